From an optimization exercise on the open Yosys and OpenROAD flow, aimed at small area; shortcuts taken in it are not production practice.
Where RTL was checked, it was by simulation tests only, not by an equivalence proof against the original.
Runs are listed by start time; runs that overlapped did not see each other's results, and the first one shown may already differ from the original design.
Some runs may be left out. An edit can pass the tests and still lose a function that they never use.
For runs 2, 3 and 7, only the layout was checked, not whether the RTL still works.
The clock cells of runs 9 to 16 come from the design's own scripts or RTL, not from TritonCTS.
The flow treats the clock pin as an ideal source. Dropping or thinning the clock tree relies on that and would not hold on a real chip.
No activity file was given, so power comes from the tool's default toggle rates.

### design.v
module keypad_encoder_4x4(input [7:0]data,output reg [3:0] encode_data);
  always @(data) begin
    case(data)
      8'h81: encode_data = 4'd0;
      8'h82: encode_data = 4'd1;
      8'h84: encode_data = 4'd2;
      8'h88: encode_data = 4'd3;
      8'h41: encode_data = 4'd4;
      8'h42: encode_data = 4'd5;
      8'h44: encode_data = 4'd6;
      8'h48: encode_data = 4'd7;
      8'h21: encode_data = 4'd8;
      8'h22: encode_data = 4'd9;
      8'h24: encode_data = 4'd10;
      8'h28: encode_data = 4'd11;
      8'h11: encode_data = 4'd12;
      8'h12: encode_data = 4'd13;
      8'h14: encode_data = 4'd14;
      8'h18: encode_data = 4'd15;
      default: encode_data = 4'd0;
  endcase
 end
endmodule
module keypad_scanner #(parameter rows_count=4, 
                        parameter cols_count=4)(input clk, rst, start, input [rows_count-1:0] rows, input ack, 
                                                output reg[cols_count-1:0] cols,output reg[cols_count+rows_count-1:0] data, output reg done);
  typedef enum {scan_rows, detect_row, wait_key_release} States_e;
  States_e state,nextState;
  always_ff @(posedge clk) begin: rst_clk_blk
    if(!rst) begin
      state <= scan_rows;
    end
    else
      state <= nextState;
  end:rst_clk_blk
  always_ff @(posedge clk) begin: Scanning
   if (!rst) begin 
      cols <= '0;
      cols[0] <= 1; 
   end
   else begin
   if(start == 1) begin:start_fsm
    case(state) 
      scan_rows: begin
                     if(rows == 0) begin
                       cols <= {cols[cols_count-2:0],cols[cols_count-1]}; 
                     end
      end
 endcase
   end
  end
  end:Scanning
  always_comb begin
     case(state) 
      scan_rows: begin 
                   data = '0;
                   done = 0;
                 end
      detect_row: begin 
                    if (ack == 0) begin data = {rows,cols};
                                        done = 1;
                                  end
                    else begin data = 0;
                               done = 0;
                  end
                end            
      wait_key_release: begin 
                   data = 0;
                   done = 0;
                 end  
      default: begin 
                   data = 0;
                   done = 0;
                 end  
    endcase
  end
  always_comb begin: state_change
   case(state) 
     scan_rows: begin
                 if(rows != 0 )
                      nextState = detect_row;
                 else
                      nextState = scan_rows;
     end
     detect_row: if(ack == 1) begin
                    nextState = wait_key_release;
                 end
                 else nextState = detect_row;
     wait_key_release: if(rows != 0) nextState = wait_key_release;
                       else          nextState = scan_rows;
     default: nextState = scan_rows;
   endcase
  end:state_change
endmodule
module keypad_controller #(parameter cols_count=4,parameter rows_count=4)(
                           input clk, rst, enable, ack,
                           output [cols_count-1:0] cols,
                           input [rows_count-1:0]rows,
                           output reg [3:0] encode_data,
                           output reg done);
  wire [cols_count+rows_count-1:0] data;
  keypad_scanner kpad_scanner(.clk(clk), .rst(rst), .start(enable), .rows(rows),.cols(cols),.data(data),.ack(ack),.done(done));
  keypad_encoder_4x4 kpad_encode(.data(data),.encode_data(encode_data));
endmodule
module alu #(parameter BCDdigits=2)(           input [3:0]operator,
					       input bit op1_sign,
					       input bit op2_sign,
                                               input [BCDdigits*4-1:0] operand1,operand2,
                                               output reg [BCDdigits*4*2-1:0]result,
                                               output reg sign);
  parameter plus     = 4'd10;
  parameter subtract = 4'd11;
  parameter mul      = 4'd12;
  parameter div      = 4'd13;
  always_comb begin
     sign = 0;
     case(operator) 
        plus: begin
             if(op1_sign == 0 && op2_sign == 0) begin
	     result =  operand1 + operand2;
             sign = 0;
	     end
	     else if(op1_sign == 0 && op2_sign == 1) begin
	     result =  operand1 - operand2;
             sign = 0;
	     end
	     else if(op1_sign == 1 && op2_sign == 0) begin
	       if (operand1 < operand2) begin
	         result =  operand2 - operand1;
                 sign = 0;
	       end
	       else begin
	         result = operand1 - operand2;
	         sign = 1;
	       end
	       end
	     else begin
	     result =  operand1 + operand2;
             sign = 1;
	     end
            end
        subtract: begin
             if(op1_sign == 0 && op2_sign == 0) begin
	      if (operand1 < operand2) begin
               result = operand2 - operand1;
               sign = 1;
             end
             else begin
               result = operand1 - operand2;
               sign = 0;
             end
             end
            else if(op1_sign == 1 && op2_sign == 1) begin
	      if (operand1 < operand2) begin
               result = operand2 - operand1;
               sign = 0;
             end
             else begin
               result = operand1 - operand2;
               sign = 1;
             end
             end
            else if(op1_sign == 0 && op2_sign == 1) begin
	       result = operand1 + operand2;
               sign = 0;
            end
            else begin
	       result = operand1 + operand2;
               sign = 1;
             end
            end
        mul: begin
             if(op1_sign == 0 && op2_sign == 0) begin
	      result =  operand1 * operand2;
              sign = 0;
	     end
	     else if(op1_sign == 0 && op2_sign == 1) begin
	     result =  operand1 * operand2;
             sign = 1;
	     end
	     else if(op1_sign == 1 && op2_sign == 0) begin
	     result =  operand1 * operand2;
             sign = 1;
	     end
	     else begin
	     result =  operand1 * operand2;
             sign = 0;
	     end
            end
        div: begin
               if(operand2 == 0) result = 0;      
               else  begin
             if(op1_sign == 0 && op2_sign == 0) begin
	      result =  operand1 / operand2;
              sign = 0;
	     end
	     else if(op1_sign == 0 && op2_sign == 1) begin
	     result =  operand1 / operand2;
             sign = 1;
	     end
	     else if(op1_sign == 1 && op2_sign == 0) begin
	     result =  operand1 / operand2;
             sign = 1;
	     end
	     else begin
	     result =  operand1 / operand2;
             sign = 0;
	     end
	       end
            end
        default: begin 
	          result = 0;
		  sign = 0;
		 end
      endcase
  end
endmodule
module BCD2binary #(parameter BCDdigits = 4)(input [BCDdigits*4-1:0] bcd,
                                             output reg [BCDdigits*4-1:0] binary);
 always @(bcd)begin
    binary = bcd[15:12]* 10'd1000 + bcd[11:8] * 8'd100 +bcd[7:4] * 8'd10 + bcd[3:0]; 
 end
endmodule
module binary2BCD(input [15:0] binary,
                  output reg [15:0] bcd);
  reg[3:0] digit1,digit2,digit3,digit4;
  integer counter;
  always @(binary) begin
      digit1 = 0;
      digit2 = 0;
      digit3 = 0;
      digit4 = 0;
      counter = 0;
   if(binary <= 16'h270f) begin   
    for (counter = 15; counter >= 0; counter = counter - 1) begin
      if(digit2 >= 5)  digit2 = digit2 + 3;
      if(digit3 >= 5)  digit3 = digit3 + 3;
      if(digit4 >= 5)  digit4 = digit4 + 3;
      digit1 = digit1 << 1;
      digit1[0] = digit2[3];
      digit2 = digit2 << 1;
      digit2[0] = digit3[3];
      digit3 = digit3 << 1;
      digit3[0] = digit4[3];
      digit4 = digit4 << 1;
      digit4[0] = binary[counter];  
    end
   bcd = {digit1,digit2,digit3,digit4};
  end
  else begin
    bcd = {4'h0,4'ha,4'hb,4'hb};
  end
  end
endmodule
`timescale 1 ns / 1 ns
module control_logic #(parameter BCDdigits=2)(input [3:0] data,
                                            input clk, rst, done,
                                            output reg ack,
                                            output reg [BCDdigits*4*2-1:0] display,
                                            output reg sign);
  typedef enum {start, receiveBCDdigits_set1, receiveOperation, receiveBCDdigits_set2, compute_and_continue, ack_BCDdigits_set1, ack_BCDdigits_set2, ack_operation} States_e;
  States_e state,nextState;
  reg [BCDdigits*4-1:0] operand1,operand2;
  reg [3:0] operator;
  reg op1_sign;
  wire [BCDdigits*4*2-1:0] op_bin1,op_bin2;
  wire [BCDdigits*4*2-1:0] op;
  wire op2_sign,alu_sign;
  reg [15:0] alu_op1,alu_op2;    
  reg [31:0] alu_result;
  reg [15:0] condt_result;
  assign condt_result = (alu_result > 32'd9999) ? '1:alu_result[15:0];
  assign op2_sign = '0;
  alu#(.BCDdigits(4)) alu(.operator(operator),.operand1(op_bin1),.operand2(op_bin2),.result(alu_result),.sign(alu_sign),.op1_sign(op1_sign),.op2_sign(op2_sign));  
  BCD2binary bb1(.bcd(alu_op1),.binary(op_bin1));
  BCD2binary bb2(.bcd(alu_op2),.binary(op_bin2));
  binary2BCD b2b(.binary(condt_result),.bcd(op));
  always_ff @(posedge clk) begin: rst_clk_blk
    if(!rst) begin
     state <= start;
    end
    else
      state <= nextState;
  end:rst_clk_blk
 always @(posedge clk) begin:fsm_logic
      case(state)
        start:   begin  ack <= '0;
                   operand1 <= '0;
                   operand2 <= '0;
                   operator <= '0;
                   alu_op1  <= '0;
                   alu_op2  <= '0; 
                   op1_sign <= '0;
                 end
        receiveBCDdigits_set1: begin 
                            ack <= 1;
                            if(data <= 4'd9) begin   
                              operand1 <= {operand1[BCDdigits*4-4-1:0],data};   
                            end
                            sign <= 0;
                           end
        ack_BCDdigits_set1: 
                            begin 
                               ack <= 0;
                               alu_op1 <= operand1;
                               display <= operand1;
                            end
        receiveOperation: begin
                           ack <= 1;
                           operator <= data[3:0];   
                          end
        ack_operation: 
                       begin 
                          ack <= 0;
                       end
        receiveBCDdigits_set2: begin 
                           ack <= 1;
                             operand2 <= {operand2[BCDdigits*4-4-1:0],data};   
                           sign <= 0;
                         end
        ack_BCDdigits_set2: 
                            begin
                              ack <= 0;
			      sign <= 0;
                              display <= operand2;
                              alu_op2 <= operand2;
                            end
        compute_and_continue: begin 
                         ack <= 1;
                         if(data >=4'd9) begin   
                           if(op != 16'habb) alu_op1 <= op;
                           else alu_op1 <= 0;
                           op1_sign <= alu_sign;
                           operand2 <= '0;
                           alu_op2 <= '0;
                           operator <= data[3:0];
                           display <= op; 
			   sign <= alu_sign;
                         end
                   end
        endcase
  end:fsm_logic
  always_comb begin: always_comb_nextstate
    case(state)
         start:           if(done == 1) nextState = receiveBCDdigits_set1;
                          else nextState = start;
        receiveBCDdigits_set1: 
                          if (done == 1) nextState = ack_BCDdigits_set1;
                          else nextState = receiveBCDdigits_set1;
        ack_BCDdigits_set1: 
                         if(done == 1 && data <= 4'd9) 
                           nextState = receiveBCDdigits_set1;
                         else if (done == 1 && data <=4'd13) 
                           nextState = receiveOperation;
                         else if(done ==1)
                           nextState = start;
                         else nextState = ack_BCDdigits_set1;
        receiveOperation:
                          if(done == 1) nextState = ack_operation;
                          else nextState = receiveOperation;
        ack_operation: 
                     if(done==1)
                       nextState = receiveBCDdigits_set2;
                     else nextState = ack_operation;
        receiveBCDdigits_set2:
                          if (done == 1) nextState = ack_BCDdigits_set2;
                          else nextState = receiveBCDdigits_set2;
        ack_BCDdigits_set2:
                         if(done == 1 && data <= 4'd9) 
                           nextState = receiveBCDdigits_set2;
                         else if (done == 1 && data <= 4'd14) 
                           nextState = compute_and_continue;
                         else if(done ==1)
                           nextState = start;
                         else nextState = ack_BCDdigits_set2;
        compute_and_continue: if (data <= 4'd13)
                           nextState = ack_operation;
                         else if (done == 1)
                           nextState = start;
                         else nextState = compute_and_continue;
        default : nextState = start;       
        endcase
  end: always_comb_nextstate
endmodule
module BCD2seg7 (input [3:0] bcd,
                 output reg [7:0]leds);
	always @(bcd)
		case (bcd)      
			4'h0: leds = 8'b0111_1110;
	   		4'h1: leds = 8'b0011_0000;
			4'h2: leds = 8'b0110_1101;
			4'h3: leds = 8'b0111_1001;
			4'h4: leds = 8'b0011_0011;
			4'h5: leds = 8'b0101_1011;
			4'h6: leds = 8'b0101_1111;
			4'h7: leds = 8'b0111_0000;
			4'h8: leds = 8'b0111_1111;
			4'h9: leds = 8'b0111_1011;
			4'ha: leds = 8'b0100_1111;   
			4'hb: leds = 8'b0000_0101;   
			default: leds = 8'b0000_0000;
		endcase
endmodule
module display #(parameter BCDdigits = 2)(input [BCDdigits*4*2-1:0] display_data,
                                          output wire [7:0]seven_seg_data1,seven_seg_data2,seven_seg_data3,seven_seg_data4);
 BCD2seg7 disp1(.bcd(display_data[15:12]),.leds(seven_seg_data1));
 BCD2seg7 disp2(.bcd(display_data[11:8]),.leds(seven_seg_data2));
 BCD2seg7 disp3(.bcd(display_data[7:4]),.leds(seven_seg_data3));
 BCD2seg7 disp4(.bcd(display_data[3:0]),.leds(seven_seg_data4));
endmodule
`timescale 1 ns / 1 ns
module calculator #(parameter BCDdigits = 2,parameter cols_count=4,parameter rows_count=4)(
                                                                                          input clk,rst,start,
                                                                                          output [cols_count-1:0] cols,
                                                                                          input [rows_count-1:0] rows,
                                                                                          output reg [7:0] digit1,digit2,digit3,digit4,
                                                                                          output reg sign);
  wire [BCDdigits*4*2-1:0] display;
  wire [3:0]encode_data;
  wire done,ack;
  keypad_controller kpad_controller(.clk(clk), .rst(rst), .enable(start), .ack(ack),.cols(cols),.rows(rows),.encode_data(encode_data),.done(done));
  control_logic control_logic(.data(encode_data), .clk(clk), .rst(rst), .done(done), .ack(ack), .display(display),.sign(sign));
  display disp(.display_data(display[15:0]),.seven_seg_data1(digit1),.seven_seg_data2(digit2),.seven_seg_data3(digit3),.seven_seg_data4(digit4));
 endmodule
### run.sh
#!/bin/bash
# synth_recipe.tcl (not shown) runs the flow's synth.tcl, then flattens the netlist and writes it again
# the make line also repeats each setting of config.mk as NAME=value (left out here)
make -C /OpenROAD-flow-scripts/flow DESIGN_CONFIG=/design/flow/config.mk WORK_HOME=/design/flow/orfs CLKGATE_MAP_FILE= SYNTH_SCRIPT=/design/flow/synth_recipe.tcl finish
### config.mk
export PLATFORM = sky130hd
export DESIGN_NAME = calculator
export DESIGN_NICKNAME = calculator
export VERILOG_FILES = /design/flow/design.v
export SDC_FILE = /design/flow/constraint.sdc
export NUM_CORES = 4
export LEC_CHECK = 0
export CAP_MARGIN = 20
export CORE_MARGIN = 2
export CORE_UTILIZATION = 40
export SLEW_MARGIN = 20
### constraint.sdc
create_clock -name core_clock -period 85.0 [get_ports {clk}]
set_input_delay 17.0000 -clock core_clock [delete_from_list [all_inputs] [get_ports {clk}]]
set_output_delay 17.0000 -clock core_clock [all_outputs]
set_load 0.01 [all_outputs]
==> results.txt, run 1 <==
status timing/DRC/antenna clean; initial antenna violation count 3; flop-to-flop setup slack around 5500 ps; Inserted Diodes 0; FF-to-FF End digit2[0]$_DFF_P_; Yosys warning count 8; layout net count between 5000 and 6000; I/O Pins 44; pin slew with the least headroom to its limit ~1100 ps; Sequential cell area between 2000 and 3000 sq um; Worst Hold End kpad_controller.kpad_scanner.state[0]$_SDFF_PN0_; WP data required between 80000 and 90000 ps; clock latency on the worst-skew pair roughly 350 ps; max incr delay on CP just over 700 ps; commonest register cell after synthesis edfxtp_1; Max Fanout on Critical Path 18; Layout Area Growth over Synthesis 9.290%; Starting DRT DRC Count 2555; fmax 12.58 MHz; CTS sink cnt 100; Startpoint Class register; Max Cap Viol 0; CTS root buffer clkbuf_16; DRC Markers 0; Synth cell types 150; TritonCTS clock tree yes; EDFF count, synth between 60 and 70; Tcrit/Tclk final 93.55%; ANT nets after route 0; worst hold stages 1; Routed WL per cell about 18 um; Cells after Synth 4767; DRT Pass-1 Iters 6; PortBufs 39; Initial Util approximately 40%; Final min period around 80000 ps; die area about 92000 sq um; Worst slew margin a little over a quarter; Layout fillers slightly above 9000; Rows 110; gp weighted congestion 0.9306; Vias approximately 36000; GRT overflow 0; most common cell after layout, fill and taps aside ha_1; Arrival @ worst endpoint 79730 ps; pin count of the biggest net entering global routing 44; # setup viols final 0; layout cell share with drive strength beyond 1 11.29%; CTS max path bufs 2; Die Ht roughly 300 um; Hold WC Path Type reg2reg; Final Hold Viols 0; Hold Startpoint kpad_controller.kpad_scanner.state[1]$_SDFF_PN0_; vias in the first global route 33290; Worst setup EP type register; sequential area share after synthesis under 10%; flops & latches, synth 100; Mean Syn Cell Area 7.555 sq um; R2R cell count ~390; multi-input combinational cell area between 30000 and 40000 sq um; htree depth 3; WL final approximately 110000 um; clock skew 6.968 ps; Clock transition at path regs approximately 70 ps; Cell Area, Synth approximately 36000 sq um; Detailed Place HPWL about 85000 um; worst r2r src control_logic.alu_op2[6]$_SDFFCE_PN0P_; Core ar. 89600 sq um; most used cell, CP o21a_1; Setup CP Type reg2reg; final slew viol count 0; Die W 304.1 um; global-route wire length before repair about 170000 um; CTS Buf Count 9; final core occ a little over two fifths; GRT Resource Usage Total about 22%; slowest CP cell a2111oi_0; Synth async-reset ratio 0%; commonest cells after routing, fill and taps aside ha_1 (505), nor2_1 (485), nand2_1 (381), inv_1 (321), a21oi_1 (252); Via-to-Cell Ratio 5.920
## per-layer routing
metal | vias up | wire length, um | track usage, %
li1 | 17860 | - | -
met1 | 16890 | 51280 | 31.45
met2 | 865 | 49000 | 36.90
met3 | 133 | 4973 | 1.247
met4 | 6 | 1707 | 3.922
met5 | - | 41 | 0
## cells by family (layout without fill, tap and decap cells)
kind of cell,Yosys count,after routing,synth area share (%)
simple gates,1802,1804,25.05
compound gates,1371,1371,27.56
fa+ha+maj,623,623,23.99
buf+inv,468,542,5.117
xor+xnor,233,233,5.847
mux,168,168,5.110
flops,100,100,7.309
other cells,2,22,0.02085
## state kept, by name, indices dropped and copies added (netlist names), 7 cells and up
| signal | flops |
|---|---|
| control_logic.operand1 | 8 |
| control_logic.operand2 | 8 |
| digit1 | 7 |
| control_logic.display | 16 |
| digit2 | 7 |
| digit4 | 7 |
| control_logic.alu_op1 | 16 |
| digit3 | 7 |
| control_logic.alu_op2 | 8 |
## through the flow
step           std cells  TNS (ps)  hold slack [ps]  area, sq um  setup slack (ps)
6_report            6039         0            508.1        39360              5485
5_1_grt             6039     -2927            531.6        39360            -261.9
4_1_cts             5978         0            508.6        38370             99.90
3_5_place_dp        5962     -8257            499.3        38060            -856.0
3_3_place_gp        5962         0            503.1        38060              1712
2_1_floorplan       4787         0            460.0        36090              2949
## synthesized netlist by cell type, types with 79 or more instances
cell / number / area share (%)
nor3_1: 248 / 3.4
a21oi_1: 270 / 3.8
ha_1: 505 / 18
fa_1: 114 / 6.3
clkbuf_1: 79 / 0.82
xnor2_1: 143 / 3.5
nand2_1: 382 / 4.0
mux2_2: 98 / 3.1
inv_1: 324 / 3.4
o21a_1: 190 / 4.0
nor2_1: 499 / 5.2
o21ai_0: 188 / 2.6
a21o_1: 79 / 1.6
nand3_1: 104 / 1.4
xor2_1: 83 / 2.0
## worst max path at each step
stage,to,slack (ps),start,cells past startpoint
after floorplan,digit4[5]$_DFF_P_,2950,control_logic.alu_op2[6]$_SDFFCE_PN0P_,421
after global placement,digit4[3]$_DFF_P_,1710,control_logic.alu_op2[6]$_SDFFCE_PN0P_,393
after detailed placement,digit4[6]$_DFF_P_,-860,control_logic.alu_op2[6]$_SDFFCE_PN0P_,393
after CTS,digit4[6]$_DFF_P_,100,control_logic.alu_op2[6]$_SDFFCE_PN0P_,396
after global routing,digit4[6]$_DFF_P_,-260,control_logic.alu_op2[6]$_SDFFCE_PN0P_,400
final,digit2[0]$_DFF_P_,5480,control_logic.alu_op2[6]$_SDFFCE_PN0P_,394
## worst max-delay path: cells and delay by family, from the launching register on
kind            cells  cell delay [ps]
flops               1              450
mux                 9             2520
compound gates    198            39550
simple gates      112            21670
xor+xnor            1               90
fa+ha+maj          41            11340
buf+inv            33             3610
## layout make-up
class	count	area share [%]
clock buffer	11	0.6421
tap	1176	3.738
timing repair buffer	182	3.729
multi-input combinational	4221	81.82
clock inverter	5	0.09218
inverter	344	3.293
sequential	100	6.688
## timing repair
item	4_1_cts	5_1_grt
endpoints found under the setup margin	35	60
buffers inserted	0	59
hold buffers	0	0
pin swaps	0	24
resized for setup	7	122
gates cloned	0	2
Power of run 1 is left out: the tool's default activity adds up to more than one toggle a clock period on the data nets, which glitch-free logic cannot reach.
==> run 2, diff against run 1 <==
==> design.v (replaced) <==
module calculator #(parameter BCDdigits = 2, parameter cols_count = 4, parameter rows_count = 4)(
  input clk, rst, start,
  output [cols_count-1:0] cols,
  input  [rows_count-1:0] rows,
  output reg [7:0] digit1, digit2, digit3, digit4,
  output reg sign);
  reg [1:0] c;           
  reg       busy;        
  wire      rnz = |rows;
  always @(posedge clk) begin
    busy <= rnz;
    if (!rst) c <= 2'd0;
    else if (start & ~busy & ~rnz) c <= {c[1] ^ c[0], ~c[0]};
  end
  assign cols = {c[1] & c[0], c[1] & ~c[0], ~c[1] & c[0], ~c[1] & ~c[0]};
  wire ev = ~busy & rnz;                          
  wire [3:0] k = {rows[0] | rows[1], rows[0] | rows[2], c};
  wire kdig = ~k[3] | (~k[2] & ~k[1]);            
  wire kop  = k[3] & (k[2] ^ k[1]);               
  wire keq  = k[3] & k[2] & k[1] & ~k[0];         
  wire kclr = k[3] & k[2] & k[1] & k[0];          
  reg e, f;
  reg [1:0] op, nop;     
  reg s;                 
  reg F;                 
  reg act, kind;         
  reg [5:0] cnt;
  reg [15:0] d;          
  reg [13:0] q;          
  wire [7:0] A = d[15:8];
  wire [3:0] st = cnt[3:0];
  wire [1:0] slot = cnt[5:4];
  function [1:0] fa(input a, input b, input ci); fa = {(a & b) | (ci & (a ^ b)), a ^ b ^ ci}; endfunction
  function [1:0] ha(input a, input b); ha = {a & b, a ^ b}; endfunction
  wire [3:0] h = d[7:4], l = d[3:0];
  wire [1:0] b1 = ha(l[1], h[0]);
  wire [1:0] b2 = fa(l[2], h[1], b1[1]);
  wire [1:0] b3a = fa(l[3], h[2], h[0]);
  wire [1:0] b3 = ha(b3a[0], b2[1]);
  wire [1:0] b4a = fa(h[3], h[1], b3a[1]);
  wire [1:0] b4 = ha(b4a[0], b3[1]);
  wire [1:0] b5a = fa(h[2], b4a[1], b4[1]);
  wire [1:0] b6 = ha(h[3], b5a[1]);
  wire [7:0] B = {b6[1], b6[0], b5a[0], b4[0], b3[0], b2[0], b1[0], l[0]};
  wire bz = ~|d[7:0];
  wire mul = ~op[1] & ~op[0];
  wire div = ~op[1] & op[0];
  wire sub = op[1] & (op[0] ^ s);
  wire cmp   = act & kind;
  wire pass1 = cmp & (slot == 2'd0) & ~(st[3] & st[2] & st[1]);
  wire pass2 = cmp & (slot == 2'd1) & ~(st[3] & st[2] & st[1]) & sub;
  wire dab   = cmp & (slot == 2'd2) & ~(st[3] & st[2] & st[1]);
  wire errf  = cmp & (slot == 2'd3) & F;
  wire right = (pass1 & ~div) | pass2;
  wire dv    = pass1 & div;
  wire [7:0] X = dv ? {A[6:0], q[13]} : A;
  wire [7:0] Y = dv ? ~B : (pass1 & (mul ? q[0] : ~(st[3] | st[2] | st[1] | st[0]))) ? B : 8'd0;
  wire cin = dv ? 1'b1 : mul & pass1 ? 1'b0 : (q[0] ^ (pass1 ? sub : ~F));
  wire [8:0] cy;
  wire [7:0] sm;
  assign cy[0] = cin;
  genvar gi;
  generate for (gi = 0; gi < 8; gi = gi + 1) begin : add
    assign {cy[gi+1], sm[gi]} = fa(X[gi], Y[gi], cy[gi]);
  end endgenerate
  wire [8:0] sum = {cy[8], sm};
  wire ge = ~bz & (A[7] | sum[8]);
  wire [7:0] An = dv ? (ge ? sum[7:0] : X) : sum[8:1];
  function [3:0] c3(input [3:0] n, input en);
    reg g;
    begin
      g = en & (n[3] | (n[2] & (n[1] | n[0])));
      c3 = {n[3] | g,
            g ? n[3] & n[0] : n[2],
            g ? (n[2] & n[1] & n[0]) | (n[3] & ~n[0]) : n[1],
            g ? ~n[0] & (n[1] | n[3]) : n[0]};
    end
  endfunction
  wire [15:0] dc = {d[15:12], c3(d[11:8], dab), c3(d[7:4], dab), c3(d[3:0], dab)};
  wire ovf5 = d[15] | (d[14] & (d[13] | d[12]));
  wire [1:0] ei = ~cnt[1:0];
  wire ebit = k[ei] & ~(e & ~f & ~kdig);
  wire pbit = ((st[3] | st[2]) & ~st[0]) | (st[3] & st[1] & st[0]);
  wire ent = act & ~kind;
  wire shl = (ent & ~(cnt[5] | cnt[4] | cnt[3] | cnt[2])) | dab | errf;
  wire sbit = errf ? pbit : dab ? q[13] : ebit;
  wire clr_hi = ent & (cnt == 6'd4);
  wire go   = ev & ~act;
  wire eNEW = go & (~(e | f) | (e & ~f & ~kdig & ~kop) | (e & f & kclr));
  wire eDIG = go & e & kdig;
  wire eOP2 = go & ~e & f;
  wire eCMP = go & e & (kop | (f & keq));
  wire clr_all = eNEW | eOP2 | (cmp & (cnt == 6'd31));
  always @(posedge clk) begin
    if (!rst) begin
      e <= 1'b0; f <= 1'b0; act <= 1'b0;
    end else begin
      if (eNEW) begin e <= 1'b1; f <= 1'b0; end
      if (eOP2) begin e <= 1'b1; f <= 1'b1; end
      if (eCMP) begin e <= 1'b0; f <= ~keq; end
      if (go & (eNEW | eDIG | eOP2 | eCMP)) begin act <= 1'b1; kind <= eCMP; cnt <= 6'd0; end
      else if (act) begin
        cnt <= cnt ^ {&cnt[4:0], &cnt[3:0], &cnt[2:0], &cnt[1:0], cnt[0], 1'b1};
        if ((~kind & cnt == 6'd4) | (kind & cnt == 6'd63)) act <= 1'b0;
      end
    end
    if (eNEW) begin op <= 2'b10; s <= 1'b0; end
    if (eCMP) begin nop <= k[1:0]; F <= 1'b0; end
    if (cmp & cnt == 6'd14) begin
      if (mul) F <= |A;
      if (sub) F <= A[0];
      if (div & bz) s <= 1'b0;
    end
    if (cmp & cnt == 6'd30 & sub) s <= s ^ F;
    if (cmp & cnt == 6'd31 & op[1]) F <= 1'b0;
    if (dab & ovf5) F <= 1'b1;
    if (cmp & cnt == 6'd63) op <= nop;
    if (clr_all) d <= 16'd0;
    else if (shl) d <= {dc[14:0], sbit};
    else begin
      if (clr_hi) d[15:8] <= 8'd0;
      else if (pass1 | pass2) d[15:8] <= An;
    end
    if (eNEW | errf) q <= 14'd0;
    else if (right) q <= {sum[0], q[13:1]};
    else if (dv) q <= {q[12:0], ge};
    else if (dab) q <= {q[12:0], q[13]};
  end
  localparam [15:0] SA = 16'h07ed, SB = 16'h039f, SC = 16'h03fb, SD = 16'h076d,
                    SE = 16'h0d45, SF = 16'h0771, SG = 16'h0f7c;
  function [7:0] seg(input [3:0] n);
    seg = {1'b0, SA[n], SB[n], SC[n], SD[n], SE[n], SF[n], SG[n]};
  endfunction
  always @* begin
    digit1 = seg(d[15:12]);
    digit2 = seg(d[11:8]);
    digit3 = seg(d[7:4]);
    digit4 = seg(d[3:0]);
    sign = s & ~e;
  end
endmodule
==> results.txt, run 2 <==
status timing/DRC/antenna clean; Synth top area share between 10% and 20%; Sum Neg Setup Slack 0 ps; Hold WC Path Type reg2reg; Die Ht about 110 um; Post-Layout Cell Count around 700; DRT Pass-1 Iters 5; Mean Syn Cell Area just over 8 sq um; Via-to-Cell Ratio ~5.5; Max Fanout on Critical Path 8; gp weighted congestion a little over 0.9; Clock transition at path regs about 70 ps; sw power about 30 uW; Cells after Synth around 560; Final min period roughly 19000 ps; Sw Ratio approximately 36%; clock skew 7.710 ps; Routed WL per cell approximately 15 um; Core ar. between 10000 and 15000 sq um; Largest regs d: 16 flops, q: 14 flops, cnt: 6 flops; Biggest register d; Starting DRT DRC Count 230; WL final about 11000 um; most common cell after layout, fill and taps aside nor2_1; PortBufs 39; die area ~12000 sq um; largest area contributor in the netlist dfxtp_1; CTS max path bufs 2; Inserted Diodes 0; Initial Util slightly above 40%; placed cell count ~700; largest cells by area after synthesis dfxtp_1 (17%), ha_1 (11%), edfxtp_1 (7.3%); PD cells between 15 and 20 nW/um^2; Tcrit/Tclk final a little under a quarter; sequential share of power approximately 38%; Setup CP Type reg2out; DRC Markers 0; Int Power approximately 53 uW; Hold Buf Count CTS 0; clock latency on the worst-skew pair approximately 300 ps; fmax between 50 and 60 MHz; top-count cell post-synth nor2_1; global-route wire length before repair between 15000 and 20000 um; Post-CTS Setup Bufs 0; Final Hold Viols 0; GRT overflow 0; Pleak around 0.0019 uW; I/O Pins 44; RSZ-0062 raised after global routing no; sequential area share after synthesis between 20% and 30%; Startpoint Class register; Max Cap Viol 0; WP data required about 70000 ps; CTS Buf Count 5; vias in the first global route approximately 3800; CTS root buffer clkbuf_16; commonest cells after routing, fill and taps aside nor2_1 (70), inv_1 (42), o21ai_0 (41), ha_1 (39), clkdlybuf4s50_1 (39); htree depth 2; layout net count approximately 630; Arrival @ worst endpoint 2480 ps; Rows 38; ANT nets after route 0; Vias approximately 3900; worst vdd ir 0.01093 mV; layout cell share with drive strength beyond 1 under 10%; Post-synth top cells nor2_1 (70), inv_1 (42), o21ai_0 (42), ha_1 (39), dfxtp_1 (38); dpl cell area about 5000 sq um; Worst setup EP type output port; Detailed Place HPWL roughly 8000 um; TritonCTS clock tree yes; Worst slew margin between 30% and 40%; Cell Area, Synth ~4500 sq um; Yosys warning count 1; pin count of the biggest net entering global routing 28; GRT Resource Usage Total 18.63%; CTS sink cnt between 40 and 50; final slew viol count 0; Clk pwr share around a quarter; post_cts resized 0; combinational power share between 30% and 40%; # setup viols final 0; Synth async-reset ratio 0%; max reg flops 16; WHS a little over 500 ps; pin slew with the least headroom to its limit approximately 1000 ps; Design Area, Final 5051 sq um; Die W approximately 110 um; commonest register cell after synthesis dfxtp_1; Layout Area Growth over Synthesis 11.58%; Synth cell types 74; initial antenna violation count 0; flops & latches, synth 49; EDFF count, synth 11
-- run 2: cell types whose count changed in the layout (fill, tap and decap cells not counted), sizes merged, moves of 249 or more --
cell   before  now
inv       338   43
nor3      261    6
a21oi     278   29
ha        505   39
nand2     386   36
nor2      503   70
-- run 2: worst paths after layout --
path	cells after the start	startpoint	endpoint	slack [ps]
hold reg to reg	1	nop[1]$_DFFE_PP_	op[1]$_SDFFCE_PN1P_	510
setup reg to reg	20	act$_SDFF_PN0_	d[8]$_SDFFE_PP0P_	78810
setup / recovery	6	d[5]$_SDFFE_PP0N_	digit3[1]	65520
hold / removal	1	nop[1]$_DFFE_PP_	op[1]$_SDFFCE_PN1P_	510
-- run 2: area by class of cell --
| class | count | area (sq um) |
|---|---|---|
| Inverter | 43 | 161.4 |
| Fill cell | 1083 | 5884 |
| Tap cell | 140 | 175.2 |
| Clock buffer | 5 | 125.1 |
| Timing Repair Buffer | 40 | 397.9 |
| Sequential cell | 49 | 1091 |
| Clock inverter | 3 | 21.27 |
| Multi-Input combinational cell | 430 | 3079 |
-- run 2: power by group through the flow --
stage,clock [uW],sequential [uW],combinational [uW]
5_1_grt,21.6,32.2,35.3
4_1_cts,20.9,31.5,31.6
6_report,20.5,31.5,31.4
3_3_place_gp,0,31.9,30.9
2_1_floorplan,0,28.8,22.2
3_5_place_dp,0,32.1,31.4
-- run 2: through the flow --
| step | power (uW) | setup WS [ps] | util, % |
|---|---|---|---|
| floorplan | 50.98 | 66400 | - |
| global placement | 62.85 | 65620 | 44.85 |
| detailed placement | 63.53 | 65520 | 44.85 |
| CTS | 84.13 | 65480 | 46.19 |
| global route | 89.10 | 65300 | 46.19 |
| finish | 83.47 | 65520 | 46.19 |
-- run 2: routing by layer --
metal  GRT usage, %  vias to the layer above  wire length [um]  share of wire, %
met3          2.881                       14               423               3.9
li1               -                     1995                 -                 -
met2          31.29                       85              5201                48
met5              0                        -                 0                 0
met4          3.929                        0               126               1.2
met1          25.36                     1825              5184                47
-- run 2: critical path, stage by stage (launching register included) --
cell	delay, ps
dfxtp_1	400
inv_1	260
ha_1	210
nor2b_1	510
o21ai_0	140
o21ai_0	100
clkdlybuf4s50_1	560
-- run 2: cell families (layout without fill, tap and decap cells) --
family,after synthesis,after routing,synth area share (%)
buffers and inverters,80,91,8.126
XOR/XNOR,6,6,1.161
adder cells (fa/ha/maj),51,51,16.09
multiplexers,19,19,4.533
flip-flops,49,49,24.10
AO/OA/AOI/OAI,166,166,25.84
AND/OR/NAND/NOR,184,184,20.07
other,1,4,0.08284
==> run 3, diff against run 2 <==
==> flow/run.sh (new file) <==
#!/bin/bash
# Own layout flow: the standard ORFS flow, except
#  - ports are buffered with buf_1 cells.
# Every tool's output goes to a log file in this folder.
set -uo pipefail
W=$PWD
P=$FLOW_PLATFORM
ARGS=$(grep -m1 '^make -C' standard.sh | sed -E 's/.*SYNTH_SCRIPT=[^ ]+ //; s/"\$\{@:-finish\}"//')
export OWN_ABC_SCRIPT=$W/flow/area.abc

regs() { grep -oE '^ *sky130_fd_sc_hd__(df|edf|sdf|dl)[a-z]*_[0-9]+ +[^ ]+' "$1" | sed -E 's/_[0-9]+ +/ /; s/^ *//' | sort; }

# 1. standard synthesis, for reference
make -C $FLOW_HOME DESIGN_CONFIG=$FLOW_CONFIG WORK_HOME=$W/ref CLKGATE_MAP_FILE= SYNTH_SCRIPT=$W/synth_recipe.tcl $ARGS synth > ref_synth.log 2>&1
regs ref/results/$P/calculator/base/1_2_yosys.v > ref_regs.txt

# 2. own synthesis
make -C $FLOW_HOME DESIGN_CONFIG=$FLOW_CONFIG WORK_HOME=$W/orfs CLKGATE_MAP_FILE= SYNTH_SCRIPT=$W/flow/own_synth.tcl $ARGS synth > own_synth.log 2>&1
regs orfs/results/$P/calculator/base/1_2_yosys.v > own_regs.txt
if ! cmp -s ref_regs.txt own_regs.txt || [ ! -s own_regs.txt ]; then
  echo "registers differ from the standard synthesis: using it" > fallback.log
  rm -rf orfs
  SYN=$W/synth_recipe.tcl
else
  SYN=$W/flow/own_synth.tcl
fi

# 3. rest of the flow
make -C $FLOW_HOME DESIGN_CONFIG=$FLOW_CONFIG WORK_HOME=$W/orfs CLKGATE_MAP_FILE= SYNTH_SCRIPT=$SYN $ARGS \
  BUFFER_PORTS_ARGS="-buffer_cell sky130_fd_sc_hd__buf_1" finish > own_finish.log 2>&1

ODB=$W/orfs/results/$P/calculator/base/6_final.odb
if [[ -f $ODB ]]; then
  : # left out here: write the final layout as DEF
fi
==> flow/area.abc (new file) <==
strash
dch -f
amap
strash
dch -f
amap
==> flow/own_synth.tcl (new file) <==
# Same as synth_recipe.tcl (standard synthesis), except that full/half adders are
# not extracted and ABC maps for area with flow/area.abc.  Registers are untouched.
proc synth {args} { yosys synth -nofsm -noshare {*}$args }
proc extract_fa {args} { puts "own flow: extract_fa skipped" }
proc abc {args} {
  set keep {}
  set skip 0
  foreach a $args {
    if {$skip} { set skip 0; continue }
    if {$a eq "-script" || $a eq "-D" || $a eq "-constr"} { set skip 1; continue }
    lappend keep $a
  }
  puts "own flow: abc $keep -script $::env(OWN_ABC_SCRIPT)"
  yosys abc {*}$keep -script $::env(OWN_ABC_SCRIPT)
}
source $::env(SCRIPTS_DIR)/synth.tcl
# left out here: clear keep_hierarchy, flatten, clean up, hide names made inside functions, write 1_2_yosys.v
==> standard.sh (new file) <==
#!/bin/bash
# synth_recipe.tcl (not shown) runs the flow's synth.tcl, then flattens the netlist and writes it again
# the make line also repeats each setting of config.mk as NAME=value (left out here)
make -C /OpenROAD-flow-scripts/flow DESIGN_CONFIG=/design/flow/config.mk WORK_HOME=/design/flow/orfs CLKGATE_MAP_FILE= SYNTH_SCRIPT=/design/flow/synth_recipe.tcl "${@:-finish}"
removed: run.sh
==> results.txt, run 3 <==
post-synthesis mux area share 0%; clock skew around 11 ps; PortBufs 39; Final min period between 15000 and 20000 ps; max incr delay on CP 750 ps; ANT nets after route 0; Yosys warning count 1; post-synthesis compound-gate area fraction 36.52%; Mean Syn Cell Area 6.542 sq um; status timing/DRC/antenna clean; layout net count 585; Vias 3908; pin count of the biggest net entering global routing 26; Hold WC Path Type reg2reg; flops & latches, synth between 40 and 50; GRT overflow 0; Largest regs d: 16 flops, q: 14 flops, cnt: 6 flops; Setup CP Type in2reg; Hold Buf Count CTS 0; DRC Markers 0; CTS sink cnt a little under 50; RSZ-0062 raised after global routing no; flop-to-flop setup slack roughly 80000 ps; htree depth 2; Max Fanout on Critical Path 8; Sum Neg Setup Slack 0 ps; Layout Area Growth over Synthesis 10.90%; global-route wire length before repair between 15000 and 20000 um; slowest CP cell nor3_1; I/O Pins 44; pin slew with the least headroom to its limit 976.1 ps; Routed WL per cell 13.66 um; placed cell count 676; CTS Buf Count 5; clock latency on the worst-skew pair ~300 ps; Pleak 0.001283 uW; Final Hold Viols 0; post_cts resized 0; top-count cell post-synth nor2_1; CTS root buffer clkbuf_8; Rows 33; Die Ht about 97 um; Detailed Place HPWL ~7000 um; DRT Pass-1 Iters 5; largest cells by area after synthesis dfxtp_1 (22%), nor2_1 (11%), o21ai_0 (9.8%); Worst setup EP type register; PnR Total Power ~76 uW; Cells after Synth 530; adder-cell share of the synthesized area 0%; die area ~9400 sq um; main combinational cell family by area after synthesis compound AO/OA/AOI/OAI gates; initial antenna violation count 0; PD cells 19.66 nW/um^2; Max Cap Viol 0; commonest cells after routing, fill and taps aside nor2_1 (103), nand2_1 (76), o21ai_0 (68), clkinv_1 (57), buf_1 (39); sequential area share after synthesis about a third; layout cell share with drive strength beyond 1 1.900%; # setup viols final 0; Arrival @ worst endpoint 19560 ps; CTS max path bufs 2; Post-CTS Setup Bufs 0; Starting DRT DRC Count 219; fmax between 50 and 60 MHz; EDFF count, synth 11; Worst slew margin between 30% and 40%; GRT Resource Usage Total between 15 and 20%; final slew viol count 0; Via-to-Cell Ratio 5.713; Die W between 90 and 100 um; Post-synth top cells nor2_1 (103), nand2_1 (76), o21ai_0 (68), clkinv_1 (57), dfxtp_1 (38); Inserted Diodes 0; Post-Layout Cell Count ~680; Synth cell types 35; Cell Area, Synth 3467 sq um; Clock transition at path regs 100 ps; Tcrit/Tclk final 22.73%; Biggest register d; gp weighted congestion around 0.86; Synth async-reset ratio 0%; most common cell after layout, fill and taps aside nor2_1; Core ar. 8299 sq um; TritonCTS clock tree yes; Startpoint Class primary input; WP data required between 80000 and 90000 ps; Synth top area share 21.94%; max reg flops 16; Synth Area in XOR/XNOR 0%; vias in the first global route ~3500; critical-path cell list buf_1, nor2_1, clkinv_1, nor3_1, nor3_1, clkinv_1, nor3_1, clkinv_1, o21ai_0, a21oi_1, nor2_1; worst vdd ir approximately 0.0092 mV; Initial Util 41.78%; Post-Synth Simple-Gate Area roughly a quarter; WL final 9345 um; commonest register cell after synthesis dfxtp_1; largest area contributor in the netlist dfxtp_1
-- run 3: cell count changes after synthesis, sizes merged, moves of 12 or more --
cell    delta
clkinv    +56
inv       -42
nand2     +40
ha        -39
nor2      +33
o21ai     +24
a31oi     +18
clkbuf    -18
o22ai     +17
mux2i     -16
buf       -15
nor2b     -15
nor3      +13
fa        -12
-- run 3: per-stage QoR --
stage	hold slack, ps	area [sq um]	util (%)	worst slack (ps)
floorplan	449.5	3478	-	66120
global placement	465.0	3749	45.17	65540
global route	508.6	3845	46.33	65270
finish	482.8	3845	46.33	65680
CTS	484.0	3845	46.33	65680
detailed placement	471.7	3749	45.17	65370
-- run 3: cell type report --
cell class,count,area (sq um)
Sequential cell,49,1091
Clock buffer,6,82.58
Multi-Input combinational cell,423,2143
Inverter,57,214.0
Tap cell,105,131.4
Clock inverter,2,13.76
Fill cell,925,4454
Timing Repair Buffer,42,168.9
-- run 3: metal layers --
metal / vias up / track usage (%) / share of wire (%)
li1: 2029 / - / -
met5: - / 0 / 0
met3: 13 / 2.806 / 4.2
met4: 0 / 4.117 / 1.3
met1: 1784 / 27.59 / 50
met2: 82 / 32.43 / 44
-- run 3: cell families (layout without fill, tap and decap cells) --
logic type      Yosys count  count (layout)
buf+inv                  61             107
flops                    49              49
other cells               1               4
compound gates          205             205
simple gates            214             214
-- run 3: final timing paths --
path	cells after the start	end	startpoint
worst max register to register	31	d[9]$_SDFFE_PP0P_	cnt[5]$_SDFFCE_PP0P_
worst min register to register	2	q[10]$_SDFFE_PP0P_	q[11]$_SDFFE_PP0P_
worst max-delay path	11	f$_SDFFE_PN0P_	rows[0]
worst min-delay path	2	q[10]$_SDFFE_PP0P_	q[11]$_SDFFE_PP0P_
-- run 3: critical path: cells and delay by family --
kind	cells	cell delay, ps
simple gates	5	1670
buf+inv	4	660
compound gates	2	240
-- run 3: power by group --
group | switching [uW] | internal, uW
logic | 18.7 | 11.4
clock network | 7.87 | 6.61
registers | 4.49 | 26.5
==> run 4, diff against run 3 <==
--- a/design.v
+++ b/design.v
@@ -23,7 +23,7 @@
   reg [1:0] op, nop;     
   reg s;                 
   reg F;                 
-  reg act, kind;         
+  reg act;               
   reg [5:0] cnt;
   reg [15:0] d;          
   reg [13:0] q;          
@@ -46,16 +46,17 @@
   wire mul = ~op[1] & ~op[0];
   wire div = ~op[1] & op[0];
   wire sub = op[1] & (op[0] ^ s);
-  wire cmp   = act & kind;
+  wire cmp   = act & ~e;
   wire pass1 = cmp & (slot == 2'd0) & ~(st[3] & st[2] & st[1]);
   wire pass2 = cmp & (slot == 2'd1) & ~(st[3] & st[2] & st[1]) & sub;
   wire dab   = cmp & (slot == 2'd2) & ~(st[3] & st[2] & st[1]);
   wire errf  = cmp & (slot == 2'd3) & F;
   wire right = (pass1 & ~div) | pass2;
   wire dv    = pass1 & div;
-  wire [7:0] X = dv ? {A[6:0], q[13]} : A;
-  wire [7:0] Y = dv ? ~B : (pass1 & (mul ? q[0] : ~(st[3] | st[2] | st[1] | st[0]))) ? B : 8'd0;
-  wire cin = dv ? 1'b1 : mul & pass1 ? 1'b0 : (q[0] ^ (pass1 ? sub : ~F));
+  wire q0 = q[0] & ~(pass1 & F);
+  wire [7:0] X = dv ? {A[6:0], q[13] & ~F} : A;
+  wire [7:0] Y = dv ? ~B : (pass1 & (mul ? q0 : ~(st[3] | st[2] | st[1] | st[0]))) ? B : 8'd0;
+  wire cin = dv ? 1'b1 : mul & pass1 ? 1'b0 : (q0 ^ (pass1 ? sub : ~F));
   wire [8:0] cy;
   wire [7:0] sm;
   assign cy[0] = cin;
@@ -81,7 +82,7 @@
   wire [1:0] ei = ~cnt[1:0];
   wire ebit = k[ei] & ~(e & ~f & ~kdig);
   wire pbit = ((st[3] | st[2]) & ~st[0]) | (st[3] & st[1] & st[0]);
-  wire ent = act & ~kind;
+  wire ent = act & e;
   wire shl = (ent & ~(cnt[5] | cnt[4] | cnt[3] | cnt[2])) | dab | errf;
   wire sbit = errf ? pbit : dab ? q[13] : ebit;
   wire clr_hi = ent & (cnt == 6'd4);
@@ -98,17 +99,16 @@
       if (eNEW) begin e <= 1'b1; f <= 1'b0; end
       if (eOP2) begin e <= 1'b1; f <= 1'b1; end
       if (eCMP) begin e <= 1'b0; f <= ~keq; end
-      if (go & (eNEW | eDIG | eOP2 | eCMP)) begin act <= 1'b1; kind <= eCMP; cnt <= 6'd0; end
+      if (go & (eNEW | eDIG | eOP2 | eCMP)) begin act <= 1'b1; cnt <= 6'd0; end
       else if (act) begin
         cnt <= cnt ^ {&cnt[4:0], &cnt[3:0], &cnt[2:0], &cnt[1:0], cnt[0], 1'b1};
-        if ((~kind & cnt == 6'd4) | (kind & cnt == 6'd63)) act <= 1'b0;
+        if ((e & cnt == 6'd4) | (~e & cnt == 6'd63)) act <= 1'b0;
       end
     end
-    if (eNEW) begin op <= 2'b10; s <= 1'b0; end
-    if (eCMP) begin nop <= k[1:0]; F <= 1'b0; end
+    if (eNEW) begin op <= 2'b10; s <= 1'b0; F <= 1'b1; end
+    if (eCMP) nop <= k[1:0];
     if (cmp & cnt == 6'd14) begin
-      if (mul) F <= |A;
-      if (sub) F <= A[0];
+      F <= (mul & |A) | (sub & A[0]);
       if (div & bz) s <= 1'b0;
     end
     if (cmp & cnt == 6'd30 & sub) s <= s ^ F;
@@ -121,8 +121,7 @@
       if (clr_hi) d[15:8] <= 8'd0;
       else if (pass1 | pass2) d[15:8] <= An;
     end
-    if (eNEW | errf) q <= 14'd0;
-    else if (right) q <= {sum[0], q[13:1]};
+    if (right) q <= {sum[0], q[13:1]};
     else if (dv) q <= {q[12:0], ge};
     else if (dab) q <= {q[12:0], q[13]};
   end
@@ -131,9 +130,20 @@
   function [7:0] seg(input [3:0] n);
     seg = {1'b0, SA[n], SB[n], SC[n], SD[n], SE[n], SF[n], SG[n]};
   endfunction
+  function [7:0] seg09(input [3:0] n, input e10);
+    seg09 = {1'b0,
+      n[3] | (~n[2] & ~n[0]) | (n[2] & n[0]) | n[1],
+      e10 ? (~n[3] & ~n[2]) | (n[3] & ~n[1]) | (~n[1] & ~n[0]) | (n[1] & n[0])
+          : ~n[2] | (~n[1] & ~n[0]) | (n[1] & n[0]),
+      n[2] | ~n[1] | n[0],
+      n[3] | (~n[2] & n[1]) | (~n[2] & ~n[0]) | (n[2] & ~n[1] & n[0]) | (n[1] & ~n[0]),
+      (~n[2] & ~n[0]) | (n[1] & ~n[0]),
+      n[3] | (n[2] & ~n[1]) | (n[2] & ~n[0]) | (~n[1] & ~n[0]),
+      n[3] | (~n[2] & n[1]) | (n[2] & ~n[1]) | (n[2] & ~n[0])};
+  endfunction
   always @* begin
-    digit1 = seg(d[15:12]);
-    digit2 = seg(d[11:8]);
+    digit1 = seg09(d[15:12], 1'b0);
+    digit2 = seg09(d[11:8], 1'b1);
     digit3 = seg(d[7:4]);
     digit4 = seg(d[3:0]);
     sign = s & ~e;
--- a/config.mk
+++ b/config.mk
@@ -8,4 +8,6 @@
 export CAP_MARGIN = 20
 export CORE_MARGIN = 2
 export CORE_UTILIZATION = 40
+export CTS_BUF_LIST = sky130_fd_sc_hd__clkbuf_8
+export CTS_CLUSTER_SIZE = 25
 export SLEW_MARGIN = 20
==> results.txt, run 4 <==
clock skew about 9.4 ps; commonest cells after routing, fill and taps aside nor2_1 (78), clkinv_1 (64), o21ai_0 (62), nand2_1 (57), buf_1 (39); critical-path cell list buf_1, or2_0, nor3_1, nor3_1, clkinv_1, a211oi_1, a31o_1, nor2_1, clkinv_1, a211oi_1; WP data required ~85000 ps; Post-synth top cells nor2_1 (78), clkinv_1 (64), o21ai_0 (62), nand2_1 (57), a21oi_1 (33); sequential area share after synthesis a little over a third; PortBufs 39; Max Fanout on Critical Path 10; slowest CP cell nor2_1; PD cells between 20 and 25 nW/um^2; WL final 8657 um; Largest regs d: 16 flops, q: 14 flops, cnt: 6 flops; Routed WL per cell approximately 14 um; Detailed Place HPWL 6737 um; max reg flops 16; placed cell count 622; CTS root buffer clkbuf_8; pin slew with the least headroom to its limit about 820 ps; initial antenna violation count 0; Clock transition at path regs ~80 ps; Layout Area Growth over Synthesis 10.74%; sequential share of power just under 40%; clock latency on the worst-skew pair 300 ps; TritonCTS clock tree yes; Sum Neg Setup Slack 0 ps; htree depth 2; vias in the first global route between 3000 and 4000; status timing/DRC/antenna clean; fmax 51.56 MHz; Yosys warning count 1; worst vdd ir ~0.011 mV; Clk pwr share 16.2%; Synth cell types 38; largest cells by area after synthesis edfxtp_1 (22%), dfxtp_1 (14%), o21ai_0 (9.3%); post_cts resized 0; Final WS setup 65600 ps; Pleak 0.001194 uW; # setup viols final 0; R2R cell count 31; I/O Pins 44; RSZ-0062 raised after global routing no; GRT overflow 0; Rows 33; Cells after Synth 477; Via-to-Cell Ratio 5.597; largest area contributor in the netlist edfxtp_1; final slew viol count 0; GRT Resource Usage Total roughly 20%; Biggest register d; commonest register cell after synthesis edfxtp_1; final core occ a little under half; EDFF count, synth 24; Vias 3526; Synth top area share 21.55%; Hold Startpoint nop[1]$_DFFE_PP_; flops & latches, synth 48; worst r2r src e$_SDFFE_PP0P_; Initial Util between 40 and 50%; Worst path top cell family by delay simple AND/OR/NAND/NOR gates; Startpoint Class primary input; gp weighted congestion around 0.87; Sw Ratio around 44%; Final Hold Viols 0; Critical path buffers and inverters 3; Setup WS pre-CTS approximately 65000 ps; Layout fillers roughly 870; DRT Pass-1 Iters 4; Final min period ~19000 ps; pin count of the biggest net entering global routing 25; ANT nets after route 0; Mean Syn Cell Area about 7.0 sq um; Max Cap Viol 0; layout cell share with drive strength beyond 1 ~1.7%; CTS max path bufs 2; Worst slew margin between 40% and 50%; layout net count between 500 and 600; sw power 35.98 uW; die area slightly above 9000 sq um; Worst Hold End op[1]$_SDFFCE_PN1P_; Starting DRT DRC Count 197; global-route wire length before repair approximately 14000 um; Int Power 45.89 uW; DRC Markers 0; CTS Buf Count 5; max incr delay on CP 550 ps; Post-Layout Cell Count 630; PnR Total Power slightly above 80 uW; Hold Buf Count CTS 0; FF-to-FF End d[12]$_SDFFE_PP0P_; Post-CTS Setup Bufs 0; combinational power share between 40 and 50%; Synth async-reset ratio 0%; Worst setup EP type register; most common cell after layout, fill and taps aside nor2_1; Cell Area, Synth approximately 3300 sq um; Hold WC Path Type reg2reg; Die W 95.44 um; Setup CP Type in2reg; flop-to-flop setup slack slightly below 80000 ps; Core ar. roughly 8200 sq um; worst hold stages 1; top-count cell post-synth nor2_1; Tcrit/Tclk final roughly 23%; Inserted Diodes 0; CTS sink cnt 48; Arrival @ worst endpoint 19610 ps; Die Ht 95.44 um
run 4: kinds of logic after synthesis:
kind of cell	Yosys count	share of synthesized area, %
other	1	0.1121
buffers and inverters	68	8.081
and+or+nand+nor	175	22.00
AOI/OAI and AO/OA	185	33.90
DFF	48	35.91
run 4: layout make-up:
cell class | count | area (sq um) | share of cell area [%]
Sequential cell | 48 | 1201 | 32.43
Clock buffer | 5 | 68.82 | 1.858
Clock inverter | 3 | 16.27 | 0.4392
Tap cell | 105 | 131.4 | 3.547
Multi-Input combinational cell | 364 | 1884 | 50.88
Timing Repair Buffer | 41 | 161.4 | 4.358
Inverter | 64 | 240.2 | 6.486
run 4: worst max-delay path by stage:
stage,startpoint,endpoint,slack (ps),cells past startpoint
6_report,rows[0],d[2]$_SDFFE_PP0N_,65600,10
5_1_grt,rows[0],d[2]$_SDFFE_PP0N_,65250,10
4_1_cts,rows[0],d[2]$_SDFFE_PP0N_,65610,10
3_5_place_dp,rows[0],d[2]$_SDFFE_PP0N_,65290,10
3_3_place_gp,rows[0],d[2]$_SDFFE_PP0N_,65410,10
2_1_floorplan,rows[1],d[0]$_SDFFE_PP0N_,66060,9
run 4: power by group through the flow:
stage	clock (uW)	combinational, uW	sequential (uW)
after floorplan	0	27.5	30.7
after CTS	13.7	36.9	31.6
after global routing	14.6	42.2	32.4
final	13.3	36.8	31.7
after global placement	0	36.3	32.2
after detailed placement	0	36.7	32.2
run 4: worst reg2reg max path, delay by kind of cell (launching register included):
kind	cells	cell delay, ps
AND/OR/NAND/NOR	14	1420
flip-flops	1	390
AO/OA/AOI/OAI	12	2590
buffers and inverters	5	1610
run 4: routing by layer:
layer	vias to the layer above	routed length, um	global-route usage [%]
met5	-	0	0
met4	0	127	6.071
met3	12	382	3.083
met2	80	3721	29.69
met1	1587	4426	29.88
li1	1847	-	-
run 4: through the flow:
stage	cell area, sq um	hold slack [ps]
final	3704	531.4
after global routing	3704	572.9
after detailed placement	3618	509.7
after global placement	3618	506.6
after floorplan	3356	486.9
after CTS	3704	529.5
==> run 5, diff against run 4 <==
--- a/design.v
+++ b/design.v
@@ -54,9 +54,10 @@
   wire right = (pass1 & ~div) | pass2;
   wire dv    = pass1 & div;
   wire q0 = q[0] & ~(pass1 & F);
-  wire [7:0] X = dv ? {A[6:0], q[13] & ~F} : A;
-  wire [7:0] Y = dv ? ~B : (pass1 & (mul ? q0 : ~(st[3] | st[2] | st[1] | st[0]))) ? B : 8'd0;
-  wire cin = dv ? 1'b1 : mul & pass1 ? 1'b0 : (q0 ^ (pass1 ? sub : ~F));
+  wire st0 = ~(st[3] | st[2] | st[1] | st[0]);
+  wire [7:0] X = dv ? {A[6:0] | {7{st0}}, ~(q[13] & ~F)} : A;
+  wire [7:0] Y = (dv | (pass1 & (mul ? q0 : st0))) ? B : 8'd0;
+  wire cin = ~dv & ~(mul & pass1) & (q0 ^ (pass1 ? sub : ~F));
   wire [8:0] cy;
   wire [7:0] sm;
   assign cy[0] = cin;
@@ -65,7 +66,7 @@
     assign {cy[gi+1], sm[gi]} = fa(X[gi], Y[gi], cy[gi]);
   end endgenerate
   wire [8:0] sum = {cy[8], sm};
-  wire ge = ~bz & (A[7] | sum[8]);
+  wire ge = ~bz & ~((A[7] | st0) & sum[8]);
   wire [7:0] An = dv ? (ge ? sum[7:0] : X) : sum[8:1];
   function [3:0] c3(input [3:0] n, input en);
     reg g;
@@ -92,6 +93,8 @@
   wire eOP2 = go & ~e & f;
   wire eCMP = go & e & (kop | (f & keq));
   wire clr_all = eNEW | eOP2 | (cmp & (cnt == 6'd31));
+  always @(posedge clk)
+    cnt <= go ? 6'd0 : cnt ^ {&cnt[4:0], &cnt[3:0], &cnt[2:0], &cnt[1:0], cnt[0], 1'b1};
   always @(posedge clk) begin
     if (!rst) begin
       e <= 1'b0; f <= 1'b0; act <= 1'b0;
@@ -99,11 +102,8 @@
       if (eNEW) begin e <= 1'b1; f <= 1'b0; end
       if (eOP2) begin e <= 1'b1; f <= 1'b1; end
       if (eCMP) begin e <= 1'b0; f <= ~keq; end
-      if (go & (eNEW | eDIG | eOP2 | eCMP)) begin act <= 1'b1; cnt <= 6'd0; end
-      else if (act) begin
-        cnt <= cnt ^ {&cnt[4:0], &cnt[3:0], &cnt[2:0], &cnt[1:0], cnt[0], 1'b1};
-        if ((e & cnt == 6'd4) | (~e & cnt == 6'd63)) act <= 1'b0;
-      end
+      if (go) act <= 1'b1;
+      else if ((e & cnt == 6'd4) | (~e & cnt == 6'd63)) act <= 1'b0;
     end
     if (eNEW) begin op <= 2'b10; s <= 1'b0; F <= 1'b1; end
     if (eCMP) nop <= k[1:0];
==> flow/area.abc (replaced) <==
strash
dc2
dc2
dch -f
amap
strash
dch -f
amap
strash
dch -f
amap
--- a/config.mk
+++ b/config.mk
@@ -8,6 +8,7 @@
 export CAP_MARGIN = 20
 export CORE_MARGIN = 2
 export CORE_UTILIZATION = 40
-export CTS_BUF_LIST = sky130_fd_sc_hd__clkbuf_8
-export CTS_CLUSTER_SIZE = 25
+export CTS_BUF_LIST = sky130_fd_sc_hd__clkbuf_16
+export CTS_CLUSTER_DIAMETER = 500
+export CTS_CLUSTER_SIZE = 50
 export SLEW_MARGIN = 20
==> results.txt, run 5 <==
status timing/DRC/antenna clean; critical-path cell list buf_1, nor2_1, clkinv_1, nor3_1, nor3_1, clkinv_1, nor2_1, o221ai_1, o31ai_1, nor2_1, clkinv_1, a311oi_1; commonest register cell after synthesis dfxtp_1; Hold WC Path Type reg2reg; max incr delay on CP between 300 and 400 ps; EDFF count, synth 18; Post-synth top cells nor2_1 (95), clkinv_1 (62), o21ai_0 (48), nand2_1 (42), a21oi_1 (34); Via-to-Cell Ratio between 5 and 6; Cell Area, Synth 3298 sq um; ANT nets after route 0; PD cells about 28 nW/um^2; max reg flops 16; CTS max path bufs 2; Worst path top cell family by delay simple AND/OR/NAND/NOR gates; Yosys warning count 1; Synth async-reset ratio 0%; Largest regs d: 16 flops, q: 14 flops, cnt: 6 flops; Post-CTS Setup Bufs 0; Core ar. 8093 sq um; Starting DRT DRC Count approximately 280; Final Hold Viols 0; clock skew about 4.3 ps; Hold Buf Count CTS 0; pin slew with the least headroom to its limit about 970 ps; Die W 94.81 um; Tcrit/Tclk final between 20% and 30%; CTS Buf Count 5; PortBufs 39; initial antenna violation count 0; WHS around 500 ps; most common cell after layout, fill and taps aside nor2_1; # setup viols final 0; CTS sink cnt 48; Sum Neg Setup Slack 0 ps; WP data required between 80000 and 90000 ps; sequential area share after synthesis 34.60%; layout net count between 500 and 600; Mean Syn Cell Area approximately 6.9 sq um; Biggest register d; Inserted Diodes 0; flops & latches, synth between 40 and 50; Initial Util roughly 41%; Die Ht 94.81 um; vias in the first global route around 3200; GRT Resource Usage Total about a fifth; slowest CP cell clkinv_1; global-route wire length before repair 15160 um; final slew viol count 0; pin count of the biggest net entering global routing 16; worst hold stages 1; Arrival @ worst endpoint just under 20000 ps; RSZ-0062 raised after global routing no; Vias 3614; DRT Pass-1 Iters 5; Max Cap Viol 0; Detailed Place HPWL between 6000 and 7000 um; die area roughly 9000 sq um; Final min period between 15000 and 20000 ps; htree depth 2; Max Fanout on Critical Path 12; clock latency on the worst-skew pair roughly 290 ps; Clock transition at path regs 60 ps; Synth top area share 18.21%; post_cts resized 0; Layout fillers around 900; Startpoint Class primary input; Cells after Synth roughly 480; R2R cell count 31; Worst slew margin roughly 36%; WL final roughly 9000 um; Routed WL per cell ~14 um; largest area contributor in the netlist dfxtp_1; top-count cell post-synth nor2_1; largest cells by area after synthesis dfxtp_1 (18%), edfxtp_1 (16%), nor2_1 (11%); TritonCTS clock tree yes; Rows 33; Worst setup EP type register; Setup CP Type in2reg; worst vdd ir 0.01449 mV; layout cell share with drive strength beyond 1 roughly 1.5%; I/O Pins 44; CTS root buffer clkbuf_16; gp weighted congestion a little under 1; fmax just over 50 MHz; commonest cells after routing, fill and taps aside nor2_1 (95), clkinv_1 (62), o21ai_0 (48), nand2_1 (42), buf_1 (39); DRC Markers 0; GRT overflow 0; Pleak 0.001198 uW; Layout Area Growth over Synthesis 13.05%; Crit path depth 12; Synth cell types 36; Critical path buffers and inverters 4
## run 5: layer usage
metal  GRT usage, %  wire length, um  share of wire, %
met5              0                0                 0
met3          3.512              542               6.0
met1          30.42             4381                49
met2          32.51             3996                44
met4          5.918              108               1.2
## run 5: metrics by stage
stage          total power [uW]  util, %  cell area [sq um]  cells  setup WS (ps)
6_report                  106.2    46.07               3729    628          65760
5_1_grt                   114.7    46.07               3729    628          65340
4_1_cts                   106.3    46.07               3729    628          65750
3_5_place_dp              83.97    44.05               3565    620          65440
3_3_place_gp              83.38    44.05               3565    620          65600
2_1_floorplan             68.86        -               3309    479          66120
## run 5: path summary, 6_finish.rpt
check                           slack (ps)                   to        startpoint
worst min-delay path                   500  op[1]$_SDFFCE_PN1P_  nop[1]$_DFFE_PP_
worst max register to register       78710   d[13]$_SDFFE_PP0P_  act$_SDFFE_PN0P_
worst min register to register         500  op[1]$_SDFFCE_PN1P_  nop[1]$_DFFE_PP_
worst max-delay path                 65760    d[0]$_SDFFE_PP0N_           rows[0]
## run 5: area by class of cell
cell class | count | area, sq um | area share, %
Multi-Input combinational cell | 365 | 1906 | 51.11
Timing Repair Buffer | 40 | 153.9 | 4.128
Tap cell | 105 | 131.4 | 3.523
Sequential cell | 48 | 1141 | 30.60
Inverter | 62 | 232.7 | 6.242
Clock buffer | 5 | 125.1 | 3.356
Clock inverter | 3 | 38.79 | 1.040
## run 5: power breakdown
part / leakage (uW) / total [uW] / switching, uW / internal [uW]
logic: 0.000711 / 47.9 / 31.4 / 16.5
clock network: 0.0000812 / 22.1 / 8.45 / 13.7
registers: 0.000406 / 36.1 / 7.33 / 28.8
## run 5: cells by family after synthesis
family / Yosys count / share of synthesized area (%)
and+or+nand+nor: 199 / 25.95
AOI/OAI and AO/OA: 162 / 31.37
buffers and inverters: 66 / 7.967
DFF: 48 / 34.60
other: 1 / 0.1137
## run 5: worst reg2reg max path, delay by kind of cell (launching register included)
| family | cells | cell delay, ps |
|---|---|---|
| AND/OR/NAND/NOR | 16 | 2950 |
| AO/OA/AOI/OAI | 11 | 1580 |
| buffers and inverters | 4 | 1120 |
| flip-flops | 1 | 500 |
==> run 6, diff against run 5 <==
--- a/flow/run.sh
+++ b/flow/run.sh
@@ -7,6 +7,9 @@
 P=$FLOW_PLATFORM
 ARGS=$(grep -m1 '^make -C' standard.sh | sed -E 's/.*SYNTH_SCRIPT=[^ ]+ //; s/"\$\{@:-finish\}"//')
 export OWN_ABC_SCRIPT=$W/flow/area.abc
+# extra make arguments for the layout steps, one per line
+EXTRA=()
+if [[ -f flow/extra_args.txt ]]; then mapfile -t EXTRA < flow/extra_args.txt; fi
 
 regs() { grep -oE '^ *sky130_fd_sc_hd__(df|edf|sdf|dl)[a-z]*_[0-9]+ +[^ ]+' "$1" | sed -E 's/_[0-9]+ +/ /; s/^ *//' | sort; }
 
@@ -27,7 +30,7 @@
 
 # 3. rest of the flow
 make -C $FLOW_HOME DESIGN_CONFIG=$FLOW_CONFIG WORK_HOME=$W/orfs CLKGATE_MAP_FILE= SYNTH_SCRIPT=$SYN $ARGS \
-  BUFFER_PORTS_ARGS="-buffer_cell sky130_fd_sc_hd__buf_1" finish > own_finish.log 2>&1
+  BUFFER_PORTS_ARGS="-buffer_cell sky130_fd_sc_hd__buf_1" "${EXTRA[@]}" finish > own_finish.log 2>&1
 
 ODB=$W/orfs/results/$P/calculator/base/6_final.odb
 if [[ -f $ODB ]]; then
==> flow/area.abc (replaced) <==
strash
&get -n
&deepsyn -T 30
&put
dch -f
amap
strash
dch -f
amap
strash
dch -f
amap
==> flow/extra_args.txt (new file) <==
CTS_ARGS=-sink_clustering_enable -repair_clock_nets -buf_list sky130_fd_sc_hd__clkbuf_8 -root_buf sky130_fd_sc_hd__clkbuf_8 -sink_clustering_size 30 -sink_clustering_max_diameter 300 -dont_use_dummy_load
--- a/config.mk
+++ b/config.mk
@@ -8,7 +8,4 @@
 export CAP_MARGIN = 20
 export CORE_MARGIN = 2
 export CORE_UTILIZATION = 40
-export CTS_BUF_LIST = sky130_fd_sc_hd__clkbuf_16
-export CTS_CLUSTER_DIAMETER = 500
-export CTS_CLUSTER_SIZE = 50
 export SLEW_MARGIN = 20
==> results.txt, run 6 <==
status timing/DRC/antenna clean; Post-synth top cells nor2_1 (115), clkinv_1 (49), nand2_1 (42), o21ai_0 (33), dfxtp_1 (30); Startpoint Class primary input; GRT Resource Usage Total ~20%; Die W ~93 um; flops & latches, synth 48; Routed WL per cell 13.93 um; fmax approximately 51 MHz; DR top layer met4; Layout Area Growth over Synthesis 10.98%; flop-to-flop setup slack about 80000 ps; Rows 32; PD cells around 28 nW/um^2; Biggest register d; Hold Startpoint nop[1]$_DFFE_PP_; Sum Neg Setup Slack 0 ps; Die Ht between 90 and 100 um; worst hold stages 1; Arrival @ worst endpoint just under 20000 ps; worst vdd ir approximately 0.011 mV; Tcrit/Tclk final between 20% and 30%; R2R cell count 24; Cells after Synth 451; CTS max path bufs 2; vias in the first global route roughly 3200; met3 wire length 411 um; Mean Syn Cell Area approximately 7.0 sq um; commonest cells after routing, fill and taps aside nor2_1 (115), clkinv_1 (49), nand2_1 (42), buf_1 (39), o21ai_0 (33); Worst slew margin 37.02%; TritonCTS clock tree yes; Synth top area share about a fifth; most common cell after layout, fill and taps aside nor2_1; DRT Pass-1 Iters 5; final slew viol count 0; pin slew with the least headroom to its limit about 940 ps; Cell Area, Synth approximately 3200 sq um; largest cells by area after synthesis dfxtp_1 (19%), edfxtp_1 (17%), nor2_1 (14%); Yosys warning count 1; clock latency on the worst-skew pair 310 ps; Clock transition at path regs 80 ps; Max Fanout on Critical Path 15; PortBufs 39; max incr delay on CP about 460 ps; top-count cell post-synth nor2_1; RSZ-0062 raised after global routing no; die area 8616 sq um; global-route wire length before repair 14210 um; Hold WC Path Type reg2reg; Worst setup EP type register; critical-path cell list buf_1, nor2_1, clkinv_1, nor3_1, nor3_1, o21ai_0, clkinv_1, nor3_1, clkinv_1, a2111oi_0; Pleak 0.001133 uW; Largest regs d: 16 flops, q: 14 flops, cnt: 6 flops; I/O Pins 44; initial antenna violation count 0; Max Cap Viol 0; PnR Total Power around 99 uW; worst r2r src act$_SDFFE_PN0P_; placed cell count about 600; commonest register cell after synthesis dfxtp_1; GRT overflow 0; Starting DRT DRC Count slightly below 200; EDFF count, synth 18; DRC Markers 0; Worst Hold End op[1]$_SDFFCE_PN1P_; Post-Layout Cell Count approximately 600; Layout fillers between 800 and 900; Critical path buffers and inverters 4; slowest CP cell clkinv_1; Initial Util approximately two fifths; sequential area share after synthesis 36.16%; # setup viols final 0; Final min period just under 20000 ps; post_cts resized 0; layout cell share with drive strength beyond 1 between 1.5 and 2%; layout net count 506; largest area contributor in the netlist dfxtp_1; pin count of the biggest net entering global routing 18; CTS root buffer clkbuf_8; Inserted Diodes 0; ANT nets after route 0; WL final ~8300 um; met2 WL 4060 um; Synth cell types 38; Setup CP Type in2reg; CTS sink cnt 48; Post-CTS Setup Bufs 0; WP data required 85170 ps; CTS Buf Count 5; htree depth 2; Hold Buf Count CTS 0; met1 wire length 3781 um; Worst path top cell family by delay simple AND/OR/NAND/NOR gates; Final Hold Viols 0; max reg flops 16; clock skew about 27 ps; gp weighted congestion about 0.9; Via-to-Cell Ratio around 5.6; Vias roughly 3400; Detailed Place HPWL 6403 um; Synth async-reset ratio 0%; Core ar. roughly 7700 sq um; FF-to-FF End d[13]$_SDFFE_PP0P_
==> run 6: cell count changes in the layout (fill, tap and decap cells not counted), sizes merged, moves of 4 or more <==
cell / change
nor2: +20
o21ai: -15
clkinv: -13
o22ai: +9
a21oi: -7
nor3: -7
or3: -7
a211oi: +6
o221ai: -5
a32oi: -4
nand4: +4
o211ai: -4
==> run 6: kinds of logic (layout without fill, tap and decap cells) <==
group | after synthesis | after routing | share of synthesized area (%)
simple gates | 208 | 208 | 27.68
flops | 48 | 48 | 36.16
compound gates | 141 | 141 | 29.26
other cells | 1 | 4 | 0.1188
buf+inv | 53 | 96 | 6.780
==> run 6: worst max-delay path by stage <==
stage,cells after the start,from,end,slack (ps)
after global routing,10,rows[0],d[0]$_SDFFE_PP0N_,65050
after global placement,10,rows[0],d[0]$_SDFFE_PP0N_,65300
after floorplan,9,rows[0],d[0]$_SDFFE_PP0N_,65880
final,10,rows[0],d[0]$_SDFFE_PP0N_,65420
after CTS,10,rows[0],d[0]$_SDFFE_PP0N_,65410
after detailed placement,10,rows[0],d[0]$_SDFFE_PP0N_,65100
==> run 6: stage by stage <==
step	setup slack, ps	instance area, sq um	util [%]	hold WS [ps]
3_3_place_gp	65300	3433	44.66	498.0
6_report	65420	3502	45.56	522.1
4_1_cts	65410	3502	45.56	518.4
5_1_grt	65050	3502	45.56	555.4
2_1_floorplan	65880	3167	-	463.3
3_5_place_dp	65100	3433	44.66	499.5
==> run 6: metal layers <==
metal | vias to the layer above | GRT usage [%]
met5 | - | 0
met2 | 93 | 35.14
met3 | 9 | 2.197
met4 | 0 | 4.902
li1 | 1729 | -
met1 | 1524 | 25.82
==> run 6: report_power, final <==
part	switching [uW]	internal (uW)	leakage (uW)	total, uW
Combinational	34.2	18.2	0.000690	52.4
Sequential	6.21	28.6	0.000407	34.8
Clock	6.80	5.31	0.0000359	12.1
Total	47.2	52.1	0.00113	99.3
==> run 6: layout make-up <==
class	instances	area [sq um]	share of cell area, %
Clock buffer	5	68.82	1.965
Inverter	49	183.9	5.252
Multi-Input combinational cell	353	1812	51.73
Sequential cell	48	1141	32.58
Tap cell	102	127.6	3.644
Timing Repair Buffer	42	168.9	4.823
==> run 6: worst reg2reg max path: stages (launching register included) <==
cell and delay [ps]:
dfxtp_1 470, nand4_1 150, nor2_1 190, clkinv_1 100, nor2_1 580, clkinv_1 540, or2_0 390, nor2_1 140
a21oi_1 70, a21oi_1 210, a21oi_1 130, o22ai_1 180, o21ai_0 160, nor2_1 160, nor2_1 70, nor2_1 130
nor2_1 60, nand2_1 110, nor2_1 60, o21ai_0 270, nor2_1 90, o21ai_0 740, nor2_1 80, nor4_1 290
a211oi_1 80
==> run 7, diff against run 6 <==
--- a/design.v
+++ b/design.v
@@ -84,9 +84,9 @@
   wire ebit = k[ei] & ~(e & ~f & ~kdig);
   wire pbit = ((st[3] | st[2]) & ~st[0]) | (st[3] & st[1] & st[0]);
   wire ent = act & e;
-  wire shl = (ent & ~(cnt[5] | cnt[4] | cnt[3] | cnt[2])) | dab | errf;
+  wire shl_hi = dab | errf;                                   
+  wire shl = (ent & ~(cnt[5] | cnt[4] | cnt[3] | cnt[2])) | shl_hi;   
   wire sbit = errf ? pbit : dab ? q[13] : ebit;
-  wire clr_hi = ent & (cnt == 6'd4);
   wire go   = ev & ~act;
   wire eNEW = go & (~(e | f) | (e & ~f & ~kdig & ~kop) | (e & f & kclr));
   wire eDIG = go & e & kdig;
@@ -103,7 +103,7 @@
       if (eOP2) begin e <= 1'b1; f <= 1'b1; end
       if (eCMP) begin e <= 1'b0; f <= ~keq; end
       if (go) act <= 1'b1;
-      else if ((e & cnt == 6'd4) | (~e & cnt == 6'd63)) act <= 1'b0;
+      else if ((e & cnt == 6'd3) | (~e & cnt == 6'd63)) act <= 1'b0;
     end
     if (eNEW) begin op <= 2'b10; s <= 1'b0; F <= 1'b1; end
     if (eCMP) nop <= k[1:0];
@@ -116,9 +116,9 @@
     if (dab & ovf5) F <= 1'b1;
     if (cmp & cnt == 6'd63) op <= nop;
     if (clr_all) d <= 16'd0;
-    else if (shl) d <= {dc[14:0], sbit};
     else begin
-      if (clr_hi) d[15:8] <= 8'd0;
+      if (shl) d[7:0] <= {dc[6:0], sbit};
+      if (shl_hi) d[15:8] <= dc[14:7];
       else if (pass1 | pass2) d[15:8] <= An;
     end
     if (right) q <= {sum[0], q[13:1]};
==> results.txt, run 7 <==
PnR Total Power 92.92 uW; commonest cells after routing, fill and taps aside nor2_1 (117), clkinv_1 (57), o21ai_0 (39), buf_1 (39), nand2_1 (38); DRT Pass-1 Iters 4; pin count of the biggest net entering global routing 17; PortBufs 39; status timing/DRC/antenna clean; initial antenna violation count 0; Hold Startpoint s$_DFF_P_; worst hold stages 1; most common cell after layout, fill and taps aside nor2_1; Post-CTS Setup Bufs 0; PD cells between 20 and 30 nW/um^2; Via-to-Cell Ratio between 5 and 6; ANT nets after route 0; Sequential cell area 1141 sq um; top-count cell post-synth nor2_1; Hold WC Path Type reg2reg; flops & latches, synth 48; Cell Area, Synth 3193 sq um; Worst Hold End s$_DFF_P_; largest area contributor in the netlist dfxtp_1; Final Hold Viols 0; vias in the first global route roughly 3200; GRT Resource Usage Total roughly a fifth; FF-to-FF End d[15]$_SDFFE_PP0P_; Die W just over 90 um; Tcrit/Tclk final 22.65%; layout net count a little over 500; # setup viols final 0; Worst setup EP type register; layout cell share with drive strength beyond 1 between 1.5 and 2%; CTS root buffer clkbuf_8; Detailed Place HPWL approximately 6900 um; Die Ht 93.35 um; WP data required around 85000 ps; Rows 32; I/O Pins 44; Startpoint Class primary input; largest cells by area after synthesis dfxtp_1 (19%), edfxtp_1 (17%), nor2_1 (14%); Biggest register d; pin slew with the least headroom to its limit 962.1 ps; die area a little under 9000 sq um; EDFF count, synth 18; Synth cell types 35; max reg flops 16; worst vdd ir approximately 0.017 mV; Max Cap Viol 0; post_cts resized 0; RSZ-0062 raised after global routing no; Yosys warning count 1; Sum Neg Setup Slack 0 ps; CTS max path bufs 2; Clock transition at path regs 80 ps; DRC Markers 0; WL final between 8000 and 9000 um; flop-to-flop setup slack just under 80000 ps; clock latency on the worst-skew pair 310 ps; Post-synth top cells nor2_1 (117), clkinv_1 (57), o21ai_0 (39), nand2_1 (38), a21oi_1 (31); Largest regs d: 16 flops, q: 14 flops, cnt: 6 flops; Synth top area share between 10% and 20%; Hold Buf Count CTS 0; R2R cell count 30; Worst slew margin around a third; CTS Buf Count 5; htree depth 2; fmax between 50 and 60 MHz; clock skew roughly 18 ps; CTS sink cnt 48; Final WS setup between 60000 and 70000 ps; Starting DRT DRC Count 199; Final min period slightly below 20000 ps; Core ar. around 7700 sq um; Vias ~3400; Mean Syn Cell Area approximately 6.9 sq um; sequential area share after synthesis a little over a third; TritonCTS clock tree yes; Pleak between 0.001 and 0.0015 uW; Inserted Diodes 0; GRT overflow 0; gp weighted congestion slightly below 0.9; final slew viol count 0; Setup WS pre-CTS ~65000 ps; worst r2r src act$_SDFFE_PN0P_; Cells after Synth ~460; global-route wire length before repair 15010 um; Synth async-reset ratio 0%; Arrival @ worst endpoint between 15000 and 20000 ps; Initial Util roughly two fifths; Max Fanout on Critical Path 12; Routed WL per cell about 15 um; commonest register cell after synthesis dfxtp_1; Setup CP Type in2reg; Layout Area Growth over Synthesis 11.01%; Layout fillers roughly 800; multi-input combinational cell area ~1800 sq um
==> run 7: worst max-delay path: stages <==
cell	delay [ps]
buf_1	90
nor4_1	540
nor3_2	230
o21ai_0	170
o22ai_1	170
nor3_1	410
o22ai_1	120
buf_4	220
nor2_1	170
clkinv_1	160
o221ai_1	190
==> run 7: logic make-up after synthesis <==
group | share of synthesized area (%)
AOI/OAI and AO/OA | 27.98
buffers and inverters | 7.641
DFF | 35.74
other | 0.1174
and+or+nand+nor | 28.53
==> run 7: layer usage <==
layer / part of all wire, % / vias up / GRT usage [%]
li1: - / 1740 / -
met1: 47 / 1568 / 29.67
met2: 45 / 120 / 34.47
met3: 5.8 / 14 / 3.223
met4: 1.4 / 0 / 5.515
met5: 0 / - / 0
==> run 7: power breakdown <==
part           switching [uW]  leakage [uW]  internal, uW
Clock                    7.26     0.0000359          5.33
Sequential               6.17      0.000405          28.4
Combinational            30.3      0.000709          15.4
Total                    43.8       0.00115          49.2
==> run 7: worst max-delay path by stage <==
stage          slack [ps]  startpoint                  to
6_report            65750     rows[1]  d[13]$_SDFFE_PP0P_
5_1_grt             65390     rows[0]  d[10]$_SDFFE_PP0P_
4_1_cts             65590     rows[0]  d[15]$_SDFFE_PP0P_
3_5_place_dp        65290     rows[0]  d[15]$_SDFFE_PP0P_
3_3_place_gp        65470     rows[0]  d[15]$_SDFFE_PP0P_
2_1_floorplan       65720     rows[1]  d[15]$_SDFFE_PP0P_
==> run 7: final cells by class <==
cell class,instances,area share [%]
repair buffers,42,4.765
multi-input cells,357,51.46
flip-flops and latches,48,32.19
inverters,57,6.036
well taps,102,3.600
clock buffers,5,1.941
==> run 7: stage by stage <==
step | hold WS (ps) | cell area, sq um | std cells | util [%]
floorplan | 440.9 | 3204 | 466 | -
global placement | 453.5 | 3471 | 606 | 44.92
detailed placement | 469.4 | 3471 | 606 | 44.92
CTS | 485.3 | 3540 | 611 | 45.81
global route | 494.6 | 3545 | 611 | 45.87
finish | 478.8 | 3545 | 611 | 45.87
==> run 8, diff against run 7 <==
--- a/design.v
+++ b/design.v
@@ -55,9 +55,10 @@
   wire dv    = pass1 & div;
   wire q0 = q[0] & ~(pass1 & F);
   wire st0 = ~(st[3] | st[2] | st[1] | st[0]);
-  wire [7:0] X = dv ? {A[6:0] | {7{st0}}, ~(q[13] & ~F)} : A;
-  wire [7:0] Y = (dv | (pass1 & (mul ? q0 : st0))) ? B : 8'd0;
-  wire cin = ~dv & ~(mul & pass1) & (q0 ^ (pass1 ? sub : ~F));
+  wire q13m = q[13] & ~F;
+  wire [7:0] X = dv ? {A[6:0], q13m} : A;
+  wire [7:0] Y = dv ? ~B : (pass1 & (mul ? q0 : st0)) ? B : 8'd0;
+  wire cin = dv | (~(mul & pass1) & (q0 ^ (pass1 ? sub : ~F)));
   wire [8:0] cy;
   wire [7:0] sm;
   assign cy[0] = cin;
@@ -66,8 +67,9 @@
     assign {cy[gi+1], sm[gi]} = fa(X[gi], Y[gi], cy[gi]);
   end endgenerate
   wire [8:0] sum = {cy[8], sm};
-  wire ge = ~bz & ~((A[7] | st0) & sum[8]);
-  wire [7:0] An = dv ? (ge ? sum[7:0] : X) : sum[8:1];
+  wire ge = ~bz & (A[7] | sum[8]);
+  wire dsh = dv & ~ge;                  
+  wire [7:0] An = dv ? sum[7:0] : sum[8:1];
   function [3:0] c3(input [3:0] n, input en);
     reg g;
     begin
@@ -118,7 +120,7 @@
     if (clr_all) d <= 16'd0;
     else begin
       if (shl) d[7:0] <= {dc[6:0], sbit};
-      if (shl_hi) d[15:8] <= dc[14:7];
+      if (shl_hi | dsh) d[15:8] <= {dc[14:8], dv ? q13m : dc[7]};
       else if (pass1 | pass2) d[15:8] <= An;
     end
     if (right) q <= {sum[0], q[13:1]};
==> results.txt, run 8 <==
CTS sink cnt 48; Core ar. ~7700 sq um; Final Hold Viols 0; CTS max path bufs 2; WP data required around 85000 ps; max reg flops 16; gp weighted congestion 0.8656; PD cells 28.96 nW/um^2; WL final slightly below 8000 um; GRT overflow 0; GRT Resource Usage Total between 10% and 20%; Die Ht between 90 and 100 um; CTS Buf Count 5; Mean Syn Cell Area about 7 sq um; Inserted Diodes 0; flops & latches, synth 48; # setup viols final 0; vias in the first global route 3033; Setup CP Type in2reg; RSZ-0062 raised after global routing no; Layout Area Growth over Synthesis 10.45%; Startpoint Class primary input; top-count cell post-synth nor2_1; Detailed Place HPWL ~6000 um; layout net count about 510; clock latency on the worst-skew pair approximately 300 ps; Worst path top cell family by delay simple AND/OR/NAND/NOR gates; die area 8657 sq um; Rows 32; most common cell after layout, fill and taps aside nor2_1; Final min period a little under 20000 ps; Worst slew margin approximately 33%; CTS root buffer clkbuf_8; Cells after Synth between 400 and 500; global-route wire length before repair roughly 14000 um; Post-CTS Setup Bufs 0; largest cells by area after synthesis dfxtp_1 (19%), edfxtp_1 (17%), nor2_1 (11%); clock skew between 15 and 20 ps; Arrival @ worst endpoint just under 20000 ps; Post-synth top cells nor2_1 (97), clkinv_1 (56), o21ai_0 (46), nand2_1 (41), dfxtp_1 (30); Hold WC Path Type reg2reg; Die W 93.05 um; Worst setup EP type register; Yosys warning count 1; Cell Area, Synth approximately 3200 sq um; Routed WL per cell around 13 um; Critical path buffers and inverters 3; I/O Pins between 40 and 50; Max Fanout on Critical Path 16; commonest cells after routing, fill and taps aside nor2_1 (97), clkinv_1 (56), o21ai_0 (46), nand2_1 (41), buf_1 (39); critical-path cell list buf_1, nor2_1, clkinv_1, nor3_1, nor3_1, clkinv_1, o21ai_0, or2_0, a21oi_1, o21ai_0, a31oi_1; Biggest register d; ANT nets after route 0; status timing/DRC/antenna clean; worst vdd ir ~0.012 mV; Largest regs d: 16 flops, q: 14 flops, cnt: 6 flops; Synth top area share 18.93%; Starting DRT DRC Count about 190; post_cts resized 0; TritonCTS clock tree yes; htree depth 2; final slew viol count 0; DRT Pass-1 Iters 4; Clock transition at path regs about 80 ps; WHS a little under 500 ps; Tcrit/Tclk final 23.07%; slowest CP cell or2_0; pin count of the biggest net entering global routing 25; Via-to-Cell Ratio approximately 5.6; PortBufs 39; Sum Neg Setup Slack 0 ps; Pleak around 0.0011 uW; max incr delay on CP approximately 830 ps; largest area contributor in the netlist dfxtp_1; DRC Markers 0; initial antenna violation count 0; Synth async-reset ratio 0%; sequential area share after synthesis 35.98%; Max Cap Viol 0; pin slew with the least headroom to its limit 1005 ps; layout cell share with drive strength beyond 1 under 10%; Hold Buf Count CTS 0; EDFF count, synth 18; Initial Util 41.26%; commonest register cell after synthesis dfxtp_1; Synth cell types 33; fmax approximately 51 MHz; Vias 3332
run 8: routing by layer:
metal | part of all wire, % | global-route usage, % | vias up
met1 | 50 | 27.96 | 1517
met2 | 45 | 30.37 | 80
li1 | - | - | 1729
met3 | 4.0 | 2.740 | 6
met5 | 0 | 0 | -
met4 | 0.72 | 5.392 | 0
run 8: kinds of logic after synthesis:
kind of cell | Yosys count | synth area share (%)
buffers and inverters | 60 | 7.574
other | 1 | 0.1182
flip-flops | 48 | 35.98
AO/OA/AOI/OAI | 154 | 30.73
AND/OR/NAND/NOR | 190 | 25.60
run 8: final timing paths:
| path | depth (start not counted) | to | slack, ps | startpoint |
|---|---|---|---|---|
| worst max-delay path | 11 | d[15]$_SDFFE_PP0P_ | 65390 | rows[0] |
| worst max register to register | 28 | d[13]$_SDFFE_PP0P_ | 79670 | act$_SDFFE_PN0P_ |
| worst min register to register | 2 | cnt[2]$_SDFF_PP0_ | 490 | cnt[2]$_SDFF_PP0_ |
| worst min-delay path | 2 | cnt[2]$_SDFF_PP0_ | 490 | cnt[2]$_SDFF_PP0_ |
run 8: through the flow:
step / util, % / setup slack (ps) / instance area (sq um) / std cells / total power (uW)
finish: 45.57 / 65390 / 3503 / 599 / 101.4
global route: 45.57 / 65040 / 3503 / 599 / 112.1
CTS: 45.57 / 65400 / 3503 / 599 / 101.6
detailed placement: 44.68 / 65120 / 3435 / 594 / 89.26
global placement: 44.68 / 65290 / 3435 / 594 / 88.62
floorplan: - / 66010 / 3183 / 456 / 74.68
run 8: final cells by class:
class / instances / area [sq um]
clock buffers: 5 / 68.82
fillers: 854 / 4184
inverters: 56 / 210.2
multi-input cells: 348 / 1802
flip-flops and latches: 48 / 1141
well taps: 102 / 127.6
repair buffers: 40 / 153.9
run 8: worst register-to-register path: cells and delay by family, from the launching register on:
kind,cells,cell delay [ps]
flops,1,470
simple gates,15,2110
compound gates,10,1620
buf+inv,3,980
run 8: power breakdown:
group	leakage, uW	internal (uW)	switching [uW]
logic	0.000672	20.4	32.9
clock network	0.0000359	5.32	6.99
registers	0.000406	28.6	7.24
total	0.00111	54.3	47.1
==> run 9, diff against run 8 <==
--- a/flow/run.sh
+++ b/flow/run.sh
@@ -10,6 +10,7 @@
 # extra make arguments for the layout steps, one per line
 EXTRA=()
 if [[ -f flow/extra_args.txt ]]; then mapfile -t EXTRA < flow/extra_args.txt; fi
+EXTRA=("${EXTRA[@]//@W@/$W}")
 
 regs() { grep -oE '^ *sky130_fd_sc_hd__(df|edf|sdf|dl)[a-z]*_[0-9]+ +[^ ]+' "$1" | sed -E 's/_[0-9]+ +/ /; s/^ *//' | sort; }
 
==> flow/cts_hook.tcl (new file) <==
# Sourced before ORFS's CTS step: replaces TritonCTS by a one-level clock
# tree.  The clock net's sinks are split by x position into OWN_CTS_GROUPS
# groups of equal size, each driven by one OWN_CTS_BUF placed at its
# group's centre.  The clock port then drives only these buffers.
rename clock_tree_synthesis tritoncts_clock_tree_synthesis
proc clock_tree_synthesis {args} {
  set ngroups $::env(OWN_CTS_GROUPS)
  set block [ord::get_db_block]
  set db [ord::get_db]
  set master [$db findMaster $::env(OWN_CTS_BUF)]
  set clk [$block findNet $::env(OWN_CTS_NET)]
  set sinks {}
  foreach it [$clk getITerms] {
    set inst [$it getInst]
    set loc [$inst getLocation]
    lappend sinks [list [lindex $loc 0] [lindex $loc 1] $it]
  }
  set sinks [lsort -integer -index 0 $sinks]
  set n [llength $sinks]
  puts "own CTS: $n sinks, $ngroups buffers of [$master getName]"
  for {set g 0} {$g < $ngroups} {incr g} {
    set lo [expr {$g * $n / $ngroups}]
    set hi [expr {($g + 1) * $n / $ngroups - 1}]
    set grp [lrange $sinks $lo $hi]
    set sx 0; set sy 0
    foreach s $grp { incr sx [lindex $s 0]; incr sy [lindex $s 1] }
    set cx [expr {$sx / [llength $grp]}]
    set cy [expr {$sy / [llength $grp]}]
    set buf [odb::dbInst_create $block $master "clkbuf_own_$g"]
    set net [odb::dbNet_create $block "clknet_own_$g"]
    $net setSigType CLOCK
    [$buf findITerm A] connect $clk
    [$buf findITerm X] connect $net
    foreach s $grp {
      set it [lindex $s 2]
      $it disconnect
      $it connect $net
    }
    $buf setLocation $cx $cy
    $buf setPlacementStatus PLACED
    puts "own CTS: clkbuf_own_$g drives [llength $grp] sinks at ($cx, $cy)"
  }
  $clk setSigType CLOCK
}
==> flow/extra_args.txt (replaced) <==
PRE_CTS_TCL=@W@/flow/cts_hook.tcl
OWN_CTS_GROUPS=3
OWN_CTS_BUF=sky130_fd_sc_hd__clkbuf_8
OWN_CTS_NET=clk
==> results.txt, run 9 <==
Initial Util approximately 41%; Tcrit/Tclk final around 23%; Post-Layout Cell Count 597; GRT Resource Usage Total a little under a fifth; post-synthesis compound-gate area fraction 30.73%; max reg flops 16; sequential area share after synthesis between 30% and 40%; Starting DRT DRC Count roughly 130; Yosys warning count 1; combinational power share a little over half; Inserted Diodes 0; Layout fillers around 860; FF-to-FF End d[13]$_SDFFE_PP0P_; Via-to-Cell Ratio 5.578; # setup viols final 0; Largest regs d: 16 flops, q: 14 flops, cnt: 6 flops; WP data required 85030 ps; PortBufs 39; slowest CP cell or2_0; R2R cell count 28; Sw Ratio ~47%; post_cts resized 0; DRT Pass-1 Iters 4; Int Power about 52 uW; die area approximately 8700 sq um; layout cell share with drive strength beyond 1 less than 1%; Rows 32; sequential share of power 36.4%; fmax roughly 51 MHz; post-synthesis mux area share 0%; Synth cell types 33; Pleak 0.001099 uW; WL final ~8000 um; flops & latches, synth 48; Core ar. about 7700 sq um; pin slew with the least headroom to its limit just under 1000 ps; Biggest register d; EDFF count, synth 18; Worst setup EP type register; Worst slew margin 35.47%; Clock transition at path regs ~100 ps; Routed WL per cell 13.34 um; flop-to-flop setup slack around 80000 ps; layout net count approximately 500; Die Ht ~93 um; Layout Area Growth over Synthesis 9.586%; max incr delay on CP roughly 800 ps; Synth async-reset ratio 0%; commonest cells after routing, fill and taps aside nor2_1 (97), clkinv_1 (56), o21ai_0 (46), nand2_1 (41), buf_1 (39); Detailed Place HPWL around 6000 um; Cells after Synth 453; gp weighted congestion approximately 0.87; Startpoint Class primary input; placed cell count around 600; clock latency on the worst-skew pair 160 ps; Post-Synth Simple-Gate Area approximately 26%; Cell Area, Synth between 3000 and 4000 sq um; RSZ-0062 raised after global routing no; worst vdd ir between 0.01 and 0.015 mV; Sum Neg Setup Slack 0 ps; worst r2r src act$_SDFFE_PN0P_; Max Cap Viol 0; most common cell after layout, fill and taps aside nor2_1; main combinational cell family by area after synthesis compound AO/OA/AOI/OAI gates; Mean Syn Cell Area 7.002 sq um; Clk pwr share 9.6%; Synth Area in XOR/XNOR 0%; vias in the first global route between 3000 and 4000; Post-CTS Setup Bufs 0; Post-synth top cells nor2_1 (97), clkinv_1 (56), o21ai_0 (46), nand2_1 (41), dfxtp_1 (30); Final min period about 20000 ps; Setup CP Type in2reg; commonest register cell after synthesis dfxtp_1; Vias 3330; I/O Pins 44; critical-path cell list buf_1, nor2_1, clkinv_1, nor3_1, nor3_1, clkinv_1, o21ai_0, or2_0, a21oi_1, o21ai_0, a31oi_1; Synth top area share 18.93%; Final Hold Viols 0; ANT nets after route 0; largest cells by area after synthesis dfxtp_1 (19%), edfxtp_1 (17%), nor2_1 (11%); Arrival @ worst endpoint around 20000 ps; Max Fanout on Critical Path 16; multi-input combinational cell area roughly 1800 sq um; clock skew between 6 and 7 ps; status timing/DRC/antenna clean; Hold Buf Count CTS 0; Worst path top cell family by delay simple AND/OR/NAND/NOR gates; Hold WC Path Type reg2reg; PD cells around 28 nW/um^2; Die W 93.05 um; GRT overflow 0; final slew viol count 0; pin count of the biggest net entering global routing 25; Worst Hold End cnt[2]$_SDFF_PP0_; worst hold stages 2; Sequential cell area ~1100 sq um; global-route wire length before repair between 10000 and 15000 um; Critical path buffers and inverters 3; sw power roughly 46 uW; DRC Markers 0; adder-cell share of the synthesized area 0%; largest area contributor in the netlist dfxtp_1; Hold Startpoint cnt[2]$_SDFF_PP0_; initial antenna violation count 0; top-count cell post-synth nor2_1
-- run 9: cell counts after synthesis --
No cell type changed its count.
-- run 9: area by class of cell --
| cell class | count | share of cell area, % |
|---|---|---|
| multi-input combinational | 348 | 51.84 |
| timing repair buffer | 40 | 4.428 |
| buffer | 3 | 1.188 |
| sequential | 48 | 32.83 |
| inverter | 56 | 6.048 |
| tap | 102 | 3.672 |
-- run 9: logic make-up after synthesis --
| kind of cell | count (synthesis) |
|---|---|
| other | 1 |
| AO/OA/AOI/OAI | 154 |
| flip-flops | 48 |
| AND/OR/NAND/NOR | 190 |
| buffers and inverters | 60 |
-- run 9: worst register-to-register path, delay by kind of cell (launching register included) --
kind                   cells  cell delay [ps]
DFF                        1              480
and+or+nand+nor           15             2150
buffers and inverters      3             1000
AOI/OAI and AO/OA         10             1610
-- run 9: metrics by stage --
step                hold WS, ps  total power, uW  utilization (%)  instance area, sq um  setup slack, ps
finish                    488.6            98.68            45.21                  3476            65300
global route              532.5            108.7            45.21                  3476            64920
CTS                       480.3            96.19            45.21                  3476            65090
detailed placement        476.1            89.26            44.68                  3435            65120
global placement          472.9            88.62            44.68                  3435            65290
floorplan                 451.9            74.68                -                  3183            66010
-- run 9: worst max path at each step --
stage                               endpoint  cells past startpoint  slack, ps    start
after floorplan           d[15]$_SDFFE_PP0P_                     10      66010  rows[0]
after global placement    d[15]$_SDFFE_PP0P_                     11      65290  rows[0]
after detailed placement  d[15]$_SDFFE_PP0P_                     11      65120  rows[0]
after CTS                 d[15]$_SDFFE_PP0P_                     11      65090  rows[0]
after global routing      d[15]$_SDFFE_PP0P_                     11      64920  rows[0]
final                     d[15]$_SDFFE_PP0P_                     11      65300  rows[0]
-- run 9: power by group through the flow --
| stage | registers, uW | logic, uW | clock network, uW |
|---|---|---|---|
| CTS | 36.3 | 53.3 | 6.62 |
| global placement | 36.1 | 52.5 | 0 |
| finish | 35.9 | 53.4 | 9.43 |
| global route | 36.7 | 61.8 | 10.2 |
| detailed placement | 36.2 | 53.1 | 0 |
| floorplan | 34.0 | 40.6 | 0 |
-- run 9: routing by layer --
layer / global-route usage, % / routed length (um) / part of all wire [%]
met5: 0 / 0 / 0
met4: 2.451 / 93 / 1.2
met3: 0.8058 / 309 / 3.9
met2: 31.40 / 3582 / 45
met1: 27.40 / 3979 / 50
==> run 10, diff against run 9 <==
==> flow/extra_args.txt (replaced) <==
PRE_CTS_TCL=@W@/flow/cts_hook.tcl
OWN_CTS_GROUPS=3
OWN_CTS_BUF=sky130_fd_sc_hd__clkbuf_8
OWN_CTS_NET=clk
SKIP_REPAIR_TIE_FANOUT=1
==> results.txt, run 10 <==
status timing/DRC/antenna clean; DRC Markers 0; CP Launch Point rows[0]; DRT Pass-1 Iters 4; worst vdd ir 0.01602 mV; Starting DRT DRC Count approximately 190; Worst path top cell family by delay simple AND/OR/NAND/NOR gates; critical-path cell list buf_1, nor2_1, clkinv_1, nor3_1, nor3_1, clkinv_1, o21ai_0, or2_0, a21oi_1, o21ai_0, a31oi_1; Setup CP Type in2reg; commonest cells after routing, fill and taps aside nor2_1 (97), clkinv_1 (56), o21ai_0 (46), nand2_1 (41), buf_1 (39); Inserted Diodes 0; Mean Syn Cell Area between 7 and 8 sq um; slowest CP cell or2_0; Cells after Synth about 450; Initial Util roughly 41%; Critical path buffers and inverters 3; Routed WL per cell 13.44 um; post_cts resized 0; Vias ~3300; fmax 50.83 MHz; Rows 32; clock latency on the worst-skew pair between 150 and 200 ps; top-count cell post-synth nor2_1; gp weighted congestion 0.8476; pin count of the biggest net entering global routing 25; clock skew around 8.3 ps; worst r2r src act$_SDFFE_PN0P_; vias in the first global route roughly 3000; Post-synth top cells nor2_1 (97), clkinv_1 (56), o21ai_0 (46), nand2_1 (41), dfxtp_1 (30); Final Hold Viols 0; Layout Area Growth over Synthesis 9.231%; Int Power 52.25 uW; layout net count around 500; combinational power share roughly 54%; Biggest register d; Startpoint Class primary input; ANT nets after route 0; Largest regs d: 16 flops, q: 14 flops, cnt: 6 flops; GRT overflow 0; Yosys warning count 1; Max Cap Viol 0; Final min period slightly below 20000 ps; WP data required 85040 ps; Final WS setup around 65000 ps; Synth top area share between 10% and 20%; Hold Startpoint cnt[2]$_SDFF_PP0_; Sw Ratio a little under half; Synth cell types 33; RSZ-0062 raised after global routing no; Die Ht between 90 and 100 um; Worst slew margin 34.90%; Setup WS pre-CTS approximately 65000 ps; largest cells by area after synthesis dfxtp_1 (19%), edfxtp_1 (17%), nor2_1 (11%); Hold WC Path Type reg2reg; Synth async-reset ratio 0%; max incr delay on CP 800 ps; sequential area share after synthesis 35.98%; EDFF count, synth 18; # setup viols final 0; flops & latches, synth 48; initial antenna violation count 0; Clock transition at path regs 110 ps; most common cell after layout, fill and taps aside nor2_1; sw power 46.82 uW; final slew viol count 0; sequential share of power a little over a third; PD cells between 20 and 30 nW/um^2; PortBufs 39; Max Fanout on Critical Path 16; Post-CTS Setup Bufs 0; largest area contributor in the netlist dfxtp_1; WL final ~8000 um; layout cell share with drive strength beyond 1 less than 1%; pin slew with the least headroom to its limit between 900 and 1000 ps; Pleak 0.001089 uW; Core ar. approximately 7700 sq um; GRT Resource Usage Total 18.56%; die area slightly below 9000 sq um; Tcrit/Tclk final between 20% and 30%; global-route wire length before repair 13860 um; Cell Area, Synth roughly 3200 sq um; commonest register cell after synthesis dfxtp_1; Arrival @ worst endpoint 19710 ps; I/O Pins 44; Sum Neg Setup Slack 0 ps; Worst setup EP type register; Clk pwr share under 10%; max reg flops 16; Die W a little over 90 um; Detailed Place HPWL ~6100 um; Hold Buf Count CTS 0; Via-to-Cell Ratio about 5.6
==> run 10: power groups by stage <==
stage                     Combinational, uW  Sequential (uW)  Clock [uW]
after floorplan                        40.6             34.0           0
after global placement                 52.6             36.2           0
after detailed placement               53.4             36.2           0
after CTS                              53.6             36.2        6.62
after global routing                   61.5             36.9        10.3
final                                  53.9             35.8        9.42
==> run 10: worst register-to-register path: cells and delay by family (launching register included) <==
family | cells | cell delay (ps)
flops | 1 | 480
compound gates | 10 | 1680
simple gates | 15 | 2160
buf+inv | 3 | 1010
==> run 10: per-layer routing <==
metal	wire, um	vias to the layer above	track usage, %
met5	0	-	0
met4	125	0	2.328
met3	268	12	0.8058
met2	3585	65	31.82
met1	4006	1499	26.76
li1	-	1730	-
==> run 10: cells by family (layout without fill, tap and decap cells) <==
logic type	Yosys count	count (layout)	share of synthesized area, %
DFF	48	48	35.98
and+or+nand+nor	190	190	25.60
AOI/OAI and AO/OA	154	154	30.73
other	1	1	0.1182
buffers and inverters	60	99	7.574
==> run 10: path summary, 6_finish.rpt <==
check                                     endpoint  slack (ps)  cells after the start
worst max-delay path            d[15]$_SDFFE_PP0P_       65330                     11
worst min-delay path             cnt[2]$_SDFF_PP0_         490                      2
worst max register to register  d[13]$_SDFFE_PP0P_       79580                     28
worst min register to register   cnt[2]$_SDFF_PP0_         490                      2
==> run 10: layout make-up <==
class | instances | area [sq um]
repair buffers | 40 | 153.9
plain buffers | 3 | 41.29
inverters | 56 | 210.2
well taps | 102 | 127.6
fillers | 841 | 4223
flip-flops and latches | 48 | 1141
multi-input cells | 345 | 1790
==> run 10: metrics by stage <==
step	util (%)	cell area [sq um]	power [uW]	hold slack (ps)	std cells
5_1_grt	45.07	3465	108.7	511.8	594
3_5_place_dp	44.53	3423	89.57	471.9	591
2_1_floorplan	-	3172	74.68	451.9	453
3_3_place_gp	44.53	3423	88.80	477.0	591
4_1_cts	45.07	3465	96.43	474.5	594
6_report	45.07	3465	99.08	486.3	594
==> run 11, diff against run 10 <==
--- a/flow/run.sh
+++ b/flow/run.sh
@@ -7,6 +7,7 @@
 P=$FLOW_PLATFORM
 ARGS=$(grep -m1 '^make -C' standard.sh | sed -E 's/.*SYNTH_SCRIPT=[^ ]+ //; s/"\$\{@:-finish\}"//')
 export OWN_ABC_SCRIPT=$W/flow/area.abc
+export OWN_ABC_SEEDS="0 1 2 3 4 5 6 7 8 9"
 # extra make arguments for the layout steps, one per line
 EXTRA=()
 if [[ -f flow/extra_args.txt ]]; then mapfile -t EXTRA < flow/extra_args.txt; fi
==> flow/area.abc (replaced) <==
strash
&get -n
&deepsyn -T 30 -S @SEED@
&put
dch -f
amap
strash
dch -f
amap
strash
dch -f
amap
==> flow/own_synth.tcl (replaced) <==
# Same as synth_recipe.tcl (standard synthesis), except that full/half adders are
# not extracted and ABC maps for area with flow/area.abc, tried with each
# random seed in OWN_ABC_SEEDS; the smallest netlist is kept.  Registers are
# untouched.
proc synth {args} { yosys synth -nofsm -noshare {*}$args }
proc extract_fa {args} { puts "own flow: extract_fa skipped" }
proc abc {args} {
  set keep {}
  set libs {}
  set skip 0
  set prev ""
  foreach a $args {
    if {$skip} { set skip 0; continue }
    if {$a eq "-script" || $a eq "-D" || $a eq "-constr"} { set skip 1; continue }
    lappend keep $a
    if {$prev eq "-liberty"} { lappend libs -liberty $a }
    set prev $a
  }
  set fd [open $::env(OWN_ABC_SCRIPT) r]
  set template [read $fd]
  close $fd
  yosys design -save own_pre_abc
  set best_area ""
  set best_script ""
  foreach seed $::env(OWN_ABC_SEEDS) {
    set script $::env(RESULTS_DIR)/own_area_$seed.abc
    set fd [open $script w]
    puts -nonewline $fd [string map [list @SEED@ $seed] $template]
    close $fd
    yosys design -load own_pre_abc
    yosys abc {*}$keep -script $script
    set statfile $::env(RESULTS_DIR)/own_abc_stat_$seed.txt
    yosys tee -q -o $statfile stat {*}$libs
    set fd [open $statfile r]
    set area ""
    foreach line [split [read $fd] "\n"] {
      if {[regexp {Chip area for module .*: ([0-9.]+)} $line -> a]} { set area $a }
    }
    close $fd
    puts "own flow: abc seed $seed area $area"
    if {$area ne "" && ($best_area eq "" || $area < $best_area)} {
      set best_area $area
      set best_script $script
    }
  }
  puts "own flow: keeping $best_script (area $best_area)"
  yosys design -load own_pre_abc
  yosys abc {*}$keep -script $best_script
}
source $::env(SCRIPTS_DIR)/synth.tcl
# left out here: clear keep_hierarchy, flatten, clean up, hide names made inside functions, write 1_2_yosys.v
==> results.txt, run 11 <==
PD cells ~27 nW/um^2; Hold Buf Count CTS 0; Max Fanout on Critical Path 14; post-synthesis compound-gate area fraction 30.69%; layout cell share with drive strength beyond 1 less than 1%; # setup viols final 0; Synth Area in XOR/XNOR 0%; Die Ht approximately 92 um; clock skew between 10 and 15 ps; I/O Pins 44; WP data required ~85000 ps; PortBufs 39; max reg flops 16; die area around 8500 sq um; worst vdd ir about 0.013 mV; global-route wire length before repair about 14000 um; top-count cell post-synth nor2_1; adder-cell share of the synthesized area 0%; Final WS setup roughly 65000 ps; status timing/DRC/antenna clean; Synth async-reset ratio 0%; vias in the first global route between 2000 and 3000; Via-to-Cell Ratio 5.453; Routed WL per cell ~14 um; Worst slew margin 34.50%; Synth cell types 37; DRT Pass-1 Iters 5; RSZ-0062 raised after global routing no; commonest register cell after synthesis dfxtp_1; GRT Resource Usage Total 19.22%; Post-Synth Simple-Gate Area 25.39%; largest area contributor in the netlist dfxtp_1; Yosys warning count 1; largest cells by area after synthesis dfxtp_1 (19%), edfxtp_1 (17%), nor2_1 (11%); Die W between 90 and 100 um; main combinational cell family by area after synthesis compound AO/OA/AOI/OAI gates; Post-CTS Setup Bufs 0; sequential area share after synthesis between 30% and 40%; Hold WC Path Type reg2reg; Detailed Place HPWL roughly 6200 um; Max Cap Viol 0; ANT nets after route 0; Post-synth top cells nor2_1 (92), clkinv_1 (52), nand2_1 (46), o21ai_0 (42), a21oi_1 (31); EDFF count, synth 18; Core ar. around 7600 sq um; most common cell after layout, fill and taps aside nor2_1; Arrival @ worst endpoint just under 20000 ps; Startpoint Class primary input; DRC Markers 0; Worst setup EP type register; Cells after Synth around 440; Cell Area, Synth 3119 sq um; Sum Neg Setup Slack 0 ps; Final min period about 20000 ps; clock latency on the worst-skew pair about 160 ps; layout net count 490; pin count of the biggest net entering global routing 21; Mean Syn Cell Area 7.057 sq um; initial antenna violation count 0; gp weighted congestion approximately 0.86; Rows 32; Tcrit/Tclk final between 20 and 25%; pin slew with the least headroom to its limit around 970 ps; post_cts resized 0; commonest cells after routing, fill and taps aside nor2_1 (92), clkinv_1 (52), nand2_1 (46), o21ai_0 (42), buf_1 (39); Pleak 0.001099 uW; WL final roughly 8000 um; Starting DRT DRC Count roughly 190; fmax around 51 MHz; GRT overflow 0; Setup CP Type in2reg; Synth top area share between 10% and 20%; Biggest register d; Final Hold Viols 0; Vias around 3200; flops & latches, synth 48; PnR Total Power approximately 93 uW; Largest regs d: 16 flops, q: 14 flops, cnt: 6 flops; Initial Util roughly two fifths; post-synthesis mux area share 0%; Setup WS pre-CTS between 60000 and 70000 ps; Layout Area Growth over Synthesis 9.386%; final slew viol count 0; Inserted Diodes 0; Clock transition at path regs 100 ps
run 11: area by class of cell:
class / count / area [sq um]
plain buffers: 3 / 41.29
fillers: 813 / 4235
inverters: 52 / 195.2
multi-input cells: 338 / 1753
flip-flops and latches: 48 / 1141
well taps: 102 / 127.6
repair buffers: 40 / 153.9
run 11: power breakdown:
| part | switching [uW] | internal, uW | total [uW] |
|---|---|---|---|
| Clock | 5.97 | 3.28 | 9.25 |
| Sequential | 6.85 | 28.4 | 35.3 |
| Combinational | 31.5 | 17.4 | 48.9 |
| Total | 44.3 | 49.1 | 93.4 |
run 11: critical path, stage by stage:
cell and delay [ps]:
buf_1 110, nor4_1 90, nor3_1 790, o211ai_1 370, o21ai_0 250, or2_0 710, or3_1 240, o22ai_1 80
run 11: path summary, 6_finish.rpt:
check / startpoint / to / slack [ps] / cells after the start
min reg2reg: c[1]$_SDFFE_PN0P_ / nop[1]$_DFFE_PP_ / 530 / 0
max: rows[0] / d[12]$_SDFFE_PP0P_ / 65400 / 8
max reg2reg: e$_SDFFE_PP0P_ / d[12]$_SDFFE_PP0P_ / 79400 / 27
min: c[1]$_SDFFE_PN0P_ / nop[1]$_DFFE_PP_ / 530 / 0
run 11: cell families (layout without fill, tap and decap cells):
kind of cell	after synthesis	after routing
other cells	1	1
buf+inv	56	95
flops	48	48
compound gates	150	150
simple gates	187	187
run 11: routing by layer:
metal / GRT usage [%] / vias to the layer above / wire length [um]
li1: - / 1682 / -
met1: 28.71 / 1423 / 4097
met2: 31.33 / 63 / 3579
met3: 1.546 / 11 / 332
met4: 2.114 / 0 / 107
met5: 0 / - / 0
run 11: per-stage QoR:
step / cells / hold WS [ps] / util [%] / instance area [sq um]
2_1_floorplan: 442 / 463.3 / - / 3119
5_1_grt: 583 / 540.7 / 44.62 / 3412
3_5_place_dp: 580 / 510.6 / 44.08 / 3371
3_3_place_gp: 580 / 497.3 / 44.08 / 3371
6_report: 583 / 525.7 / 44.62 / 3412
4_1_cts: 583 / 509.3 / 44.62 / 3412
==> run 12, diff against run 11 <==
--- a/design.v
+++ b/design.v
@@ -52,13 +52,14 @@
   wire dab   = cmp & (slot == 2'd2) & ~(st[3] & st[2] & st[1]);
   wire errf  = cmp & (slot == 2'd3) & F;
   wire right = (pass1 & ~div) | pass2;
-  wire dv    = pass1 & div;
+  wire divp  = cmp & div & ((slot == 2'd0) | ((slot == 2'd1) & ~(st[3] & st[2])));
+  wire dsft  = divp & ~cnt[0];
+  wire dsub  = divp & cnt[0];
   wire q0 = q[0] & ~(pass1 & F);
   wire st0 = ~(st[3] | st[2] | st[1] | st[0]);
-  wire q13m = q[13] & ~F;
-  wire [7:0] X = dv ? {A[6:0], q13m} : A;
-  wire [7:0] Y = dv ? ~B : (pass1 & (mul ? q0 : st0)) ? B : 8'd0;
-  wire cin = dv | (~(mul & pass1) & (q0 ^ (pass1 ? sub : ~F)));
+  wire [7:0] X = A;
+  wire [7:0] Y = dsub ? ~B : (pass1 & ~div & (mul ? q0 : st0)) ? B : 8'd0;
+  wire cin = dsub | (~(mul & pass1) & (q0 ^ (pass1 ? sub : ~F)));
   wire [8:0] cy;
   wire [7:0] sm;
   assign cy[0] = cin;
@@ -67,9 +68,8 @@
     assign {cy[gi+1], sm[gi]} = fa(X[gi], Y[gi], cy[gi]);
   end endgenerate
   wire [8:0] sum = {cy[8], sm};
-  wire ge = ~bz & (A[7] | sum[8]);
-  wire dsh = dv & ~ge;                  
-  wire [7:0] An = dv ? sum[7:0] : sum[8:1];
+  wire ge = ~bz & ~F & (q[0] | sum[8]);    
+  wire [7:0] An = dsub ? sum[7:0] : sum[8:1];
   function [3:0] c3(input [3:0] n, input en);
     reg g;
     begin
@@ -110,22 +110,22 @@
     if (eNEW) begin op <= 2'b10; s <= 1'b0; F <= 1'b1; end
     if (eCMP) nop <= k[1:0];
     if (cmp & cnt == 6'd14) begin
-      F <= (mul & |A) | (sub & A[0]);
+      if (~div) F <= (mul & |A) | (sub & A[0]);
       if (div & bz) s <= 1'b0;
     end
     if (cmp & cnt == 6'd30 & sub) s <= s ^ F;
-    if (cmp & cnt == 6'd31 & op[1]) F <= 1'b0;
+    if (cmp & cnt == 6'd31 & ~mul) F <= 1'b0;
     if (dab & ovf5) F <= 1'b1;
     if (cmp & cnt == 6'd63) op <= nop;
     if (clr_all) d <= 16'd0;
     else begin
       if (shl) d[7:0] <= {dc[6:0], sbit};
-      if (shl_hi | dsh) d[15:8] <= {dc[14:8], dv ? q13m : dc[7]};
-      else if (pass1 | pass2) d[15:8] <= An;
+      if (shl_hi | dsft) d[15:8] <= {dc[14:8], dsft ? q[13] : dc[7]};
+      else if (right | (dsub & ge)) d[15:8] <= An;
     end
     if (right) q <= {sum[0], q[13:1]};
-    else if (dv) q <= {q[12:0], ge};
-    else if (dab) q <= {q[12:0], q[13]};
+    else if (dsft | dab) q <= {q[12:0], dsft ? A[7] : q[13]};
+    else if (dsub) q[0] <= ge;
   end
   localparam [15:0] SA = 16'h07ed, SB = 16'h039f, SC = 16'h03fb, SD = 16'h076d,
                     SE = 16'h0d45, SF = 16'h0771, SG = 16'h0f7c;
==> results.txt, run 12 <==
status timing/DRC/antenna clean; # setup viols final 0; PortBufs 39; Max Cap Viol 0; Pleak approximately 0.0011 uW; worst hold stages 1; Synth cell types 38; worst r2r src op[1]$_SDFFCE_PN1P_; die area 8527 sq um; Sum Neg Setup Slack 0 ps; Worst Hold End op[1]$_SDFFCE_PN1P_; Core ar. between 7000 and 8000 sq um; GRT overflow 0; R2R cell count 26; commonest cells after routing, fill and taps aside nor2_1 (90), clkinv_1 (58), nand2_1 (48), buf_1 (39), o21ai_0 (35); Post-CTS Setup Bufs 0; Setup WS pre-CTS about 66000 ps; clock skew around 13 ps; DRT Pass-1 Iters 5; initial antenna violation count 0; Hold Buf Count CTS 0; final slew viol count 0; flop-to-flop setup slack just under 80000 ps; Startpoint Class register; Biggest register d; Arrival @ worst endpoint between 2000 and 2500 ps; Die Ht 92.34 um; dpl cell area between 3000 and 4000 sq um; Hold WC Path Type reg2reg; I/O Pins 44; flops & latches, synth 48; sequential area share after synthesis 36.55%; EDFF count, synth 18; DRC Markers 0; Detailed Place HPWL between 6000 and 7000 um; Via-to-Cell Ratio approximately 5.5; Final min period between 15000 and 20000 ps; PD cells between 20 and 30 nW/um^2; Clock transition at path regs 110 ps; Vias ~3200; Inserted Diodes 0; RSZ-0062 raised after global routing no; Tcrit/Tclk final 22.50%; Final Hold Viols 0; Final WS setup about 66000 ps; Worst slew margin between 50% and 60%; clock latency on the worst-skew pair 160 ps; vias in the first global route about 2900; Layout Area Growth over Synthesis 9.619%; Design Area, Final ~3400 sq um; FF-to-FF End d[11]$_SDFFE_PP0P_; pin slew with the least headroom to its limit ~740 ps; WL final between 7000 and 8000 um; pin count of the biggest net entering global routing 19; top-count cell post-synth nor2_1; largest area contributor in the netlist dfxtp_1; worst vdd ir 0.01232 mV; Setup CP Type reg2out; Mean Syn Cell Area 7.095 sq um; Synth top area share roughly a fifth; Hold Startpoint nop[1]$_DFFE_PP_; Synth async-reset ratio 0%; WP data required a little under 70000 ps; ANT nets after route 0; post_cts resized 0; Post-synth top cells nor2_1 (90), clkinv_1 (58), nand2_1 (48), o21ai_0 (35), dfxtp_1 (30); layout cell share with drive strength beyond 1 1.042%; largest cells by area after synthesis dfxtp_1 (19%), edfxtp_1 (17%), nor2_1 (11%); layout net count slightly below 500; Cells after Synth 440; global-route wire length before repair 13510 um; fmax 52.29 MHz; commonest register cell after synthesis dfxtp_1; GRT Resource Usage Total between 10% and 20%; Rows 32; most common cell after layout, fill and taps aside nor2_1; Worst setup EP type output port; max reg flops 16; gp weighted congestion 0.8730; Die W a little over 90 um; Routed WL per cell 13.66 um; Largest regs d: 16 flops, q: 14 flops, cnt: 6 flops; Cell Area, Synth around 3100 sq um; Yosys warning count 1; Initial Util ~40%; Starting DRT DRC Count roughly 150; Max Fanout on Critical Path 9
[run 12: worst max path at each step]
stage | start | to
2_1_floorplan | rows[0] | f$_SDFFE_PN0P_
3_3_place_gp | rows[0] | f$_SDFFE_PN0P_
3_5_place_dp | rows[0] | f$_SDFFE_PN0P_
4_1_cts | rows[0] | f$_SDFFE_PN0P_
5_1_grt | rows[0] | f$_SDFFE_PN0P_
6_report | d[7]$_SDFFE_PP0P_ | digit3[5]
[run 12: cells by family (layout without fill, tap and decap cells)]
group                  Yosys count  after routing  synth area share, %
buffers and inverters           62            102                7.936
other                            1              1               0.1201
flip-flops                      48             48                36.55
AO/OA/AOI/OAI                  143            143                30.18
AND/OR/NAND/NOR                186            186                25.21
[run 12: power by group]
| part | internal (uW) | total [uW] | leakage, uW | switching (uW) |
|---|---|---|---|---|
| sequential | 28.7 | 35.3 | 0.000405 | 6.59 |
| combinational | 19.1 | 54.1 | 0.000690 | 35.0 |
| clock | 3.28 | 9.06 | 0.0000216 | 5.78 |
| total | 51.1 | 98.4 | 0.00112 | 47.4 |
[run 12: critical path, cell delays in order, from the launching register on]
cell and delay, ps:
dfxtp_1 530, clkinv_1 220, nor2_1 280, a21oi_1 90, or2_0 220, o21ai_0 110
clkinv_1 110, a211oi_1 230, buf_1 170
[run 12: cell type report]
type	instances	area, sq um
Inverter	58	217.7
Fill cell	796	4225
Timing Repair Buffer	41	161.4
Tap cell	102	127.6
Buffer	3	41.29
Sequential cell	48	1141
Multi-Input combinational cell	330	1733
[run 12: layer usage]
layer / vias up / track usage, % / wire, um
met5: - / 0 / 0
met4: 0 / 2.363 / 90
met3: 6 / 0.9764 / 262
met2: 53 / 33.15 / 3841
met1: 1464 / 25.68 / 3756
li1: 1659 / - / -
[run 12: metrics by stage]
| stage | utilization (%) | hold WS [ps] | total power, uW | cells |
|---|---|---|---|---|
| 2_1_floorplan | - | 452.8 | 74.27 | 440 |
| 3_3_place_gp | 44.21 | 483.3 | 89.03 | 579 |
| 3_5_place_dp | 44.21 | 492.5 | 89.56 | 579 |
| 4_1_cts | 44.75 | 492.5 | 96.48 | 582 |
| 5_1_grt | 44.75 | 532.0 | 108.2 | 582 |
| 6_report | 44.75 | 499.1 | 98.43 | 582 |
==> run 13, diff against run 12 <==
--- a/flow/run.sh
+++ b/flow/run.sh
@@ -7,7 +7,7 @@
 P=$FLOW_PLATFORM
 ARGS=$(grep -m1 '^make -C' standard.sh | sed -E 's/.*SYNTH_SCRIPT=[^ ]+ //; s/"\$\{@:-finish\}"//')
 export OWN_ABC_SCRIPT=$W/flow/area.abc
-export OWN_ABC_SEEDS="0 1 2 3 4 5 6 7 8 9"
+export OWN_ABC_SEEDS="0 1 2 3 4 5 6 7 8 9 10 11"
 # extra make arguments for the layout steps, one per line
 EXTRA=()
 if [[ -f flow/extra_args.txt ]]; then mapfile -t EXTRA < flow/extra_args.txt; fi
--- a/flow/own_synth.tcl
+++ b/flow/own_synth.tcl
@@ -1,9 +1,9 @@
-# Same as synth_recipe.tcl (standard synthesis), except that full/half adders are
-# not extracted and ABC maps for area with flow/area.abc, tried with each
-# random seed in OWN_ABC_SEEDS; the smallest netlist is kept.  Registers are
-# untouched.
+# Same as synth_recipe.tcl (standard synthesis), except that only full adders
+# (not half adders) are extracted into adder cells, and ABC maps for area with
+# flow/area.abc, tried with each random seed in OWN_ABC_SEEDS; the smallest
+# netlist is kept.  Registers are untouched.
 proc synth {args} { yosys synth -nofsm -noshare {*}$args }
-proc extract_fa {args} { puts "own flow: extract_fa skipped" }
+proc extract_fa {args} { yosys extract_fa -fa }
 proc abc {args} {
   set keep {}
   set libs {}
==> results.txt, run 13 <==
Sequential cell area about 1100 sq um; Largest regs d: 16 flops, q: 14 flops, cnt: 6 flops; Startpoint Class primary input; multi-input combinational cell area roughly 1700 sq um; Cell Area, Synth 3052 sq um; critical-path cell list buf_1, nor2_1, clkinv_1, nor3_1, nor3_1, clkinv_1, or3_1, nor3_1, o21a_1, or3_1, o32ai_1; met2 usage a little under a third; sequential area share after synthesis a little under two fifths; slowest CP cell nor3_1; Tcrit/Tclk final a little under a quarter; Inserted Diodes 0; clock latency on the worst-skew pair 160 ps; pin count of the biggest net entering global routing 22; most common cell after layout, fill and taps aside nor2_1; RSZ-0062 raised after global routing no; die area 8344 sq um; post_cts resized 0; Synth async-reset ratio 0%; status timing/DRC/antenna clean; EDFF count, synth 18; Biggest register d; Die W roughly 91 um; Critical path buffers and inverters 3; Cells after Synth 389; final slew viol count 0; met3 global-route usage less than 1%; Routed WL per cell about 14 um; Hold Buf Count CTS 0; Yosys warning count 1; WL final between 7000 and 8000 um; Max Fanout on Critical Path 16; DRT Pass-1 Iters 4; ANT nets after route 0; WP data required ~85000 ps; flops & latches, synth 48; Post-synth top cells nor2_1 (79), clkinv_1 (57), dfxtp_1 (30), nand2_1 (29), o21ai_0 (22); Detailed Place HPWL a little under 6000 um; fmax a little over 50 MHz; most used cell, CP nor3_1; Initial Util approximately two fifths; gp weighted congestion slightly above 0.9; layout net count 450; Max Cap Viol 0; Synth cell types 32; met1 Use GR between 20% and 30%; global-route wire length before repair ~12000 um; Synth top area share approximately a fifth; Final WS setup around 65000 ps; Worst slew margin 40.24%; PD cells 30.27 nW/um^2; Via-to-Cell Ratio approximately 5.5; Die Ht between 90 and 100 um; DRC Markers 0; Sum Neg Setup Slack 0 ps; pin slew with the least headroom to its limit just under 900 ps; max reg flops 16; Setup CP Type in2reg; busiest grt layer met2; vias in the first global route 2676; Final min period approximately 20000 ps; commonest cells after routing, fill and taps aside nor2_1 (79), clkinv_1 (57), buf_1 (39), dfxtp_1 (30), nand2_1 (29); Rows 31; PortBufs 39; Clock transition at path regs around 100 ps; I/O Pins 44; largest area contributor in the netlist dfxtp_1; Pleak about 0.0011 uW; GRT Resource Usage Total between 10% and 20%; Arrival @ worst endpoint 19790 ps; largest cells by area after synthesis dfxtp_1 (20%), edfxtp_1 (18%), nor2_1 (9.7%); max incr delay on CP between 600 and 700 ps; clock skew between 15 and 20 ps; Final Hold Viols 0; Core ar. between 7000 and 8000 sq um; worst vdd ir 0.01784 mV; Post-CTS Setup Bufs 0; top-count cell post-synth nor2_1; layout cell share with drive strength beyond 1 between 1 and 1.5%; Hold WC Path Type reg2reg; Vias 2900; Starting DRT DRC Count about 190; initial antenna violation count 0; Layout Area Growth over Synthesis 9.881%; Mean Syn Cell Area around 8 sq um; Layout fillers 773; Worst path top cell family by delay simple AND/OR/NAND/NOR gates; Worst setup EP type register; GRT overflow 0; Setup WS pre-CTS between 60000 and 70000 ps; commonest register cell after synthesis dfxtp_1; # setup viols final 0
[run 13: path summary, 6_finish.rpt]
| path | startpoint | endpoint | slack (ps) | cells after the start |
|---|---|---|---|---|
| max | rows[0] | d[7]$_SDFFE_PP0P_ | 65230 | 11 |
| min | nop[1]$_DFFE_PP_ | op[1]$_SDFFCE_PN1P_ | 500 | 1 |
| max reg2reg | cnt[1]$_SDFF_PP0_ | d[11]$_SDFFE_PP0P_ | 78910 | 22 |
| min reg2reg | nop[1]$_DFFE_PP_ | op[1]$_SDFFCE_PN1P_ | 500 | 1 |
[run 13: layout make-up]
cell class                 count  share of cell area [%]
tap                           99                   3.694
sequential                    48                   34.03
timing repair buffer          41                   4.813
buffer                         3                   1.231
multi-input combinational    280                   49.85
inverter                      57                   6.381
[run 13: logic make-up (layout without fill, tap and decap cells)]
kind of cell	count (synthesis)	after routing	synth area share [%]
flip-flops	48	48	37.39
AND/OR/NAND/NOR	155	155	21.98
buffers and inverters	61	101	7.995
adder cells (fa/ha/maj)	12	12	7.872
other	1	1	0.1229
AO/OA/AOI/OAI	112	112	24.64
[run 13: metrics by stage]
step           instance area (sq um)  util [%]  power, uW  hold slack (ps)  instances
2_1_floorplan                   3052         -      75.52            453.5        389
6_report                        3353     45.74      101.5            496.9        528
3_3_place_gp                    3312     45.18      92.53            487.2        525
4_1_cts                         3353     45.74      99.64            489.5        528
5_1_grt                         3353     45.74      110.6            530.4        528
3_5_place_dp                    3312     45.18      92.81            489.5        525
[run 13: layer usage]
metal	vias up	part of all wire, %	wire [um]
li1	1474	-	-
met1	1333	47	3480
met2	82	47	3487
met3	11	4.8	360
met4	0	1.4	104
met5	-	0	0
[run 13: power by group]
group	leakage, uW	switching (uW)	internal [uW]
Combinational	0.000681	34.0	20.1
Sequential	0.000408	8.82	29.3
Clock	0.0000216	5.99	3.28
Total	0.00111	48.8	52.7
==> run 14, diff against run 13 <==
--- a/flow/run.sh
+++ b/flow/run.sh
@@ -1,12 +1,15 @@
 #!/bin/bash
 # Own layout flow: the standard ORFS flow, except
-#  - ports are buffered with buf_1 cells.
+#  - ports are buffered with buf_1 cells;
+#  - the clock tree is one level of clkbuf_8 cells (flow/cts_hook.tcl), each
+#    driving a third of the flip-flops; the clock port drives only them;
+#  - one tie cell drives the constant outputs.
 # Every tool's output goes to a log file in this folder.
 set -uo pipefail
 W=$PWD
 P=$FLOW_PLATFORM
 ARGS=$(grep -m1 '^make -C' standard.sh | sed -E 's/.*SYNTH_SCRIPT=[^ ]+ //; s/"\$\{@:-finish\}"//')
-export OWN_ABC_SCRIPT=$W/flow/area.abc
+export OWN_ABC_SCRIPT="$W/flow/area.abc $W/flow/area2.abc"
 export OWN_ABC_SEEDS="0 1 2 3 4 5 6 7 8 9 10 11"
 # extra make arguments for the layout steps, one per line
 EXTRA=()
==> flow/area2.abc (new file) <==
strash
&get -n
&deepsyn -T 30 -S @SEED@
&put
&st
&dch -f
&nf -a
&put
strash
dch -f
amap
==> flow/own_synth.tcl (replaced) <==
# Same as synth_recipe.tcl (standard synthesis), except that only full adders
# (not half adders) are extracted into adder cells, and ABC maps for area with
# each script in OWN_ABC_SCRIPT (flow/area*.abc), tried with each random seed
# in OWN_ABC_SEEDS; the smallest netlist is kept.  Registers are untouched.
proc synth {args} { yosys synth -nofsm -noshare {*}$args }
proc extract_fa {args} { yosys extract_fa -fa }
proc abc {args} {
  set keep {}
  set libs {}
  set skip 0
  set prev ""
  foreach a $args {
    if {$skip} { set skip 0; continue }
    if {$a eq "-script" || $a eq "-D" || $a eq "-constr"} { set skip 1; continue }
    lappend keep $a
    if {$prev eq "-liberty"} { lappend libs -liberty $a }
    set prev $a
  }
  yosys design -save own_pre_abc
  set best_area ""
  set best_script ""
  set t 0
  foreach tfile $::env(OWN_ABC_SCRIPT) {
    incr t
    set fd [open $tfile r]
    set template [read $fd]
    close $fd
    foreach seed $::env(OWN_ABC_SEEDS) {
      set script $::env(RESULTS_DIR)/own_area_${t}_$seed.abc
      set fd [open $script w]
      puts -nonewline $fd [string map [list @SEED@ $seed] $template]
      close $fd
      yosys design -load own_pre_abc
      yosys abc {*}$keep -script $script
      set statfile $::env(RESULTS_DIR)/own_abc_stat_${t}_$seed.txt
      yosys tee -q -o $statfile stat {*}$libs
      set fd [open $statfile r]
      set area ""
      foreach line [split [read $fd] "\n"] {
        if {[regexp {Chip area for module .*: ([0-9.]+)} $line -> a]} { set area $a }
      }
      close $fd
      puts "own flow: abc script $t seed $seed area $area"
      if {$area ne "" && ($best_area eq "" || $area < $best_area)} {
        set best_area $area
        set best_script $script
      }
    }
  }
  puts "own flow: keeping $best_script (area $best_area)"
  yosys design -load own_pre_abc
  yosys abc {*}$keep -script $best_script
}
source $::env(SCRIPTS_DIR)/synth.tcl
# left out here: clear keep_hierarchy, flatten, clean up, hide names made inside functions, write 1_2_yosys.v
==> results.txt, run 14 <==
Setup CP Type in2reg; Biggest register d; GRT Resource Usage Total 17.78%; RSZ-0062 raised after global routing no; Final Hold Viols 0; clock skew 6.639 ps; Worst path top cell family by delay simple AND/OR/NAND/NOR gates; Cells after Synth a little under 400; Post-Layout Cell Count 531; worst r2r src cnt[4]$_SDFF_PP0_; Die Ht slightly above 90 um; worst hold stages 1; Hold WC Path Type reg2reg; PD cells roughly 28 nW/um^2; GRT overflow 0; Tcrit/Tclk final about a quarter; slowest CP cell nor3_1; Arrival @ worst endpoint 19820 ps; # setup viols final 0; Vias roughly 2900; Core ar. 7331 sq um; top-count cell post-synth nor2_1; WL final between 7000 and 8000 um; Detailed Place HPWL 5723 um; sequential share of power between 30% and 40%; Sw Ratio approximately 48%; Pleak roughly 0.0011 uW; Largest regs d: 16 flops, q: 14 flops, cnt: 6 flops; layout net count around 450; Startpoint Class primary input; post_cts resized 0; status timing/DRC/antenna clean; vias in the first global route 2678; Worst setup EP type register; Post-synth top cells nor2_1 (73), clkinv_1 (66), nand2_1 (33), dfxtp_1 (30), nor3_1 (25); die area around 8400 sq um; commonest cells after routing, fill and taps aside nor2_1 (73), clkinv_1 (66), buf_1 (39), nand2_1 (33), dfxtp_1 (30); critical-path cell list buf_1, nor2_1, clkinv_1, nor3_1, nor3_1, clkinv_1, or3_1, nor3_1, o21a_1, nor3_1, nand4_1, o21a_1, o22a_1, o221ai_1; Initial Util between 40% and 50%; Sum Neg Setup Slack 0 ps; Synth top area share between 10% and 20%; initial antenna violation count 0; largest area contributor in the netlist dfxtp_1; global-route wire length before repair between 10000 and 15000 um; Rows 31; DRC Markers 0; sw power ~45 uW; final slew viol count 0; Mean Syn Cell Area 7.781 sq um; ANT nets after route 0; clock latency on the worst-skew pair roughly 160 ps; PnR Total Power roughly 95 uW; pin slew with the least headroom to its limit 920.5 ps; EDFF count, synth 18; Synth cell types 38; I/O Pins 44; DRT Pass-1 Iters 4; R2R cell count 22; flops & latches, synth 48; Die W slightly above 90 um; Worst slew margin roughly two fifths; Inserted Diodes 0; Layout Area Growth over Synthesis 9.452%; Layout fillers around 760; Hold Buf Count CTS 0; Starting DRT DRC Count between 150 and 200; commonest register cell after synthesis dfxtp_1; placed cell count 528; Int Power between 40 and 50 uW; Cell Area, Synth between 3000 and 4000 sq um; CP Launch Point rows[0]; combinational power share 51.4%; most used cell, CP nor3_1; WP data required 85030 ps; gp weighted congestion around 0.88; layout cell share with drive strength beyond 1 less than 1%; pin count of the biggest net entering global routing 23; FF-to-FF End d[11]$_SDFFE_PP0P_; PortBufs 39; Max Cap Viol 0; Synth async-reset ratio 0%; fmax 50.53 MHz; worst vdd ir 0.01617 mV; flop-to-flop setup slack around 79000 ps; Clock transition at path regs about 100 ps; Yosys warning count 1; Via-to-Cell Ratio approximately 5.5; Critical path buffers and inverters 3; largest cells by area after synthesis dfxtp_1 (20%), edfxtp_1 (18%), nor2_1 (9.0%); Post-CTS Setup Bufs 0; Clk pwr share approximately 9.7%; most common cell after layout, fill and taps aside nor2_1; Max Fanout on Critical Path 8; max incr delay on CP about 660 ps; Crit path depth 14; Final min period between 15000 and 20000 ps; Setup crit end d[11]$_SDFFE_PP0P_; max reg flops 16; Routed WL per cell ~14 um; sequential area share after synthesis 37.32%
[run 14: cell type report]
type | instances | area [sq um] | area share [%]
Multi-Input combinational cell | 275 | 1639 | 48.97
Sequential cell | 48 | 1141 | 34.09
Inverter | 66 | 247.7 | 7.402
Timing Repair Buffer | 40 | 153.9 | 4.598
Tap cell | 99 | 123.9 | 3.701
Buffer | 3 | 41.29 | 1.234
[run 14: power groups by stage]
stage	clock [uW]	sequential [uW]	combinational, uW
after floorplan	0	35.2	35.6
after global placement	0	37.2	48.5
after detailed placement	0	37.2	48.6
after CTS	6.62	37.3	48.8
after global routing	10.4	37.9	55.4
final	9.22	36.8	48.6
[run 14: worst reg2reg max path, cell delays in order (launching register included)]
cell and delay (ps):
dfxtp_1 480, clkinv_1 180, o211ai_1 230, or2_0 250, nor2_1 120, clkinv_1 140
o311ai_0 190, fa_1 430, fa_1 400, fa_1 390, fa_1 370, clkinv_1 70
fa_1 180, fa_1 170, clkinv_1 70, fa_1 380, fa_1 420, o211ai_1 200
or2_0 450, nand4_1 410, o21a_1 220, o22a_1 190, o221ai_1 70
[run 14: kinds of logic after synthesis]
group	share of synthesized area (%)
other	0.1226
DFF	37.32
buffers and inverters	9.084
adders and majority gates	7.856
AOI/OAI and AO/OA	23.40
and+or+nand+nor	22.22
[run 14: per-stage QoR]
step                      cell area, sq um  util [%]  hold WS, ps  worst slack [ps]
after CTS                             3347     45.66        479.0             65050
after global placement                3306     45.09        479.9             65210
after floorplan                       3058         -        453.8             65730
final                                 3347     45.66        489.6             65210
after global routing                  3347     45.66        517.0             64870
after detailed placement              3306     45.09        479.0             65080
[run 14: worst min-delay path by stage]
stage | start | end
4_1_cts | cnt[5]$_SDFF_PP0_ | cnt[5]$_SDFF_PP0_
5_1_grt | cnt[5]$_SDFF_PP0_ | cnt[5]$_SDFF_PP0_
3_5_place_dp | cnt[5]$_SDFF_PP0_ | cnt[5]$_SDFF_PP0_
6_report | cnt[5]$_SDFF_PP0_ | cnt[5]$_SDFF_PP0_
3_3_place_gp | f$_SDFFE_PN0P_ | f$_SDFFE_PN0P_
2_1_floorplan | f$_SDFFE_PN0P_ | f$_SDFFE_PN0P_
[run 14: routing by layer]
layer	global-route usage [%]	vias to the layer above	share of wire, %
met5	0	-	0
met4	1.263	0	0.75
met3	0.8299	4	4.8
met2	28.92	69	45
met1	27.25	1355	50
li1	-	1470	-
==> run 15, diff against run 14 <==
--- a/flow/own_synth.tcl
+++ b/flow/own_synth.tcl
@@ -44,12 +44,12 @@
       if {$area ne "" && ($best_area eq "" || $area < $best_area)} {
         set best_area $area
         set best_script $script
+        yosys design -save own_best_abc
       }
     }
   }
-  puts "own flow: keeping $best_script (area $best_area)"
-  yosys design -load own_pre_abc
-  yosys abc {*}$keep -script $best_script
+  puts "own flow: keeping the netlist of $best_script (area $best_area)"
+  yosys design -load own_best_abc
 }
 source $::env(SCRIPTS_DIR)/synth.tcl
 # left out here: clear keep_hierarchy, flatten, clean up, hide names made inside functions, write 1_2_yosys.v
==> results.txt, run 15 <==
PD cells about 30 nW/um^2; Initial Util 41.63%; Die W just over 90 um; Setup CP Type in2reg; Routed WL per cell between 10 and 15 um; commonest cells after routing, fill and taps aside nor2_1 (79), clkinv_1 (57), buf_1 (39), dfxtp_1 (30), nand2_1 (29); Yosys warning count 1; Final Hold Viols 0; Hold Buf Count CTS 0; Hold WC Path Type reg2reg; Cell Area, Synth 3052 sq um; layout cell share with drive strength beyond 1 1.399%; RSZ-0062 raised after global routing no; Starting DRT DRC Count between 150 and 200; top-count cell post-synth nor2_1; Via-to-Cell Ratio around 5.5; vias in the first global route between 2000 and 3000; Die Ht slightly above 90 um; Largest regs d: 16 flops, q: 14 flops, cnt: 6 flops; Arrival @ worst endpoint a little under 20000 ps; Setup WS pre-CTS ~65000 ps; Vias between 2000 and 3000; Max Cap Viol 0; status timing/DRC/antenna clean; final slew viol count 0; flops & latches, synth 48; Biggest register d; Rows 31; Pleak around 0.0011 uW; clock latency on the worst-skew pair ~160 ps; layout net count 450; Synth cell types 32; GRT Resource Usage Total 17.44%; Layout fillers between 700 and 800; Final min period around 20000 ps; Layout Area Growth over Synthesis 9.881%; Worst setup EP type register; gp weighted congestion between 0.9 and 1; Post-CTS Setup Bufs 0; Tcrit/Tclk final 23.25%; flop-to-flop setup slack 78910 ps; Core ar. about 7300 sq um; clock skew around 17 ps; ANT nets after route 0; commonest register cell after synthesis dfxtp_1; WL final approximately 7400 um; die area between 8000 and 9000 sq um; worst vdd ir 0.01784 mV; pin slew with the least headroom to its limit around 900 ps; EDFF count, synth 18; WP data required roughly 85000 ps; post_cts resized 0; Synth async-reset ratio 0%; Synth top area share between 15 and 20%; global-route wire length before repair roughly 12000 um; PortBufs 39; most common cell after layout, fill and taps aside nor2_1; Post-synth top cells nor2_1 (79), clkinv_1 (57), dfxtp_1 (30), nand2_1 (29), o21ai_0 (22); initial antenna violation count 0; Max Fanout on Critical Path 16; pin count of the biggest net entering global routing 22; Cells after Synth between 300 and 400; largest area contributor in the netlist dfxtp_1; Worst slew margin 40.24%; Startpoint Class primary input; largest cells by area after synthesis dfxtp_1 (20%), edfxtp_1 (18%), nor2_1 (9.7%); DRT Pass-1 Iters 4; max reg flops 16; # setup viols final 0; Inserted Diodes 0; Detailed Place HPWL 5808 um; I/O Pins 44; Final WS setup 65230 ps; GRT overflow 0; sequential area share after synthesis 37.39%; DRC Markers 0; Clock transition at path regs approximately 100 ps; Mean Syn Cell Area roughly 7.8 sq um; Sum Neg Setup Slack 0 ps; fmax about 51 MHz
run 15: cell count changes in the layout (fill, tap and decap cells not counted), sizes merged, moves of 5 or more:
cell,change
a211oi,+8
a31oi,+5
clkinv,-9
nor2,+6
nor3,-9
o221ai,-6
run 15: cell families after synthesis:
| family | count (synthesis) | share of synthesized area [%] |
|---|---|---|
| DFF | 48 | 37.39 |
| and+or+nand+nor | 155 | 21.98 |
| other | 1 | 0.1229 |
| buffers and inverters | 61 | 7.995 |
| AOI/OAI and AO/OA | 112 | 24.64 |
| adders and majority gates | 12 | 7.872 |
run 15: worst paths after layout:
check	from	end	cells after the start
max	rows[0]	d[7]$_SDFFE_PP0P_	11
min	nop[1]$_DFFE_PP_	op[1]$_SDFFCE_PN1P_	1
max reg2reg	cnt[1]$_SDFF_PP0_	d[11]$_SDFFE_PP0P_	22
min reg2reg	nop[1]$_DFFE_PP_	op[1]$_SDFFCE_PN1P_	1
run 15: area by class of cell:
type	instances	area, sq um	share of cell area [%]
inverters	57	214.0	6.381
flip-flops and latches	48	1141	34.03
plain buffers	3	41.29	1.231
well taps	99	123.9	3.694
multi-input cells	280	1672	49.85
repair buffers	41	161.4	4.813
run 15: critical path, stage by stage:
cell and delay (ps):
buf_1 120, nor2_1 90, clkinv_1 60, nor3_1 60, nor3_1 640, clkinv_1 230
or3_1 400, nor3_1 290, o21a_1 190, or3_1 530, o32ai_1 180
run 15: power breakdown:
part / leakage (uW) / switching [uW] / internal (uW) / total [uW]
clock: 0.0000216 / 5.99 / 3.28 / 9.28
sequential: 0.000408 / 8.82 / 29.3 / 38.1
combinational: 0.000681 / 34.0 / 20.1 / 54.1
total: 0.00111 / 48.8 / 52.7 / 101
run 15: through the flow:
stage | total power [uW] | hold slack [ps] | cells | area, sq um | util, %
after global placement | 92.53 | 487.2 | 525 | 3312 | 45.18
after floorplan | 75.52 | 453.5 | 389 | 3052 | -
after CTS | 99.64 | 489.5 | 528 | 3353 | 45.74
after global routing | 110.6 | 530.4 | 528 | 3353 | 45.74
final | 101.5 | 496.9 | 528 | 3353 | 45.74
after detailed placement | 92.81 | 489.5 | 525 | 3312 | 45.18
run 15: layer usage:
| layer | wire [um] | global-route usage (%) | up-vias | share of wire, % |
|---|---|---|---|---|
| li1 | - | - | 1474 | - |
| met1 | 3480 | 24.80 | 1333 | 47 |
| met2 | 3487 | 30.06 | 82 | 47 |
| met3 | 360 | 0.8299 | 11 | 4.8 |
| met4 | 104 | 2.652 | 0 | 1.4 |
| met5 | 0 | 0 | - | 0 |
==> run 16, diff against run 15 <==
--- a/flow/run.sh
+++ b/flow/run.sh
@@ -9,7 +9,7 @@
 W=$PWD
 P=$FLOW_PLATFORM
 ARGS=$(grep -m1 '^make -C' standard.sh | sed -E 's/.*SYNTH_SCRIPT=[^ ]+ //; s/"\$\{@:-finish\}"//')
-export OWN_ABC_SCRIPT="$W/flow/area.abc $W/flow/area2.abc"
+export OWN_ABC_SCRIPT="$W/flow/area.abc $W/flow/area2.abc $W/flow/area3.abc"
 export OWN_ABC_SEEDS="0 1 2 3 4 5 6 7 8 9 10 11"
 # extra make arguments for the layout steps, one per line
 EXTRA=()
==> flow/area3.abc (new file) <==
strash
&get -n
&deepsyn -T 30 -S @SEED@
&put
dch -f
map -a
strash
dch -f
map -a
strash
dch -f
amap
==> results.txt, run 16 <==
max reg flops 16; Setup WS pre-CTS approximately 65000 ps; Sum Neg Setup Slack 0 ps; RSZ-0062 raised after global routing no; Clock transition at path regs approximately 110 ps; Tcrit/Tclk final a little under a quarter; DRT Pass-1 Iters 6; Yosys warning count 1; final core occ 45.64%; Synth async-reset ratio 0%; status timing/DRC/antenna clean; post_cts resized 0; Synth Area in XOR/XNOR 0%; fmax approximately 49 MHz; Setup CP Type in2reg; WHS approximately 500 ps; clock latency on the worst-skew pair 170 ps; max incr delay on CP around 670 ps; Die Ht roughly 90 um; Pleak 0.001084 uW; Detailed Place HPWL 5628 um; ANT nets after route 0; Max Cap Viol 0; worst vdd ir approximately 0.018 mV; Initial Util between 40% and 50%; Cell Area, Synth approximately 3000 sq um; Final Hold Viols 0; global-route wire length before repair between 10000 and 15000 um; PortBufs 39; Largest regs d: 16 flops, q: 14 flops, cnt: 6 flops; most used cell, CP nor3_1; WP data required roughly 85000 ps; initial antenna violation count 0; Post-synth top cells nor2_1 (70), clkinv_1 (58), dfxtp_1 (30), o21ai_0 (28), a21oi_1 (26); Die W roughly 91 um; GRT Resource Usage Total between 10% and 20%; Vias ~2900; largest cells by area after synthesis dfxtp_1 (20%), edfxtp_1 (18%), nor2_1 (8.7%); critical-path cell list buf_1, nor2_1, clkinv_1, nor3_1, nor3_1, clkinv_1, nor3_1, clkinv_1, nor3_1, nand2_1, o211ai_1, nor2_1, nand3_1, o22ai_1, a221o_1; Arrival @ worst endpoint around 20000 ps; layout net count between 400 and 500; Hold Buf Count CTS 0; Rows 31; post-synthesis compound-gate area fraction 26.12%; Worst slew margin 45.13%; gp weighted congestion approximately 0.87; Routed WL per cell approximately 14 um; Final WS setup about 65000 ps; slowest CP cell nor3_1; Biggest register d; die area 8292 sq um; clock skew 12.30 ps; Max Fanout on Critical Path 10; flops & latches, synth 48; EDFF count, synth 18; largest area contributor in the netlist dfxtp_1; Worst setup EP type register; layout cell share with drive strength beyond 1 1.188%; PD cells approximately 28 nW/um^2; Layout Area Growth over Synthesis 9.781%; pin count of the biggest net entering global routing 22; Synth top area share approximately 20%; Post-CTS Setup Bufs 0; Mean Syn Cell Area roughly 8.0 sq um; final slew viol count 0; Via-to-Cell Ratio approximately 5.6; Final min period around 20000 ps; post-synthesis mux area share 0%; Cells after Synth approximately 380; commonest register cell after synthesis dfxtp_1; sequential area share after synthesis ~38%; Synth cell types 39; Inserted Diodes 0; Starting DRT DRC Count between 150 and 200; DRC Markers 0; WL final around 7400 um; adder-cell share of the synthesized area 7.924%; Post-Synth Simple-Gate Area 20.02%; # setup viols final 0; Core ar. about 7300 sq um; I/O Pins 44; top-count cell post-synth nor2_1; Hold WC Path Type reg2reg; most common cell after layout, fill and taps aside nor2_1; pin slew with the least headroom to its limit between 800 and 900 ps; vias in the first global route 2573; commonest cells after routing, fill and taps aside nor2_1 (70), clkinv_1 (58), buf_1 (39), dfxtp_1 (30), o21ai_0 (28); main combinational cell family by area after synthesis compound AO/OA/AOI/OAI gates; Layout fillers 786; Startpoint Class primary input; GRT overflow 0
run 16: changes by cell type in the layout (fill, tap and decap cells not counted), moves of 6 or more:
cell,delta
o21ai_0,+6
a31oi_1,-6
nor2_1,-9
a21oi_1,+6
nor3_1,+9
or3_1,-9
a211oi_1,-7
nand2_1,-7
run 16: per-stage QoR:
stage | area [sq um] | power, uW | cells
global placement | 3287 | 83.90 | 517
global route | 3328 | 101.3 | 520
finish | 3328 | 93.77 | 520
CTS | 3328 | 90.98 | 520
floorplan | 3032 | 69.57 | 381
detailed placement | 3287 | 84.10 | 517
run 16: area by class of cell:
type / count / area, sq um / area share (%)
sequential: 48 / 1141 / 34.29
tap: 99 / 123.9 / 3.722
buffer: 3 / 41.29 / 1.241
timing repair buffer: 41 / 161.4 / 4.850
inverter: 58 / 217.7 / 6.541
multi-input combinational: 271 / 1643 / 49.36
run 16: critical path, delay by kind of cell:
family	cells	cell delay (ps)
AND/OR/NAND/NOR	8	1890
AO/OA/AOI/OAI	3	790
buffers and inverters	4	630
run 16: path summary, 6_finish.rpt:
kind	start	to	slack, ps	depth (start not counted)
setup reg to reg	cnt[0]$_SDFF_PP0_	d[11]$_SDFFE_PP0P_	79010	21
hold reg to reg	nop[1]$_DFFE_PP_	op[1]$_SDFFCE_PN1P_	500	1
setup / recovery	rows[0]	d[15]$_SDFFE_PP0P_	64730	15
hold / removal	nop[1]$_DFFE_PP_	op[1]$_SDFFCE_PN1P_	500	1
run 16: power by group:
| part | total [uW] | leakage [uW] | switching [uW] | internal (uW) |
|---|---|---|---|---|
| Combinational | 48.1 | 0.000658 | 30.9 | 17.2 |
| Sequential | 36.1 | 0.000405 | 7.34 | 28.7 |
| Clock | 9.57 | 0.0000216 | 6.28 | 3.29 |
run 16: cell families after synthesis:
logic type               after synthesis
other                                  1
buffers and inverters                 62
adder cells (fa/ha/maj)               12
AND/OR/NAND/NOR                      140
flip-flops                            48
AO/OA/AOI/OAI                        118
run 16: per-layer routing:
layer	up-vias	track usage (%)	routed length, um
li1	1449	-	-
met1	1366	25.67	3566
met2	94	28.21	3415
met3	5	1.577	426
met4	0	1.641	31
met5	-	0	0

-- separate check: timing with driven ports --
The flow's constraints put no driver on any port. The routed layouts listed below were extracted and timed again, unchanged, in two steps.
Step 1: set_driving_cell puts a clkbuf_16 on clk and a buf_2 on each other input, an assumption about the parent block.
Step 2 also shifts input and output timing later by t, the mid clock arrival at the registers, as if the neighbouring blocks saw the same clock.
a / b / c = no drivers / after step 1 / after step 2; a / b = the first two.
| run | t (ns) | setup WS [ns] | hold WS [ns] |
|---|---|---|---|
| run 1 | 0.380 | 5.485 / 5.485 / 5.485 | 0.508 / 0.508 / 0.508 |
| run 2 | 0.325 | 65.523 / 65.490 / 65.541 | 0.507 / 0.507 / 0.507 |
| run 3 | 0.322 | 65.681 / 65.684 / 65.362 | 0.483 / 0.483 / 0.483 |
| run 4 | 0.333 | 65.603 / 65.617 / 65.285 | 0.531 / 0.531 / 0.531 |
| run 5 | 0.320 | 65.759 / 65.774 / 65.455 | 0.497 / 0.497 / 0.497 |
| run 6 | 0.323 | 65.415 / 65.426 / 65.103 | 0.522 / 0.522 / 0.522 |
| run 7 | 0.330 | 65.748 / 65.759 / 65.430 | 0.479 / 0.479 / 0.479 |
| run 8 | 0.323 | 65.388 / 65.388 / 65.066 | 0.486 / 0.486 / 0.486 |
| run 9 | 0.208 | 65.303 / 65.327 / 65.118 | 0.489 / 0.489 / 0.489 |
| run 10 | 0.205 | 65.325 / 65.350 / 65.145 | 0.486 / 0.486 / 0.486 |
| run 11 | 0.209 | 65.398 / 65.429 / 65.219 | 0.526 / 0.526 / 0.526 |
| run 12 | 0.207 | 65.874 / 65.823 / 65.699 | 0.499 / 0.499 / 0.499 |
| run 13 | 0.205 | 65.234 / 65.260 / 65.055 | 0.497 / 0.497 / 0.497 |
| run 14 | 0.206 | 65.209 / 65.236 / 65.031 | 0.490 / 0.490 / 0.490 |
| run 15 | 0.205 | 65.234 / 65.260 / 65.055 | 0.497 / 0.497 / 0.497 |
| run 16 | 0.210 | 64.735 / 64.761 / 64.551 | 0.504 / 0.504 / 0.504 |
After both steps every run listed still meets setup and hold. The setup slack of run 8, which loses most, moves by 0.000 ns with the drivers and by -0.322 ns with both steps.
